Source: an optimization exercise on an open RTL-to-GDS flow (aim: small area, a short achievable clock period and few clock cycles per item). Production flows keep margins and buffers that such runs may drop. At most, simulation tests tie the RTL to the original design; equivalence was not proved. Order is by start time. A run may have started before the one above it ended, and the first run may already hold edits. The series may have gaps, and a smaller design here may also do less where the tests do not look. No functional check of the RTL was part of runs 2, 3 and 9. Power figures rest on the tool's default switching activity, not on a simulated workload.

===== flow/config.mk =====
export PLATFORM = sky130hd
export DESIGN_NAME = systolic_pq
export DESIGN_NICKNAME = systolic_pq
export VERILOG_FILES = /design/flow/design.v
export SDC_FILE = /design/flow/constraint.sdc
export NUM_CORES = 4
export LEC_CHECK = 0
export CAP_MARGIN = 20
export CORE_MARGIN = 2
export CORE_UTILIZATION = 40
export PLACE_DENSITY = 0.6
export SLEW_MARGIN = 20

===== flow/constraint.sdc =====
create_clock -name core_clock -period 4.5 [get_ports {clk}]
set_input_delay 0.9000 -clock core_clock [delete_from_list [all_inputs] [get_ports {clk}]]
set_output_delay 0.9000 -clock core_clock [all_outputs]
set_load 0.01 [all_outputs]

===== flow/design.v =====
module systolic_pq #(parameter KW=16, VW=16, N=16) (
  input logic clk, rst, ivalid,
  input logic [KW+VW-1:0] idata,
  output logic irdy,
  output logic ovalid,
  output logic [KW+VW-1:0] odata,
  input logic ordy
  );
  localparam int W = KW + VW;
  logic [W-1:0] e [0:N-1];    
  logic [N-1:0] v;            
  logic [N:0]   gt;           
  assign odata  = e[0];
  assign ovalid = v[0];
  assign irdy   = !v[N-1];
  logic ins, ext;
  assign ins = ivalid && irdy;
  assign ext = ordy && ovalid;
  genvar i;
  generate
    for (i = 0; i < N; i = i + 1) begin : G_CMP
      assign gt[i] = !v[i] || (e[i][W-1:VW] > idata[W-1:VW]);
    end
  endgenerate
  assign gt[N] = 1'b1;
  generate
    for (i = 0; i < N; i = i + 1) begin : G_ENT
      logic [W-1:0] lo, hi;    
      logic gtl;               
      if (i == 0) begin : G_FIRST
        assign lo = idata;
        assign gtl = 1'b0;
      end else begin : G_MID
        assign lo = e[i-1];
        assign gtl = gt[i-1];
      end
      if (i == N-1) begin : G_LAST
        assign hi = e[i];
      end else begin : G_UP
        assign hi = e[i+1];
      end
      always_ff @(posedge clk) begin
        if (ins && ext) begin
          if (!gt[i+1])               e[i] <= hi;
          else if (i == 0 || !gt[i])  e[i] <= idata;
        end else if (ins) begin
          if (gt[i]) e[i] <= gtl ? lo : idata;
        end else if (ext) begin
          e[i] <= hi;
        end
      end
    end
  endgenerate
  always_ff @(posedge clk) begin
    if (rst)
      v <= '0;
    else if (ins && !ext)
      v <= {v[N-2:0], 1'b1};
    else if (ext && !ins)
      v <= {1'b0, v[N-1:1]};
  end
endmodule

===== flow/run.sh =====
#!/bin/bash
# synth_recipe.tcl (not shown) runs the flow's synth.tcl, then flattens the netlist and writes it again
# the make line also repeats each setting of config.mk as NAME=value (left out here)
make -C /OpenROAD-flow-scripts/flow DESIGN_CONFIG=/design/flow/config.mk WORK_HOME=/design/flow/orfs CLKGATE_MAP_FILE= SYNTH_SCRIPT=/design/flow/synth_recipe.tcl finish

==> run summary, run 1 <==
Clock buffer depth: 3
Initial antenna violation count: 1
Area occupied by multi-input gates: 21,300 um2
WP buf/inv: 5
Fillers: 8,846
Worst hold slack: 0.568 ns
DR iter-0 viols: 3,504
WP data arrival: 4.42 ns
TritonCTS clock tree: built
Site Rows: 113
Final Hold Viols: 0
WS Path Type: in -> reg
Startpoint types: input port
Worst VDD drop: 0.327 mV
Sequential power share: 42.2%
Width of the die: 314 um
Chip Height: 314 um
Async SR Flop Fraction: 0%
Max-cap viol count: 0
Outcome: complete, no violations
Mapped Avg Cell Area: 9.89 um2
Most frequent cell after synthesis: edfxtp_1
Setup WS post-layout: 0.497 ns
Yosys reg bits: 528
Most frequent cells after synthesis: edfxtp_1 (512), nor2_1 (493), a21oi_1 (263), ha_1 (259), clkbuf_1 (236)
Logic pwr share: 32.5%
Sequential-to-total area share from yosys stat: 40.9%
Distinct cells, synth: 79
Post-Synthesis Cells: 3,885
Clock net sink count: 528
Wire per inst: 23.5 um
Skew-Pair Late Insertion Delay: 0.67 ns
CTS root buf: clkbuf_16
Congestion Overflow GR: 0
Core region area: 95,200 um2
Critical-path cell list: clkdlybuf4s50_1 -> inv_1 -> buf_4 -> buf_4 -> ha_1 -> nand4_1 -> nor4_1 -> o21ai_0 -> a31oi_4 -> buf_12 -> mux2i_1 -> a21oi_1 -> o221a_2
Slowest cell on crit path: clkdlybuf4s50_1
Post-synth EDFFs: 512
Peak Freq: 0.250 GHz
Global-route wire length before repair: 190,000 um
Worst slew margin: 40.2%
Setup WS pre-CTS: -0.225 ns
Hold WC Path Type: reg -> reg
RSZ-0062 raised after global routing: false
Area contributors post-synth: edfxtp_1 (40%), ha_1 (8.4%), nor2_1 (4.8%)
Cell area after synthesis: 38,400 um2
Port Buffer Count: 69
Initial Utilization: 40.4%
Leakage power: 16.4 nW
Period utilisation layout: 88.9%
# setup viols final: 0
Synth-to-Final Area Change: 14.0%
Synth Flop Type: edfxtp_1
DRT Pass-1 Iters: 7
Part of the power in the clock network: 25.3%
Final Max Tran Viols: 0
Final ANT Viol Nets: 0
Crit-path max FO: 34
Worst slew pin tran: 0.894 ns
CP Capture Type: register
Critical Path Most Common Cell: buf_4
Post-synth top area share: 40.0%
Layout Nets: 4,183
Final Critical Period: 4.00 ns
Via count: 33,000
I/O pin total: 70
Post-Route WL: 122,000 um
DP HPWL: 90,900 um
TritonCTS buffer count: 60
H-tree levels: 2
PD cells: 430 nW/um2
Cell Int Power: 12.3 mW
Post-CTS Resized: 0
DRC Markers: 0
Worst Path Required: 4.92 ns
Post-CTS Setup Repair Bufs: 0
Placer Congestion: 0.875
CP max stage delay: 0.51 ns
Largest area contributor in the netlist: edfxtp_1
Die area: 98,500 um2
Number of global-route vias before repair: 31,800
Proportion of layout cells with a drive suffix above 1: 13.9%
P_sw: 6.49 mW
Number of synthesis warnings: 2
Switch share: 34.5%
GRT Total Usage: 24.2%
Storage element area: 15,700 um2
Reg clk slew, reported paths: 0.06 ns
Post-DP Area: 42,000 um2
Vias per inst: 6.34
Largest delay contributor family on the critical path: buffers and inverters
Design Area, Final: 43,800 um2
Cts hold-fix bufs: 0
Largest net degree at the start of global routing: 142
Clock skew: 0.0196 ns
## worst register-to-register path, stage by stage (launching register included)
cell	delay, ns
edfxtp_1	0.43
ha_1	0.35
nand4_1	0.25
nor4_1	0.54
o21ai_0	0.32
a31oi_4	0.26
buf_12	0.30
mux2i_1	0.26
a21oi_1	0.14
o221a_2	0.28
## state kept, by name (all words and copies together), names as in the netlist
signal and flops:
e 512, v 16
## layout by cell type (no fill, tap or decap), drive strengths merged, types with 7 or more instances in the layout
cell	netlist	layout
clkdlybuf4s50	0	69
o22a	126	126
or3	33	33
nand2	207	207
o21ai	61	61
or4	7	7
nand3b	7	7
a211o	33	33
a2bb2oi	36	36
nor2	493	493
dfxtp	16	16
a21o	27	27
buf	116	227
a32o	31	31
a21oi	263	263
o2bb2ai	61	61
o221ai	98	98
mux2i	148	148
o221a	127	127
and3	17	17
o211ai	76	76
nand3	31	31
inv	64	65
nand2b	10	10
mux2	64	64
clkinv	1	22
nor3	178	178
nand4	102	102
and2	32	32
a222oi	32	32
nor2b	15	15
clkbuf	239	86
a211oi	85	85
a31oi	11	11
edfxtp	512	512
o22ai	128	128
o211a	66	66
ha	259	259
## per-layer routing
layer / part of all wire (%) / GRT usage [%]
met2: 46 / 39.0
met5: 0 / 0
met3: 6.3 / 2.39
met4: 2.5 / 6.95
met1: 45 / 34.4
## cells by family after synthesis
| group | share of synthesized area (%) |
|---|---|
| buf+inv | 4.62 |
| fa+ha+maj | 8.44 |
| compound gates | 26.8 |
| simple gates | 13.6 |
| mux | 5.75 |
| flops | 40.9 |
## stage by stage
step / cells / TNS [ns] / power [mW] / util (%)
after floorplan: 3885 / -1482.51 / 12.1 / -
after global placement: 5091 / -12.43 / 13.9 / 44.1
after detailed placement: 5091 / -17.94 / 14.1 / 44.1
after CTS: 5201 / 0 / 18.8 / 46.0
after global routing: 5202 / 0 / 19.9 / 46.0
final: 5203 / 0 / 18.8 / 46.0
## power groups by stage
stage / clock (mW) / sequential [mW] / combinational (mW)
3_5_place_dp: 0 / 8.02 / 6.06
2_1_floorplan: 0 / 7.73 / 4.38
4_1_cts: 4.82 / 7.93 / 6.09
5_1_grt: 5.01 / 8.09 / 6.76
3_3_place_gp: 0 / 7.99 / 5.93
6_report: 4.77 / 7.95 / 6.11
## final cells by class
type                       count  area share (%)
antenna                        2          0.0114
clock buffer                  86            3.79
clock inverter                24           0.369
inverter                      65           0.566
multi-input combinational   2937            48.6
sequential                   528            35.8
tap                         1265            3.61
timing repair buffer         296            7.24
## path summary, 6_finish.rpt
| check | from | to | slack (ns) | cells past startpoint |
|---|---|---|---|---|
| max | idata[28] | e[2][19] | 0.50 | 13 |
| min | e[1][14] | e[0][14] | 0.57 | 2 |
| max reg2reg | e[1][27] | e[2][19] | 1.13 | 9 |
| min reg2reg | e[1][14] | e[0][14] | 0.57 | 2 |
Testbench counts, summed over its fixed seeds: cycles 32,000, ops 32,000.
==> run 2, diff against run 1 <==
--- a/flow/design.v
+++ b/flow/design.v
@@ -1,3 +1,25 @@
+module systolic_pq_sort3 #(parameter KW=16) (
+    input logic [KW-1:0] a, b,
+    output logic gt);
+  localparam int L = $clog2(KW);
+  logic [L:0][KW-1:0] g, q;
+  assign g[0] = a & ~b;
+  assign q[0] = ~(a ^ b);
+  genvar l, j;
+  generate
+    for (l = 1; l <= L; l = l + 1) begin : G_LVL
+      for (j = 0; j < (KW >> l); j = j + 1) begin : G_NODE
+        assign g[l][j] = g[l-1][2*j+1] | (q[l-1][2*j+1] & g[l-1][2*j]);
+        assign q[l][j] = q[l-1][2*j+1] & q[l-1][2*j];
+      end
+      if ((KW >> l) < KW) begin : G_PAD
+        assign g[l][KW-1:(KW >> l)] = '0;
+        assign q[l][KW-1:(KW >> l)] = '0;
+      end
+    end
+  endgenerate
+  assign gt = g[L][0];
+endmodule
 module systolic_pq #(parameter KW=16, VW=16, N=16) (
   input logic clk, rst, ivalid,
   input logic [KW+VW-1:0] idata,
@@ -19,7 +41,9 @@
   genvar i;
   generate
     for (i = 0; i < N; i = i + 1) begin : G_CMP
-      assign gt[i] = !v[i] || (e[i][W-1:VW] > idata[W-1:VW]);
+      logic kgt;
+      systolic_pq_sort3 #(.KW(KW)) U_CMP (.a(e[i][W-1:VW]), .b(idata[W-1:VW]), .gt(kgt));
+      assign gt[i] = !v[i] || kgt;
     end
   endgenerate
   assign gt[N] = 1'b1;
@@ -27,6 +51,7 @@
     for (i = 0; i < N; i = i + 1) begin : G_ENT
       logic [W-1:0] lo, hi;    
       logic gtl;               
+      logic s_hold, s_lo, s_hi, s_new;
       if (i == 0) begin : G_FIRST
         assign lo = idata;
         assign gtl = 1'b0;
@@ -39,16 +64,25 @@
       end else begin : G_UP
         assign hi = e[i+1];
       end
-      always_ff @(posedge clk) begin
+      always_comb begin
+        s_hold = 1'b0; s_lo = 1'b0; s_hi = 1'b0; s_new = 1'b0;
         if (ins && ext) begin
-          if (!gt[i+1])               e[i] <= hi;
-          else if (i == 0 || !gt[i])  e[i] <= idata;
+          if (!gt[i+1])               s_hi = 1'b1;
+          else if (i == 0 || !gt[i])  s_new = 1'b1;
+          else                        s_hold = 1'b1;
         end else if (ins) begin
-          if (gt[i]) e[i] <= gtl ? lo : idata;
+          if (!gt[i])      s_hold = 1'b1;
+          else if (gtl)    s_lo = 1'b1;
+          else             s_new = 1'b1;
         end else if (ext) begin
-          e[i] <= hi;
+          s_hi = 1'b1;
+        end else begin
+          s_hold = 1'b1;
         end
       end
+      always_ff @(posedge clk)
+        e[i] <= ({W{s_hold}} & e[i]) | ({W{s_lo}} & lo) |
+                ({W{s_hi}} & hi) | ({W{s_new}} & idata);
     end
   endgenerate
   always_ff @(posedge clk) begin
--- a/flow/config.mk
+++ b/flow/config.mk
@@ -7,6 +7,7 @@
 export LEC_CHECK = 0
 export CAP_MARGIN = 20
 export CORE_MARGIN = 2
-export CORE_UTILIZATION = 40
-export PLACE_DENSITY = 0.6
+export CORE_UTILIZATION = 55
+export PLACE_DENSITY = 0.7
+export SETUP_SLACK_MARGIN = 2.2
 export SLEW_MARGIN = 20
==> run summary, run 2 <==
CTS root buf: clkbuf_16
Mapped Avg Cell Area: 9.42 um2 (-4.7%)
Worst Path Required: 5.01 ns (+0.09 ns)
Initial antenna violation count: 1 (unchanged)
Post-DP Area: 30,000 um2 (-29%)
Worst hold slack: 0.462 ns (-0.106 ns)
Sequential-to-total area share from yosys stat: 38.1% (-2.8 points)
Synth-to-Final Area Change: 37.4%
Site Rows: 82 (-27%)
GRT Total Usage: 37.9% (+14 points)
Worst VDD drop: 0.354 mV (+8.3%)
Post-synth EDFFs: 0 (-100%)
Die area: 52,300 um2 (-47%)
WP data arrival: 3.63 ns (-0.79 ns)
Port Buffer Count: 69 (unchanged)
Antenna diodes: 0 (-2)
Synth Flop Type: dfxtp_1
Period utilisation layout: 69.2% (-20 points)
DP HPWL: 62,100 um (-32%)
Clock net sink count: 528 (unchanged)
PD cells: 448 nW/um2 (+4.3%)
Post-synth top area share: 38.1% (-1.9 points)
Outcome: complete, no violations
Chip Height: 229 um (-27%)
WS Path Type: in -> reg
Congestion Overflow GR: 0 (unchanged)
Reg2reg start: e[13][17]
Peak Freq: 0.321 GHz (+28%)
Worst slew margin: 30.0% (-10 points)
Final Critical Period: 3.12 ns (-0.887 ns)
FF-to-FF End: e[13][24]
Core region area: 50,000 um2 (-47%)
Final Max Tran Viols: 0 (unchanged)
Number of flip-flops in the largest register: 512 (unchanged)
DR iter-0 viols: 4,490 (+28%)
Proportion of layout cells with a drive suffix above 1: 27.9% (+14 points)
Cts hold-fix bufs: 0 (unchanged)
Placer Congestion: 0.885 (+1.2%)
Number of global-route vias before repair: 26,500 (-17%)
Post-Route WL: 116,000 um (-5.5%)
Worst slew pin tran: 1.05 ns (+0.154 ns)
Number of synthesis warnings: 3 (+1)
Width of the die: 229 um (-27%)
TritonCTS buffer count: 57 (-5.0%)
Yosys reg bits: 528 (unchanged)
Startpoint types: input port
Max-cap viol count: 0 (unchanged)
Crit-path max FO: 8 (-76%)
Vias per inst: 7.41 (+17%)
CP Capture Type: register
Final ANT Viol Nets: 0 (unchanged)
Most frequent cell after synthesis: dfxtp_1
CP startpoint: idata[18]
Worst Setup EP: e[4][21]
Hold WC Path Type: reg -> reg
# setup viols final: 0 (unchanged)
Clock buffer depth: 3 (unchanged)
DRC Markers: 0 (unchanged)
H-tree levels: 2 (unchanged)
Async SR Flop Fraction: 0% (unchanged)
DRT Pass-1 Iters: 10 (+3)
Reg2reg path depth: 11 (+2)
Area contributors post-synth: dfxtp_1 (38%), ha_1 (11%), a221o_1 (11%)
Most flops, register: e
Via count: 28,900 (-12%)
Cell area after synthesis: 27,700 um2 (-28%)
Slowest cell on crit path: a221o_1
Largest area contributor in the netlist: dfxtp_1
Most frequent cells after synthesis: dfxtp_1 (528), nand2_1 (423), a221o_1 (294), a22o_1 (257), ha_1 (243)
RSZ-0062 raised after global routing: true
TritonCTS clock tree: built
Distinct cells, synth: 64 (-19%)
Clock skew: 0.0569 ns (+0.0373 ns)
Top flop regs: e (512), v (16)
Largest net degree at the start of global routing: 40 (-72%)
Reg clk slew, reported paths: 0.06 ns (about the same)
Initial Utilization: 55.5% (+15 points)
Global-route wire length before repair: 157,000 um (-17%)
Critical-path cell list: buf_12 -> inv_16 -> buf_12 -> ha_4 -> and4b_1 -> a2111oi_4 -> o41ai_2 -> buf_4 -> a221o_1 -> a21oi_4 -> buf_6 -> nand3b_1 -> buf_6 -> o31ai_4 -> a221o_1
CP max stage delay: 0.38 ns (-0.13 ns)
Layout Nets: 3,470 (-17%)
I/O pin total: 70 (unchanged)
Final Hold Viols: 0 (unchanged)
Most frequent cells in the layout: dfxtp_1 (508), nand2_1 (404), a221o_1 (294), a22o_1 (257), ha_1 (194)
R2r setup slk: 1.45 ns (+0.32 ns)
Skew-Pair Late Insertion Delay: 0.67 ns (about the same)
Commonest non-fill, non-tap cell in the layout: dfxtp_1
Leakage power: 16.3 nW (-0.89%)
Post-Synthesis Cells: 2,944 (-24%)
Design Area, Final: 38,100 um2 (-13%)
Wire per inst: 29.6 um (+26%)
==> run 2: cell types whose count changed after synthesis, sizes merged, moves of 216 or more <==
| cell | previous run | this run |
|---|---|---|
| a221o | 4 | 294 |
| a22o | 0 | 257 |
| dfxtp | 16 | 528 |
| edfxtp | 512 | 0 |
| nand2 | 207 | 423 |
| nor2 | 493 | 69 |
==> run 2: layout make-up <==
class                      instances  area [um2]
clock buffer                      85        1700
sequential                       528       10600
timing repair inverter             2        10.0
clock inverter                    18         290
tap                              672         841
multi-input combinational       2063       18500
fill                            3215       11900
timing repair buffer             448        5670
inverter                          91         499
==> run 2: kinds of logic (layout without fill, tap and decap cells) <==
logic type / Yosys count / count (layout) / share of synthesized area [%]
AO/OA/AOI/OAI: 1104 / 1112 / 33.7
multiplexers: 44 / 47 / 1.71
buffers and inverters: 369 / 644 / 5.25
flip-flops: 528 / 528 / 38.1
adder cells (fa/ha/maj): 243 / 243 / 11.0
AND/OR/NAND/NOR: 656 / 661 / 10.3
==> run 2: how the worst min path moves through the flow <==
| stage | from | end | slack, ns | cells past startpoint |
|---|---|---|---|---|
| 2_1_floorplan | e[8][0] | e[8][0] | 0.43 | 2 |
| 3_3_place_gp | e[15][2] | e[15][2] | 0.44 | 2 |
| 3_5_place_dp | e[0][2] | e[0][2] | 0.45 | 2 |
| 4_1_cts | e[0][2] | e[0][2] | 0.46 | 2 |
| 5_1_grt | e[0][2] | e[0][2] | 0.48 | 2 |
| 6_report | e[0][2] | e[0][2] | 0.46 | 2 |
==> run 2: per-stage QoR <==
| step | instances | setup TNS [ns] | setup slack (ns) | power (mW) | util [%] |
|---|---|---|---|---|---|
| 6_report | 3907 | 0 | 1.38 | 17.1 | 76.3 |
| 2_1_floorplan | 2944 | 0 | 1.01 | 9.57 | - |
| 3_5_place_dp | 3526 | -5.33 | -0.143 | 10.9 | 60.0 |
| 3_3_place_gp | 3525 | -3.91 | -0.0929 | 10.6 | 60.0 |
| 4_1_cts | 3814 | 0 | 1.52 | 16.3 | 71.6 |
| 5_1_grt | 3907 | 0 | 1.30 | 17.7 | 76.3 |
==> run 2: power breakdown <==
part / internal, mW / leakage [nW] / switching, mW
Clock: 2.96 / 0.983 / 2.09
Combinational: 2.40 / 10.9 / 2.20
Sequential: 5.89 / 4.35 / 1.54
Total: 11.2 / 16.3 / 5.84
==> run 2: what timing repair did <==
item,CTS,global route
resized for setup,505,250
setup buffers,139,58
gates cloned,46,35
pin swaps,130,240
endpoints found under the setup margin,562,532
==> run 2: layer usage <==
metal	vias up	routed length [um]	GRT usage [%]
met1	13900	42400	48.2
met3	634	11200	5.91
met4	0	9980	22.6
li1	12300	-	-
met2	2157	52000	60.8
met5	-	0	0
==> run 2: critical path: cells and delay by family <==
family | cells | cell delay (ns)
compound gates | 6 | 1.38
fa+ha+maj | 1 | 0.20
buf+inv | 6 | 0.73
simple gates | 2 | 0.40
==> run 3, diff against run 2 <==
--- a/flow/design.v
+++ b/flow/design.v
@@ -2,19 +2,19 @@
     input logic [KW-1:0] a, b,
     output logic gt);
   localparam int L = $clog2(KW);
-  logic [L:0][KW-1:0] g, q;
-  assign g[0] = a & ~b;
-  assign q[0] = ~(a ^ b);
+  logic [L:0][KW-1:0] g, ge;
+  assign g[0]  = a & ~b;
+  assign ge[0] = a | ~b;
   genvar l, j;
   generate
     for (l = 1; l <= L; l = l + 1) begin : G_LVL
       for (j = 0; j < (KW >> l); j = j + 1) begin : G_NODE
-        assign g[l][j] = g[l-1][2*j+1] | (q[l-1][2*j+1] & g[l-1][2*j]);
-        assign q[l][j] = q[l-1][2*j+1] & q[l-1][2*j];
+        assign g[l][j]  = g[l-1][2*j+1] | (ge[l-1][2*j+1] & g[l-1][2*j]);
+        assign ge[l][j] = g[l-1][2*j+1] | (ge[l-1][2*j+1] & ge[l-1][2*j]);
       end
       if ((KW >> l) < KW) begin : G_PAD
         assign g[l][KW-1:(KW >> l)] = '0;
-        assign q[l][KW-1:(KW >> l)] = '0;
+        assign ge[l][KW-1:(KW >> l)] = '0;
       end
     end
   endgenerate
==> flow/config.mk (replaced) <==
export PLATFORM = sky130hd
export DESIGN_NAME = systolic_pq
export DESIGN_NICKNAME = systolic_pq
export VERILOG_FILES = /design/flow/design.v
export SDC_FILE = /design/flow/constraint.sdc
export NUM_CORES = 4
export LEC_CHECK = 0
export ABC_CLOCK_PERIOD_IN_PS = 2000
export CAP_MARGIN = 20
export CORE_MARGIN = 2
export CORE_UTILIZATION = 60
export PLACE_DENSITY = 0.75
export SETUP_SLACK_MARGIN = 2.5
export SLEW_MARGIN = 20
==> run summary, run 3 <==
Largest area contributor in the netlist: dfxtp_1
Most frequent cell after synthesis: dfxtp_1
TritonCTS buffer count: 57 (unchanged)
H-tree levels: 2 (unchanged)
Congestion Overflow GR: 17
Area contributors post-synth: dfxtp_1 (38%), a221o_1 (13%), a22o_1 (6.7%)
Site Rows: 78 (-4.9%)
DP HPWL: 66,300 um (+6.6%)
Largest net degree at the start of global routing: 40
GR repair worst EP: e[6][2]$_DFF_P_/D
Async SR Flop Fraction: 0% (unchanged)
Clock buffer depth: 3 (unchanged)
Number of synthesis warnings: 3 (unchanged)
Post-synth top area share: 38.3% (+0.18 points)
Clock net sink count: 528 (unchanged)
GRT Total Usage: 77.6%
Stop err: [ERROR GRT-0232] Routing congestion too high. Check the congestion heatmap in the GUI.
Placer Congestion: 0.949 (+7.2%)
Sequential-to-total area share from yosys stat: 38.3% (+0.18 points)
Stage reached: 5_1_grt
CTS root buf: clkbuf_16
Most frequent cells after synthesis: dfxtp_1 (528), a221o_1 (355), clkbuf_1 (218), a22o_1 (212), nand2_1 (152)
Yosys reg bits: 528 (unchanged)
Port Buffer Count: 69 (unchanged)
Cts hold-fix bufs: 0 (unchanged)
Synth Flop Type: dfxtp_1
Width of the die: 219 um (-4.4%)
I/O pin total: 70 (unchanged)
Post-synth EDFFs: 0 (unchanged)
WEP type: sequential cell input
Mapped Avg Cell Area: 9.28 um2 (-1.6%)
Cell area after synthesis: 27,600 um2 (-0.48%)
Initial Utilization: 60.8% (+5.3 points)
Chip Height: 219 um (-4.4%)
Post-Synthesis Cells: 2,976 (+1.1%)
Placed instance count: 3,478 (-1.4%)
Distinct cells, synth: 80 (+25%)
Outcome: aborted with a tool error
-- run 3: worst min-delay path by stage --
stage	start	endpoint	cells past startpoint
floorplan	e[7][0]	e[7][0]	2
global placement	e[7][13]	e[7][13]	2
detailed placement	e[7][13]	e[7][13]	2
CTS	e[7][13]	e[7][13]	2
-- run 3: stage by stage --
stage	hold slack (ns)	instance area (um2)	setup WS [ns]
global placement	0.452	30400	-0.107
detailed placement	0.460	30500	-0.168
floorplan	0.432	29200	1.03
CTS	0.468	37300	1.21
-- run 3: what timing repair did --
action	4_1_cts
pin swaps	145
gates cloned	69
setup endpoints to repair	559
setup buffers	185
gates resized for setup	618
-- run 3: logic make-up after synthesis --
logic type / count (synthesis) / share of synthesized area, %
multiplexers: 49 / 1.78
adder cells (fa/ha/maj): 117 / 4.32
AO/OA/AOI/OAI: 1272 / 38.6
buffers and inverters: 444 / 6.51
flip-flops: 528 / 38.3
AND/OR/NAND/NOR: 566 / 10.5
-- run 3: power by group through the flow --
stage	Sequential (mW)	Clock, mW	Combinational [mW]
4_1_cts	7.90	5.11	5.33
3_5_place_dp	7.95	0	4.52
3_3_place_gp	7.89	0	4.34
2_1_floorplan	7.30	0	3.56
-- run 3: per-layer routing --
layer | global-route usage (%) | GRT overflow
met1 | 78.5 | 0
met2 | 90.3 | 6
met3 | 67.7 | 2
met4 | 69.4 | 9
met5 | 53.4 | 0
==> run 4, diff against run 3 <==
--- a/flow/design.v
+++ b/flow/design.v
@@ -38,6 +38,11 @@
   logic ins, ext;
   assign ins = ivalid && irdy;
   assign ext = ordy && ovalid;
+  logic ins_only, ext_only, both, idle;
+  assign ins_only = ins && !ext;
+  assign ext_only = ext && !ins;
+  assign both     = ins && ext;
+  assign idle     = !ins && !ext;
   genvar i;
   generate
     for (i = 0; i < N; i = i + 1) begin : G_CMP
@@ -64,22 +69,16 @@
       end else begin : G_UP
         assign hi = e[i+1];
       end
-      always_comb begin
-        s_hold = 1'b0; s_lo = 1'b0; s_hi = 1'b0; s_new = 1'b0;
-        if (ins && ext) begin
-          if (!gt[i+1])               s_hi = 1'b1;
-          else if (i == 0 || !gt[i])  s_new = 1'b1;
-          else                        s_hold = 1'b1;
-        end else if (ins) begin
-          if (!gt[i])      s_hold = 1'b1;
-          else if (gtl)    s_lo = 1'b1;
-          else             s_new = 1'b1;
-        end else if (ext) begin
-          s_hi = 1'b1;
-        end else begin
-          s_hold = 1'b1;
-        end
-      end
+      logic p_below, p_just, p_at, p_above;
+      assign p_below = !gt[i+1];
+      assign p_just  = gt[i+1] && !gt[i];
+      assign p_at    = gt[i] && !gtl;
+      assign p_above = gtl;
+      assign s_hi   = ext_only || (both && p_below);
+      assign s_new  = (ins_only && p_at) || (both && (p_just || (i == 0 && p_at)));
+      assign s_lo   = ins_only && p_above;
+      assign s_hold = idle || (ins_only && (p_below || p_just)) ||
+                      (both && (p_above || (i != 0 && p_at)));
       always_ff @(posedge clk)
         e[i] <= ({W{s_hold}} & e[i]) | ({W{s_lo}} & lo) |
                 ({W{s_hi}} & hi) | ({W{s_new}} & idata);
==> flow/config.mk (replaced) <==
export PLATFORM = sky130hd
export DESIGN_NAME = systolic_pq
export DESIGN_NICKNAME = systolic_pq
export VERILOG_FILES = /design/flow/design.v
export SDC_FILE = /design/flow/constraint.sdc
export NUM_CORES = 4
export LEC_CHECK = 0
export CAP_MARGIN = 20
export CORE_MARGIN = 2
export CORE_UTILIZATION = 50
export PLACE_DENSITY = 0.65
export SETUP_SLACK_MARGIN = 2.4
export SLEW_MARGIN = 20
==> run summary, run 4 <==
Most frequent cells after synthesis: dfxtp_1 (528), a221o_1 (436), a22o_1 (228), clkbuf_1 (220), nand2_1 (209)
WS Path Type: in -> reg
Non-filler cells in the finished layout: 4,597
Period utilisation layout: 87.0%
Mapped Avg Cell Area: 8.84 um2 (-4.7%)
Width of the die: 251 um (+15%)
Outcome: complete, no violations
Clock skew: 0.0132 ns
Async SR Flop Fraction: 0% (unchanged)
Post-Route WL: 156,000 um
DR iter-0 viols: 6,004
Placer Congestion: 0.976 (+2.8%)
DP HPWL: 86,300 um (+30%)
Synth-to-Final Area Change: 42.6%
Core region area: 60,200 um2
Number of flip-flops in the largest register: 512
Leakage power: 16.8 nW
Vias per inst: 7.75
Site Rows: 90 (+15%)
Worst slew margin: 21.2%
Final ANT Viol Nets: 0
Reg clk slew, reported paths: 0.06 ns
Final Critical Period: 3.91 ns
Hold WC Path Type: reg -> reg
Congestion Overflow GR: 0
TritonCTS clock tree: built
Startpoint types: input port
I/O pin total: 70 (unchanged)
Die area: 62,800 um2
RSZ-0062 raised after global routing: true
H-tree levels: 2 (unchanged)
Via count: 35,600
Cts hold-fix bufs: 0 (unchanged)
Setup TNS: 0 ns
Crit-path max FO: 10
Proportion of layout cells with a drive suffix above 1: 32.4%
CP startpoint: idata[28]
Layout Nets: 3,808
Wire per inst: 34.0 um
# setup viols final: 0
Placed instance count: 4,089 (+18%)
Clock buffer depth: 3 (unchanged)
PD cells: 633 nW/um2
Worst VDD drop: 0.410 mV
Skew-Pair Late Insertion Delay: 0.67 ns
Clock net sink count: 528 (unchanged)
WP data arrival: 4.46 ns
Max-cap viol count: 0
Largest net degree at the start of global routing: 88
Global-route wire length before repair: 217,000 um
Top flop regs: e (512), v (16)
Final Max Tran Viols: 0
Largest area contributor in the netlist: dfxtp_1
Worst hold slack: 0.499 ns
TritonCTS buffer count: 59 (+3.5%)
Synth Flop Type: dfxtp_1
Peak Freq: 0.255 GHz
CP Capture Type: register
Worst Setup EP: e[5][24]
Commonest non-fill, non-tap cell in the layout: dfxtp_1
DRT Pass-1 Iters: 10
Post-synth top area share: 34.8% (-3.5 points)
Reg2reg path depth: 13
Distinct cells, synth: 92 (+15%)
Chip Height: 251 um (+15%)
Most frequent cells in the layout: dfxtp_1 (484), a221o_1 (436), buf_4 (245), a22o_1 (228), nand2_1 (199)
R2r setup slk: 0.67 ns
Fillers: 4,200
Sequential-to-total area share from yosys stat: 34.8% (-3.5 points)
Area contributors post-synth: dfxtp_1 (35%), a221o_1 (14%), a22o_1 (6.6%)
Min-Delay Startpoint: e[3][8]
Worst Path Required: 5.05 ns
Setup WS post-layout: 0.586 ns
GRT Total Usage: 45.4%
Final Hold Viols: 0
Port Buffer Count: 69 (unchanged)
FF-to-FF End: e[5][24]
Most flops, register: e
Most frequent cell after synthesis: dfxtp_1
Number of global-route vias before repair: 32,800
Post-Synthesis Cells: 3,439 (+16%)
Yosys reg bits: 528 (unchanged)
Initial antenna violation count: 3
Reg2reg start: e[6][28]
Cell area after synthesis: 30,400 um2 (+10%)
Worst slew pin tran: 1.18 ns
Post-synth EDFFs: 0 (unchanged)
Setup WS pre-CTS: 0.0173 ns (+0.185 ns)
CTS root buf: clkbuf_16
Initial Utilization: 50.5% (-10 points)
DRC Markers: 0
Number of synthesis warnings: 3 (unchanged)
==> run 4: changes by cell type after synthesis, moves of 63 or more <==
cell,change
o211ai_1,+96
inv_1,+93
a221o_1,+81
o21ai_0,-78
a222oi_1,-63
a32o_1,-63
==> run 4: worst max-delay path, cell delays in order <==
cell and delay [ns]:
bufbuf_16 0.26, nor2b_1 0.13, maj3_2 0.32, maj3_2 0.32
a22oi_2 0.58, nand4_1 0.52, nand4_4 0.27, buf_4 0.15
buf_6 0.10, and3_4 0.20, a211oi_4 0.05, buf_6 0.15
clkbuf_16 0.18, a221o_1 0.30
==> run 4: cell families (layout without fill, tap and decap cells) <==
| logic type | Yosys count | after routing | synth area share, % |
|---|---|---|---|
| buf+inv | 578 | 941 | 8.10 |
| mux | 14 | 14 | 0.461 |
| flops | 528 | 528 | 34.8 |
| other cells | 0 | 2 | 0 |
| compound gates | 1495 | 1504 | 41.0 |
| fa+ha+maj | 126 | 126 | 4.26 |
| simple gates | 698 | 700 | 11.4 |
==> run 4: area by class of cell <==
cell class                 count  area [um2]  area share (%)
antenna                        2        5.00          0.0115
clock buffer                  84        1800            4.15
clock inverter                22         283           0.652
inverter                     212         946            2.18
multi-input combinational   2344       20400            47.0
sequential                   528       10700            24.6
tap                          782         978            2.26
timing repair buffer         621        8300            19.1
timing repair inverter         2        20.0          0.0462
==> run 4: how the worst min path moves through the flow <==
stage,endpoint,cells after the start
floorplan,v[15],2
global placement,v[15],2
detailed placement,e[15][9],1
CTS,e[15][9],1
global route,e[15][5],1
finish,e[3][8],1
==> run 4: metrics by stage <==
step	total power, mW	instance area, um2	util [%]
2_1_floorplan	15.1	31800	-
3_3_place_gp	17.7	32900	54.7
3_5_place_dp	18.0	32900	54.7
4_1_cts	25.8	41900	69.5
5_1_grt	28.2	43400	72.0
6_report	27.4	43400	72.0
==> run 4: repair_timing <==
item                                    CTS  global route
endpoints found under the setup margin  562           544
resized for setup                       892           183
pin swaps                               196           130
buffers inserted                        257            49
cloned                                   81            13
==> run 4: metal layers <==
metal	track usage (%)	vias to the layer above	routed length (um)
met3	11.6	941	22100
met4	29.3	2	13700
met1	60.1	16900	57800
met2	65.3	3278	62700
li1	-	14500	-
met5	0.0772	-	12
==> run 4: power breakdown <==
| group | internal [mW] | leakage [nW] | switching [mW] |
|---|---|---|---|
| registers | 6.90 | 4.40 | 3.13 |
| logic | 6.16 | 11.4 | 5.97 |
| clock network | 3.06 | 1.03 | 2.22 |
| total | 16.1 | 16.8 | 11.3 |
Testbench counts for the RTL of run 4, summed over its fixed seeds: cycles 32,000, ops 32,000.
==> run 5, diff against run 4 <==
==> flow/flow/run.sh (new file) <==
#!/bin/bash
# Own flow: the standard layout, with a synthesis whose ABC mapping aims at
# delay (flow/abc_fast.script, delay target MY_ABC_D ps) instead of ORFS's
# area-recovering script. Registers, their names and cells are unchanged.
set -euo pipefail
W=$PWD
export MY_ABC_SCRIPT=$W/flow/abc_fast.script
export MY_ABC_D=${MY_ABC_D:-1000}
cat flow/abc_hook.tcl synth_recipe.tcl > my_synth.tcl
sed "s#SYNTH_SCRIPT=[^ ]*synth_recipe.tcl#SYNTH_SCRIPT=$W/my_synth.tcl#" standard.sh > my_standard.sh
grep -q "SYNTH_SCRIPT=$W/my_synth.tcl" my_standard.sh
bash my_standard.sh synth > synth.log 2>&1
grep -q "flow abc:" orfs/logs/*/systolic_pq/base/1_2_yosys.log
bash standard.sh > layout.log 2>&1
==> flow/flow/abc_fast.script (new file) <==
strash
dch
balance
map {D}
topo
buffer
upsize {D}
dnsize {D}
stime -p
==> flow/flow/abc_hook.tcl (new file) <==
# Run Yosys's abc with this flow's ABC script and delay target in place of
# ORFS's; everything else in the synthesis is the standard one.
proc abc {args} {
  set i [lsearch -exact $args -script]
  if {$i >= 0} { lset args [expr {$i + 1}] $::env(MY_ABC_SCRIPT) }
  set j [lsearch -exact $args -D]
  if {$j >= 0} { lset args [expr {$j + 1}] $::env(MY_ABC_D) } else { lappend args -D $::env(MY_ABC_D) }
  puts "flow abc: $args"
  yosys abc {*}$args
}
==> flow/standard.sh (new file) <==
#!/bin/bash
# synth_recipe.tcl (not shown) runs the flow's synth.tcl, then flattens the netlist and writes it again
# the make line also repeats each setting of config.mk as NAME=value (left out here)
make -C /OpenROAD-flow-scripts/flow DESIGN_CONFIG=/design/flow/config.mk WORK_HOME=/design/flow/orfs CLKGATE_MAP_FILE= SYNTH_SCRIPT=/design/flow/synth_recipe.tcl "${@:-finish}"
--- a/flow/config.mk
+++ b/flow/config.mk
@@ -7,7 +7,7 @@
 export LEC_CHECK = 0
 export CAP_MARGIN = 20
 export CORE_MARGIN = 2
-export CORE_UTILIZATION = 50
-export PLACE_DENSITY = 0.65
-export SETUP_SLACK_MARGIN = 2.4
+export CORE_UTILIZATION = 35
+export PLACE_DENSITY = 0.6
+export SETUP_SLACK_MARGIN = 2.0
 export SLEW_MARGIN = 20
removed: flow/run.sh
==> run summary, run 5 <==
Outcome: complete, no violations
Synth-to-Final Area Change: 35.4%
Startpoint types: input port
Most flops, register: e
Post-synth top area share: 36.7% (+2.0 points)
DRT Pass-1 Iters: 8 (-2)
Non-filler cells in the finished layout: 5,365 (+17%)
Initial antenna violation count: 2 (-1)
Number of global-route vias before repair: 29,400 (-10%)
Vias per inst: 6.29 (-19%)
Placed instance count: 5,020 (+23%)
Hold WC Path Type: reg -> reg
Cell area after synthesis: 28,800 um2 (-5.4%)
H-tree levels: 2 (unchanged)
Area contributors post-synth: dfxtp_1 (37%), nand2_1 (11%), o21ai_0 (9.8%)
Post-synth EDFFs: 0 (unchanged)
I/O pin total: 70 (unchanged)
Site Rows: 105 (+17%)
Most frequent cell after synthesis: nand2_1
Sequential-to-total area share from yosys stat: 36.7% (+2.0 points)
Worst slew margin: 24.1% (+2.9 points)
Most frequent cells in the layout: nand2_1 (739), dfxtp_1 (515), nand3_1 (417), o21ai_0 (282), a22oi_1 (273)
DP HPWL: 75,800 um (-12%)
Core region area: 81,700 um2 (+36%)
Peak Freq: 0.385 GHz (+51%)
Crit-path max FO: 12 (+2)
Worst VDD drop: 0.362 mV (-12%)
Final Max Tran Viols: 0 (unchanged)
PD cells: 591 nW/um2 (-6.6%)
Largest net degree at the start of global routing: 68 (-23%)
DR iter-0 viols: 4,464 (-26%)
Chip Height: 291 um (+16%)
Port Buffer Count: 69 (unchanged)
Cts hold-fix bufs: 0 (unchanged)
Final Critical Period: 2.59 ns (-1.32 ns)
Clock buffer depth: 3 (unchanged)
Wire per inst: 23.7 um (-30%)
Skew-Pair Late Insertion Delay: 0.67 ns (about the same)
Largest area contributor in the netlist: dfxtp_1
WS Path Type: in -> reg
Final ANT Viol Nets: 0 (unchanged)
Congestion Overflow GR: 0 (unchanged)
Synth Flop Type: dfxtp_1
Worst Path Required: 5.02 ns (-0.03 ns)
Proportion of layout cells with a drive suffix above 1: 23.0% (-9.4 points)
GR Util met3: 4.03% (-7.6 points)
Die area: 84,500 um2 (+35%)
Max-cap viol count: 0 (unchanged)
TritonCTS buffer count: 60 (+1.7%)
Via count: 33,700 (-5.3%)
Reg clk slew, reported paths: 0.06 ns (about the same)
Met2 Usage GRT: 40.5% (-25 points)
Post-Route WL: 127,000 um (-19%)
Initial Utilization: 35.2% (-15 points)
Global-route wire length before repair: 181,000 um (-16%)
DRC Markers: 0 (unchanged)
Top flop regs: e (512), v (16)
WP data arrival: 3.11 ns (-1.35 ns)
Width of the die: 291 um (+16%)
Post-Synthesis Cells: 4,100 (+19%)
Clock net sink count: 528 (unchanged)
Gr busiest metal: met2
Fillers: 7,624 (+82%)
Final Hold Viols: 0 (unchanged)
CP Capture Type: register
Async SR Flop Fraction: 0% (unchanged)
R2r setup slk: 2.06 ns (+1.39 ns)
# setup viols final: 0 (unchanged)
Period utilisation layout: 57.7% (-29 points)
Clock skew: 0.0286 ns (+0.0155 ns)
Worst hold slack: 0.468 ns (-0.0308 ns)
Number of synthesis warnings: 3 (unchanged)
Mapped Avg Cell Area: 7.02 um2 (-21%)
Yosys reg bits: 528 (unchanged)
Placer Congestion: 0.890 (-8.8%)
GRT Total Usage: 26.5% (-19 points)
Worst slew pin tran: 1.13 ns (-0.0474 ns)
Routing usage on met1: 37.1% (-23 points)
CTS root buf: clkbuf_16
Leakage power: 15.4 nW (-8.5%)
Most frequent cells after synthesis: nand2_1 (866), o21ai_0 (562), dfxtp_1 (528), nand3_1 (497), a22oi_1 (319)
Distinct cells, synth: 64 (-30%)
Number of flip-flops in the largest register: 512 (unchanged)
Layout Nets: 4,287 (+13%)
Commonest non-fill, non-tap cell in the layout: nand2_1
Setup TNS: 0 ns (unchanged)
RSZ-0062 raised after global routing: true
TritonCTS clock tree: built
[run 5: worst paths after layout]
check	from	endpoint	cells past startpoint
max reg2reg	e[1][23]	e[0][31]	12
min	e[15][12]	e[15][12]	2
max	idata[18]	e[13][22]	19
min reg2reg	e[15][12]	e[15][12]	2
[run 5: critical path, cell delays in order]
cell	delay [ns]
buf_8	0.08
clkinvlp_4	0.08
buf_12	0.13
buf_12	0.14
buf_8	0.12
o22ai_4	0.17
o21ai_2	0.09
nand4_1	0.09
o211ai_1	0.09
buf_4	0.18
nand2_8	0.10
buf_12	0.12
nand4_1	0.09
nand2_1	0.09
nand4_1	0.14
buf_6	0.19
buf_8	0.15
nand2_1	0.07
nand4_1	0.07
[run 5: timing repair]
action | in CTS | in global routing
resized for setup | 366 | 617
pin swaps | 59 | 135
setup endpoints to repair | 561 | 514
cloned | 32 | 39
setup buffers | 102 | 62
[run 5: routing by layer]
metal  part of all wire (%)  up-vias  wire length [um]
met4                    5.7        0              7220
met1                     41    16200             52500
met2                     44     2015             55700
met3                    9.1      413             11600
met5                      0        -                 0
li1                       -    15100                 -
[run 5: final cells by class]
type,count,area (um2),share of cell area [%]
Timing Repair inverter,6,58.8,0.151
Sequential cell,528,10600,27.2
Clock inverter,13,111,0.286
Antenna cell,2,5.00,0.0128
Inverter,204,885,2.27
Multi-Input combinational cell,3018,18500,47.6
Clock buffer,95,1810,4.65
Tap cell,1070,1340,3.44
Timing Repair Buffer,429,5610,14.4
[run 5: cell families after synthesis]
family	Yosys count	share of synthesized area, %
simple gates	1586	23.6
flops	528	36.7
fa+ha+maj	4	0.174
compound gates	1423	31.3
buf+inv	559	8.10
[run 5: per-stage QoR]
step / utilization [%] / setup WS [ns] / power, mW / cell area, um2
floorplan: - / 1.88 / 13.1 / 29700
global placement: 37.8 / 0.377 / 15.4 / 30900
detailed placement: 37.8 / 0.482 / 15.6 / 30900
CTS: 43.3 / 1.99 / 21.4 / 35400
global route: 47.7 / 1.87 / 24.2 / 39000
finish: 47.7 / 1.91 / 23.0 / 39000
[run 5: where the power goes]
part           internal, mW  switching (mW)
clock                  2.75            2.16
combinational          3.94            5.24
sequential             6.59            2.34
total                  13.3            9.74
==> run 6, diff against run 5 <==
--- a/flow/config.mk
+++ b/flow/config.mk
@@ -9,5 +9,5 @@
 export CORE_MARGIN = 2
 export CORE_UTILIZATION = 35
 export PLACE_DENSITY = 0.6
-export SETUP_SLACK_MARGIN = 2.0
+export SETUP_SLACK_MARGIN = 1.7
 export SLEW_MARGIN = 20
==> run summary, run 6 <==
Max-cap viol count: 0 (unchanged)
Distinct cells, synth: 64 (unchanged)
Most frequent cells in the layout: nand2_1 (850), o21ai_0 (535), dfxtp_1 (527), nand3_1 (488), a22oi_1 (314)
Worst Path Required: 3.60 ns (-1.42 ns)
Layout Nets: 4,135 (-3.5%)
Chip Height: 291 um (unchanged)
Final Critical Period: 2.77 ns (+0.174 ns)
Most frequent cells after synthesis: nand2_1 (866), o21ai_0 (562), dfxtp_1 (528), nand3_1 (497), a22oi_1 (319)
Via count: 32,100 (-4.7%)
Period utilisation layout: 61.5% (+3.9 points)
DP HPWL: 73,800 um (-2.7%)
Post-synth top area share: 36.7% (unchanged)
Storage element area: 10,600 um2 (-0.19%)
CTS root buf: clkbuf_16
Final ANT Viol Nets: 0 (unchanged)
Die area: 84,500 um2 (unchanged)
Clock buffer depth: 3 (unchanged)
DRC Markers: 0 (unchanged)
Synth Area in Adders: 0.174% (unchanged)
Slowest cell on crit path: clkdlybuf4s50_1
Outcome: complete, no violations
Clock skew: 0.0329 ns (+0.00427 ns)
Async SR Flop Fraction: 0% (unchanged)
Min-Delay Endpoint: v[14]
PD cells: 617 nW/um2 (+4.4%)
RSZ-0062 raised after global routing: true
Reg clk slew, reported paths: 0.06 ns (about the same)
R2r setup slk: 1.86 ns (-0.20 ns)
Leakage power: 13.3 nW (-14%)
Area occupied by multi-input gates: 16,600 um2 (-11%)
Site Rows: 105 (unchanged)
Post-synth EDFFs: 0 (unchanged)
Reg2reg path depth: 10 (-2)
Synth Flop Type: dfxtp_1
CP Capture Type: output port
Largest delay contributor family on the critical path: buffers and inverters
Most frequent cell after synthesis: nand2_1
FF-to-FF End: e[1][10]
Vias per inst: 6.17 (-1.9%)
Setup WS post-layout: 1.73 ns (-0.174 ns)
Synth-to-Final Area Change: 20.4%
Placer Congestion: 0.898 (+0.85%)
PnR Total Power: 21.4 mW (-7.2%)
Hold path depth: 2 (unchanged)
Worst slew pin tran: 1.02 ns (-0.116 ns)
Number of global-route vias before repair: 28,800 (-2.1%)
Largest area contributor in the netlist: dfxtp_1
Number of synthesis warnings: 3 (unchanged)
Hold WC Path Type: reg -> reg
Placed instance count: 5,011 (-0.18%)
Commonest non-fill, non-tap cell in the layout: nand2_1
TritonCTS buffer count: 59 (-1.7%)
Setup TNS: 0 ns (unchanged)
Wire per inst: 22.1 um (-6.6%)
Critical-path cell list: clkdlybuf4s50_1
Most flops, register: e
Non-filler cells in the finished layout: 5,213 (-2.8%)
Clock net sink count: 528 (unchanged)
Cell area after synthesis: 28,800 um2 (unchanged)
WS Path Type: reg -> out
Port Buffer Count: 69 (unchanged)
Crit-path max FO: 5 (-7)
Largest net degree at the start of global routing: 74 (+8.8%)
Post-Route WL: 115,000 um (-9.2%)
Final Hold Viols: 0 (unchanged)
Worst slew margin: 31.9% (+7.8 points)
Core region area: 81,700 um2 (unchanged)
Min-Delay Startpoint: v[15]
Worst VDD drop: 0.354 mV (-2.3%)
Fillers: 8,243 (+8.1%)
Top flop regs: e (512), v (16)
Post-layout util: 42.4% (-5.3 points)
DRT Pass-1 Iters: 10 (+2)
Setup WS pre-CTS: 0.234 ns (-0.249 ns)
Mux cell area share after synthesis: 0% (unchanged)
XOR/XNOR Fraction of Synth Area: 0% (unchanged)
Global-route wire length before repair: 172,000 um (-4.8%)
Final Max Tran Viols: 0 (unchanged)
Proportion of layout cells with a drive suffix above 1: 11.5% (-11 points)
Yosys reg bits: 528 (unchanged)
Post-Synthesis Cells: 4,100 (unchanged)
Congestion Overflow GR: 0 (unchanged)
WP buf/inv: 1 (-8)
GRT Total Usage: 25.0% (-1.5 points)
Mapped Avg Cell Area: 7.02 um2 (unchanged)
Sequential-to-total area share from yosys stat: 36.7% (unchanged)
Synth Area in Compound Gates: 31.3% (unchanged)
Width of the die: 291 um (unchanged)
WP data arrival: 1.87 ns (-1.24 ns)
Initial antenna violation count: 3 (+1)
DR iter-0 viols: 3,821 (-14%)
CP max stage delay: 0.66 ns (+0.47 ns)
Startpoint types: register
Post-Synth Simple-Gate Area: 23.6% (unchanged)
Largest family of logic cells by synthesized area: compound AO/OA/AOI/OAI gates
Area contributors post-synth: dfxtp_1 (37%), nand2_1 (11%), o21ai_0 (9.8%)
H-tree levels: 2 (unchanged)
# setup viols final: 0 (unchanged)
Peak Freq: 0.361 GHz (-6.3%)
I/O pin total: 70 (unchanged)
Initial Utilization: 35.2% (unchanged)
Skew-Pair Late Insertion Delay: 0.65 ns (-0.02 ns)
Antenna diodes: 0 (-2)
Number of flip-flops in the largest register: 512 (unchanged)
TritonCTS clock tree: built
Reg2reg start: v[15]
run 6: cell counts after synthesis:
No cell type changed its count.
run 6: worst min-delay path: cells and delay by family (launching register included):
kind	cells	cell delay [ns]
simple gates	1	0.06
compound gates	1	0.06
flops	1	0.31
run 6: final cells by class:
type / count / area share [%]
Clock inverter: 15 / 0.549
Timing Repair Buffer: 281 / 9.47
Tap cell: 1070 / 3.87
Sequential cell: 528 / 30.5
Inverter: 204 / 2.35
Timing Repair inverter: 4 / 0.101
Multi-Input combinational cell: 3017 / 47.9
Clock buffer: 94 / 5.25
run 6: routing by layer:
layer  vias up  wire length, um  share of wire (%)  global-route usage (%)
met5         -               13              0.011                       0
met4         2             3900                3.4                    6.60
met3       216             9440                8.2                    3.10
met2      1619            52200                 45                    39.8
met1     15500            49700                 43                    35.6
li1      14800                -                  -                       -
run 6: metrics by stage:
stage	instance area, um2	hold WS (ns)
after floorplan	28800	0.454
after global placement	30500	0.465
after detailed placement	30500	0.470
after CTS	33600	0.479
after global routing	34600	0.499
final	34600	0.479
run 6: worst max path at each step:
stage / depth (start not counted) / slack, ns / to / start
final: 1 / 1.73 / odata[26] / e[0][26]
after floorplan: 11 / 1.77 / e[0][21] / idata[25]
after global routing: 12 / 1.66 / e[8][25] / idata[26]
after global placement: 13 / 0.24 / e[9][14] / idata[16]
after CTS: 13 / 1.67 / e[10][25] / idata[27]
after detailed placement: 13 / 0.23 / e[9][17] / idata[16]
run 6: what timing repair did:
item / CTS / global route
gates cloned: 9 / 22
buffers inserted: 33 / 29
pin swaps: 22 / 33
hold endpoints to repair: 0 / 0
endpoints found under the setup margin: 513 / 512
gates resized for setup: 208 / 106
hold buffers: 0 / 0
run 6: cell families after synthesis:
logic type / after synthesis
adder cells (fa/ha/maj): 4
AND/OR/NAND/NOR: 1586
flip-flops: 528
AO/OA/AOI/OAI: 1423
buffers and inverters: 559
run 6: report_power, final:
| part | internal, mW | switching (mW) |
|---|---|---|
| clock | 2.93 | 2.12 |
| combinational | 3.10 | 4.47 |
| sequential | 6.58 | 2.17 |
| total | 12.6 | 8.76 |
==> run 7, diff against run 6 <==
==> flow/flow/abc_fast.script (replaced) <==
strash
dc2
balance
map {D}
topo
buffer
upsize {D}
dnsize {D}
stime -p
==> run summary, run 7 <==
Outcome: complete, no violations
WS Path Type: reg -> out
Largest delay contributor family on the critical path: buffers and inverters
Reg clk slew, reported paths: 0.06 ns (about the same)
Mapped Avg Cell Area: 6.97 um2 (-0.60%)
Worst slew margin: 36.9% (+5.0 points)
Number of flip-flops in the largest register: 512 (unchanged)
Most frequent cell after synthesis: nand2_1
Sequential-to-total area share from yosys stat: 37.8% (+1.1 points)
Layout Nets: 4,089 (-1.1%)
Final ANT Viol Nets: 0 (unchanged)
Final Max Tran Viols: 0 (unchanged)
RSZ-0062 raised after global routing: false
CP Capture Type: output port
Width of the die: 287 um (-1.4%)
Setup TNS: 0 ns (unchanged)
Mux cell area share after synthesis: 0% (unchanged)
Synth Flop Type: dfxtp_1
Wire per inst: 22.4 um (+1.1%)
Initial Utilization: 35.4% (+0.16 points)
Design Area, Final: 33,900 um2 (-2.2%)
Switch share: 40.7% (-0.31 points)
Final Hold Viols: 0 (unchanged)
WP data arrival: 1.86 ns (about the same)
Initial antenna violation count: 1 (-2)
Synth-to-Final Area Change: 21.2%
Hold WC Path Type: reg -> reg
DR iter-0 viols: 3,538 (-7.4%)
Peak Freq: 0.362 GHz (+0.22%)
TritonCTS clock tree: built
Leakage power: 13.4 nW (+1.2%)
Worst VDD drop: 0.377 mV (+6.5%)
WP buf/inv: 2 (+1)
Synth Area in Compound Gates: 26.9% (-4.4 points)
CP max stage delay: 0.51 ns (-0.15 ns)
XOR/XNOR Fraction of Synth Area: 0% (unchanged)
# setup viols final: 0 (unchanged)
Global-route wire length before repair: 176,000 um (+2.1%)
Number of global-route vias before repair: 28,900 (+0.47%)
Async SR Flop Fraction: 0% (unchanged)
Skew-Pair Late Insertion Delay: 0.68 ns (+0.03 ns)
Chip Height: 287 um (-1.4%)
I/O pin total: 70 (unchanged)
Top flop regs: e (512), v (16)
Number of synthesis warnings: 3 (unchanged)
Core region area: 79,000 um2 (-3.3%)
Clock buffer depth: 3 (unchanged)
Post-synth top area share: 37.8% (+1.1 points)
Worst Path Required: 3.60 ns (about the same)
Vias per inst: 6.05 (-1.9%)
Cell area after synthesis: 27,900 um2 (-2.9%)
Antenna diodes: 0 (unchanged)
DRC Markers: 0 (unchanged)
Max-cap viol count: 0 (unchanged)
Startpoint types: register
Clock skew: 0.0353 ns (+0.00238 ns)
Final Critical Period: 2.76 ns (-0.00618 ns)
Fillers: 7,883 (-4.4%)
Via count: 31,100 (-3.1%)
Clock net sink count: 528 (unchanged)
Most flops, register: e
GRT Total Usage: 26.9% (+2.0 points)
Most frequent cells after synthesis: nand2_1 (1,098), dfxtp_1 (528), nand3_1 (465), a22oi_1 (341), o21ai_0 (297)
Cell Int Power: 12.7 mW (+0.71%)
Most frequent cells in the layout: nand2_1 (1,088), dfxtp_1 (527), nand3_1 (462), a22oi_1 (341), o21ai_0 (287)
Die area: 82,100 um2 (-2.8%)
Commonest non-fill, non-tap cell in the layout: nand2_1
CTS root buf: clkbuf_16
Worst slew pin tran: 0.946 ns (-0.0721 ns)
Distinct cells, synth: 64 (unchanged)
Cts hold-fix bufs: 0 (unchanged)
Sequential power share: 40.6% (-0.4 points)
Synth Area in Adders: 0.179% (+0.0051 points)
PnR Total Power: 21.4 mW (+0.20%)
PD cells: 632 nW/um2 (+2.4%)
Critical-path cell list: inv_1 -> clkdlybuf4s50_1
Slowest cell on crit path: clkdlybuf4s50_1
Congestion Overflow GR: 0 (unchanged)
Crit-path max FO: 4 (-1)
Logic pwr share: 34.5% (-0.9 points)
Site Rows: 103 (-1.9%)
Placer Congestion: 0.912 (+1.6%)
DRT Pass-1 Iters: 6 (-4)
Post-DP Area: 30,000 um2 (-1.8%)
DP HPWL: 74,500 um (+0.97%)
Port Buffer Count: 69 (unchanged)
Post-synth EDFFs: 0 (unchanged)
Post-Synthesis Cells: 4,006 (-2.3%)
H-tree levels: 2 (unchanged)
Post-Route WL: 115,000 um (-0.11%)
Yosys reg bits: 528 (unchanged)
Proportion of layout cells with a drive suffix above 1: 11.9% (+0.36 points)
Part of the power in the clock network: 24.9% (+1.3 points)
TritonCTS buffer count: 59 (unchanged)
Largest net degree at the start of global routing: 131 (+77%)
Largest family of logic cells by synthesized area: simple AND/OR/NAND/NOR gates
P_sw: 8.72 mW (-0.55%)
Period utilisation layout: 61.4% (-0.14 points)
Post-Synth Simple-Gate Area: 27.3% (+3.6 points)
Largest area contributor in the netlist: dfxtp_1
Area contributors post-synth: dfxtp_1 (38%), nand2_1 (15%), a22oi_1 (9.2%)
-- run 7: cell type report --
class / instances / area, um2 / share of cell area, %
clock inverters: 30 / 428 / 1.26
clock buffers: 82 / 1690 / 5.00
repair buffers: 310 / 3460 / 10.2
multi-input cells: 2979 / 15700 / 46.3
flip-flops and latches: 528 / 10600 / 31.2
inverters: 169 / 706 / 2.08
well taps: 1050 / 1310 / 3.88
repair inverters: 2 / 12.5 / 0.0369
-- run 7: logic make-up after synthesis --
kind of cell / after synthesis
simple gates: 1807
compound gates: 1164
flops: 528
fa+ha+maj: 4
buf+inv: 503
-- run 7: metal layers --
metal / GRT usage (%) / up-vias / wire, um
li1: - / 14200 / -
met1: 35.1 / 15000 / 47000
met2: 43.7 / 1561 / 52800
met3: 4.66 / 302 / 10500
met4: 11.8 / 2 / 4870
met5: 0 / - / 13
-- run 7: timing repair --
item / CTS / global route
gates cloned: 18 / 6
resized for setup: 167 / 80
pin swaps: 24 / 14
endpoints found under the setup margin: 513 / 513
setup buffers: 54 / 13
endpoints found under the hold margin: 0 / 0
-- run 7: power groups by stage --
stage	combinational (mW)	sequential [mW]	clock, mW
5_1_grt	8.13	8.94	5.57
3_3_place_gp	6.39	8.73	0
3_5_place_dp	6.52	8.71	0
6_report	7.38	8.70	5.34
2_1_floorplan	4.57	7.95	0
4_1_cts	7.04	8.63	5.36
-- run 7: final timing paths --
check / cells past startpoint / from / end / slack [ns]
worst max register to register: 10 / v[15] / e[11][10] / 1.77
worst max-delay path: 2 / v[15] / irdy / 1.74
worst min register to register: 2 / e[15][10] / e[15][10] / 0.48
worst min-delay path: 2 / e[15][10] / e[15][10] / 0.48
-- run 7: tightest hold or removal path, cell delays in order, from the launching register on --
cell and delay [ns]:
dfxtp_1 0.30, o21ai_0 0.06, nand3_1 0.06
-- run 7: stage by stage --
stage	setup slack (ns)	util (%)	hold WS (ns)	std cells
after floorplan	1.71	-	0.439	4006
after global placement	0.182	37.9	0.461	4947
after detailed placement	0.163	37.9	0.471	4947
after CTS	1.70	42.3	0.478	5131
after global routing	1.69	42.9	0.501	5150
final	1.74	42.9	0.476	5150
==> run 8, diff against run 7 <==
--- a/flow/config.mk
+++ b/flow/config.mk
@@ -8,6 +8,8 @@
 export CAP_MARGIN = 20
 export CORE_MARGIN = 2
 export CORE_UTILIZATION = 35
+export CTS_CLUSTER_DIAMETER = 100
+export CTS_CLUSTER_SIZE = 30
 export PLACE_DENSITY = 0.6
 export SETUP_SLACK_MARGIN = 1.7
 export SLEW_MARGIN = 20
==> run summary, run 8 <==
Layout Nets: 4,070 (-0.46%)
PD cells: 587 nW/um2 (-7.1%)
Gr busiest metal: met2
Placer Congestion: 0.912 (unchanged)
Post-layout util: 41.7% (-1.1 points)
Non-filler cells in the finished layout: 5,095 (-1.1%)
Largest delay contributor family on the critical path: buffers and inverters
Commonest non-fill, non-tap cell in the layout: nand2_1
Cell area after synthesis: 27,900 um2 (unchanged)
Clock skew: 0.0438 ns (+0.00856 ns)
Fillers: 8,051 (+2.1%)
Global-route wire length before repair: 174,000 um (-1.4%)
Clock net sink count: 528 (unchanged)
Number of synthesis warnings: 3 (unchanged)
GR Util met3: 3.93% (-0.72 points)
TritonCTS buffer count: 27 (-54%)
Final Hold Viols: 0 (unchanged)
Outcome: complete, no violations
Period utilisation layout: 62.1% (+0.70 points)
Post-synth top area share: 37.8% (unchanged)
GRT Total Usage: 26.4% (-0.55 points)
Worst slew margin: 37.2% (+0.30 points)
PnR Total Power: 19.4 mW (-9.6%)
DRC Markers: 0 (unchanged)
Initial antenna violation count: 4 (+3)
Clock buffer depth: 3 (unchanged)
I/O pin total: 70 (unchanged)
Area contributors post-synth: dfxtp_1 (38%), nand2_1 (15%), a22oi_1 (9.2%)
Largest area contributor in the netlist: dfxtp_1
Site Rows: 103 (unchanged)
Synth-to-Final Area Change: 18.0%
Port Buffer Count: 69 (unchanged)
Via count: 30,900 (-0.66%)
Synth Flop Type: dfxtp_1
Chip Height: 287 um (unchanged)
Width of the die: 287 um (unchanged)
WP buf/inv: 6 (+4)
WS Path Type: in -> reg
Worst Path Required: 5.08 ns (+1.48 ns)
Routing usage on met1: 34.8% (-0.29 points)
Critical Path Most Common Cell: buf_4
Post-synth EDFFs: 0 (unchanged)
DR iter-0 viols: 3,663 (+3.5%)
CP max stage delay: 0.38 ns (-0.13 ns)
Hold WC Path Type: reg -> reg
TritonCTS clock tree: built
Antenna diodes: 0 (unchanged)
Final ANT Viol Nets: 0 (unchanged)
Startpoint types: input port
Most frequent cell after synthesis: nand2_1
Congestion Overflow GR: 0 (unchanged)
Die area: 82,100 um2 (unchanged)
Final Max Tran Viols: 0 (unchanged)
Top flop regs: e (512), v (16)
Leakage power: 12.9 nW (-3.8%)
Placed instance count: 4,947 (unchanged)
Distinct cells, synth: 64 (unchanged)
Setup TNS: 0 ns (unchanged)
# setup viols final: 0 (unchanged)
Largest net degree at the start of global routing: 131 (unchanged)
Setup WS post-layout: 1.71 ns (-0.0314 ns)
Skew-Pair Late Insertion Delay: 0.64 ns (-0.04 ns)
RSZ-0062 raised after global routing: true
CTS root buf: clkbuf_16
Setup WS pre-CTS: 0.163 ns (unchanged)
Worst slew pin tran: 0.941 ns (-0.00453 ns)
Cts hold-fix bufs: 0 (unchanged)
Wire per inst: 22.5 um (+0.76%)
CP Capture Type: register
Peak Freq: 0.358 GHz (-1.1%)
Critical-path cell list: buf_2 -> buf_6 -> buf_4 -> nor2_1 -> o21ai_0 -> o21bai_2 -> nand2_2 -> buf_4 -> o211ai_1 -> buf_4 -> clkbuf_16 -> o21ai_1 -> nand3_1
Mapped Avg Cell Area: 6.97 um2 (unchanged)
Most frequent cells after synthesis: nand2_1 (1,098), dfxtp_1 (528), nand3_1 (465), a22oi_1 (341), o21ai_0 (297)
Met2 Usage GRT: 43.2% (-0.45 points)
Async SR Flop Fraction: 0% (unchanged)
Crit-path max FO: 37 (+33)
Vias per inst: 6.07 (+0.41%)
DP HPWL: 74,500 um (unchanged)
Post-Synthesis Cells: 4,006 (unchanged)
Number of global-route vias before repair: 28,500 (-1.4%)
H-tree levels: 1 (-1)
Core region area: 79,000 um2 (unchanged)
Worst VDD drop: 0.295 mV (-22%)
Post-Route WL: 115,000 um (-0.31%)
Final Critical Period: 2.79 ns (+0.0314 ns)
DRT Pass-1 Iters: 6 (unchanged)
Proportion of layout cells with a drive suffix above 1: 11.4% (-0.48 points)
WP data arrival: 3.38 ns (+1.52 ns)
Max-cap viol count: 0 (unchanged)
Yosys reg bits: 528 (unchanged)
Most frequent cells in the layout: nand2_1 (1,086), dfxtp_1 (527), nand3_1 (462), a22oi_1 (340), o21ai_0 (285)
Most flops, register: e
Slowest cell on crit path: o21ai_0
Initial Utilization: 35.4% (unchanged)
Sequential-to-total area share from yosys stat: 37.8% (unchanged)
Number of flip-flops in the largest register: 512 (unchanged)
Reg clk slew, reported paths: 0.12 ns (+0.06 ns)
[run 8: cell counts after synthesis]
No cell type changed its count.
[run 8: tightest hold or removal path, delay by kind of cell (launching register included)]
family / cells / cell delay, ns
AO/OA/AOI/OAI: 1 / 0.07
flip-flops: 1 / 0.33
AND/OR/NAND/NOR: 1 / 0.08
[run 8: where the power goes]
| group | switching (mW) | internal, mW | total (mW) |
|---|---|---|---|
| combinational | 4.44 | 3.10 | 7.54 |
| sequential | 2.12 | 6.57 | 8.68 |
| clock | 1.89 | 1.25 | 3.14 |
| total | 8.45 | 10.9 | 19.4 |
[run 8: layout make-up]
class / count / area (um2) / area share, %
multi-input combinational: 2980 / 15800 / 47.8
sequential: 528 / 10600 / 32.1
timing repair buffer: 322 / 3660 / 11.1
tap: 1050 / 1310 / 3.98
inverter: 169 / 709 / 2.15
clock buffer: 30 / 707 / 2.14
clock inverter: 14 / 240 / 0.729
timing repair inverter: 2 / 12.5 / 0.0380
[run 8: per-layer routing]
| metal | routed length, um | up-vias |
|---|---|---|
| met5 | 64 | - |
| met4 | 4750 | 8 |
| met3 | 9760 | 280 |
| met2 | 52400 | 1435 |
| met1 | 47800 | 15000 |
| li1 | - | 14200 |
[run 8: kinds of logic after synthesis]
| family | after synthesis | share of synthesized area, % |
|---|---|---|
| and+or+nand+nor | 1807 | 27.3 |
| DFF | 528 | 37.8 |
| adders and majority gates | 4 | 0.179 |
| AOI/OAI and AO/OA | 1164 | 26.9 |
| buffers and inverters | 503 | 7.81 |
[run 8: through the flow]
step,instance area [um2],hold slack [ns]
4_1_cts,32200,0.474
6_report,33000,0.472
5_1_grt,33000,0.499
2_1_floorplan,27900,0.439
3_5_place_dp,30000,0.471
3_3_place_gp,30000,0.461
[run 8: final timing paths]
| check | endpoint | slack, ns | cells past startpoint | from |
|---|---|---|---|---|
| worst max-delay path | e[11][22] | 1.71 | 13 | idata[29] |
| worst min-delay path | e[14][10] | 0.47 | 2 | e[15][10] |
| worst max register to register | e[0][9] | 1.73 | 11 | v[15] |
| worst min register to register | e[14][10] | 0.47 | 2 | e[15][10] |
[run 8: timing repair]
action	CTS	global route
gates resized for setup	174	99
buffers inserted	56	21
cloned	15	12
pin swaps	29	37
endpoints found under the hold margin	0	0
setup endpoints to repair	513	511
==> run 9, diff against run 8 <==
--- a/flow/design.v
+++ b/flow/design.v
@@ -1,24 +1,9 @@
-module systolic_pq_sort3 #(parameter KW=16) (
-    input logic [KW-1:0] a, b,
-    output logic gt);
-  localparam int L = $clog2(KW);
-  logic [L:0][KW-1:0] g, ge;
-  assign g[0]  = a & ~b;
-  assign ge[0] = a | ~b;
-  genvar l, j;
-  generate
-    for (l = 1; l <= L; l = l + 1) begin : G_LVL
-      for (j = 0; j < (KW >> l); j = j + 1) begin : G_NODE
-        assign g[l][j]  = g[l-1][2*j+1] | (ge[l-1][2*j+1] & g[l-1][2*j]);
-        assign ge[l][j] = g[l-1][2*j+1] | (ge[l-1][2*j+1] & ge[l-1][2*j]);
-      end
-      if ((KW >> l) < KW) begin : G_PAD
-        assign g[l][KW-1:(KW >> l)] = '0;
-        assign ge[l][KW-1:(KW >> l)] = '0;
-      end
-    end
-  endgenerate
-  assign gt = g[L][0];
+module systolic_pq_proc #(parameter W=32) (
+    input logic s_hold, s_lo, s_hi, s_new,
+    input logic [W-1:0] e, lo, hi, n,
+    output logic [W-1:0] d);
+  assign d = ({W{s_hold}} & e) | ({W{s_lo}} & lo) |
+             ({W{s_hi}} & hi) | ({W{s_new}} & n);
 endmodule
 module systolic_pq #(parameter KW=16, VW=16, N=16) (
   input logic clk, rst, ivalid,
@@ -46,9 +31,27 @@
   genvar i;
   generate
     for (i = 0; i < N; i = i + 1) begin : G_CMP
-      logic kgt;
-      systolic_pq_sort3 #(.KW(KW)) U_CMP (.a(e[i][W-1:VW]), .b(idata[W-1:VW]), .gt(kgt));
-      assign gt[i] = !v[i] || kgt;
+      logic [15:0] g0, ge0;
+      logic [7:0]  g1, ge1;
+      logic [3:0]  g2, ge2;
+      logic [1:0]  g3, ge3;
+      logic        g4;
+      assign g0  = e[i][W-1:VW] & ~idata[W-1:VW];
+      assign ge0 = e[i][W-1:VW] | ~idata[W-1:VW];
+      for (genvar j = 0; j < 8; j = j + 1) begin : G_L1
+        assign g1[j]  = g0[2*j+1] | (ge0[2*j+1] & g0[2*j]);
+        assign ge1[j] = g0[2*j+1] | (ge0[2*j+1] & ge0[2*j]);
+      end
+      for (genvar j = 0; j < 4; j = j + 1) begin : G_L2
+        assign g2[j]  = g1[2*j+1] | (ge1[2*j+1] & g1[2*j]);
+        assign ge2[j] = g1[2*j+1] | (ge1[2*j+1] & ge1[2*j]);
+      end
+      for (genvar j = 0; j < 2; j = j + 1) begin : G_L3
+        assign g3[j]  = g2[2*j+1] | (ge2[2*j+1] & g2[2*j]);
+        assign ge3[j] = g2[2*j+1] | (ge2[2*j+1] & ge2[2*j]);
+      end
+      assign g4 = g3[1] | (ge3[1] & g3[0]);
+      assign gt[i] = !v[i] || g4;
     end
   endgenerate
   assign gt[N] = 1'b1;
@@ -79,9 +82,11 @@
       assign s_lo   = ins_only && p_above;
       assign s_hold = idle || (ins_only && (p_below || p_just)) ||
                       (both && (p_above || (i != 0 && p_at)));
+      logic [W-1:0] d;
+      systolic_pq_proc #(.W(W)) U_MUX (.s_hold, .s_lo, .s_hi, .s_new,
+          .e(e[i]), .lo, .hi, .n(idata), .d);
       always_ff @(posedge clk)
-        e[i] <= ({W{s_hold}} & e[i]) | ({W{s_lo}} & lo) |
-                ({W{s_hi}} & hi) | ({W{s_new}} & idata);
+        e[i] <= d;
     end
   endgenerate
   always_ff @(posedge clk) begin
==> flow/flow/run.sh (replaced) <==
#!/bin/bash
# Own flow: the standard layout, with a synthesis that keeps the design's
# combinational modules apart until ABC has mapped them, maps the per-entry
# mux for area (flow/abc_area.script) and the rest for delay
# (flow/abc_fast.script), then flattens as the standard synthesis does.
# All registers sit in the top module, so their names and cells are the
# standard synthesis's.
set -euo pipefail
W=$PWD
export MY_ABC_SCRIPT=$W/flow/abc_fast.script
export MY_ABC_AREA_SCRIPT=$W/flow/abc_area.script
export MY_AREA_SEL='*systolic_pq_proc*'
cat flow/abc_hook.tcl synth_recipe.tcl > my_synth.tcl
sed "s#SYNTH_SCRIPT=[^ ]*synth_recipe.tcl#SYNTH_SCRIPT=$W/my_synth.tcl SYNTH_HIERARCHICAL=1 SYNTH_MINIMUM_KEEP_SIZE=0#" standard.sh > my_standard.sh
grep -q "SYNTH_SCRIPT=$W/my_synth.tcl" my_standard.sh
bash my_standard.sh synth > synth.log 2>&1
grep -q "flow abc (area):" orfs/logs/*/systolic_pq/base/1_2_yosys.log
bash standard.sh > layout.log 2>&1
==> flow/flow/abc_area.script (new file) <==
strash
dch
map -a
topo
stime -p
==> flow/flow/abc_hook.tcl (replaced) <==
# Yosys's abc with this flow's ABC scripts in place of ORFS's. The per-entry
# next-value mux (module systolic_pq_proc, kept as its own module during
# synthesis) is mapped for area first; then the rest of the design is
# mapped for delay. Everything else in the synthesis is the standard one.
proc abc {args} {
  set i [lsearch -exact $args -script]
  set a $args
  lset a [expr {$i + 1}] $::env(MY_ABC_AREA_SCRIPT)
  puts "flow abc (area): $a $::env(MY_AREA_SEL)"
  yosys abc {*}$a $::env(MY_AREA_SEL)
  lset args [expr {$i + 1}] $::env(MY_ABC_SCRIPT)
  puts "flow abc: $args"
  yosys abc {*}$args
}
==> run summary, run 9 <==
Outcome: complete, no violations
Most frequent cells in the layout: a22oi_1 (897), nand2_1 (638), dfxtp_1 (528), a22oi_2 (174), nor2_1 (142)
Final Critical Period: 2.86 ns (+0.0697 ns)
Clock buffer depth: 3 (unchanged)
CP startpoint: idata[17]
Area occupied by multi-input gates: 16,500 um2 (+4.9%)
Critical-path cell list: buf_6 -> buf_12 -> inv_16 -> nor2_1 -> o21ai_1 -> a221oi_1 -> o21a_1 -> o21a_1 -> o21bai_4 -> a21boi_4 -> buf_4 -> o21ai_4 -> buf_4 -> nand3_4 -> clkbuf_16 -> a22oi_1 -> nand2_1
Core region area: 71,600 um2 (-9.4%)
Worst slew pin tran: 0.957 ns (+0.0152 ns)
Post-Route WL: 94,500 um (-18%)
Worst Setup EP: e[5][28]
WP data arrival: 3.35 ns (-0.03 ns)
R2r setup slk: 1.75 ns (+0.02 ns)
Reg2reg path depth: 16 (+5)
Leakage power: 13.1 nW (+1.8%)
Vias per inst: 6.01 (-1.0%)
Initial antenna violation count: 1 (-3)
Initial Utilization: 35.4% (+0.079 points)
Clock skew: 0.0304 ns (-0.0134 ns)
Most frequent cell after synthesis: a22oi_1
Skew-Pair Late Insertion Delay: 0.61 ns (-0.03 ns)
Congestion Overflow GR: 0 (unchanged)
WS Path Type: in -> reg
FF-to-FF End: e[1][27]
Hold WC Path Type: reg -> reg
WL met3: 3910 um (-60%)
Peak Freq: 0.349 GHz (-2.4%)
Worst VDD drop: 0.305 mV (+3.4%)
Crit-path max FO: 29 (-22%)
Met2 routed WL: 44,300 um (-16%)
Max-cap viol count: 0 (unchanged)
Async SR Flop Fraction: 0% (unchanged)
Wire per inst: 21.6 um (-4.0%)
Cts hold-fix bufs: 0 (unchanged)
# setup viols final: 0 (unchanged)
RSZ-0062 raised after global routing: true
PD cells: 584 nW/um2 (-0.46%)
Number of global-route vias before repair: 23,600 (-17%)
Yosys reg bits: 528 (unchanged)
Post-synth top area share: 41.6% (+3.8 points)
Cell area after synthesis: 25,400 um2 (-9.2%)
Post-Synthesis Cells: 3,096 (-23%)
Area contributors post-synth: dfxtp_1 (42%), a22oi_1 (32%), nand2_1 (9.8%)
DP HPWL: 56,500 um (-24%)
Top flop regs: e (512), v (16)
Reg2reg start: e[0][17]
Levels on crit path: 17 (+4)
Reg clk slew, reported paths: 0.11 ns (about the same)
H-tree levels: 1 (unchanged)
WP buf/inv: 6 (unchanged)
Worst Path Required: 4.98 ns (-0.10 ns)
Mapped Avg Cell Area: 8.20 um2 (+18%)
Synth Flop Type: dfxtp_1
Largest delay contributor family on the critical path: compound AO/OA/AOI/OAI gates
Via count: 26,300 (-15%)
DR iter-0 viols: 2,426 (-34%)
Final Max Tran Viols: 0 (unchanged)
Storage element area: 10,600 um2 (about the same)
Final Hold Viols: 0 (unchanged)
Width of the die: 273 um (-4.6%)
Post-synth EDFFs: 0 (unchanged)
Placer Congestion: 0.821 (-10%)
Period utilisation layout: 63.6% (+1.5 points)
TritonCTS buffer count: 22 (-19%)
I/O pin total: 70 (unchanged)
Met1 WL: 41,500 um (-13%)
Port Buffer Count: 69 (unchanged)
Most frequent cells after synthesis: a22oi_1 (1,070), nand2_1 (663), dfxtp_1 (528), nor2_1 (166), inv_1 (152)
Clock net sink count: 528 (unchanged)
Distinct cells, synth: 49 (-23%)
DRT Pass-1 Iters: 6 (unchanged)
Number of synthesis warnings: 9 (+6)
TritonCTS clock tree: built
Slowest cell on crit path: o21a_1
Layout Nets: 3,451 (-15%)
Sequential-to-total area share from yosys stat: 41.6% (+3.8 points)
Post-layout util: 46.4% (+4.6 points)
Commonest non-fill, non-tap cell in the layout: a22oi_1
Final ANT Viol Nets: 0 (unchanged)
Proportion of layout cells with a drive suffix above 1: 19.9% (+8.5 points)
Synth-to-Final Area Change: 30.8%
Worst slew margin: 36.0% (-1.2 points)
Worst hold slack: 0.512 ns (+0.0398 ns)
CP Capture Type: register
Fillers: 6,996 (-13%)
Largest net degree at the start of global routing: 50 (-62%)
Highest routed layer: met4
CP max stage delay: 0.21 ns (-0.17 ns)
Number of flip-flops in the largest register: 512 (unchanged)
Die area: 74,700 um2 (-9.0%)
Chip Height: 273 um (-4.6%)
Setup TNS: 0 ns (unchanged)
Most flops, register: e
Site Rows: 98 (-4.9%)
GRT Total Usage: 22.7% (-3.7 points)
CTS root buf: clkbuf_16
Global-route wire length before repair: 140,000 um (-20%)
Largest area contributor in the netlist: dfxtp_1
Startpoint types: input port
DRC Markers: 0 (unchanged)
[run 9: worst min-delay path, stage by stage (launching register included)]
cell	delay (ns)
dfxtp_1	0.37
a22oi_1	0.07
nand2_1	0.06
[run 9: how the worst min path moves through the flow]
stage | cells after the start | end | slack, ns | start
final | 2 | e[3][7] | 0.51 | e[2][7]
after detailed placement | 2 | e[4][6] | 0.49 | e[3][6]
after CTS | 2 | v[10] | 0.51 | v[9]
after global placement | 2 | e[15][3] | 0.48 | e[14][3]
after global routing | 2 | e[3][7] | 0.54 | e[2][7]
after floorplan | 2 | v[15] | 0.45 | v[14]
[run 9: layer usage]
layer  GRT usage [%]  up-vias
met5               0        -
met4            9.72        0
met3            1.88      200
met2            37.0      748
met1            30.7    12700
li1                -    12700
[run 9: area by class of cell]
cell class | count | share of cell area, %
diodes | 1 | 0.00754
clock buffers | 23 | 1.70
clock inverters | 8 | 0.294
inverters | 157 | 2.02
multi-input cells | 2401 | 49.8
flip-flops and latches | 528 | 31.8
well taps | 950 | 3.58
repair buffers | 300 | 10.8
repair inverters | 1 | 0.0226
[run 9: kinds of logic after synthesis]
group,after synthesis,share of synthesized area [%]
AND/OR/NAND/NOR,862,13.0
buffers and inverters,220,3.47
flip-flops,528,41.6
other,1,0.0148
AO/OA/AOI/OAI,1481,41.7
adder cells (fa/ha/maj),4,0.197
[run 9: metrics by stage]
stage,cell area (um2),cells,setup WS [ns],total power [mW]
final,33200,4369,1.64,19.4
after detailed placement,28500,4183,0.0800,14.7
after global routing,33200,4369,1.57,20.6
after floorplan,26100,3127,1.40,12.5
after global placement,28500,4183,0.0416,14.6
after CTS,31400,4327,1.62,18.3
[run 9: where the power goes]
part	internal, mW	leakage, nW	switching [mW]
combinational	3.62	8.41	4.35
clock	0.995	0.323	1.61
sequential	6.59	4.40	2.25
[run 9: repair_timing]
| action | CTS | global route |
|---|---|---|
| gates cloned | 24 | 14 |
| setup buffers | 89 | 27 |
| pin swaps | 72 | 69 |
| gates resized for setup | 270 | 303 |
| endpoints found under the hold margin | 0 | 0 |
| endpoints found under the setup margin | 512 | 512 |
==> run 10, diff against run 9 <==
==> flow/design.v: back to that of run 4 <==
==> flow/flow/run.sh (replaced) <==
#!/bin/bash
# Own flow: the standard layout, with a synthesis whose ABC mapping aims at
# delay (flow/abc_fast.script, delay target MY_ABC_D ps) instead of ORFS's
# area-recovering script. Registers, their names and cells are unchanged.
set -euo pipefail
W=$PWD
export MY_ABC_SCRIPT=$W/flow/abc_fast.script
export MY_ABC_D=${MY_ABC_D:-1000}
cat flow/abc_hook.tcl synth_recipe.tcl > my_synth.tcl
sed "s#SYNTH_SCRIPT=[^ ]*synth_recipe.tcl#SYNTH_SCRIPT=$W/my_synth.tcl#" standard.sh > my_standard.sh
grep -q "SYNTH_SCRIPT=$W/my_synth.tcl" my_standard.sh
bash my_standard.sh synth > synth.log 2>&1
grep -q "flow abc:" orfs/logs/*/systolic_pq/base/1_2_yosys.log
bash standard.sh > layout.log 2>&1
==> flow/flow/abc_hook.tcl (replaced) <==
# Run Yosys's abc with this flow's ABC script and delay target in place of
# ORFS's; everything else in the synthesis is the standard one.
proc abc {args} {
  set i [lsearch -exact $args -script]
  if {$i >= 0} { lset args [expr {$i + 1}] $::env(MY_ABC_SCRIPT) }
  set j [lsearch -exact $args -D]
  if {$j >= 0} { lset args [expr {$j + 1}] $::env(MY_ABC_D) } else { lappend args -D $::env(MY_ABC_D) }
  puts "flow abc: $args"
  yosys abc {*}$args
}
--- a/flow/config.mk
+++ b/flow/config.mk
@@ -11,5 +11,5 @@
 export CTS_CLUSTER_DIAMETER = 100
 export CTS_CLUSTER_SIZE = 30
 export PLACE_DENSITY = 0.6
-export SETUP_SLACK_MARGIN = 1.7
+export SETUP_SLACK_MARGIN = 1.45
 export SLEW_MARGIN = 20
removed: flow/flow/abc_area.script
==> run summary, run 10 <==
Outcome: complete, no violations
Worst VDD drop: 0.318 mV (+4.2%)
GRT Total Usage: 25.2% (+2.5 points)
Max-cap viol count: 0 (unchanged)
CP Capture Type: register
Post-Route WL: 109,000 um (+16%)
Global-route wire length before repair: 167,000 um (+19%)
Via count: 30,000 (+14%)
Min-Delay Startpoint: e[15][10]
Critical-path cell list: clkdlybuf4s50_1 -> inv_1 -> buf_4 -> o221ai_1 -> o21bai_2 -> a21boi_4 -> buf_4 -> buf_4 -> o22ai_2 -> buf_12 -> nand2_1 -> nand3_1
# setup viols final: 0 (unchanged)
Critical Path Most Common Cell: buf_4
TritonCTS clock tree: built
Proportion of layout cells with a drive suffix above 1: 8.68% (-11 points)
Peak Freq: 0.335 GHz (-4.2%)
Most flops, register: e
Vias per inst: 5.98 (-0.58%)
Chip Height: 287 um (+4.8%)
CTS root buf: clkbuf_16
R2r setup slk: 1.57 ns (-0.18 ns)
Number of global-route vias before repair: 27,700 (+17%)
Most frequent cell after synthesis: nand2_1
PD cells: 589 nW/um2 (+0.74%)
TritonCTS buffer count: 26 (+18%)
Post-synth top area share: 37.8% (-3.8 points)
Port Buffer Count: 69 (unchanged)
Leakage power: 12.4 nW (-5.5%)
CP max stage delay: 0.41 ns (+0.20 ns)
Sequential-to-total area share from yosys stat: 37.8% (-3.8 points)
Worst Path Required: 5.07 ns (+0.09 ns)
Core region area: 79,000 um2 (+10%)
Final ANT Viol Nets: 0 (unchanged)
Layout Nets: 4,001 (+16%)
Placer Congestion: 0.898 (+9.4%)
Congestion Overflow GR: 0 (unchanged)
Startpoint types: input port
Reg2reg start: v[15]
Area contributors post-synth: dfxtp_1 (38%), nand2_1 (15%), a22oi_1 (9.2%)
Worst slew pin tran: 1.06 ns (+0.106 ns)
Placed instance count: 4,930 (+18%)
Post-Synthesis Cells: 4,006 (+29%)
Crit-path max FO: 32 (+10%)
Initial antenna violation count: 2 (+1)
Most frequent cells after synthesis: nand2_1 (1,098), dfxtp_1 (528), nand3_1 (465), a22oi_1 (341), o21ai_0 (297)
Distinct cells, synth: 64 (+31%)
DRC Markers: 0 (unchanged)
Hold WC Path Type: reg -> reg
Width of the die: 287 um (+4.8%)
WP data arrival: 3.55 ns (+0.20 ns)
Storage element area: 10,600 um2 (unchanged)
Largest delay contributor family on the critical path: buffers and inverters
Final Critical Period: 2.99 ns (+0.125 ns)
Cell area after synthesis: 27,900 um2 (+10%)
Reg clk slew, reported paths: 0.12 ns (about the same)
Site Rows: 103 (+5.1%)
Hold path depth: 2 (unchanged)
Area occupied by multi-input gates: 15,600 um2 (-5.8%)
I/O pin total: 70 (unchanged)
Commonest non-fill, non-tap cell in the layout: nand2_1
Clock net sink count: 528 (unchanged)
WP buf/inv: 6 (unchanged)
Largest net degree at the start of global routing: 131 (+160%)
Reg2reg path depth: 10 (-6)
Slowest cell on crit path: clkdlybuf4s50_1
FF-to-FF End: e[9][10]
Final Hold Viols: 0 (unchanged)
Final Max Tran Viols: 0 (unchanged)
Top flop regs: e (512), v (16)
Largest area contributor in the netlist: dfxtp_1
Clock skew: 0.0280 ns (-0.00245 ns)
Mapped Avg Cell Area: 6.97 um2 (-15%)
Design Area, Final: 31,700 um2 (-4.4%)
H-tree levels: 1 (unchanged)
Post-DP Area: 29,700 um2 (+4.3%)
Yosys reg bits: 528 (unchanged)
RSZ-0062 raised after global routing: true
Cts hold-fix bufs: 0 (unchanged)
Skew-Pair Late Insertion Delay: 0.63 ns (+0.02 ns)
Fillers: 8,063 (+15%)
WS Path Type: in -> reg
Number of synthesis warnings: 3 (-6)
Initial Utilization: 35.4% (-0.079 points)
Synth Flop Type: dfxtp_1
Min-Delay Endpoint: e[15][10]
Post-synth EDFFs: 0 (unchanged)
Worst slew margin: 29.2% (-6.8 points)
DP HPWL: 74,100 um (+31%)
Synth-to-Final Area Change: 13.6%
DR iter-0 viols: 3,324 (+37%)
Clock buffer depth: 3 (unchanged)
Setup TNS: 0 ns (unchanged)
DRT Pass-1 Iters: 8 (+2)
Period utilisation layout: 66.4% (+2.8 points)
Async SR Flop Fraction: 0% (unchanged)
Die area: 82,100 um2 (+9.9%)
Non-filler cells in the finished layout: 5,027 (+15%)
Wire per inst: 21.7 um (+0.39%)
Most frequent cells in the layout: nand2_1 (1,090), dfxtp_1 (528), nand3_1 (465), a22oi_1 (341), o21ai_0 (291)
Number of flip-flops in the largest register: 512 (unchanged)
[run 10: cells by family after synthesis]
logic type | count (synthesis) | synth area share, %
AOI/OAI and AO/OA | 1164 | 26.9
adders and majority gates | 4 | 0.179
buffers and inverters | 503 | 7.81
DFF | 528 | 37.8
and+or+nand+nor | 1807 | 27.3
[run 10: worst max-delay path by stage]
stage | from | depth (start not counted) | to | slack, ns
floorplan | idata[25] | 11 | e[5][10] | 1.69
global placement | idata[19] | 13 | e[11][12] | 0.26
detailed placement | idata[18] | 11 | e[11][12] | 0.24
CTS | idata[31] | 11 | e[0][18] | 1.44
global route | idata[23] | 12 | e[12][15] | 1.37
finish | idata[23] | 12 | e[9][10] | 1.51
[run 10: routing by layer]
layer	global-route usage (%)	routed length [um]	vias up
li1	-	-	14000
met1	33.9	46200	14400
met2	41.2	49900	1411
met3	3.72	9210	217
met4	8.04	3890	2
met5	0	14	-
[run 10: layout make-up]
cell class / instances / share of cell area [%]
Sequential cell: 528 / 33.3
Inverter: 169 / 2.18
Tap cell: 1050 / 4.14
Timing Repair inverter: 3 / 0.0670
Clock inverter: 15 / 0.647
Antenna cell: 1 / 0.00789
Multi-Input combinational cell: 2978 / 49.0
Timing Repair Buffer: 255 / 8.45
Clock buffer: 28 / 2.14
[run 10: metrics by stage]
stage / util, % / power (mW) / hold slack, ns / setup slack (ns)
finish: 40.2 / 18.7 / 0.483 / 1.51
global route: 40.2 / 19.8 / 0.498 / 1.37
CTS: 39.5 / 18.4 / 0.485 / 1.44
detailed placement: 37.6 / 15.2 / 0.465 / 0.238
global placement: 37.6 / 15.1 / 0.460 / 0.256
floorplan: - / 12.5 / 0.439 / 1.69
[run 10: timing repair]
action,in CTS,in global routing
setup endpoints to repair,510,512
gates cloned,4,7
buffers inserted,25,17
pin swaps,14,10
resized for setup,82,73
[run 10: worst register-to-register path: cells and delay by family (launching register included)]
| kind | cells | cell delay (ns) |
|---|---|---|
| compound gates | 1 | 0.28 |
| fa+ha+maj | 1 | 0.17 |
| buf+inv | 4 | 1.19 |
| flops | 1 | 0.43 |
| simple gates | 4 | 0.79 |
[run 10: power breakdown]
group	internal, mW	total (mW)	switching (mW)	leakage (nW)
Sequential	6.57	8.72	2.15	4.40
Clock	1.19	3.04	1.85	0.425
Combinational	2.79	6.92	4.14	7.59
Total	10.5	18.7	8.14	12.4
Testbench counts for the RTL of run 10, summed over its fixed seeds: cycles 32,000, ops 32,000.
==> run 11, diff against run 10 <==
--- a/flow/config.mk
+++ b/flow/config.mk
@@ -7,9 +7,9 @@
 export LEC_CHECK = 0
 export CAP_MARGIN = 20
 export CORE_MARGIN = 2
-export CORE_UTILIZATION = 35
+export CORE_UTILIZATION = 55
 export CTS_CLUSTER_DIAMETER = 100
 export CTS_CLUSTER_SIZE = 30
-export PLACE_DENSITY = 0.6
-export SETUP_SLACK_MARGIN = 1.45
+export PLACE_DENSITY = 0.75
+export SETUP_SLACK_MARGIN = 1.7
 export SLEW_MARGIN = 20
==> run summary, run 11 <==
Peak Freq: 0.356 GHz (+6.3%)
Cts hold-fix bufs: 0 (unchanged)
Post-synth EDFFs: 0 (unchanged)
Placed instance count: 4,534 (-8.0%)
Post-Route WL: 97,100 um (-11%)
Period utilisation layout: 62.5% (-4.0 points)
Congestion Overflow GR: 0 (unchanged)
Worst slew margin: 33.3% (+4.1 points)
Number of flip-flops in the largest register: 512 (unchanged)
Logic pwr share: 37.9% (+0.8 points)
Max-cap viol count: 0 (unchanged)
DP HPWL: 63,900 um (-14%)
Leakage power: 12.4 nW (-0.18%)
Post-synth top area share: 37.8% (unchanged)
Most flops, register: e
GRT Total Usage: 35.0% (+9.8 points)
Hold WC Path Type: reg -> reg
Core region area: 50,200 um2 (-36%)
Area occupied by multi-input gates: 15,600 um2 (+0.49%)
Clock skew: 0.0287 ns (+0.000697 ns)
Skew-Pair Late Insertion Delay: 0.61 ns (-0.02 ns)
Most frequent cell after synthesis: nand2_1
Initial Utilization: 55.7% (+20 points)
Fillers: 4,382 (-46%)
Via count: 30,200 (+0.54%)
PD cells: 579 nW/um2 (-1.6%)
Async SR Flop Fraction: 0% (unchanged)
Min-Delay Startpoint: e[15][15]
Sequential power share: 47.8% (+1.1 points)
Most frequent cells after synthesis: nand2_1 (1,098), dfxtp_1 (528), nand3_1 (465), a22oi_1 (341), o21ai_0 (297)
Mapped Avg Cell Area: 6.97 um2 (unchanged)
CP Capture Type: output port
Layout Nets: 4,028 (+0.67%)
R2r setup slk: 1.73 ns (+0.16 ns)
Setup WS post-layout: 1.69 ns (+0.178 ns)
DR iter-0 viols: 4,178 (+26%)
Hold path depth: 2 (unchanged)
Crit-path max FO: 4 (-88%)
DRC Markers: 0 (unchanged)
Proportion of layout cells with a drive suffix above 1: 9.57% (+0.89 points)
Largest net degree at the start of global routing: 50 (-62%)
Final Critical Period: 2.81 ns (-0.178 ns)
Number of synthesis warnings: 3 (unchanged)
Area contributors post-synth: dfxtp_1 (38%), nand2_1 (15%), a22oi_1 (9.2%)
Initial antenna violation count: 1 (-1)
Post-layout util: 62.4% (+22 points)
Wire per inst: 20.8 um (-4.2%)
Site Rows: 82 (-20%)
Synth-to-Final Area Change: 12.0%
Commonest non-fill, non-tap cell in the layout: nand2_1
Die area: 52,600 um2 (-36%)
I/O pin total: 70 (unchanged)
Clock buffer depth: 3 (unchanged)
Switch share: 42.8% (-0.71 points)
Startpoint types: register
WS Path Type: reg -> out
Distinct cells, synth: 64 (unchanged)
Final ANT Viol Nets: 0 (unchanged)
Cell Int Power: 10.4 mW (-1.8%)
Setup WS pre-CTS: 0.368 ns (+0.130 ns)
CP startpoint: v[15]
Vias per inst: 6.47 (+8.3%)
Min-Delay Endpoint: e[15][15]
Width of the die: 229 um (-20%)
RSZ-0062 raised after global routing: false
Port Buffer Count: 69 (unchanged)
CTS root buf: clkbuf_16
Reg2reg path depth: 11 (+1)
Sequential-to-total area share from yosys stat: 37.8% (unchanged)
DRT Pass-1 Iters: 7 (-1)
H-tree levels: 1 (unchanged)
Most frequent cells in the layout: nand2_1 (1,090), dfxtp_1 (528), nand3_1 (460), a22oi_1 (340), o21ai_0 (294)
# setup viols final: 0 (unchanged)
Post-Synthesis Cells: 4,006 (unchanged)
Outcome: complete, no violations
Reg clk slew, reported paths: 0.12 ns (about the same)
Worst Path Required: 3.60 ns (-1.47 ns)
Final Max Tran Viols: 0 (unchanged)
Synth Flop Type: dfxtp_1
Non-filler cells in the finished layout: 4,666 (-7.2%)
Part of the power in the clock network: 14.3% (-2.0 points)
Number of global-route vias before repair: 27,100 (-2.0%)
Placer Congestion: 0.900 (+0.24%)
Reg2reg start: v[15]
TritonCTS buffer count: 22 (-15%)
Cell area after synthesis: 27,900 um2 (unchanged)
Worst slew pin tran: 1.00 ns (-0.0611 ns)
Largest area contributor in the netlist: dfxtp_1
P_sw: 7.77 mW (-4.6%)
TritonCTS clock tree: built
WP data arrival: 1.91 ns (-1.64 ns)
Worst VDD drop: 0.311 mV (-2.1%)
Global-route wire length before repair: 152,000 um (-8.6%)
Storage element area: 10,600 um2 (unchanged)
Final Hold Viols: 0 (unchanged)
Chip Height: 229 um (-20%)
Setup TNS: 0 ns (unchanged)
Yosys reg bits: 528 (unchanged)
FF-to-FF End: e[5][13]
Clock net sink count: 528 (unchanged)
Top flop regs: e (512), v (16)
==> run 11: kinds of logic (layout without fill, tap and decap cells) <==
family                     Yosys count  in the layout  synth area share (%)
DFF                                528            528                  37.8
buffers and inverters              503            486                  7.81
AOI/OAI and AO/OA                 1164           1167                  26.9
adders and majority gates            4              4                 0.179
other                                0              1                     0
and+or+nand+nor                   1807           1808                  27.3
==> run 11: final cells by class <==
| class | count | share of cell area [%] |
|---|---|---|
| Timing Repair Buffer | 281 | 8.99 |
| Sequential cell | 528 | 33.8 |
| Multi-Input combinational cell | 2979 | 50.0 |
| Antenna cell | 1 | 0.00800 |
| Clock inverter | 4 | 0.160 |
| Tap cell | 672 | 2.69 |
| Inverter | 169 | 2.34 |
| Clock buffer | 25 | 1.90 |
| Timing Repair inverter | 7 | 0.148 |
==> run 11: through the flow <==
step | power, mW | hold WS [ns] | area [um2]
2_1_floorplan | 12.5 | 0.439 | 27900
3_3_place_gp | 14.7 | 0.463 | 29000
3_5_place_dp | 14.8 | 0.466 | 29000
4_1_cts | 17.7 | 0.485 | 30900
5_1_grt | 19.2 | 0.501 | 31300
6_report | 18.1 | 0.485 | 31300
==> run 11: what timing repair did <==
item | in CTS | in global routing
resized for setup | 149 | 69
buffers inserted | 65 | 16
pin swaps | 22 | 9
cloned | 17 | 4
endpoints found under the setup margin | 512 | 512
==> run 11: how the worst max path moves through the flow <==
stage                            to  slack (ns)
final                          irdy        1.69
after global routing      e[11][10]        1.69
after CTS                  e[14][7]        1.70
after detailed placement    e[8][5]        0.37
after global placement     e[5][16]        0.37
after floorplan           e[11][11]        1.71
==> run 11: power groups by stage <==
stage,clock network [mW],logic (mW),registers [mW]
floorplan,0,4.57,7.95
global placement,0,6.03,8.65
detailed placement,0,6.19,8.66
CTS,2.58,6.59,8.56
global route,2.73,7.59,8.91
finish,2.59,6.87,8.67
==> run 11: critical path, cell delays in order (launching register included) <==
cell and delay [ns]:
dfxtp_1 0.57, inv_1 0.21, clkdlybuf4s50_1 0.53
==> run 11: metal layers <==
layer,GRT usage (%),vias up,routed length [um]
li1,-,14100,-
met1,48.2,14100,40400
met2,55.8,1784,43400
met3,4.83,222,9670
met4,12.9,0,3610
met5,0,-,0
==> run 12, diff against run 11 <==
--- a/flow/config.mk
+++ b/flow/config.mk
@@ -8,8 +8,8 @@
 export CAP_MARGIN = 20
 export CORE_MARGIN = 2
 export CORE_UTILIZATION = 55
-export CTS_CLUSTER_DIAMETER = 100
-export CTS_CLUSTER_SIZE = 30
+export CTS_CLUSTER_DIAMETER = 60
+export CTS_CLUSTER_SIZE = 20
 export PLACE_DENSITY = 0.75
 export SETUP_SLACK_MARGIN = 1.7
 export SLEW_MARGIN = 20
==> run summary, run 12 <==
Outcome: complete, no violations
Wire per inst: 20.8 um (-0.16%)
Top flop regs: e (512), v (16)
Most frequent cells in the layout: nand2_1 (1,090), dfxtp_1 (528), nand3_1 (461), a22oi_1 (339), o21ai_0 (288)
Final Critical Period: 2.79 ns (-0.0222 ns)
Post-Synth Simple-Gate Area: 27.3% (unchanged)
Final Hold Viols: 0 (unchanged)
Reg2reg start: v[15]
Final Max Tran Viols: 0 (unchanged)
DR iter-0 viols: 4,038 (-3.4%)
DP HPWL: 63,900 um (unchanged)
Sequential-to-total area share from yosys stat: 37.8% (unchanged)
I/O pin total: 70 (unchanged)
H-tree levels: 2 (+1)
Leakage power: 12.8 nW (+3.6%)
Most frequent cell after synthesis: nand2_1
Site Rows: 82 (unchanged)
Core region area: 50,200 um2 (unchanged)
TritonCTS buffer count: 44 (+100%)
Commonest non-fill, non-tap cell in the layout: nand2_1
TritonCTS clock tree: built
Cell area after synthesis: 27,900 um2 (unchanged)
Synth Flop Type: dfxtp_1
Non-filler cells in the finished layout: 4,726 (+1.3%)
Proportion of layout cells with a drive suffix above 1: 11.0% (+1.4 points)
Synth Area in Adders: 0.179% (unchanged)
Post-layout util: 64.2% (+1.9 points)
RSZ-0062 raised after global routing: true
Peak Freq: 0.359 GHz (+0.80%)
Mapped Avg Cell Area: 6.97 um2 (unchanged)
Async SR Flop Fraction: 0% (unchanged)
Cts hold-fix bufs: 0 (unchanged)
Synth Area in Compound Gates: 26.9% (unchanged)
Area occupied by multi-input gates: 15,700 um2 (+0.45%)
CP startpoint: v[15]
# setup viols final: 0 (unchanged)
PnR Total Power: 19.8 mW (+9.0%)
CP Capture Type: output port
Initial Utilization: 55.7% (unchanged)
DRC Markers: 0 (unchanged)
Worst VDD drop: 0.315 mV (+1.3%)
Post-Synthesis Cells: 4,006 (unchanged)
Post-synth top area share: 37.8% (unchanged)
Startpoint types: register
Post-Route WL: 98,200 um (+1.1%)
Number of synthesis warnings: 3 (unchanged)
Setup TNS: 0 ns (unchanged)
Distinct cells, synth: 64 (unchanged)
Final ANT Viol Nets: 0 (unchanged)
Period utilisation layout: 62.0% (-0.49 points)
Worst Path Required: 3.60 ns (about the same)
Global-route wire length before repair: 153,000 um (+0.36%)
Most flops, register: e
Vias per inst: 6.48 (about the same)
Port Buffer Count: 69 (unchanged)
Skew-Pair Late Insertion Delay: 0.62 ns (about the same)
Fillers: 4,249 (-3.0%)
Max-cap viol count: 0 (unchanged)
Width of the die: 229 um (unchanged)
Min-Delay Startpoint: e[6][14]
Mux cell area share after synthesis: 0% (unchanged)
Number of global-route vias before repair: 27,200 (+0.24%)
Layout Nets: 4,059 (+0.77%)
CTS root buf: clkbuf_16
Largest family of logic cells by synthesized area: simple AND/OR/NAND/NOR gates
Most frequent cells after synthesis: nand2_1 (1,098), dfxtp_1 (528), nand3_1 (465), a22oi_1 (341), o21ai_0 (297)
Worst slew pin tran: 0.975 ns (-0.0266 ns)
Initial antenna violation count: 3 (+2)
Clock buffer depth: 3 (unchanged)
GRT Total Usage: 35.3% (+0.29 points)
Worst slew margin: 34.8% (+1.6 points)
Via count: 30,600 (+1.4%)
Placed instance count: 4,534 (unchanged)
Congestion Overflow GR: 0 (unchanged)
Chip Height: 229 um (unchanged)
Hold WC Path Type: reg -> reg
Reg clk slew, reported paths: 0.08 ns (-0.04 ns)
PD cells: 613 nW/um2 (+5.8%)
WS Path Type: reg -> out
DRT Pass-1 Iters: 6 (-1)
Clock skew: 0.0256 ns (-0.00306 ns)
Storage element area: 10,600 um2 (unchanged)
Largest net degree at the start of global routing: 50 (unchanged)
Number of flip-flops in the largest register: 512 (unchanged)
Largest area contributor in the netlist: dfxtp_1
Synth-to-Final Area Change: 15.3%
Yosys reg bits: 528 (unchanged)
Crit-path max FO: 4 (unchanged)
Clock net sink count: 528 (unchanged)
XOR/XNOR Fraction of Synth Area: 0% (unchanged)
Placer Congestion: 0.900 (unchanged)
Die area: 52,600 um2 (unchanged)
Post-synth EDFFs: 0 (unchanged)
Area contributors post-synth: dfxtp_1 (38%), nand2_1 (15%), a22oi_1 (9.2%)
WP data arrival: 1.89 ns (-0.02 ns)
## run 12: cell count changes in the layout (fill, tap and decap cells not counted), moves of 4 or more
cell        previous run  this run
buf_4                132       142
clkbuf_16             25        45
clkinv_4               1         5
clkinvlp_4            11        15
inv_6                  4        15
inv_8                  0         6
o21ai_0              294       288
o21ai_1              117       121
## run 12: path summary, 6_finish.rpt
path / endpoint / slack, ns / cells past startpoint
min: e[6][14] / 0.48 / 2
min reg2reg: e[6][14] / 0.48 / 2
max: irdy / 1.71 / 2
max reg2reg: e[4][3] / 1.77 / 11
## run 12: cells by family (layout without fill, tap and decap cells)
| family | after synthesis | count (layout) |
|---|---|---|
| AND/OR/NAND/NOR | 1807 | 1809 |
| AO/OA/AOI/OAI | 1164 | 1167 |
| flip-flops | 528 | 528 |
| buffers and inverters | 503 | 544 |
| adder cells (fa/ha/maj) | 4 | 4 |
| other | 0 | 2 |
## run 12: report_power, final
part	internal (mW)	switching (mW)	leakage [nW]
registers	6.57	2.11	4.40
clock network	2.05	2.08	0.724
logic	2.85	4.08	7.71
## run 12: timing repair
item                                    4_1_cts  5_1_grt
setup buffers                                63       28
endpoints found under the setup margin      512      512
cloned                                       16        4
gates resized for setup                     140       97
pin swaps                                    19       14
## run 12: metrics by stage
step / setup slack, ns / instance area, um2 / hold slack [ns]
floorplan: 1.71 / 27900 / 0.439
global placement: 0.367 / 29000 / 0.463
detailed placement: 0.368 / 29000 / 0.466
CTS: 1.68 / 31700 / 0.479
global route: 1.63 / 32200 / 0.495
finish: 1.71 / 32200 / 0.481
## run 12: layout make-up
class | count | share of cell area, %
Antenna cell | 2 | 0.0155
Clock buffer | 48 | 3.56
Clock inverter | 31 | 1.06
Inverter | 169 | 2.26
Multi-Input combinational cell | 2980 | 48.7
Sequential cell | 528 | 32.8
Tap cell | 672 | 2.61
Timing Repair Buffer | 287 | 8.74
Timing Repair inverter | 9 | 0.202
## run 12: metal layers
metal,GRT usage (%),share of wire [%],up-vias
met1,48.4,42,14300
met2,55.4,44,1814
met3,6.24,10,279
met4,13.1,4.0,0
met5,0,0,-
li1,-,-,14200
## run 12: worst max-delay path, stage by stage, from the launching register on
cell	delay [ns]
dfxtp_1	0.55
inv_1	0.19
clkdlybuf4s50_1	0.52
==> run 13, diff against run 12 <==
--- a/flow/config.mk
+++ b/flow/config.mk
@@ -8,8 +8,8 @@
 export CAP_MARGIN = 20
 export CORE_MARGIN = 2
 export CORE_UTILIZATION = 55
-export CTS_CLUSTER_DIAMETER = 60
-export CTS_CLUSTER_SIZE = 20
+export CTS_CLUSTER_DIAMETER = 50
+export CTS_CLUSTER_SIZE = 30
 export PLACE_DENSITY = 0.75
 export SETUP_SLACK_MARGIN = 1.7
 export SLEW_MARGIN = 20
==> run summary, run 13 <==
Worst VDD drop: 0.318 mV (+0.84%)
Synth Flop Type: dfxtp_1
Post-synth top area share: 37.8% (unchanged)
Clock skew: 0.0334 ns (+0.00775 ns)
Wire per inst: 20.7 um (-0.12%)
Top flop regs: e (512), v (16)
Vias per inst: 6.49 (+0.11%)
H-tree levels: 2 (unchanged)
Setup WS post-layout: 1.67 ns (-0.0447 ns)
Chip Height: 229 um (unchanged)
CP max stage delay: 0.46 ns (-0.09 ns)
Congestion Overflow GR: 0 (unchanged)
P_sw: 8.31 mW (+0.39%)
Setup WS pre-CTS: 0.368 ns (unchanged)
Commonest non-fill, non-tap cell in the layout: nand2_1
Startpoint types: input port
Proportion of layout cells with a drive suffix above 1: 10.9% (-0.093 points)
Final Hold Viols: 0 (unchanged)
TritonCTS buffer count: 52 (+18%)
Logic pwr share: 33.8% (-1.3 points)
DRC Markers: 0 (unchanged)
Most frequent cells in the layout: nand2_1 (1,089), dfxtp_1 (528), nand3_1 (462), a22oi_1 (340), o21ai_0 (288)
Cts hold-fix bufs: 0 (unchanged)
Number of flip-flops in the largest register: 512 (unchanged)
Number of synthesis warnings: 3 (unchanged)
Placed instance count: 4,534 (unchanged)
Non-filler cells in the finished layout: 4,724 (-0.042%)
Die area: 52,600 um2 (unchanged)
Via count: 30,600 (+0.069%)
Part of the power in the clock network: 23.5% (+2.6 points)
Clock buffer depth: 3 (unchanged)
Area contributors post-synth: dfxtp_1 (38%), nand2_1 (15%), a22oi_1 (9.2%)
Critical-path cell list: clkdlybuf4s50_1 -> nand2_1 -> inv_1 -> ha_4 -> clkinvlp_4 -> buf_12 -> buf_4 -> o31ai_4 -> buf_12 -> buf_4 -> nand2_1 -> nand4_1
DP HPWL: 63,900 um (unchanged)
DR iter-0 viols: 3,902 (-3.4%)
Largest net degree at the start of global routing: 50 (unchanged)
Peak Freq: 0.353 GHz (-1.6%)
Async SR Flop Fraction: 0% (unchanged)
Design Area, Final: 32,400 um2 (+0.68%)
Synth-to-Final Area Change: 16.1%
Port Buffer Count: 69 (unchanged)
Most flops, register: e
Worst slew pin tran: 1.00 ns (+0.0290 ns)
Hold WC Path Type: reg -> reg
Skew-Pair Late Insertion Delay: 0.63 ns (about the same)
Switch share: 40.8% (-1.0 points)
Crit-path max FO: 10 (+6)
Setup TNS: 0 ns (unchanged)
I/O pin total: 70 (unchanged)
Max-cap viol count: 0 (unchanged)
Distinct cells, synth: 64 (unchanged)
Cell area after synthesis: 27,900 um2 (unchanged)
Outcome: complete, no violations
Clock net sink count: 528 (unchanged)
Worst Path Required: 5.06 ns (+1.46 ns)
Layout Nets: 4,049 (-0.25%)
Final Critical Period: 2.83 ns (+0.0447 ns)
Core region area: 50,200 um2 (unchanged)
Cell Int Power: 12.0 mW (+4.8%)
GRT Total Usage: 35.6% (+0.35 points)
Most frequent cells after synthesis: nand2_1 (1,098), dfxtp_1 (528), nand3_1 (465), a22oi_1 (341), o21ai_0 (297)
Post-Synthesis Cells: 4,006 (unchanged)
Number of global-route vias before repair: 27,500 (+1.2%)
Period utilisation layout: 63.0% (+0.99 points)
Worst slew margin: 32.9% (-1.9 points)
Final ANT Viol Nets: 0 (unchanged)
Reg clk slew, reported paths: 0.08 ns (about the same)
WS Path Type: in -> reg
TritonCTS clock tree: built
Fillers: 4,241 (-0.19%)
Initial Utilization: 55.7% (unchanged)
RSZ-0062 raised after global routing: true
Global-route wire length before repair: 154,000 um (+0.88%)
PD cells: 627 nW/um2 (+2.3%)
Mapped Avg Cell Area: 6.97 um2 (unchanged)
Sequential power share: 42.7% (-1.3 points)
Post-synth EDFFs: 0 (unchanged)
Worst hold slack: 0.481 ns (+0.000482 ns)
Slowest cell on crit path: clkdlybuf4s50_1
Leakage power: 12.9 nW (+0.85%)
Post-DP Area: 29,000 um2 (unchanged)
Initial antenna violation count: 2 (-1)
WP data arrival: 3.39 ns (+1.50 ns)
Most frequent cell after synthesis: nand2_1
PnR Total Power: 20.3 mW (+3.0%)
CP Capture Type: register
Post-layout util: 64.7% (+0.43 points)
DRT Pass-1 Iters: 6 (unchanged)
Yosys reg bits: 528 (unchanged)
# setup viols final: 0 (unchanged)
CTS root buf: clkbuf_16
Sequential-to-total area share from yosys stat: 37.8% (unchanged)
Width of the die: 229 um (unchanged)
Site Rows: 82 (unchanged)
Placer Congestion: 0.900 (unchanged)
Final Max Tran Viols: 0 (unchanged)
Post-Route WL: 98,000 um (-0.17%)
Largest area contributor in the netlist: dfxtp_1
[run 13: cell types whose count changed in the layout (fill, tap and decap cells not counted), moves of 3 or more]
cell       previous run  this run
bufinv_16             3         6
buf_8                 8        12
clkbuf_8              1         8
buf_4               142       127
buf_6                46        39
clkinv_4              5         1
clkbuf_16            45        55
inv_6                15        10
[run 13: area by class of cell]
cell class,instances,area (um2),area share (%)
Tap cell,672,841,2.59
Timing Repair inverter,7,48.8,0.150
Timing Repair Buffer,272,2750,8.48
Clock inverter,32,397,1.22
Antenna cell,2,5.00,0.0154
Sequential cell,528,10600,32.6
Multi-Input combinational cell,2979,15700,48.2
Inverter,169,732,2.26
Clock buffer,63,1440,4.45
[run 13: cells by family (layout without fill, tap and decap cells)]
logic type	after synthesis	in the layout	synth area share, %
other cells	0	2	0
fa+ha+maj	4	4	0.179
buf+inv	503	543	7.81
flops	528	528	37.8
compound gates	1164	1167	26.9
simple gates	1807	1808	27.3
[run 13: routing by layer]
layer  vias to the layer above  GRT usage [%]  share of wire (%)
met5                         -              0                  0
met4                         0           15.6                4.2
met3                       267           5.86                 10
met2                      1870           56.1                 44
met1                     14300           48.2                 41
li1                      14200              -                  -
[run 13: repair_timing]
| item | in CTS | in global routing |
|---|---|---|
| gates cloned | 20 | 2 |
| pin swaps | 22 | 13 |
| gates resized for setup | 151 | 76 |
| setup endpoints to repair | 512 | 512 |
| setup buffers | 55 | 16 |
| hold endpoints to repair | 0 | 0 |
[run 13: path summary, 6_finish.rpt]
kind	startpoint	end	slack, ns	cells after the start
max reg2reg	v[15]	e[4][29]	1.72	12
min	e[15][11]	e[15][11]	0.48	2
max	ivalid	e[4][29]	1.67	12
min reg2reg	e[15][11]	e[15][11]	0.48	2
[run 13: critical path: cells and delay by family]
kind / cells / cell delay, ns
AOI/OAI and AO/OA: 1 / 0.27
adders and majority gates: 1 / 0.26
buffers and inverters: 7 / 1.52
and+or+nand+nor: 3 / 0.42
[run 13: power by group through the flow]
stage / combinational (mW) / clock, mW / sequential, mW
after floorplan: 4.57 / 0 / 7.95
after global placement: 6.03 / 0 / 8.65
after detailed placement: 6.19 / 0 / 8.66
after CTS: 6.60 / 4.78 / 8.58
after global routing: 7.60 / 4.96 / 8.91
final: 6.87 / 4.78 / 8.69
==> run 14, diff against run 13 <==
--- a/flow/config.mk
+++ b/flow/config.mk
@@ -7,9 +7,9 @@
 export LEC_CHECK = 0
 export CAP_MARGIN = 20
 export CORE_MARGIN = 2
-export CORE_UTILIZATION = 55
-export CTS_CLUSTER_DIAMETER = 50
-export CTS_CLUSTER_SIZE = 30
-export PLACE_DENSITY = 0.75
+export CORE_UTILIZATION = 45
+export CTS_CLUSTER_DIAMETER = 60
+export CTS_CLUSTER_SIZE = 20
+export PLACE_DENSITY = 0.7
 export SETUP_SLACK_MARGIN = 1.7
 export SLEW_MARGIN = 20
==> run summary, run 14 <==
Initial Utilization: 45.4% (-10 points)
Leakage power: 13.0 nW (+0.13%)
Skew-Pair Late Insertion Delay: 0.63 ns (about the same)
Die area: 64,100 um2 (+22%)
Number of flip-flops in the largest register: 512 (unchanged)
Levels on crit path: 10 (-2)
TritonCTS buffer count: 44 (-15%)
Setup TNS: 0 ns (unchanged)
Width of the die: 253 um (+10%)
Mapped Avg Cell Area: 6.97 um2 (unchanged)
Largest family of logic cells by synthesized area: simple AND/OR/NAND/NOR gates
Async SR Flop Fraction: 0% (unchanged)
Largest net degree at the start of global routing: 131 (+160%)
Worst slew margin: 27.5% (-5.3 points)
I/O pin total: 70 (unchanged)
WP buf/inv: 4 (-3)
Synth Area in Adders: 0.179% (unchanged)
DRC Markers: 0 (unchanged)
Synth Flop Type: dfxtp_1
Clock net sink count: 528 (unchanged)
Number of global-route vias before repair: 28,000 (+1.8%)
Post-Synth Simple-Gate Area: 27.3% (unchanged)
RSZ-0062 raised after global routing: true
Top flop regs: e (512), v (16)
Synth Area in Compound Gates: 26.9% (unchanged)
R2r setup slk: 1.78 ns (+0.06 ns)
CP max stage delay: 0.45 ns (about the same)
Peak Freq: 0.363 GHz (+2.8%)
Startpoint types: input port
Post-DP Area: 29,300 um2 (+0.78%)
Sequential-to-total area share from yosys stat: 37.8% (unchanged)
Distinct cells, synth: 64 (unchanged)
Initial antenna violation count: 2 (unchanged)
Outcome: complete, no violations
XOR/XNOR Fraction of Synth Area: 0% (unchanged)
Final Hold Viols: 0 (unchanged)
Via count: 30,600 (unchanged)
# setup viols final: 0 (unchanged)
Clock buffer depth: 3 (unchanged)
Site Rows: 91 (+11%)
FF-to-FF End: e[3][27]
Port Buffer Count: 69 (unchanged)
Design Area, Final: 32,800 um2 (+1.1%)
Reg2reg start: v[0]
Global-route wire length before repair: 158,000 um (+2.7%)
CP Capture Type: register
Worst slew pin tran: 1.08 ns (+0.0799 ns)
Slowest cell on crit path: clkdlybuf4s50_1
Reg clk slew, reported paths: 0.08 ns (about the same)
Vias per inst: 6.28 (-3.2%)
Crit-path max FO: 21 (+11)
Worst VDD drop: 0.272 mV (-14%)
Synth-to-Final Area Change: 17.4%
Post-synth top area share: 37.8% (unchanged)
Post-Synthesis Cells: 4,006 (unchanged)
Final Max Tran Viols: 0 (unchanged)
GRT Total Usage: 30.5% (-5.2 points)
Wire per inst: 21.0 um (+1.5%)
Post-Route WL: 103,000 um (+4.9%)
Final ANT Viol Nets: 0 (unchanged)
PD cells: 611 nW/um2 (-2.6%)
DR iter-0 viols: 3,941 (+1.0%)
Worst Setup EP: e[3][27]
Number of synthesis warnings: 3 (unchanged)
H-tree levels: 2 (unchanged)
Period utilisation layout: 61.2% (-1.7 points)
Yosys reg bits: 528 (unchanged)
Chip Height: 253 um (+10%)
Placer Congestion: 0.877 (-2.5%)
Hold WC Path Type: reg -> reg
Most frequent cells after synthesis: nand2_1 (1,098), dfxtp_1 (528), nand3_1 (465), a22oi_1 (341), o21ai_0 (297)
Critical-path cell list: clkdlybuf4s50_1 -> nand2_1 -> inv_1 -> ha_1 -> buf_4 -> nand2_1 -> o21ai_4 -> buf_4 -> nand2_1 -> nand3_1
Layout Nets: 4,051 (+0.049%)
Worst hold slack: 0.480 ns (-0.00103 ns)
Most frequent cell after synthesis: nand2_1
Reg2reg path depth: 9 (-3)
Commonest non-fill, non-tap cell in the layout: nand2_1
DP HPWL: 66,000 um (+3.2%)
Largest delay contributor family on the critical path: buffers and inverters
DRT Pass-1 Iters: 6 (unchanged)
TritonCTS clock tree: built
WP data arrival: 3.29 ns (-0.10 ns)
Most frequent cells in the layout: nand2_1 (1,091), dfxtp_1 (528), nand3_1 (462), a22oi_1 (340), o21ai_0 (286)
Proportion of layout cells with a drive suffix above 1: 11.0% (+0.12 points)
Post-synth EDFFs: 0 (unchanged)
WS Path Type: in -> reg
CTS root buf: clkbuf_16
CP startpoint: ordy
Largest area contributor in the netlist: dfxtp_1
Final Critical Period: 2.76 ns (-0.0779 ns)
Mux cell area share after synthesis: 0% (unchanged)
Cell area after synthesis: 27,900 um2 (unchanged)
Core region area: 61,600 um2 (+23%)
Congestion Overflow GR: 0 (unchanged)
Most flops, register: e
Clock skew: 0.0430 ns (+0.00968 ns)
Worst Path Required: 5.04 ns (-0.02 ns)
Max-cap viol count: 0 (unchanged)
Critical Path Most Common Cell: nand2_1
Area contributors post-synth: dfxtp_1 (38%), nand2_1 (15%), a22oi_1 (9.2%)
run 14: cell types whose count changed in the layout (fill, tap and decap cells not counted), sizes merged:
| cell | delta |
|---|---|
| nand3 | -1 |
| clkbuf | -11 |
| diode | -1 |
| inv | -1 |
| dlymetal6s2s | -1 |
| bufinv | -2 |
| o22ai | -1 |
| buf | +9 |
| clkdlybuf4s15 | -1 |
| dlygate4sd2 | +3 |
| clkinvlp | -4 |
| clkinv | +4 |
run 14: area by class of cell:
class	count	area [um2]
antenna	1	2.50
clock buffer	49	1180
clock inverter	30	349
fill	5703	28800
inverter	169	753
multi-input combinational	2977	15700
sequential	528	10600
tap	837	1050
timing repair buffer	285	3200
timing repair inverter	6	38.8
run 14: logic make-up after synthesis:
family	Yosys count
AO/OA/AOI/OAI	1164
buffers and inverters	503
flip-flops	528
adder cells (fa/ha/maj)	4
AND/OR/NAND/NOR	1807
run 14: worst min path at each step:
| stage | from | endpoint | slack [ns] | cells past startpoint |
|---|---|---|---|---|
| detailed placement | e[15][2] | e[15][2] | 0.47 | 2 |
| global placement | e[15][2] | e[15][2] | 0.46 | 2 |
| CTS | e[15][2] | e[15][2] | 0.48 | 2 |
| finish | e[15][8] | e[15][8] | 0.48 | 2 |
| floorplan | e[6][11] | e[6][11] | 0.44 | 2 |
| global route | e[6][7] | e[6][7] | 0.50 | 2 |
run 14: where the power goes:
part / switching, mW / internal, mW
sequential: 2.16 / 6.57
combinational: 4.14 / 2.95
clock: 2.07 / 2.16
run 14: worst register-to-register path, delay by kind of cell, from the launching register on:
family                     cells  cell delay [ns]
buffers and inverters          3             0.78
adders and majority gates      1             0.29
DFF                            1             0.59
and+or+nand+nor                4             0.69
AOI/OAI and AO/OA              1             0.31
run 14: metal layers:
layer  routed length [um]  up-vias  GRT usage [%]
met5                   13        -              0
met1                42100    14500           40.8
met3                10500      273           4.99
met2                46000     1732           48.8
met4                 4190        2           12.5
li1                     -    14100              -
run 14: timing repair:
item | CTS | global route
setup buffers | 62 | 21
pin swaps | 24 | 13
endpoints found under the setup margin | 512 | 512
gates cloned | 15 | 8
hold buffers | 0 | 0
gates resized for setup | 165 | 84
run 14: per-stage QoR:
| stage | worst slack [ns] | total power, mW | instances | utilization, % |
|---|---|---|---|---|
| global placement | 0.570 | 14.8 | 4696 | 47.5 |
| finish | 1.74 | 20.0 | 4882 | 53.3 |
| global route | 1.67 | 21.2 | 4882 | 53.3 |
| CTS | 1.67 | 19.6 | 4852 | 52.4 |
| detailed placement | 0.556 | 14.9 | 4696 | 47.5 |
| floorplan | 1.71 | 12.5 | 4006 | - |
==> run 15, diff against run 14 <==
--- a/flow/config.mk
+++ b/flow/config.mk
@@ -8,8 +8,8 @@
 export CAP_MARGIN = 20
 export CORE_MARGIN = 2
 export CORE_UTILIZATION = 45
-export CTS_CLUSTER_DIAMETER = 60
-export CTS_CLUSTER_SIZE = 20
+export CTS_CLUSTER_DIAMETER = 100
+export CTS_CLUSTER_SIZE = 30
 export PLACE_DENSITY = 0.7
 export SETUP_SLACK_MARGIN = 1.7
 export SLEW_MARGIN = 20
==> run summary, run 15 <==
Global-route wire length before repair: 156,000 um (-1.4%)
Async SR Flop Fraction: 0% (unchanged)
Reg2reg start: v[0]
Storage element area: 10,600 um2 (unchanged)
RSZ-0062 raised after global routing: true
Cell area after synthesis: 27,900 um2 (unchanged)
Distinct cells, synth: 64 (unchanged)
Fillers: 5,789 (+1.5%)
PD cells: 581 nW/um2 (-4.9%)
Startpoint types: register
Largest area contributor in the netlist: dfxtp_1
Most frequent cells after synthesis: nand2_1 (1,098), dfxtp_1 (528), nand3_1 (465), a22oi_1 (341), o21ai_0 (297)
Proportion of layout cells with a drive suffix above 1: 10.2% (-0.82 points)
Most flops, register: e
Largest net degree at the start of global routing: 131 (unchanged)
GRT Total Usage: 29.9% (-0.58 points)
Wire per inst: 20.9 um (-0.57%)
Clock buffer depth: 3 (unchanged)
DP HPWL: 66,000 um (unchanged)
Clock net sink count: 528 (unchanged)
CP startpoint: v[15]
Reg clk slew, reported paths: 0.12 ns (+0.04 ns)
Worst slew margin: 30.9% (+3.4 points)
Synth Flop Type: dfxtp_1
TritonCTS buffer count: 25 (-43%)
DRC Markers: 0 (unchanged)
Skew-Pair Late Insertion Delay: 0.61 ns (-0.02 ns)
Port Buffer Count: 69 (unchanged)
Post-Synthesis Cells: 4,006 (unchanged)
Period utilisation layout: 61.6% (+0.31 points)
Worst VDD drop: 0.312 mV (+15%)
Via count: 30,400 (-0.68%)
Max-cap viol count: 0 (unchanged)
Clock skew: 0.0291 ns (-0.0140 ns)
Cts hold-fix bufs: 0 (unchanged)
Vias per inst: 6.28 (+0.10%)
WP buf/inv: 2 (-2)
Largest delay contributor family on the critical path: buffers and inverters
DR iter-0 viols: 4,045 (+2.6%)
Synth-to-Final Area Change: 14.8%
I/O pin total: 70 (unchanged)
Worst Path Required: 3.60 ns (-1.44 ns)
Final Hold Viols: 0 (unchanged)
Post-Route WL: 101,000 um (-1.3%)
Layout Nets: 4,038 (-0.32%)
Core region area: 61,600 um2 (unchanged)
Post-synth top area share: 37.8% (unchanged)
Antenna diodes: 0 (-1)
Number of synthesis warnings: 3 (unchanged)
CP Capture Type: output port
Peak Freq: 0.361 GHz (-0.51%)
Yosys reg bits: 528 (unchanged)
# setup viols final: 0 (unchanged)
Die area: 64,100 um2 (unchanged)
Post-synth EDFFs: 0 (unchanged)
Mapped Avg Cell Area: 6.97 um2 (unchanged)
Chip Height: 253 um (unchanged)
Site Rows: 91 (unchanged)
Initial antenna violation count: 1 (-1)
Hold path depth: 2 (unchanged)
Most frequent cells in the layout: nand2_1 (1,092), dfxtp_1 (528), nand3_1 (463), a22oi_1 (336), o21ai_0 (272)
Width of the die: 253 um (unchanged)
Number of global-route vias before repair: 27,500 (-1.8%)
Area contributors post-synth: dfxtp_1 (38%), nand2_1 (15%), a22oi_1 (9.2%)
CP max stage delay: 0.54 ns (+0.09 ns)
Final ANT Viol Nets: 0 (unchanged)
Commonest non-fill, non-tap cell in the layout: nand2_1
Number of flip-flops in the largest register: 512 (unchanged)
Setup TNS: 0 ns (unchanged)
Crit-path max FO: 4 (-81%)
DRT Pass-1 Iters: 6 (unchanged)
TritonCTS clock tree: built
WP data arrival: 1.87 ns (-1.42 ns)
Reg2reg path depth: 9 (unchanged)
Post-DP Area: 29,300 um2 (unchanged)
Area occupied by multi-input gates: 15,600 um2 (-0.14%)
Most frequent cell after synthesis: nand2_1
CTS root buf: clkbuf_16
Placer Congestion: 0.877 (unchanged)
Critical-path cell list: inv_1 -> clkdlybuf4s50_1
Congestion Overflow GR: 0 (unchanged)
Initial Utilization: 45.4% (unchanged)
Min-Delay Startpoint: e[15][2]
Leakage power: 12.6 nW (-2.7%)
WS Path Type: reg -> out
Final Max Tran Viols: 0 (unchanged)
Final Critical Period: 2.77 ns (+0.0142 ns)
Levels on crit path: 2 (-8)
H-tree levels: 1 (-1)
Worst slew pin tran: 1.03 ns (-0.0502 ns)
Design Area, Final: 32,100 um2 (-2.2%)
Hold WC Path Type: reg -> reg
Sequential-to-total area share from yosys stat: 37.8% (unchanged)
Outcome: complete, no violations
Slowest cell on crit path: dfxtp_1
Top flop regs: e (512), v (16)
-- run 15: cell counts after synthesis --
Identical to the previous run, type by type.
-- run 15: path summary, 6_finish.rpt --
check	to	slack, ns
worst max-delay path	irdy	1.73
worst max register to register	e[12][20]	1.84
worst min register to register	e[15][2]	0.48
worst min-delay path	e[15][2]	0.48
-- run 15: cell type report --
cell class	instances	area share, %
clock buffer	25	1.95
multi-input combinational	2977	48.8
clock inverter	11	0.519
inverter	169	2.37
timing repair buffer	290	10.0
timing repair inverter	7	0.156
tap	837	3.26
sequential	528	33.0
-- run 15: metrics by stage --
step	util (%)	power, mW	hold slack [ns]	cells	setup WS, ns
after floorplan	-	12.5	0.439	4006	1.71
after global placement	47.5	14.8	0.459	4696	0.570
after detailed placement	47.5	14.9	0.470	4696	0.556
after CTS	51.1	18.2	0.487	4807	1.70
after global routing	52.1	19.8	0.499	4844	1.64
final	52.1	18.6	0.483	4844	1.73
-- run 15: logic make-up (layout without fill, tap and decap cells) --
| group | Yosys count | after routing | share of synthesized area (%) |
|---|---|---|---|
| fa+ha+maj | 4 | 4 | 0.179 |
| buf+inv | 503 | 502 | 7.81 |
| flops | 528 | 528 | 37.8 |
| compound gates | 1164 | 1166 | 26.9 |
| simple gates | 1807 | 1807 | 27.3 |
-- run 15: repair_timing --
item                                    4_1_cts  5_1_grt
pin swaps                                    20       20
gates resized for setup                     166       99
buffers inserted                             60       26
cloned                                       15       11
endpoints found under the setup margin      512      512
-- run 15: metal layers --
layer / GRT usage [%] / routed length (um) / vias to the layer above
li1: - / - / 14100
met1: 41.4 / 42200 / 14400
met2: 48.1 / 45500 / 1714
met3: 3.41 / 9950 / 254
met4: 10.6 / 3720 / 2
met5: 0 / 13 / -
-- run 15: where the power goes --
part | total [mW] | leakage [nW] | switching, mW | internal [mW]
registers | 8.72 | 4.40 | 2.15 | 6.57
clock network | 2.84 | 0.384 | 1.75 | 1.09
logic | 7.09 | 7.83 | 4.12 | 2.97
total | 18.6 | 12.6 | 8.02 | 10.6
-- run 15: worst min-delay path, stage by stage (launching register included) --
cell and delay [ns]:
dfxtp_1 0.34, o21ai_1 0.06, nand3_1 0.06
==> run 16, diff against run 15 <==
--- a/flow/config.mk
+++ b/flow/config.mk
@@ -8,8 +8,8 @@
 export CAP_MARGIN = 20
 export CORE_MARGIN = 2
 export CORE_UTILIZATION = 45
-export CTS_CLUSTER_DIAMETER = 100
-export CTS_CLUSTER_SIZE = 30
+export CTS_CLUSTER_DIAMETER = 60
+export CTS_CLUSTER_SIZE = 20
 export PLACE_DENSITY = 0.7
-export SETUP_SLACK_MARGIN = 1.7
+export SETUP_SLACK_MARGIN = 1.6
 export SLEW_MARGIN = 20
==> run summary, run 16 <==
RSZ-0062 raised after global routing: true
Global-route wire length before repair: 159,000 um (+1.9%)
Worst hold slack: 0.472 ns (-0.0111 ns)
Outcome: complete, no violations
Layout Nets: 4,049 (+0.27%)
Chip Height: 253 um (unchanged)
Post-Synthesis Cells: 4,006 (unchanged)
Synth-to-Final Area Change: 15.3%
Crit-path max FO: 20 (+16)
Min-Delay Endpoint: e[14][14]
TritonCTS buffer count: 46 (+84%)
Setup WS pre-CTS: 0.385 ns (-0.171 ns)
Commonest non-fill, non-tap cell in the layout: nand2_1
Congestion Overflow GR: 0 (unchanged)
Area contributors post-synth: dfxtp_1 (38%), nand2_1 (15%), a22oi_1 (9.2%)
Initial Utilization: 45.4% (unchanged)
Site Rows: 91 (unchanged)
Width of the die: 253 um (unchanged)
Post-synth EDFFs: 0 (unchanged)
Clock net sink count: 528 (unchanged)
WS Path Type: in -> reg
Synth Flop Type: dfxtp_1
I/O pin total: 70 (unchanged)
Leakage power: 12.8 nW (+1.4%)
Largest net degree at the start of global routing: 131 (unchanged)
Sequential-to-total area share from yosys stat: 37.8% (unchanged)
Proportion of layout cells with a drive suffix above 1: 10.5% (+0.33 points)
Most flops, register: e
Period utilisation layout: 63.0% (+1.5 points)
XOR/XNOR Fraction of Synth Area: 0% (unchanged)
Post-Route WL: 102,000 um (+0.53%)
# setup viols final: 0 (unchanged)
Reg2reg start: v[0]
Clock buffer depth: 3 (unchanged)
Min-Delay Startpoint: e[15][14]
CP Capture Type: register
Final Max Tran Viols: 0 (unchanged)
GRT Total Usage: 30.7% (+0.84 points)
Worst slew margin: 36.4% (+5.5 points)
Number of flip-flops in the largest register: 512 (unchanged)
PD cells: 618 nW/um2 (+6.2%)
CTS root buf: clkbuf_16
Placer Congestion: 0.891 (+1.6%)
Number of global-route vias before repair: 27,300 (-0.97%)
Post-layout util: 52.3% (+0.24 points)
Final ANT Viol Nets: 0 (unchanged)
Most frequent cells in the layout: nand2_1 (1,091), dfxtp_1 (528), nand3_1 (462), a22oi_1 (341), o21ai_0 (291)
Vias per inst: 6.22 (-0.94%)
Number of synthesis warnings: 3 (unchanged)
Synth Area in Adders: 0.179% (unchanged)
R2r setup slk: 1.81 ns (-0.03 ns)
Die area: 64,100 um2 (unchanged)
Startpoint types: input port
DRC Markers: 0 (unchanged)
Clock skew: 0.0290 ns (-0.000106 ns)
H-tree levels: 2 (+1)
TritonCTS clock tree: built
Largest family of logic cells by synthesized area: simple AND/OR/NAND/NOR gates
Top flop regs: e (512), v (16)
Initial antenna violation count: 2 (+1)
Yosys reg bits: 528 (unchanged)
Reg2reg path depth: 9 (unchanged)
Final Hold Viols: 0 (unchanged)
Critical-path cell list: dlygate4sd2_1 -> bufinv_8 -> nor2_1 -> o311ai_0 -> a31oi_2 -> nand3_2 -> o21ai_2 -> buf_4 -> a21oi_1 -> nand2_1
Async SR Flop Fraction: 0% (unchanged)
Max-cap viol count: 0 (unchanged)
Hold WC Path Type: reg -> reg
Setup TNS: 0 ns (unchanged)
Most frequent cell after synthesis: nand2_1
Peak Freq: 0.353 GHz (-2.3%)
Via count: 30,400 (-0.18%)
Distinct cells, synth: 64 (unchanged)
Post-synth top area share: 37.8% (unchanged)
Skew-Pair Late Insertion Delay: 0.62 ns (about the same)
Post-Synth Simple-Gate Area: 27.3% (unchanged)
Cell area after synthesis: 27,900 um2 (unchanged)
Mapped Avg Cell Area: 6.97 um2 (unchanged)
Worst Path Required: 5.07 ns (+1.47 ns)
Setup WS post-layout: 1.66 ns (-0.0658 ns)
Slowest cell on crit path: a31oi_2
Worst VDD drop: 0.277 mV (-11%)
Core region area: 61,600 um2 (unchanged)
Worst slew pin tran: 0.954 ns (-0.0790 ns)
Most frequent cells after synthesis: nand2_1 (1,098), dfxtp_1 (528), nand3_1 (465), a22oi_1 (341), o21ai_0 (297)
PnR Total Power: 19.9 mW (+6.7%)
DRT Pass-1 Iters: 6 (unchanged)
CP max stage delay: 0.49 ns (-0.05 ns)
Synth Area in Compound Gates: 26.9% (unchanged)
Wire per inst: 20.9 um (-0.23%)
Port Buffer Count: 69 (unchanged)
FF-to-FF End: e[9][12]
Hold path depth: 2 (unchanged)
DP HPWL: 67,700 um (+2.6%)
DR iter-0 viols: 4,159 (+2.8%)
Largest area contributor in the netlist: dfxtp_1
Mux cell area share after synthesis: 0% (unchanged)
WP data arrival: 3.40 ns (+1.53 ns)
Reg clk slew, reported paths: 0.08 ns (-0.04 ns)
Final Critical Period: 2.84 ns (+0.0658 ns)
[run 16: layout make-up]
class                      count  area [um2]
clock buffer                  51        1220
fill                        5799       29400
timing repair buffer         280        2680
clock inverter                31         357
timing repair inverter         5        33.8
antenna                        1        2.50
tap                          837        1050
sequential                   528       10600
inverter                     169         729
multi-input combinational   2979       15600
[run 16: how the worst max path moves through the flow]
stage | start | end | slack [ns] | cells past startpoint
2_1_floorplan | idata[25] | e[5][10] | 1.69 | 11
3_3_place_gp | idata[31] | e[13][14] | 0.47 | 13
3_5_place_dp | idata[31] | e[13][9] | 0.39 | 13
4_1_cts | ivalid | e[11][11] | 1.58 | 10
5_1_grt | idata[17] | e[13][29] | 1.57 | 15
6_report | idata[31] | e[6][2] | 1.66 | 10
[run 16: timing repair]
item | in CTS | in global routing
buffers inserted | 57 | 18
endpoints found under the setup margin | 512 | 512
pin swaps | 24 | 3
gates cloned | 11 | 2
hold buffers | 0 | 0
resized for setup | 120 | 45
[run 16: stage by stage]
step | cells | instance area, um2
2_1_floorplan | 4006 | 27900
3_3_place_gp | 4710 | 29300
3_5_place_dp | 4710 | 29300
4_1_cts | 4860 | 32000
5_1_grt | 4881 | 32200
6_report | 4881 | 32200
[run 16: critical path, delay by kind of cell]
| family | cells | cell delay, ns |
|---|---|---|
| buffers and inverters | 3 | 1.07 |
| AOI/OAI and AO/OA | 4 | 0.95 |
| and+or+nand+nor | 3 | 0.48 |
[run 16: per-layer routing]
metal	vias up	global-route usage (%)	wire, um
met4	2	12.4	3970
met5	-	0	13
met1	14400	42.0	42200
met3	236	3.87	9900
li1	14100	-	-
met2	1650	49.2	45800
[run 16: logic make-up (layout without fill, tap and decap cells)]
| logic type | Yosys count | count (layout) |
|---|---|---|
| AND/OR/NAND/NOR | 1807 | 1809 |
| AO/OA/AOI/OAI | 1164 | 1166 |
| flip-flops | 528 | 528 |
| buffers and inverters | 503 | 536 |
| adder cells (fa/ha/maj) | 4 | 4 |
| other | 0 | 1 |
[run 16: where the power goes]
| group | internal [mW] | switching (mW) | leakage [nW] |
|---|---|---|---|
| clock network | 2.20 | 2.07 | 0.757 |
| registers | 6.58 | 2.19 | 4.40 |
| logic | 2.82 | 4.05 | 7.64 |
==> run 17, diff against run 16 <==
--- a/flow/config.mk
+++ b/flow/config.mk
@@ -11,5 +11,5 @@
 export CTS_CLUSTER_DIAMETER = 60
 export CTS_CLUSTER_SIZE = 20
 export PLACE_DENSITY = 0.7
-export SETUP_SLACK_MARGIN = 1.6
+export SETUP_SLACK_MARGIN = 1.8
 export SLEW_MARGIN = 20
==> run summary, run 17 <==
Sequential power share: 43.5% (-0.5 points)
Outcome: complete, no violations
DP HPWL: 64,000 um (-5.5%)
Congestion Overflow GR: 0 (unchanged)
Site Rows: 91 (unchanged)
Number of synthesis warnings: 3 (unchanged)
Post-Synthesis Cells: 4,006 (unchanged)
Async SR Flop Fraction: 0% (unchanged)
TritonCTS buffer count: 43 (-6.5%)
TritonCTS clock tree: built
I/O pin total: 70 (unchanged)
# setup viols final: 0 (unchanged)
Most frequent cell after synthesis: nand2_1
Commonest non-fill, non-tap cell in the layout: nand2_1
Clock net sink count: 528 (unchanged)
Reg clk slew, reported paths: 0.09 ns (about the same)
Vias per inst: 6.16 (-1.0%)
Proportion of layout cells with a drive suffix above 1: 13.0% (+2.5 points)
Slowest cell on crit path: clkdlybuf4s50_1
Via count: 30,300 (-0.28%)
Period utilisation layout: 60.2% (-2.8 points)
Area contributors post-synth: dfxtp_1 (38%), nand2_1 (15%), a22oi_1 (9.2%)
Clock skew: 0.0228 ns (-0.00615 ns)
Crit-path max FO: 5 (-75%)
Setup WS post-layout: 1.79 ns (+0.128 ns)
Design Area, Final: 33,200 um2 (+3.1%)
WP buf/inv: 1 (-2)
Critical-path cell list: clkdlybuf4s50_1
Post-DP Area: 29,300 um2 (about the same)
Port Buffer Count: 69 (unchanged)
Initial antenna violation count: 1 (-1)
Sequential-to-total area share from yosys stat: 37.8% (unchanged)
Startpoint types: register
Final Critical Period: 2.71 ns (-0.128 ns)
Number of global-route vias before repair: 27,300 (+0.12%)
Core region area: 61,600 um2 (unchanged)
Placed instance count: 4,697 (-0.28%)
WS Path Type: reg -> out
Layout Nets: 4,088 (+0.96%)
Wire per inst: 19.9 um (-4.7%)
Worst VDD drop: 0.279 mV (+0.53%)
Top flop regs: e (512), v (16)
Setup WS pre-CTS: 0.419 ns (+0.0336 ns)
Placer Congestion: 0.873 (-2.0%)
Non-filler cells in the finished layout: 4,917 (+0.74%)
RSZ-0062 raised after global routing: true
Cell Int Power: 11.6 mW (about the same)
Cell area after synthesis: 27,900 um2 (unchanged)
Largest area contributor in the netlist: dfxtp_1
Final Hold Viols: 0 (unchanged)
Largest delay contributor family on the critical path: buffers and inverters
WP data arrival: 1.81 ns (-1.59 ns)
DRC Markers: 0 (unchanged)
Synth-to-Final Area Change: 18.9%
Post-Route WL: 97,900 um (-4.0%)
Most frequent cells after synthesis: nand2_1 (1,098), dfxtp_1 (528), nand3_1 (465), a22oi_1 (341), o21ai_0 (297)
Skew-Pair Late Insertion Delay: 0.61 ns (about the same)
Most frequent cells in the layout: nand2_1 (1,068), dfxtp_1 (527), nand3_1 (455), a22oi_1 (340), o21ai_0 (208)
Logic pwr share: 36.0% (+1.5 points)
Most flops, register: e
DRT Pass-1 Iters: 6 (unchanged)
Distinct cells, synth: 64 (unchanged)
Post-synth EDFFs: 0 (unchanged)
Hold WC Path Type: reg -> reg
Clock buffer depth: 3 (unchanged)
Worst slew margin: 39.8% (+3.5 points)
Initial Utilization: 45.4% (unchanged)
Max-cap viol count: 0 (unchanged)
Worst slew pin tran: 0.900 ns (-0.0547 ns)
Global-route wire length before repair: 153,000 um (-4.2%)
Peak Freq: 0.369 GHz (+4.7%)
P_sw: 8.26 mW (-0.62%)
Worst hold slack: 0.475 ns (+0.00327 ns)
Chip Height: 253 um (unchanged)
Final ANT Viol Nets: 0 (unchanged)
Synth Flop Type: dfxtp_1
Mapped Avg Cell Area: 6.97 um2 (unchanged)
Setup TNS: 0 ns (unchanged)
H-tree levels: 2 (unchanged)
GRT Total Usage: 28.9% (-1.8 points)
Part of the power in the clock network: 20.5% (-0.9 points)
Number of flip-flops in the largest register: 512 (unchanged)
CP Capture Type: output port
DR iter-0 viols: 3,518 (-15%)
Largest net degree at the start of global routing: 86 (-34%)
Leakage power: 13.1 nW (+2.5%)
Yosys reg bits: 528 (unchanged)
Final Max Tran Viols: 0 (unchanged)
Switch share: 41.6% (-0.14 points)
PnR Total Power: 19.8 mW (-0.28%)
CTS root buf: clkbuf_16
Die area: 64,100 um2 (unchanged)
Width of the die: 253 um (unchanged)
Post-layout util: 54.0% (+1.6 points)
Worst Path Required: 3.60 ns (-1.47 ns)
Post-synth top area share: 37.8% (unchanged)
Fillers: 5,565 (-4.0%)
CP max stage delay: 0.66 ns (+0.17 ns)
PD cells: 597 nW/um2 (-3.3%)
-- run 17: cell counts after synthesis --
Identical to the previous run, type by type.
-- run 17: layout make-up --
cell class	count	area, um2	area share, %
sequential	528	10600	31.8
inverter	169	758	2.28
clock buffer	46	1120	3.37
tap	837	1050	3.15
clock inverter	30	334	1.01
multi-input combinational	2980	16000	48.1
antenna	1	2.50	0.00753
timing repair buffer	320	3380	10.2
timing repair inverter	6	46.3	0.139
-- run 17: cell families (layout without fill, tap and decap cells) --
family | count (synthesis) | count (layout) | share of synthesized area [%]
AO/OA/AOI/OAI | 1164 | 1168 | 26.9
adder cells (fa/ha/maj) | 4 | 4 | 0.179
buffers and inverters | 503 | 571 | 7.81
flip-flops | 528 | 528 | 37.8
other | 0 | 1 | 0
AND/OR/NAND/NOR | 1807 | 1808 | 27.3
-- run 17: power by group through the flow --
stage | combinational, mW | clock, mW | sequential (mW)
floorplan | 4.74 | 0 | 7.96
global placement | 6.05 | 0 | 8.63
detailed placement | 6.21 | 0 | 8.64
CTS | 6.68 | 4.09 | 8.56
global route | 7.91 | 4.25 | 8.90
finish | 7.14 | 4.07 | 8.64
-- run 17: worst paths after layout --
kind              startpoint  cells past startpoint        end  slack, ns
hold reg to reg     e[15][3]                      2   e[14][3]       0.48
setup reg to reg   e[14][17]                     13  e[14][13]       2.06
setup / recovery    e[0][29]                      1  odata[29]       1.79
hold / removal      e[15][3]                      2   e[14][3]       0.48
-- run 17: repair_timing --
action,in CTS,in global routing
buffers inserted,76,39
hold buffers,0,0
pin swaps,26,40
gates resized for setup,188,157
cloned,14,14
endpoints found under the setup margin,513,521
-- run 17: metal layers --
metal | share of wire, % | vias to the layer above | track usage [%]
met5 | 0.053 | - | 0
met2 | 46 | 1522 | 48.0
met1 | 42 | 14300 | 38.8
met3 | 7.6 | 255 | 3.25
li1 | - | 14300 | -
met4 | 4.0 | 2 | 10.4

what the ideal ports hide:
How much do the figures lean on ideal ports? The routed layouts below were timed once more, with nothing changed but the port constraints.
Step 1: set_driving_cell puts a clkbuf_16 on clk and a buf_2 on each other input, an assumption about the parent block.
Step 2 times the ports against the registers' clock, not the clock port: input delays grow and output delays shrink by t, the midpoint of the rising clock arrivals with the driver on.
Slacks: ideal / step 1 / step 2; pairs: ideal / step 1.
run	t (ns)	setup WS [ns]	worst setup path after step 2
run 1	0.735	0.497 / 0.539 / -0.196	input to register
run 2	0.714	1.384 / 1.394 / 0.681	input to register
run 4	0.728	0.586 / 0.524 / -0.205	input to register
run 5	0.716	1.905 / 1.915 / 1.200	input to register
run 6	0.702	1.731 / 1.664 / 1.107	input to register
run 7	0.732	1.737 / 1.669 / 1.098	input to register
run 8	0.681	1.706 / 1.689 / 1.060	input to register
run 9	0.655	1.636 / 1.665 / 1.009	input to register
run 10	0.679	1.511 / 1.538 / 0.859	input to register
run 11	0.655	1.689 / 1.627 / 1.112	input to register
run 12	0.667	1.711 / 1.656 / 1.070	input to register
run 13	0.673	1.666 / 1.644 / 1.025	input to register
run 14	0.670	1.744 / 1.714 / 1.082	input to register
run 15	0.661	1.730 / 1.669 / 1.152	input to register
run 16	0.673	1.664 / 1.701 / 1.033	input to register
run 17	0.665	1.792 / 1.729 / 1.215	input to register
With both steps, setup timing fails in run 1 and run 4, where it was met with ideal ports. For run 4, which loses most, drivers alone change the setup slack by -0.062 ns; drivers and shift together by -0.791 ns.
